What follows belongs to an exercise in optimizing a design on an open flow for small area, a short achievable clock period and few clock cycles per item; a production flow would make more cautious choices.
RTL that was checked went through simulation tests only; none was proved equivalent to the original.
The runs stand in the order in which they began. Some may have run side by side, so a run need not build on the results above it, and the first need not be the original design.
The series may have gaps, and a smaller design here may also do less where the tests do not look.
The RTL of runs 2 and 3 was laid out without a check of its function.
Power is estimated from default activity; no workload was simulated.

==> flow/design.v <==
module abs #(
  parameter WIDTH=8
  ) (
  input clk,
  input [WIDTH-1:0] i,
  output reg [WIDTH-1:0] o,
  output reg s
);
always@(posedge clk)
begin
  s <= i[WIDTH-1];
  o <= i[WIDTH-1] ? -i : i;
end
endmodule
module sign #(
  parameter WIDTH=8
  ) (
  input clk,
  input [WIDTH-1:0] i,
  input s,
  output reg [WIDTH-1:0] o
);
always@(posedge clk)
begin
  o <= s ? -i : i;
end
endmodule
module div_multistep #(
  parameter DIVISOR_WIDTH=8,
  parameter OUTPUT_WIDTH=8,
  parameter LOGSTEPS=2
  ) (
  input clk,
  input [LOGSTEPS-1:0] state,
  input [DIVISOR_WIDTH-1:0] divisor_in,
  input [DIVISOR_WIDTH:0] acc_in,
  input [OUTPUT_WIDTH-1:0] quot_in,
  input sign_in,
  output reg [DIVISOR_WIDTH-1:0] divisor_out,
  output [DIVISOR_WIDTH:0] acc_out,
  output [OUTPUT_WIDTH-1:0] quot_out,
  output reg sign_out
);
localparam STEPS = 1<<(LOGSTEPS);
reg [DIVISOR_WIDTH:0] acc_buf;
reg [OUTPUT_WIDTH-1:0] quot_buf;
wire [DIVISOR_WIDTH:0] acc = (state==0) ? acc_in : acc_buf;
wire [DIVISOR_WIDTH+1:0] acc_sub = acc - divisor_out;
wire acc_bigger = ~acc_sub[DIVISOR_WIDTH+1];
wire [DIVISOR_WIDTH:0] acc_temp = acc_bigger ? acc_sub : acc;
wire [OUTPUT_WIDTH-1:0] quot = (state==0) ? quot_in : quot_buf;
assign acc_out = acc_buf;
assign quot_out = quot_buf;
always@(posedge clk)
begin
  {acc_buf, quot_buf} <= {acc_temp, quot, acc_bigger};
end
always@(posedge clk)
begin
  if(state==STEPS-1)
  begin
    divisor_out <= divisor_in;
    sign_out <= sign_in;
  end
end
endmodule
module div_multi #(
  parameter DIVIDEND_WIDTH=21,
  parameter DIVISOR_WIDTH=12,
  parameter OUTPUT_WIDTH=22,
  parameter OUTPUT_FRAC=6,
  parameter LOGSTEPS=2
  ) (
  input clk,
  input rst,
  input [DIVIDEND_WIDTH-1:0] dividend,  
  input [DIVISOR_WIDTH-1:0] divisor,  
  output [OUTPUT_WIDTH-1:0] quotient,
  output pull,
  output push
);
localparam ITERATIONS = (OUTPUT_WIDTH+OUTPUT_FRAC)>>LOGSTEPS;
localparam INIT_PADDING = DIVISOR_WIDTH + OUTPUT_WIDTH - DIVIDEND_WIDTH;
localparam STEPS = 1<<(LOGSTEPS);
wire [DIVISOR_WIDTH-1:0] divisor_i [0:ITERATIONS];
wire [DIVISOR_WIDTH:0] accumulator [0:ITERATIONS];
wire [OUTPUT_WIDTH-1:0] quotient_i [0:ITERATIONS];
wire sign_i [0:ITERATIONS];
reg [LOGSTEPS-1:0] state;
always@(posedge clk)
begin
  if(rst)
    state <= 0;
  else
    state <= state + 1;
end
assign pull = state == STEPS - 3;
assign push = state == 1;
wire dividend_sign;
wire divisor_sign;
wire [DIVIDEND_WIDTH-1:0] dividend_abs;
abs #(.WIDTH(DIVIDEND_WIDTH)) abs_dividend (
  .clk(clk),
  .i(dividend),
  .o(dividend_abs),
  .s(dividend_sign)
);
abs #(.WIDTH(DIVISOR_WIDTH)) abs_divisor (
  .clk(clk),
  .i(divisor),
  .o(divisor_i[0]),
  .s(divisor_sign)
);
assign sign_i[0] = dividend_sign ^ divisor_sign;
assign {accumulator[0], quotient_i[0]} = { {INIT_PADDING{1'b0}}, dividend_abs, 1'b0};
genvar i;
generate
  for (i=0; i<ITERATIONS; i=i+1) begin
    div_multistep #(.DIVISOR_WIDTH(DIVISOR_WIDTH), .OUTPUT_WIDTH(OUTPUT_WIDTH), .LOGSTEPS(LOGSTEPS))
    step (
      .clk(clk),
      .state(state),
      .divisor_in(divisor_i[i]),
      .acc_in(accumulator[i]),
      .quot_in(quotient_i[i]),
      .sign_in(sign_i[i]),
      .divisor_out(divisor_i[i+1]),
      .acc_out(accumulator[i+1]),
      .quot_out(quotient_i[i+1]),
      .sign_out(sign_i[i+1])
    );
  end
endgenerate
reg quotient_sign;
always@(posedge clk) quotient_sign <= sign_i[ITERATIONS];
sign #(.WIDTH(OUTPUT_WIDTH)) sign_quotient (
  .clk(clk),
  .i(quotient_i[ITERATIONS]),
  .s(quotient_sign),
  .o(quotient)
);
endmodule
module precalc(
  input clk,
  input rst,
  input [121:0] vertices_data,
  input vertices_empty,
  output vertices_pull,
  output reg [216:0] triangle_data,
  input triangle_full,
  output reg triangle_push
);
localparam DSEL_Q =4'h0,
           DSEL_MZ=4'h1,
           DSEL_MR=4'h2,
           DSEL_MG=4'h3,
           DSEL_MB=4'h4,
           DSEL_M1=4'h5,
           DSEL_M2=4'h6,
           DSEL_M3=4'h7,
           DSEL_NZ=4'h8,
           DSEL_NR=4'h9,
           DSEL_NG=4'hA,
           DSEL_NB=4'hB;
localparam MSEL_QX=3'h0,
           MSEL_QZ=3'h1,
           MSEL_QR=3'h2,
           MSEL_QG=3'h3,
           MSEL_QB=3'h4;
wire [7:0] vertex_command = vertices_data[121:114];
wire [37:0] vertex_a = vertices_data[113:76];  
wire [37:0] vertex_b = vertices_data[75:38];  
wire [37:0] vertex_c = vertices_data[37:0];  
reg [7:0] command [0:1];
reg signed [16:0] dividend;  
reg signed [12:0] divisor;   
wire signed [17:0] quotient; 
reg signed [10:0] mult;  
wire signed [18:0] product;      
reg  [5:0] x1[0:1], x2[0:1], x3[0:1];  
reg  [5:0] y1[0:1], y2[0:1], y3[0:1];  
reg  [9:0] z1[0:1], z2[0:1], z3[0:1];  
reg  [4:0] r1[0:1], r2[0:1], r3[0:1];  
reg  [5:0] g1[0:1], g2[0:1], g3[0:1];  
reg  [4:0] b1[0:1], b2[0:1], b3[0:1];  
reg signed  [6:0] Q;      reg load_Q;       
reg signed [16:0] mz;     reg load_mz;      
reg signed [11:0] mr;     reg load_mr;      
reg signed [12:0] mg;     reg load_mg;      
reg signed [11:0] mb;     reg load_mb;      
reg signed [12:0] m1;     reg load_m1;      
reg signed [12:0] m2;     reg load_m2;      
reg signed [12:0] m3;     reg load_m3;      
reg signed [16:0] nz;     reg load_nz;      
reg signed [11:0] nr;     reg load_nr;      
reg signed [12:0] ng;     reg load_ng;      
reg signed [11:0] nb;     reg load_nb;      
reg signed [12:0] QMultX; reg load_QMultX;  
reg signed [16:0] QMultZ; reg load_QMultZ;  
reg signed [11:0] QMultR; reg load_QMultR;  
reg signed [12:0] QMultG; reg load_QMultG;  
reg signed [11:0] QMultB; reg load_QMultB;  
reg [3:0] div_sel;
reg [2:0] mult_sel;
wire div_next;
reg [5:0] state;
reg pop;
reg push;
reg empty[0:1];
wire [5:0] ya = vertex_a[31:26];
wire [5:0] yb = vertex_b[31:26];
wire [5:0] yc = vertex_c[31:26];
wire [2:0] sort_sel = {ya<=yb,ya<=yc,yb<=yc};
assign vertices_pull = pop & ~triangle_full;
always@(posedge clk)
begin
  if(rst)
  begin
    empty[0]<=1; empty[1]<=1;
  end
  else if(pop)
  begin
    empty[0]<=vertices_empty | triangle_full;
    empty[1]<=empty[0];
    case(sort_sel)
      'b111: begin  
        {x1[0],y1[0],z1[0],r1[0],g1[0],b1[0]} <= vertex_a;
        {x2[0],y2[0],z2[0],r2[0],g2[0],b2[0]} <= vertex_b;
        {x3[0],y3[0],z3[0],r3[0],g3[0],b3[0]} <= vertex_c;
      end
      'b110: begin  
        {x1[0],y1[0],z1[0],r1[0],g1[0],b1[0]} <= vertex_a;
        {x2[0],y2[0],z2[0],r2[0],g2[0],b2[0]} <= vertex_c;
        {x3[0],y3[0],z3[0],r3[0],g3[0],b3[0]} <= vertex_b;
      end
      'b011: begin  
        {x1[0],y1[0],z1[0],r1[0],g1[0],b1[0]} <= vertex_b;
        {x2[0],y2[0],z2[0],r2[0],g2[0],b2[0]} <= vertex_a;
        {x3[0],y3[0],z3[0],r3[0],g3[0],b3[0]} <= vertex_c;
      end
      'b100: begin  
        {x1[0],y1[0],z1[0],r1[0],g1[0],b1[0]} <= vertex_c;
        {x2[0],y2[0],z2[0],r2[0],g2[0],b2[0]} <= vertex_a;
        {x3[0],y3[0],z3[0],r3[0],g3[0],b3[0]} <= vertex_b;
      end
      'b001: begin  
        {x1[0],y1[0],z1[0],r1[0],g1[0],b1[0]} <= vertex_b;
        {x2[0],y2[0],z2[0],r2[0],g2[0],b2[0]} <= vertex_c;
        {x3[0],y3[0],z3[0],r3[0],g3[0],b3[0]} <= vertex_a;
      end
      'b000: begin  
        {x1[0],y1[0],z1[0],r1[0],g1[0],b1[0]} <= vertex_c;
        {x2[0],y2[0],z2[0],r2[0],g2[0],b2[0]} <= vertex_b;
        {x3[0],y3[0],z3[0],r3[0],g3[0],b3[0]} <= vertex_a;
      end
    endcase
    x1[1]<=x1[0];
    x2[1]<=x2[0];
    x3[1]<=x3[0];
    y1[1]<=y1[0];
    y2[1]<=y2[0];
    y3[1]<=y3[0];
    z1[1]<=z1[0];
    z2[1]<=z2[0];
    z3[1]<=z3[0];
    r1[1]<=r1[0];
    r2[1]<=r2[0];
    r3[1]<=r3[0];
    g1[1]<=g1[0];
    g2[1]<=g2[0];
    g3[1]<=g3[0];
    b1[1]<=b1[0];
    b2[1]<=b2[0];
    b3[1]<=b3[0];
    command[0]<=vertex_command;
    command[1]<=command[0];
  end
end
always@(posedge clk)
begin
  triangle_data <= { 
    command[1],
    x1[1],x2[1],x3[1],  
    y1[1],y2[1],y3[1],  
    m1,m2,m3,  
    z1[1],mz,nz,  
    r1[1],mr,nr,  
    g1[1],mg,ng,  
    b1[1],mb,nb   
  };
  triangle_push <= push & !empty[1];
end
always@*
begin
  pop = 0;
  div_sel = 0;
  load_Q = 0;
  load_mz = 0;
  load_mr = 0;
  load_mg = 0;
  load_mb = 0;
  load_m1 = 0;
  load_m2 = 0;
  load_m3 = 0;
  load_nz = 0;
  load_nr = 0;
  load_ng = 0;
  load_nb = 0;
  mult_sel = 0;
  load_QMultX = 0;
  load_QMultZ = 0;
  load_QMultR = 0;
  load_QMultG = 0;
  load_QMultB = 0;
  push = 0;
  case(state)
    'h00:
    begin
      div_sel = DSEL_Q;
    end
    'h01:
    begin
      div_sel = DSEL_Q;
      load_nz = 1;
    end
    'h02:
    begin
      div_sel = DSEL_Q;
    end
    'h03:
    begin
      div_sel = DSEL_Q;
    end
    'h04:
    begin
      div_sel = DSEL_MZ;
    end
    'h05:
    begin
      div_sel = DSEL_MZ;
      load_nr = 1;
    end
    'h06:
    begin
      div_sel = DSEL_MZ;
    end
    'h07:
    begin
      div_sel = DSEL_MZ;
    end
    'h08:
    begin
      div_sel = DSEL_MR;
    end
    'h09:
    begin
      div_sel = DSEL_MR;
      load_ng = 1;
    end
    'h0A:
    begin
      div_sel = DSEL_MR;
    end
    'h0B:
    begin
      div_sel = DSEL_MR;
    end
    'h0C:
    begin
      div_sel = DSEL_MG;
    end
    'h0D:
    begin
      div_sel = DSEL_MG;
      load_nb = 1;
    end
    'h0E:
    begin
      div_sel = DSEL_MG;
    end
    'h0F:
    begin
      div_sel = DSEL_MG;
    end
    'h10:
    begin
      div_sel = DSEL_MB;
    end
    'h11:
    begin
      div_sel = DSEL_MB;
    end
    'h12:
    begin
      div_sel = DSEL_MB;
    end
    'h13:
    begin
      div_sel = DSEL_MB;
    end
    'h14:
    begin
      div_sel = DSEL_M1;
    end
    'h15:
    begin
      div_sel = DSEL_M1;
    end
    'h16:
    begin
      div_sel = DSEL_M1;
    end
    'h17:
    begin
      div_sel = DSEL_M1;
    end
    'h18:
    begin
      div_sel = DSEL_M2;
    end
    'h19:
    begin
      div_sel = DSEL_M2;
    end
    'h1A:
    begin
      div_sel = DSEL_M2;
    end
    'h1B:
    begin
      div_sel = DSEL_M2;
    end
    'h1C:
    begin
      div_sel = DSEL_M3;
    end
    'h1D:
    begin
      div_sel = DSEL_M3;
      load_Q = 1;
    end
    'h1E:
    begin
      div_sel = DSEL_M3;
      push = 1;
    end
    'h1F:
    begin
      mult_sel = MSEL_QX;
      div_sel = DSEL_M3;
    end
    'h20:
    begin
      mult_sel = MSEL_QZ;
    end
    'h21:
    begin
      load_mz = 1;
      mult_sel = MSEL_QR;
      load_QMultX = 1;
    end
    'h22:
    begin
      mult_sel = MSEL_QG;
      load_QMultZ = 1;
    end
    'h23:
    begin
      mult_sel = MSEL_QB;
      load_QMultR = 1;
    end
    'h24:
    begin
      div_sel = DSEL_NZ;
      load_QMultG = 1;
    end
    'h25:
    begin
      div_sel = DSEL_NZ;
      load_mr = 1;
      load_QMultB = 1;
    end
    'h26:
    begin
      div_sel = DSEL_NZ;
    end
    'h27:
    begin
      div_sel = DSEL_NZ;
    end
    'h28:
    begin
      div_sel = DSEL_NR;
    end
    'h29:
    begin
      div_sel = DSEL_NR;
      load_mg = 1;
    end
    'h2A:
    begin
      div_sel = DSEL_NR;
    end
    'h2B:
    begin
      div_sel = DSEL_NR;
    end
    'h2C:
    begin
      div_sel = DSEL_NG;
    end
    'h2D:
    begin
      div_sel = DSEL_NG;
      load_mb = 1;
    end
    'h2E:
    begin
      div_sel = DSEL_NG;
    end
    'h2F:
    begin
      div_sel = DSEL_NG;
    end
    'h30:
    begin
      div_sel = DSEL_NB;
    end
    'h31:
    begin
      div_sel = DSEL_NB;
      load_m1 = 1;
    end
    'h32:
    begin
      div_sel = DSEL_NB;
    end
    'h33:
    begin
      div_sel = DSEL_NB;
    end
    'h34:
    begin
      mult_sel = MSEL_QX;
    end
    'h35:
    begin
      load_m2 = 1;
    end
    'h39:
    begin
      load_m3 = 1;
    end
    'h3F:
    begin
      pop = 1;
    end
  endcase
end
always@(posedge clk)
begin
  if(rst)
    state <= 0;
  else
    state <= state + 1;
end
reg signed [6:0] y3y1;
reg signed [6:0] y2y1;
reg signed [6:0] y3y2;
reg signed [6:0] x3x1;
reg signed [6:0] x2x1;
reg signed [6:0] x3x2;
reg signed [10:0] z3z1;
reg signed [5:0] r3r1;
reg signed [6:0] g3g1;
reg signed [5:0] b3b1;
reg signed [12:0] x2Qxx1;
reg signed [16:0] z2Qzz1;
reg signed [11:0] r2Qrr1;
reg signed [12:0] g2Qgg1;
reg signed [11:0] b2Qbb1;
always@*
begin
  y3y1   = (y3[0]-y1[0]);
  y2y1   = (y2[0]-y1[0]);
  y3y2   = (y3[0]-y2[0]);
  x3x1   = (x3[0]-x1[0]);
  x2x1   = (x2[0]-x1[0]);
  x3x2   = (x3[0]-x2[0]);
  z3z1   = (z3[0]-z1[0]);
  r3r1   = (r3[0]-r1[0]);
  g3g1   = (g3[0]-g1[0]);
  b3b1   = (b3[0]-b1[0]);
  x2Qxx1 = (-QMultX-{x1[0],6'h00})+{x2[0],6'h00};
  z2Qzz1 = (-QMultZ-{z1[0],6'h00})+{z2[0],6'h00};
  r2Qrr1 = (-QMultR-{r1[0],6'h00})+{r2[0],6'h00};
  g2Qgg1 = (-QMultG-{g1[0],6'h00})+{g2[0],6'h00};
  b2Qbb1 = (-QMultB-{b1[0],6'h00})+{b2[0],6'h00};
end
always@(posedge clk)
begin
  case(div_sel)
    DSEL_Q : dividend <= y2y1;
    DSEL_MZ: dividend <= z3z1;
    DSEL_MR: dividend <= r3r1;
    DSEL_MG: dividend <= g3g1;
    DSEL_MB: dividend <= b3b1;
    DSEL_M1: dividend <= x3x1;
    DSEL_M2: dividend <= x2x1;
    DSEL_M3: dividend <= x3x2;
    DSEL_NZ: dividend <= z2Qzz1;
    DSEL_NR: dividend <= r2Qrr1;
    DSEL_NG: dividend <= g2Qgg1;
    DSEL_NB: dividend <= b2Qbb1;
    default: dividend <= 0;
  endcase
end
always@(posedge clk)
begin
  case(div_sel)
    DSEL_Q : divisor <= y3y1;
    DSEL_MZ: divisor <= y3y1;
    DSEL_MR: divisor <= y3y1;
    DSEL_MG: divisor <= y3y1;
    DSEL_MB: divisor <= y3y1;
    DSEL_M1: divisor <= y3y1;
    DSEL_M2: divisor <= y2y1;
    DSEL_M3: divisor <= y3y2;
    DSEL_NZ: divisor <= x2Qxx1;
    DSEL_NR: divisor <= x2Qxx1;
    DSEL_NG: divisor <= x2Qxx1;
    DSEL_NB: divisor <= x2Qxx1;
    default: divisor <= 0;
  endcase
end
always@(posedge clk)
begin
  if(load_Q)
  begin
    Q<=quotient[6:0];
  end
  if(load_mz)
  begin
    mz<=quotient[16:0];
  end
  if(load_mr)
  begin
    mr<=quotient[11:0];
  end
  if(load_mg)
  begin
    mg<=quotient[12:0];
  end
  if(load_mb)
  begin
    mb<=quotient[11:0];
  end
  if(load_m1)
  begin
    m1<=quotient[12:0];
  end
  if(load_m2)
  begin
    m2<=quotient[12:0];
  end
  if(load_m3)
  begin
    m3<=quotient[12:0];
  end
  if(load_nz)
  begin
    nz<=quotient[16:0];
  end
  if(load_nr)
  begin
    nr<=quotient[11:0];
  end
  if(load_ng)
  begin
    ng<=quotient[12:0];
  end
  if(load_nb)
  begin
    nb<=quotient[11:0];
  end
end
always@(posedge clk) 
begin
  case(mult_sel)
    MSEL_QX: mult <= x3x1;
    MSEL_QZ: mult <= z3z1;
    MSEL_QR: mult <= r3r1;
    MSEL_QG: mult <= g3g1;
    MSEL_QB: mult <= b3b1;
    default: mult <= 0;
  endcase
end
always@(posedge clk)
begin
  if(load_QMultX)
  begin
    QMultX<=product[12:0];
  end
  if(load_QMultZ)
  begin
    QMultZ<=product[16:0];
  end
  if(load_QMultR)
  begin
    QMultR<=product[11:0];
  end
  if(load_QMultG)
  begin
    QMultG<=product[12:0];
  end
  if(load_QMultB)
  begin
    QMultB<=product[11:0];
  end
end
div_multi #(
  .DIVIDEND_WIDTH(17),
  .DIVISOR_WIDTH(13),
  .OUTPUT_WIDTH(18),
  .OUTPUT_FRAC(6),
  .LOGSTEPS(2)
) precalcdiv (
  .clk(clk),
  .rst(rst),
  .dividend(dividend),
  .divisor(divisor),
  .quotient(quotient),
  .pull(div_next)
);
reg signed [18:0] product_r;
always@(posedge clk)
  product_r <= $signed({1'h0,Q}) * mult;
assign product = product_r;
endmodule
==> flow/run.sh <==
#!/bin/bash
# synth_recipe.tcl (not shown) runs the flow's synth.tcl, then flattens the netlist and writes it again
# the make line also repeats each setting of config.mk as NAME=value (left out here)
make -C /OpenROAD-flow-scripts/flow DESIGN_CONFIG=/design/flow/config.mk WORK_HOME=/design/flow/orfs CLKGATE_MAP_FILE= SYNTH_SCRIPT=/design/flow/synth_recipe.tcl finish
==> flow/config.mk <==
export PLATFORM = sky130hd
export DESIGN_NAME = precalc
export DESIGN_NICKNAME = precalc
export VERILOG_FILES = /design/flow/design.v
export SDC_FILE = /design/flow/constraint.sdc
export NUM_CORES = 4
export LEC_CHECK = 0
export CAP_MARGIN = 20
export CORE_MARGIN = 2
export CORE_UTILIZATION = 40
export SLEW_MARGIN = 20
==> flow/constraint.sdc <==
create_clock -name core_clock -period 5.5 [get_ports {clk}]
set_input_delay 1.1000 -clock core_clock [delete_from_list [all_inputs] [get_ports {clk}]]
set_output_delay 1.1000 -clock core_clock [all_outputs]
set_load 0.01 [all_outputs]
==> impl_metrics.toml, run 1 <==
[run_status]
status = "complete, no violations"

[power_and_ir_drop]
powerDensity_mw_per_mm2 = 368
p_leak_nw = 22.8
finalPower_mw = 20.4
ir_worst_vdd_uv = 344

[synthesis]
synth.cell_area_mm2 = 0.0460
yosys_most_used_dff = "dfxtp_1"
yosysSeqAreaShare_pct = 56.4
synthAdderAreaFrac_pct = 11.8
syn_nets = 4247
synthDistinctLibCells = 83
muxShareOfSynthArea_pct = 6.36
synth-seq-cells = 1048
async_flop_share_pct = 0
synthSimpleGateAreaFrac_pct = 8.32
avgSynthCellArea_um2 = 12.3
ys.warnings.count = 26
synth_xor_area_share_pct = 3.77
syn_inst = 3751
synth_compound_area_share_pct = 9.46
synth_edf_count = 497
synth_top_family_by_area = "adder cells"

[floorplan]
die_w_um = 343
rows = 124
die_area_mm2 = 0.118
die_h_um = 343
core_area_mm2 = 0.114
num_io_pins = 345
start_util_pct = 40.3

[clocking]
cts_buffers = 110
root_buffer = "clkbuf_16"
clkSinkCount = 1048
post-cts-setup-buffer-count = 0
cts_tree = "built"
path_clk_slew_ps = 70
ctsResizeCount = 0
cts_buffer_depth = 3
ctsHoldBuffers = 0
clock_latency_ps = 740
htreeDepth = 3

[placed_design]
routabilityCongestion = 0.913
port_buffers = 344
placed_area_mm2 = 0.0513
place_hpwl_mm = 83.6

[worst_setup_path]
slowest_stage = "edfxtp_1"
cp-end-kind = "flip-flop"
cp.arrival_ps = 5120
critPathKind = "reg2reg"
crit_required_ps = 6130
worstReg2RegStart = "Q[2]"
r2r_slack_ps = 1010
setup.worst_path.start_class = "flip-flop"
worst_r2r_endpoint = "product[15]"
worstRegToRegCells = 15
path_max_fanout = 11
crit_chain = "and2_1 > fa_1 > fa_1 > inv_1 > fa_1 > fa_1 > inv_1 > ha_1 > o21a_1 > o21ai_1 > nand2b_1 > a31o_1 > a41o_1 > o41ai_1 > xnor2_1"
critPathMaxStageDelay_ps = 530
crit_top_cell = "fa_1"

[layout]
final_util_pct = 48.4
post-route-cell-area_mm2 = 0.0553
layout-drive-gt1-share_pct = 11.4
final_cell_mix = "dfxtp_1 (549), edfxtp_1 (497), inv_1 (365)"
area_growth_pct = 20.2
fillers = 10200
final_common_cell = "dfxtp_1"
num_antenna_cells = 0
nets = 4647

[timing]
max_freq_mhz = 223
rsz0062_at_grt = "no"
worst_pin_slew_ps = 1060
slew_headroom_pct = 29.6
finClkSkew_ps = 82.7
finalSetupViolations = 0
final.setup.tns_ps = 0
fin_crit_sh_pct = 81.6
period_needed_ps = 4490
hold_violations = 0
maxSlewViolCount = 0

[global_route]
antenna_found_initial = 4
grt.met1_usage_pct = 24.6
grt_max_degree = 79
grt_pass1_wl_mm = 171
grt_use_total_pct = 18.8
use_met2_pct = 31.8
top_usage_layer = "met2"
grt_overflow = 0
met3_usage_pct = 2.87
grt_pass1_vias = 28800

[worst_hold_path]
hold_depth = 0
hold_start = "nb[2]"
hold_class = "reg2reg"
whs_endpoint = "triangle_data[2]"

[drt]
ant_nets = 0
wl_mm = 112
vias = 28700
drt_first_pass_iters = 5
first_iter_violations = 1731
via_per_inst = 4.99
drc = 0
wl_per_cell_um = 19.4

[job]
drv_cap = 0
-- final cells by class --
cell class | instances | area, um^2 | share of cell area [%]
Timing Repair Buffer | 375 | 3750 | 6.78
Sequential cell | 1048 | 26000 | 47.0
Clock buffer | 156 | 3220 | 5.83
Inverter | 367 | 1380 | 2.49
Multi-Input combinational cell | 2249 | 18400 | 33.3
Tap cell | 1512 | 1890 | 3.42
Clock inverter | 54 | 698 | 1.26
-- power breakdown --
group | switching [mW] | total [mW] | leakage, nW | internal [mW]
sequential | 0.516 | 9.48 | 9.11 | 8.96
combinational | 1.49 | 3.12 | 11.8 | 1.63
clock | 3.23 | 7.76 | 1.90 | 4.53
total | 5.23 | 20.4 | 22.8 | 15.1
-- sequential cells by signal, indices dropped and copies added (netlist names), 13 cells and up --
name                                 cells
QMultG                                  13
QMultX                                  13
QMultZ                                  17
command                                 16
dividend                                17
divisor                                 13
m1                                      13
m2                                      13
m3                                      13
mg                                      13
mz                                      17
ng                                      13
nz                                      17
precalcdiv.abs_dividend.o               17
precalcdiv.abs_divisor.o                13
precalcdiv.genblk1.step.acc_buf         84
precalcdiv.genblk1.step.divisor_out     78
precalcdiv.genblk1.step.quot_buf       108
precalcdiv.sign_quotient.o              17
product                                 17
triangle_data                          217
z1                                      20
-- Yosys cell counts (17+ instances only) --
master	n	share of area, %
a211o_1	18	0.34
inv_1	365	3.0
xnor2_1	155	3.0
nand3_1	39	0.42
mux2i_1	28	0.61
nand2_1	342	2.8
or3_1	19	0.26
xor2_1	43	0.82
o21a_1	24	0.39
o21ai_0	75	0.82
and2_1	59	0.80
mux2_4	35	1.1
dfxtp_1	551	24
clkbuf_1	40	0.33
o22ai_1	17	0.23
a211oi_1	39	0.64
nor2b_1	58	0.79
mux2_2	179	4.4
a21o_1	54	0.88
fa_1	104	4.5
o21ai_1	29	0.32
edfxtp_1	497	32
ha_1	266	7.2
nor2_1	150	1.2
a21oi_1	94	1.0
a22oi_1	117	1.9
nor3_1	82	0.89
buf_2	33	0.36
nand2b_1	20	0.27
-- metrics by stage --
step	worst slack (ps)	cells	hold slack (ps)
global route	802	5761	317
finish	1010	5761	292
global placement	953	5550	324
CTS	988	5760	301
floorplan	816	3751	323
detailed placement	891	5550	327
-- cells by family after synthesis --
family / after synthesis
adders and majority gates: 370
xor gates and xnor gates: 198
muxes: 249
buffers and inverters: 454
DFF: 1048
AOI/OAI and AO/OA: 608
and+or+nand+nor: 824
-- worst max-delay path: cells and delay by family (launching register included) --
kind                       cells  cell delay [ps]
xor gates and xnor gates       1              160
buffers and inverters          2               90
and+or+nand+nor                2              320
DFF                            1              530
adders and majority gates      5             2210
AOI/OAI and AO/OA              5             1110
-- how the worst max path moves through the flow --
stage                      start          end  slack (ps)  cells after the start
2_1_floorplan                rst     b1[0][0]         820                      3
3_3_place_gp   vertices_data[65]     b2[0][0]         950                     11
3_5_place_dp   vertices_data[65]     b2[0][1]         890                     11
4_1_cts                     Q[2]  product[15]         990                     15
5_1_grt                     Q[2]  product[15]         800                     15
6_report                    Q[2]  product[15]        1010                     15
-- per-layer routing --
layer / routed length [um] / up-vias
met5: 0 / -
met4: 3360 / 0
met3: 5650 / 178
met2: 53800 / 746
met1: 48900 / 13800
li1: - / 14000
Testbench counts, summed over its fixed seeds: cycles 33,536, items 512.
==> run 2: too many edits to list; what changed since run 1 <==
flow/design.v: 739 -> 3014 lines; modules unchanged: 0
  precalc: edited, 597 -> 3014 lines, shown in part
  removed: abs, sign, div_multistep, div_multi
==> module precalc as of run 2, first 37 of 3014 lines <==
module precalc(
  input clk,
  input rst,
  input [121:0] vertices_data,
  input vertices_empty,
  output vertices_pull,
  output reg [216:0] triangle_data,
  input triangle_full,
  output reg triangle_push
);
assign vertices_pull = ~triangle_full;
wire [7:0] cmd_s0 = vertices_data[121:114];
reg [7:0] cmd_s1; always @(posedge clk) cmd_s1 <= cmd_s0;
reg [7:0] cmd_s2; always @(posedge clk) cmd_s2 <= cmd_s1;
reg [7:0] cmd_s3; always @(posedge clk) cmd_s3 <= cmd_s2;
reg [7:0] cmd_s4; always @(posedge clk) cmd_s4 <= cmd_s3;
reg [7:0] cmd_s5; always @(posedge clk) cmd_s5 <= cmd_s4;
reg [7:0] cmd_s6; always @(posedge clk) cmd_s6 <= cmd_s5;
reg [7:0] cmd_s7; always @(posedge clk) cmd_s7 <= cmd_s6;
reg [7:0] cmd_s8; always @(posedge clk) cmd_s8 <= cmd_s7;
reg [7:0] cmd_s9; always @(posedge clk) cmd_s9 <= cmd_s8;
reg [7:0] cmd_s10; always @(posedge clk) cmd_s10 <= cmd_s9;
reg [7:0] cmd_s11; always @(posedge clk) cmd_s11 <= cmd_s10;
reg [7:0] cmd_s12; always @(posedge clk) cmd_s12 <= cmd_s11;
reg [7:0] cmd_s13; always @(posedge clk) cmd_s13 <= cmd_s12;
reg [7:0] cmd_s14; always @(posedge clk) cmd_s14 <= cmd_s13;
reg [7:0] cmd_s15; always @(posedge clk) cmd_s15 <= cmd_s14;
reg [7:0] cmd_s16; always @(posedge clk) cmd_s16 <= cmd_s15;
reg [7:0] cmd_s17; always @(posedge clk) cmd_s17 <= cmd_s16;
reg [7:0] cmd_s18; always @(posedge clk) cmd_s18 <= cmd_s17;
reg [7:0] cmd_s19; always @(posedge clk) cmd_s19 <= cmd_s18;
reg [7:0] cmd_s20; always @(posedge clk) cmd_s20 <= cmd_s19;
reg [7:0] cmd_s21; always @(posedge clk) cmd_s21 <= cmd_s20;
reg [7:0] cmd_s22; always @(posedge clk) cmd_s22 <= cmd_s21;
reg [7:0] cmd_s23; always @(posedge clk) cmd_s23 <= cmd_s22;
reg [7:0] cmd_s24; always @(posedge clk) cmd_s24 <= cmd_s23;
reg [7:0] cmd_s25; always @(posedge clk) cmd_s25 <= cmd_s24;
--- a/flow/config.mk
+++ b/flow/config.mk
@@ -5,7 +5,9 @@
 export SDC_FILE = /design/flow/constraint.sdc
 export NUM_CORES = 4
 export LEC_CHECK = 0
+export ABC_CLOCK_PERIOD_IN_PS = 3000
 export CAP_MARGIN = 20
 export CORE_MARGIN = 2
 export CORE_UTILIZATION = 40
+export SETUP_SLACK_MARGIN = 2.5
 export SLEW_MARGIN = 20
==> impl_metrics.toml, run 2 <==
[synthesis]
synthDistinctLibCells = 94
yosys_most_used_dff = "dfxtp_1"
syn_inst = 15600
async_flop_share_pct = 0
yosysTopAreaCell = "dfxtp_1"
synth-seq-cells = 5173
yosys-top-cells-area = "dfxtp_1 (57%), ha_1 (11%), mux2_2 (3.8%), xnor2_1 (3.5%), fa_1 (2.7%)"
synth.cell_area_mm2 = 0.181
yosysSeqAreaShare_pct = 57.3
ys.warnings.count = 1
synth_top_cells_by_count = "dfxtp_1 (5173), ha_1 (1540), inv_1 (1262), nand2_1 (882), nor2_1 (826)"
synth_edf_count = 0
avgSynthCellArea_um2 = 11.6
yosys.area.top_type_share_pct = 57.3
syn_nets = 17500
synth_most_common_cell = "dfxtp_1"

[worst_hold_path]
hold_depth = 0
hold_class = "reg2reg"

[global_route]
grt_pass1_vias = 106000
grt_use_total_pct = 15.2
grt_pass1_wl_mm = 561
grt_max_degree = 53
antenna_found_initial = 43
top_usage_layer = "met2"
grt_overflow = 0
grt.met1_usage_pct = 20.0
met3_usage_pct = 2.15
use_met2_pct = 26.0

[clocking]
root_buffer = "clkbuf_16"
cts_buffer_depth = 4
clkSinkCount = 5173
cts_buffers = 535
cts_tree = "built"
path_clk_slew_ps = 60
clock_latency_ps = 1050
htreeDepth = 6

[placed_design]
pre_cts_slack_ps = 35.2
port_buffers = 344
place_hpwl_mm = 266
post-place-cells = 21900
routabilityCongestion = 0.832

[floorplan]
num_io_pins = 345
die_area_mm2 = 0.457
core_area_mm2 = 0.449
start_util_pct = 40.2
die_w_um = 676
rows = 246
die_h_um = 676

[timing]
setup_ws_ps = 214
fin_crit_sh_pct = 96.1
worst_pin_slew_ps = 1130
hold_violations = 0
finClkSkew_ps = 99.0
period_needed_ps = 5290
rsz0062_at_grt = "yes"
max_freq_mhz = 189
maxSlewViolCount = 0
slew_headroom_pct = 23.6
finalSetupViolations = 0
holdWs_ps = 265

[worst_setup_path]
path_max_fanout = 5
setup.worst_path.start_class = "flip-flop"
slowest_stage = "fa_1"
crit_required_ps = 6470
cp.arrival_ps = 6260
cp-end-kind = "flip-flop"
critPathMaxStageDelay_ps = 490
worstRegToRegCells = 30
critPathKind = "reg2reg"

[layout]
finalNonFillerCells = 23100
final_cell_mix = "dfxtp_1 (5114), ha_1 (1449), inv_1 (1223)"
nets = 18600
layout-drive-gt1-share_pct = 15.3
area_growth_pct = 19.7
final_common_cell = "dfxtp_1"

[drt]
drc = 0
wl_per_cell_um = 15.4
ant_nets = 0
first_iter_violations = 4381
drt_first_pass_iters = 5
via_per_inst = 4.55
wl_mm = 355
vias = 105000

[job]
drv_cap = 0

[run_status]
status = "complete, no violations"
[run 2: cell types whose count changed after synthesis, sizes merged, moves of 573 or more]
cell   previous run  this run
dfxtp           551      5173
ha              266      1540
inv             366      1262
o21ai           111       833
nor2            152       826
a21oi            95       669
xnor2           155       728
[run 2: kinds of logic (layout without fill, tap and decap cells)]
kind of cell,count (synthesis),after routing,synth area share [%]
other cells,0,9,0
mux,851,851,5.14
simple gates,2791,2791,7.27
xor+xnor,1122,1122,5.45
compound gates,2495,2496,8.51
buf+inv,1422,2936,2.99
fa+ha+maj,1780,1780,13.3
flops,5173,5173,57.3
[run 2: critical path: cells and delay by family (launching register included)]
kind	cells	cell delay, ps
simple gates	7	810
flops	1	330
fa+ha+maj	4	1150
compound gates	13	2310
buf+inv	5	500
xor+xnor	1	110
[run 2: worst paths after layout]
| check | slack (ps) | from | end |
|---|---|---|---|
| worst min register to register | 270 | aNZ_6_s8 | aNZ_6_s9 |
| worst max-delay path | 210 | y31u_s2[1] | Nb_h3_s3[11] |
| worst max register to register | 210 | y31u_s2[1] | Nb_h3_s3[11] |
| worst min-delay path | 270 | aNZ_6_s8 | aNZ_6_s9 |
[run 2: routing by layer]
layer | part of all wire (%) | wire length (um)
met5 | 0.0056 | 20
met4 | 2.6 | 9380
met3 | 3.8 | 13600
met2 | 47 | 166000
met1 | 47 | 166000
[run 2: layout make-up]
class,instances,area (um^2)
fill,40000,233000
sequential,5173,104000
multi-input combinational,9040,75100
clock buffer,721,15200
tap,5952,7450
timing repair buffer,719,6670
inverter,1262,4820
clock inverter,234,3260
antenna,9,22.5
[run 2: timing repair]
item                                    CTS  global route
pin swaps                               140           238
buffers inserted                        122           130
gates cloned                              7             1
setup endpoints to repair              1383          1419
resized for setup                       343           478
endpoints found under the hold margin     0             0
hold buffers                              0             0
[run 2: metrics by stage]
step | TNS, ps | util (%) | area (um^2)
after detailed placement | 0 | 43.0 | 193000
after CTS | 0 | 47.5 | 213000
after global placement | 0 | 43.0 | 193000
after floorplan | 0 | - | 182000
final | 0 | 48.1 | 216000
after global routing | -67.5 | 48.1 | 216000
Power of run 2 is left out: the tool's default activity adds up to more than one toggle a clock period on the data nets, which glitch-free logic cannot reach.
==> run 3: too many edits to list; what changed since run 2 <==
flow/design.v: 3014 -> 2351 lines; modules unchanged: 0
  precalc: edited, 3014 -> 2351 lines, shown in part
==> module precalc, changes in run 3, first 28 of 4107 lines <==
@@ -35,44 +35,61 @@
 reg [7:0] cmd_s23; always @(posedge clk) cmd_s23 <= cmd_s22;
 reg [7:0] cmd_s24; always @(posedge clk) cmd_s24 <= cmd_s23;
 reg [7:0] cmd_s25; always @(posedge clk) cmd_s25 <= cmd_s24;
-wire [37:0] va_s0 = vertices_data[113:76];
-wire [37:0] vb_s0 = vertices_data[75:38];
-wire [37:0] vc_s0 = vertices_data[37:0];
-wire [0:0] sab_s0 = va_s0[31:26] <= vb_s0[31:26];
-wire [0:0] sac_s0 = va_s0[31:26] <= vc_s0[31:26];
-wire [0:0] sbc_s0 = vb_s0[31:26] <= vc_s0[31:26];
-wire [37:0] v1_s0 = (sab_s0 & sac_s0) ? va_s0 : ((!sab_s0 & sbc_s0) ? vb_s0 : vc_s0);
+reg [7:0] cmd_s26; always @(posedge clk) cmd_s26 <= cmd_s25;
+reg [7:0] cmd_s27; always @(posedge clk) cmd_s27 <= cmd_s26;
+reg [7:0] cmd_s28; always @(posedge clk) cmd_s28 <= cmd_s27;
+wire [37:0] av_s0 = vertices_data[113:76];
+wire [37:0] bv_s0 = vertices_data[75:38];
+wire [37:0] cv_s0 = vertices_data[37:0];
+wire [0:0] sab_s0 = av_s0[31:26] <= bv_s0[31:26];
+wire [0:0] sac_s0 = av_s0[31:26] <= cv_s0[31:26];
+wire [0:0] sbc_s0 = bv_s0[31:26] <= cv_s0[31:26];
+wire [37:0] v1_s0 = (sab_s0 & sac_s0) ? av_s0 : ((!sab_s0 & sbc_s0) ? bv_s0 : cv_s0);
 reg [37:0] v1_s1; always @(posedge clk) v1_s1 <= v1_s0;
-wire [37:0] v3_s0 = (sac_s0 & sbc_s0) ? vc_s0 : ((!sbc_s0 & sab_s0) ? vb_s0 : va_s0);
+wire [37:0] v3_s0 = (sac_s0 & sbc_s0) ? cv_s0 : ((!sbc_s0 & sab_s0) ? bv_s0 : av_s0);
 reg [37:0] v3_s1; always @(posedge clk) v3_s1 <= v3_s0;
-wire [37:0] v2_s0 = ((sab_s0 & sbc_s0) | (!sab_s0 & !sbc_s0)) ? vb_s0 : (((sab_s0 & !sac_s0) | (!sab_s0 & sac_s0)) ? va_s0 : vc_s0);
+wire [37:0] v2_s0 = ((sab_s0 & sbc_s0) | (!sab_s0 & !sbc_s0)) ? bv_s0 : (((sab_s0 & !sac_s0) | (!sab_s0 & sac_s0)) ? av_s0 : cv_s0);
 reg [37:0] v2_s1; always @(posedge clk) v2_s1 <= v2_s0;
==> flow/config.mk (replaced) <==
export PLATFORM = sky130hd
export DESIGN_NAME = precalc
export DESIGN_NICKNAME = precalc
export VERILOG_FILES = /design/flow/design.v
export SDC_FILE = /design/flow/constraint.sdc
export NUM_CORES = 4
export LEC_CHECK = 0
export ABC_AREA = 1
export CAP_MARGIN = 20
export CORE_MARGIN = 2
export CORE_UTILIZATION = 40
export SETUP_SLACK_MARGIN = 2.6
export SLEW_MARGIN = 20
==> impl_metrics.toml, run 3 <==
[run_status]
status = "complete, no violations"

[worst_setup_path]
cp-end-kind = "flip-flop"
worstRegToRegCells = 18
crit_required_ps = 6480
r2r_slack_ps = 2080
cp.arrival_ps = 4400
path_max_fanout = 6
critPathKind = "reg2reg"
worstReg2RegStart = "y31_s1[3]"
setup.worst_path.start_class = "flip-flop"
worst_r2r_endpoint = "qm_cs3_s2[9]"

[clocking]
path_clk_slew_ps = 60
cts_buffers = 575
clkSinkCount = 5701
cts_buffer_depth = 4
clock_latency_ps = 1080
root_buffer = "clkbuf_16"
cts_tree = "built"
htreeDepth = 6

[floorplan]
start_util_pct = 40.2
die_area_mm2 = 0.518
die_h_um = 720
core_area_mm2 = 0.510
rows = 262
num_io_pins = 345
die_w_um = 720

[worst_hold_path]
hold_depth = 0
whs_endpoint = "r1_s11[2]"
hold_class = "reg2reg"
hold_start = "r1_s10[2]"

[timing]
maxSlewViolCount = 0
worst_pin_slew_ps = 1160
max_freq_mhz = 293
final.setup.tns_ps = 0
finalSetupViolations = 0
hold_violations = 0
fin_crit_sh_pct = 62.1
period_needed_ps = 3420
slew_headroom_pct = 22.4
finClkSkew_ps = 71.2
holdWs_ps = 288
rsz0062_at_grt = "yes"

[placed_design]
routabilityCongestion = 0.875
place_hpwl_mm = 335
port_buffers = 344
placed_area_mm2 = 0.216

[synthesis]
synth.cell_area_mm2 = 0.205
synthDistinctLibCells = 73
synth-seq-cells = 5701
ys.warnings.count = 1
yosys_most_used_dff = "dfxtp_1"
synth_edf_count = 0
synth_top_cells_by_count = "dfxtp_1 (5701), inv_1 (3355), nand2_1 (3332), ha_1 (1206), nor2_1 (1065)"
yosysSeqAreaShare_pct = 55.7
synth_most_common_cell = "dfxtp_1"
syn_nets = 22500
async_flop_share_pct = 0
yosysTopAreaCell = "dfxtp_1"
syn_inst = 20200
avgSynthCellArea_um2 = 10.1
yosys-top-cells-area = "dfxtp_1 (56%), fa_1 (9.1%), ha_1 (7.4%), inv_1 (6.1%), nand2_1 (6.1%)"
yosys.area.top_type_share_pct = 55.7

[global_route]
grt_overflow = 0
grt_pass1_vias = 132000
grt_pass1_wl_mm = 719
grt_max_degree = 75
grt_use_total_pct = 17.4
antenna_found_initial = 20

[drt]
vias = 129000
ant_nets = 0
wl_mm = 465
via_per_inst = 4.50
wl_per_cell_um = 16.2
first_iter_violations = 5603
drc = 0
drt_first_pass_iters = 6

[layout]
final_common_cell = "dfxtp_1"
layout-drive-gt1-share_pct = 14.8
final_cell_mix = "dfxtp_1 (5610), inv_1 (3090), nand2_1 (3053)"
nets = 23700
area_growth_pct = 21.9
post-route-cell-area_mm2 = 0.250

[job]
drv_cap = 0
## run 3: changes by cell type in the layout (fill, tap and decap cells not counted), moves of 327 or more
cell     before   now
dfxtp_1    5114  5610
fa_1        232   847
inv_1      1223  3090
mux2_2      566     1
nand2_1     839  3053
xnor2_1     718   391
## run 3: final cells by class
cell class / instances / area [um^2]
diodes: 100 / 250
clock buffers: 776 / 16300
clock inverters: 251 / 3820
fillers: 45700 / 260000
inverters: 3368 / 12900
multi-input cells: 10800 / 84100
flip-flops and latches: 5701 / 114000
well taps: 6732 / 8420
repair buffers: 1016 / 9810
repair inverters: 3 / 23.8
## run 3: layer usage
layer,track usage (%),part of all wire [%]
met1,20.8,42
met2,30.6,49
met3,2.63,4.3
met4,8.10,5.2
met5,0,0.0024
## run 3: logic make-up (layout without fill, tap and decap cells)
logic type / after synthesis / count (layout) / synth area share, %
fa+ha+maj: 2138 / 2138 / 16.5
other cells: 0 / 100 / 0
xor+xnor: 979 / 979 / 4.19
buf+inv: 3754 / 5414 / 6.94
mux: 12 / 12 / 0.0592
simple gates: 5393 / 5410 / 10.8
compound gates: 2253 / 2279 / 5.90
flops: 5701 / 5701 / 55.7
## run 3: what timing repair did
| item | 4_1_cts | 5_1_grt |
|---|---|---|
| hold buffers | 0 | 0 |
| gates cloned | 48 | 19 |
| endpoints found under the setup margin | 1130 | 939 |
| pin swaps | 400 | 497 |
| resized for setup | 1496 | 968 |
| setup buffers | 362 | 228 |
## run 3: stage by stage
step	utilization (%)	instances	setup WS, ps
final	49.0	28800	2080
after detailed placement	42.4	27000	870
after CTS	47.9	28400	2100
after global placement	42.4	27000	865
after global routing	49.0	28800	1960
after floorplan	-	20200	2100
## run 3: how the worst max path moves through the flow
stage / startpoint / to / slack (ps) / depth (start not counted)
after global placement: vertices_data[102] / y31_s1[1] / 860 / 17
after floorplan: vertices_data[26] / y21_s1[3] / 2100 / 16
final: y31_s1[3] / qm_cs3_s2[9] / 2080 / 18
after detailed placement: vertices_data[26] / v1_s1[21] / 870 / 14
after global routing: y31_s1[3] / qm_cs3_s2[6] / 1960 / 17
after CTS: y31_s1[5] / qm_cs3_s2[6] / 2100 / 17
## run 3: worst max-delay path: stages, from the launching register on
cell     delay, ps
dfxtp_4        420
inv_6           60
nand2_8         90
nor2_4          40
inv_2           60
nor2_2          50
inv_2          100
nand2_2         80
nor4_2         270
nand4_1        200
nor3_2         200
nand4_1        130
nor3_2         150
nand4_1        120
buf_6          160
nand2_2         50
inv_2           50
fa_1           510
fa_2           570
Power of run 3 is not shown: the default activity estimate is doubtful for this run.
--- run 4: outline of the changes from run 3 ---
flow/design.v: 2351 -> 3336 lines; modules unchanged: 0
  precalc: edited, 2351 -> 3336 lines, shown in part
==> module precalc, changes in run 4, first 28 of 3620 lines <==
@@ -37,7 +37,6 @@
 reg [7:0] cmd_s25; always @(posedge clk) cmd_s25 <= cmd_s24;
 reg [7:0] cmd_s26; always @(posedge clk) cmd_s26 <= cmd_s25;
 reg [7:0] cmd_s27; always @(posedge clk) cmd_s27 <= cmd_s26;
-reg [7:0] cmd_s28; always @(posedge clk) cmd_s28 <= cmd_s27;
 wire [37:0] av_s0 = vertices_data[113:76];
 wire [37:0] bv_s0 = vertices_data[75:38];
 wire [37:0] cv_s0 = vertices_data[37:0];
@@ -78,7 +77,6 @@
 reg [0:0] valid_s25; always @(posedge clk) valid_s25 <= ~rst & valid_s24;
 reg [0:0] valid_s26; always @(posedge clk) valid_s26 <= ~rst & valid_s25;
 reg [0:0] valid_s27; always @(posedge clk) valid_s27 <= ~rst & valid_s26;
-reg [0:0] valid_s28; always @(posedge clk) valid_s28 <= ~rst & valid_s27;
 wire [6:0] dab_s0 = {1'b0,bv_s0[31:26]} - {1'b0,av_s0[31:26]};
 wire [6:0] dac_s0 = {1'b0,cv_s0[31:26]} - {1'b0,av_s0[31:26]};
 wire [6:0] dbc_s0 = {1'b0,cv_s0[31:26]} - {1'b0,bv_s0[31:26]};
@@ -87,9 +85,85 @@
 wire [6:0] ndbc_s0 = -dbc_s0;
 wire [5:0] y21_s0 = (!sab_s0 & !sac_s0 & !sbc_s0) ? ndbc_s0[5:0] : (!sab_s0 & !sac_s0 & sbc_s0) ? dbc_s0[5:0] : (sab_s0 & !sac_s0 & !sbc_s0) ? ndac_s0[5:0] : (!sab_s0 & sac_s0 & sbc_s0) ? ndab_s0[5:0] : (sab_s0 & sac_s0 & !sbc_s0) ? dac_s0[5:0] : (sab_s0 & sac_s0 & sbc_s0) ? dab_s0[5:0] : 6'd0;
 reg [5:0] y21_s1; always @(posedge clk) y21_s1 <= y21_s0;
+reg [5:0] y21_s2; always @(posedge clk) y21_s2 <= y21_s1;
+reg [5:0] y21_s3; always @(posedge clk) y21_s3 <= y21_s2;
+reg [5:0] y21_s4; always @(posedge clk) y21_s4 <= y21_s3;
+reg [5:0] y21_s5; always @(posedge clk) y21_s5 <= y21_s4;
+reg [5:0] y21_s6; always @(posedge clk) y21_s6 <= y21_s5;
+reg [5:0] y21_s7; always @(posedge clk) y21_s7 <= y21_s6;
+reg [5:0] y21_s8; always @(posedge clk) y21_s8 <= y21_s7;
+reg [5:0] y21_s9; always @(posedge clk) y21_s9 <= y21_s8;
--- a/flow/config.mk
+++ b/flow/config.mk
@@ -5,9 +5,8 @@
 export SDC_FILE = /design/flow/constraint.sdc
 export NUM_CORES = 4
 export LEC_CHECK = 0
-export ABC_AREA = 1
 export CAP_MARGIN = 20
 export CORE_MARGIN = 2
 export CORE_UTILIZATION = 40
-export SETUP_SLACK_MARGIN = 2.6
+export SETUP_SLACK_MARGIN = 2.3
 export SLEW_MARGIN = 20
==> impl_metrics.toml, run 4 <==
[timing]
worst_pin_slew_ps = 1160
max_freq_mhz = 272
fin_crit_sh_pct = 66.9
finalSetupViolations = 0
rsz0062_at_grt = "yes"
slew_headroom_pct = 22.9
final.setup.tns_ps = 0
hold_violations = 0
maxSlewViolCount = 0
period_needed_ps = 3680
finClkSkew_ps = 90.0

[clocking]
root_buffer = "clkbuf_16"
clkSinkCount = 6354
cts_buffer_depth = 4
path_clk_slew_ps = 60
htreeDepth = 6
cts_tree = "built"
cts_buffers = 632
clock_latency_ps = 1080

[synthesis]
yosysTopAreaCell = "dfxtp_1"
avgSynthCellArea_um2 = 12.3
synth_top_cells_by_count = "dfxtp_1 (6354), inv_1 (1396), ha_1 (1375), nor2_1 (838), a21oi_1 (744)"
ys.warnings.count = 1
yosys.area.top_type_share_pct = 61.9
synth_edf_count = 0
synth_most_common_cell = "dfxtp_1"
yosysSeqAreaShare_pct = 61.9
syn_inst = 16800
yosys_most_used_dff = "dfxtp_1"
async_flop_share_pct = 0
synthDistinctLibCells = 92
yosys-top-cells-area = "dfxtp_1 (62%), ha_1 (8.4%), fa_1 (4.4%), xnor2_1 (2.9%), inv_1 (2.5%)"
syn_nets = 18700
synth-seq-cells = 6354
synth.cell_area_mm2 = 0.206

[layout]
layout-drive-gt1-share_pct = 15.5
area_growth_pct = 20.5
nets = 19900
post-route-cell-area_mm2 = 0.248
final_cell_mix = "dfxtp_1 (6308), inv_1 (1316), ha_1 (1297)"
fillers = 44700
final_common_cell = "dfxtp_1"

[floorplan]
die_area_mm2 = 0.520
num_io_pins = 345
die_w_um = 721
rows = 263
core_area_mm2 = 0.512
die_h_um = 721
start_util_pct = 40.1

[placed_design]
place_hpwl_mm = 295
port_buffers = 344
placed_area_mm2 = 0.218
routabilityCongestion = 0.849

[worst_setup_path]
crit_required_ps = 6480
setup.worst_path.start_class = "flip-flop"
path_max_fanout = 6
cp-end-kind = "flip-flop"
critPathKind = "reg2reg"
cp.arrival_ps = 4660

[global_route]
antenna_found_initial = 50
grt_overflow = 0
grt_pass1_wl_mm = 635
grt_pass1_vias = 115000
grt_max_degree = 59
grt_use_total_pct = 15.3

[drt]
drc = 0
ant_nets = 0
vias = 114000
via_per_inst = 4.50
drt_first_pass_iters = 5
wl_mm = 410
wl_per_cell_um = 16.2
first_iter_violations = 5118

[job]
drv_cap = 0

[worst_hold_path]
hold_class = "reg2reg"

[run_status]
status = "complete, no violations"
==> run 4: cell count changes after synthesis, moves of 232 or more <==
cell / previous run / this run
a21o_1: 55 / 287
dfxtp_1: 5701 / 6354
fa_1: 932 / 447
inv_1: 3355 / 1396
mux2_2: 1 / 453
mux2i_1: 11 / 266
nand2_1: 3332 / 718
nand3_1: 429 / 81
nor2b_1: 0 / 233
o21ai_0: 1015 / 639
xnor2_1: 403 / 679
==> run 4: per-stage QoR <==
stage	utilization [%]	std cells	hold slack (ps)	worst slack [ps]
5_1_grt	48.3	25300	256	1680
2_1_floorplan	-	16800	310	1880
3_3_place_gp	42.5	23700	310	594
6_report	48.4	25300	261	1820
4_1_cts	47.7	25100	266	1800
3_5_place_dp	42.5	23700	312	637
==> run 4: path summary, 6_finish.rpt <==
path                      from       endpoint  slack (ps)  depth (start not counted)
hold / removal       nz_b3_s10      nz_b3_s11         260                          0
hold reg to reg      nz_b3_s10      nz_b3_s11         260                          0
setup reg to reg  qm_cc4_s2[9]  NG_cs29_s3[3]        1820                         14
setup / recovery  qm_cc4_s2[9]  NG_cs29_s3[3]        1820                         14
==> run 4: layout make-up <==
type	instances	area (um^2)	share of cell area (%)
flip-flops and latches	6354	127000	51.4
multi-input cells	8786	76400	30.9
clock buffers	850	17900	7.23
well taps	6757	8450	3.41
repair buffers	792	7910	3.19
inverters	1399	5330	2.15
clock inverters	309	4340	1.75
diodes	21	52.6	0.0212
==> run 4: critical path, cell delays in order, from the launching register on <==
cell      delay (ps)
dfxtp_2          330
ha_4             240
a2111o_1         370
a31oi_1          150
o21a_2           210
o31ai_4          100
a21o_1           220
xor2_1           150
a21o_4           280
buf_12           150
buf_16           130
and2_4           160
fa_1             510
inv_2             40
fa_2             510
==> run 4: routing by layer <==
metal	up-vias	GRT usage (%)	wire (um)	share of wire [%]
met5	-	0	27	0.0066
met4	4	5.25	13600	3.3
met3	751	2.47	17300	4.2
met2	1855	24.8	184000	45
met1	53000	20.8	195000	48
li1	58100	-	-	-
==> run 4: kinds of logic (layout without fill, tap and decap cells) <==
logic type / count (synthesis) / in the layout / share of synthesized area, %
DFF: 6354 / 6354 / 61.9
and+or+nand+nor: 2611 / 2611 / 5.97
AOI/OAI and AO/OA: 2505 / 2511 / 7.71
adders and majority gates: 1822 / 1822 / 12.7
buffers and inverters: 1648 / 3350 / 3.04
xor gates and xnor gates: 1028 / 1028 / 4.38
muxes: 814 / 814 / 4.31
other: 0 / 21 / 0
==> run 4: what timing repair did <==
item,4_1_cts,5_1_grt
gates cloned,17,10
hold buffers,0,0
resized for setup,640,486
setup buffers,212,141
endpoints found under the setup margin,849,801
pin swaps,213,247
Testbench counts for the RTL of run 4, summed over its fixed seeds: cycles 728, items 512.
Power of run 4 is left out: the tool's default activity adds up to more than one toggle a clock period on the data nets, which glitch-free logic cannot reach.
==> run 5: too many edits to list; what changed since run 4 <==
flow/design.v: 3336 -> 1696 lines; modules unchanged: 0
  precalc: edited, 3336 -> 1696 lines, shown in part
==> module precalc as of run 5, first 38 of 1696 lines <==
module precalc(
  input clk,
  input rst,
  input [121:0] vertices_data,
  input vertices_empty,
  output vertices_pull,
  output reg [216:0] triangle_data,
  input triangle_full,
  output reg triangle_push
);
assign vertices_pull = ~triangle_full;
wire [7:0] cmd_s0 = vertices_data[121:114];
reg [7:0] cmd_s1; always @(posedge clk) cmd_s1 <= cmd_s0;
reg [7:0] cmd_s2; always @(posedge clk) cmd_s2 <= cmd_s1;
reg [7:0] cmd_s3; always @(posedge clk) cmd_s3 <= cmd_s2;
reg [7:0] cmd_s4; always @(posedge clk) cmd_s4 <= cmd_s3;
reg [7:0] cmd_s5; always @(posedge clk) cmd_s5 <= cmd_s4;
reg [7:0] cmd_s6; always @(posedge clk) cmd_s6 <= cmd_s5;
reg [7:0] cmd_s7; always @(posedge clk) cmd_s7 <= cmd_s6;
reg [7:0] cmd_s8; always @(posedge clk) cmd_s8 <= cmd_s7;
reg [7:0] cmd_s9; always @(posedge clk) cmd_s9 <= cmd_s8;
reg [7:0] cmd_s10; always @(posedge clk) cmd_s10 <= cmd_s9;
reg [7:0] cmd_s11; always @(posedge clk) cmd_s11 <= cmd_s10;
reg [7:0] cmd_s12; always @(posedge clk) cmd_s12 <= cmd_s11;
reg [7:0] cmd_s13; always @(posedge clk) cmd_s13 <= cmd_s12;
reg [7:0] cmd_s14; always @(posedge clk) cmd_s14 <= cmd_s13;
reg [7:0] cmd_s15; always @(posedge clk) cmd_s15 <= cmd_s14;
reg [7:0] cmd_s16; always @(posedge clk) cmd_s16 <= cmd_s15;
reg [7:0] cmd_s17; always @(posedge clk) cmd_s17 <= cmd_s16;
reg [7:0] cmd_s18; always @(posedge clk) cmd_s18 <= cmd_s17;
wire [37:0] av_s0 = vertices_data[113:76];
wire [37:0] bv_s0 = vertices_data[75:38];
wire [37:0] cv_s0 = vertices_data[37:0];
wire [0:0] sab_s0 = av_s0[31:26] <= bv_s0[31:26];
wire [0:0] sac_s0 = av_s0[31:26] <= cv_s0[31:26];
wire [0:0] sbc_s0 = bv_s0[31:26] <= cv_s0[31:26];
wire [37:0] v1_s0 = (sab_s0 & sac_s0) ? av_s0 : ((!sab_s0 & sbc_s0) ? bv_s0 : cv_s0);
reg [37:0] v1_s1; always @(posedge clk) v1_s1 <= v1_s0;
--- a/flow/config.mk
+++ b/flow/config.mk
@@ -5,8 +5,9 @@
 export SDC_FILE = /design/flow/constraint.sdc
 export NUM_CORES = 4
 export LEC_CHECK = 0
+export ABC_AREA = 1
 export CAP_MARGIN = 20
 export CORE_MARGIN = 2
 export CORE_UTILIZATION = 40
-export SETUP_SLACK_MARGIN = 2.3
+export SETUP_SLACK_MARGIN = 2.6
 export SLEW_MARGIN = 20
==> impl_metrics.toml, run 5 <==
[drt]
drc = 0
wl_per_cell_um = 18.1
dr_wl_met2_mm = 250
met1_length_mm = 233
ant_nets = 0
first_iter_violations = 9619
vias = 144000
wl_mm = 542
via_per_inst = 4.81
met3_length_mm = 27.6
drt_first_pass_iters = 14
top_layer = "met5"

[layout]
final_common_cell = "nand2_1"
area_growth_pct = 16.6
nets = 25700
final_cell_mix = "nand2_1 (4378), dfxtp_1 (3896), inv_1 (3849)"
layout-drive-gt1-share_pct = 8.64

[clocking]
clock_latency_ps = 1080
ctsHoldBuffers = 0
cts_buffers = 415
clkSinkCount = 4012
path_clk_slew_ps = 60
cts_tree = "built"
cts_buffer_depth = 4
root_buffer = "clkbuf_16"
htreeDepth = 5

[synthesis]
synthAdderAreaFrac_pct = 20.0
syn_inst = 22200
synth-seq-cells = 4012
synth_top_cells_by_count = "nand2_1 (4482), dfxtp_1 (4012), inv_1 (4010), ha_1 (1555), a21oi_1 (1179)"
yosys_most_used_dff = "dfxtp_1"
synth_xor_area_share_pct = 4.25
synth_compound_area_share_pct = 8.82
synthSimpleGateAreaFrac_pct = 16.0
synthDistinctLibCells = 89
syn_nets = 24800
yosys.area.top_type_share_pct = 42.0
yosys-top-cells-area = "dfxtp_1 (42%), ha_1 (10%), fa_1 (9.9%), nand2_1 (8.8%), inv_1 (7.9%)"
muxShareOfSynthArea_pct = 0.0792
yosysSeqAreaShare_pct = 42.0
ys.warnings.count = 1
synth.cell_area_mm2 = 0.191
yosysTopAreaCell = "dfxtp_1"
async_flop_share_pct = 0
synth_most_common_cell = "nand2_1"
synth_top_family_by_area = "adder cells"
avgSynthCellArea_um2 = 8.61
synth_edf_count = 0

[floorplan]
num_io_pins = 345
die_h_um = 695
core_area_mm2 = 0.475
die_w_um = 695
rows = 253
start_util_pct = 40.2
die_area_mm2 = 0.484

[global_route]
grt_use_total_pct = 21.8
grt_max_degree = 45
grt_pass1_wl_mm = 821
antenna_found_initial = 45
grt_pass1_vias = 141000
grt_overflow = 0

[worst_setup_path]
path_max_fanout = 4
setup.worst_path.start_class = "flip-flop"
crit_required_ps = 6350
cp.arrival_ps = 3900
cp-end-kind = "flip-flop"
critPathKind = "reg2reg"

[timing]
slew_headroom_pct = 23.3
max_freq_mhz = 328
rsz0062_at_grt = "yes"
finClkSkew_ps = 148
maxSlewViolCount = 0
hold_violations = 0
finalSetupViolations = 0
worst_pin_slew_ps = 1150
fin_crit_sh_pct = 55.5
period_needed_ps = 3050
final.setup.tns_ps = 0

[worst_hold_path]
hold_class = "reg2reg"

[run_status]
status = "complete, no violations"

[placed_design]
place_hpwl_mm = 424
port_buffers = 344
routabilityCongestion = 0.965

[job]
drv_cap = 0
run 5: cell count changes after synthesis, sizes merged, moves of 252 or more:
cell / before / now
a21oi: 754 / 1188
dfxtp: 6354 / 4012
fa: 447 / 943
inv: 1397 / 4039
mux2: 545 / 1
mux2i: 266 / 14
nand2: 718 / 4512
nand3: 81 / 828
nand4: 9 / 287
nor2: 838 / 1189
o21ai: 707 / 1116
xnor2: 679 / 349
run 5: critical path, stage by stage (launching register included):
cell and delay, ps:
dfxtp_2 320, fa_2 590, fa_1 440, ha_4 320
nand2_4 70, nor2_4 180, buf_4 150, a21oi_4 50
o21ai_4 100, nand2_2 90, nand2_2 70, nand2_2 60
nand2_2 80, nand2_2 60, nand2_2 70, a21oi_1 70
o21ai_0 80, nand2_1 70
run 5: stage by stage:
step                      area, um^2  std cells  worst slack (ps)  hold WS (ps)  util [%]
after global placement        202000      28600               829           310      42.5
after global routing          223000      29900              2330           249      46.9
after floorplan               192000      22200              2110           310         -
after CTS                     219000      29600              2460           249      46.1
after detailed placement      202000      28600               807           312      42.5
final                         223000      30000              2450           245      46.9
run 5: kinds of logic after synthesis:
family | after synthesis
buf+inv | 4420
compound gates | 2992
xor+xnor | 924
flops | 4012
fa+ha+maj | 2498
simple gates | 7346
mux | 15
run 5: final timing paths:
kind         slack (ps)           from       end  cells after the start
max                2450  qm_cs2_s2[12]   Q_s3[4]                     17
min                 240       b3_s2[2]  b3_s3[2]                      0
max reg2reg        2450  qm_cs2_s2[12]   Q_s3[4]                     17
min reg2reg         240       b3_s2[2]  b3_s3[2]                      0
run 5: what timing repair did:
item / 4_1_cts / 5_1_grt
hold endpoints to repair: 0 / 0
gates resized for setup: 540 / 569
buffers inserted: 178 / 173
gates cloned: 11 / 15
pin swaps: 61 / 205
setup endpoints to repair: 805 / 573
run 5: final cells by class:
cell class | instances | area [um^2]
fill | 45700 | 252000
sequential | 4012 | 80500
timing repair buffer | 781 | 7450
timing repair inverter | 10 | 65.1
clock buffer | 549 | 11500
inverter | 4047 | 15500
multi-input combinational | 13800 | 96400
antenna | 192 | 480
tap | 6375 | 7980
clock inverter | 224 | 3080
run 5: layer usage:
layer	vias up	track usage [%]
li1	72100	-
met1	67300	27.5
met2	3666	36.6
met3	1069	3.01
met4	12	10.5
met5	-	0
Testbench counts for the RTL of run 5, summed over its fixed seeds: cycles 656, items 512.
Power of run 5 is not shown: the default activity estimate is doubtful for this run.
==> inputs of run 6 (changes only) <==
--- a/flow/config.mk
+++ b/flow/config.mk
@@ -8,6 +8,6 @@
 export ABC_AREA = 1
 export CAP_MARGIN = 20
 export CORE_MARGIN = 2
-export CORE_UTILIZATION = 40
+export CORE_UTILIZATION = 60
 export SETUP_SLACK_MARGIN = 2.6
 export SLEW_MARGIN = 20
==> impl_metrics.toml, run 6 <==
[drt]
wl_per_cell_um = 19.6
vias = 147000
ant_nets = 0
wl_mm = 539
via_per_inst = 5.32
first_iter_violations = 11200
drt_first_pass_iters = 9
drc = 0

[worst_setup_path]
cp.arrival_ps = 3980
crit_required_ps = 6380
setup.worst_path.start_class = "flip-flop"
cp-end-kind = "flip-flop"
crit_top_cell = "buf_4"
slowest_stage = "fa_2"
crit_chain = "buf_12 > buf_16 > nand2_4 > inv_2 > fa_2 > inv_2 > buf_4 > buf_4 > buf_4 > buf_4 > buf_4 > buf_4 > buf_6 > xor2_4 > xor2_2 > xor2_1 > inv_1"
worst-path-buf-inv = 12
path_delay_family = "buffers and inverters"
path_max_fanout = 6
critPathKind = "reg2reg"
critPathMaxStageDelay_ps = 600

[global_route]
met3_usage_pct = 4.52
use_met2_pct = 53.8
grt_max_degree = 77
grt_pass1_wl_mm = 815
top_usage_layer = "met2"
grt_overflow = 0
grt_use_total_pct = 32.4
grt.met1_usage_pct = 40.7
antenna_found_initial = 42
grt_pass1_vias = 144000

[synthesis]
synth_xor_area_share_pct = 4.25
synth.cell_area_mm2 = 0.191
synth_top_cells_by_count = "nand2_1 (4482), dfxtp_1 (4012), inv_1 (4010), ha_1 (1555), a21oi_1 (1179)"
ys.warnings.count = 1
yosysSeqAreaShare_pct = 42.0
synth_compound_area_share_pct = 8.82
synthAdderAreaFrac_pct = 20.0
synth-seq-cells = 4012
avgSynthCellArea_um2 = 8.61
synthDistinctLibCells = 89
synthSimpleGateAreaFrac_pct = 16.0
yosys_most_used_dff = "dfxtp_1"
yosysTopAreaCell = "dfxtp_1"
muxShareOfSynthArea_pct = 0.0792
syn_inst = 22200
synth_top_family_by_area = "adder cells"
synth_most_common_cell = "nand2_1"
async_flop_share_pct = 0
yosys-top-cells-area = "dfxtp_1 (42%), ha_1 (10%), fa_1 (9.9%), nand2_1 (8.8%), inv_1 (7.9%)"
yosys.area.top_type_share_pct = 42.0
synth_edf_count = 0
syn_nets = 24800

[floorplan]
die_area_mm2 = 0.323
num_io_pins = 345
core_area_mm2 = 0.318
start_util_pct = 60.2
die_w_um = 569
rows = 207
die_h_um = 569

[timing]
worst_pin_slew_ps = 1140
final.setup.tns_ps = 0
slew_headroom_pct = 23.3
fin_crit_sh_pct = 56.4
max_freq_mhz = 322
period_needed_ps = 3100
finalSetupViolations = 0
hold_violations = 0
setup_ws_ps = 2400
maxSlewViolCount = 0
finClkSkew_ps = 81.4
rsz0062_at_grt = "yes"

[layout]
nets = 25600
layout-drive-gt1-share_pct = 8.45
final_common_cell = "nand2_1"
final_cell_mix = "nand2_1 (4372), dfxtp_1 (3910), inv_1 (3836)"
post-route-cell-area_mm2 = 0.219
area_growth_pct = 14.5

[placed_design]
pre_cts_slack_ps = 788
placed_area_mm2 = 0.199
place_hpwl_mm = 412
port_buffers = 344
routabilityCongestion = 1.01

[worst_hold_path]
hold_class = "reg2reg"

[clocking]
cts_buffer_depth = 4
path_clk_slew_ps = 70
htreeDepth = 5
clock_latency_ps = 970
cts_tree = "built"
cts_buffers = 385
root_buffer = "clkbuf_16"
clkSinkCount = 4012

[job]
drv_cap = 0

[run_status]
status = "complete, no violations"
## run 6: final timing paths
check | end | from | slack (ps) | cells past startpoint
setup / recovery | NB_S_s4[11] | Q_s3[3] | 2400 | 17
hold / removal | nb_b7_s15 | nb_b7_s14 | 280 | 0
setup reg to reg | NB_S_s4[11] | Q_s3[3] | 2400 | 17
hold reg to reg | nb_b7_s15 | nb_b7_s14 | 280 | 0
## run 6: layout make-up
cell class,count,area (um^2)
antenna,92,230
timing repair inverter,6,42.5
clock inverter,206,3090
sequential,4012,80500
fill,25000,98500
tap,4180,5230
inverter,4047,15500
timing repair buffer,753,7270
clock buffer,498,10800
multi-input combinational,13800,96400
## run 6: cells by family (layout without fill, tap and decap cells)
kind of cell             Yosys count  count (layout)
buffers and inverters           4420            5510
other                              0              92
AND/OR/NAND/NOR                 7346            7350
multiplexers                      15              15
adder cells (fa/ha/maj)         2498            2498
AO/OA/AOI/OAI                   2992            2992
flip-flops                      4012            4012
XOR/XNOR                         924             924
## run 6: worst reg2reg max path, stage by stage (launching register included)
cell and delay, ps:
dfxtp_4 360, buf_12 130, buf_16 150, nand2_4 80, inv_2 40, fa_2 600
inv_2 50, buf_4 130, buf_4 120, buf_4 120, buf_4 130, buf_4 120
buf_4 120, buf_6 120, xor2_4 190, xor2_2 210, xor2_1 240, inv_1 70
## run 6: routing by layer
metal,routed length [um],share of wire (%)
met1,221000,41
met2,249000,46
met3,35100,6.5
met4,34200,6.3
met5,123,0.023
## run 6: repair_timing
item | 4_1_cts | 5_1_grt
gates resized for setup | 551 | 535
buffers inserted | 172 | 158
setup endpoints to repair | 809 | 596
hold buffers | 0 | 0
cloned | 10 | 15
pin swaps | 146 | 190
## run 6: per-stage QoR
step	std cells	util [%]	hold slack [ps]
after detailed placement	26400	62.7	312
after CTS	27300	67.9	284
final	27600	69.0	283
after global placement	26400	62.7	310
after floorplan	22200	-	310
after global routing	27600	69.0	282
Power of run 6 is left out: the tool's default activity adds up to more than one toggle a clock period on the data nets, which glitch-free logic cannot reach.
==> inputs of run 7 (changes only) <==
--- a/flow/design.v
+++ b/flow/design.v
@@ -31,9 +31,12 @@
 wire [37:0] av_s0 = vertices_data[113:76];
 wire [37:0] bv_s0 = vertices_data[75:38];
 wire [37:0] cv_s0 = vertices_data[37:0];
-wire [0:0] sab_s0 = av_s0[31:26] <= bv_s0[31:26];
-wire [0:0] sac_s0 = av_s0[31:26] <= cv_s0[31:26];
-wire [0:0] sbc_s0 = bv_s0[31:26] <= cv_s0[31:26];
+wire [6:0] dab_s0 = {1'b0,bv_s0[31:26]} - {1'b0,av_s0[31:26]};
+wire [6:0] dac_s0 = {1'b0,cv_s0[31:26]} - {1'b0,av_s0[31:26]};
+wire [6:0] dbc_s0 = {1'b0,cv_s0[31:26]} - {1'b0,bv_s0[31:26]};
+wire [0:0] sab_s0 = ~dab_s0[6];
+wire [0:0] sac_s0 = ~dac_s0[6];
+wire [0:0] sbc_s0 = ~dbc_s0[6];
 wire [37:0] v1_s0 = (sab_s0 & sac_s0) ? av_s0 : ((!sab_s0 & sbc_s0) ? bv_s0 : cv_s0);
 reg [37:0] v1_s1; always @(posedge clk) v1_s1 <= v1_s0;
 wire [37:0] v3_s0 = (sac_s0 & sbc_s0) ? cv_s0 : ((!sbc_s0 & sab_s0) ? bv_s0 : av_s0);
@@ -59,12 +62,9 @@
 reg [0:0] valid_s16; always @(posedge clk) valid_s16 <= ~rst & valid_s15;
 reg [0:0] valid_s17; always @(posedge clk) valid_s17 <= ~rst & valid_s16;
 reg [0:0] valid_s18; always @(posedge clk) valid_s18 <= ~rst & valid_s17;
-wire [6:0] dab_s0 = {1'b0,bv_s0[31:26]} - {1'b0,av_s0[31:26]};
-wire [6:0] dac_s0 = {1'b0,cv_s0[31:26]} - {1'b0,av_s0[31:26]};
-wire [6:0] dbc_s0 = {1'b0,cv_s0[31:26]} - {1'b0,bv_s0[31:26]};
-wire [6:0] ndab_s0 = -dab_s0;
-wire [6:0] ndac_s0 = -dac_s0;
-wire [6:0] ndbc_s0 = -dbc_s0;
+wire [6:0] ndab_s0 = {1'b0,av_s0[31:26]} - {1'b0,bv_s0[31:26]};
+wire [6:0] ndac_s0 = {1'b0,av_s0[31:26]} - {1'b0,cv_s0[31:26]};
+wire [6:0] ndbc_s0 = {1'b0,bv_s0[31:26]} - {1'b0,cv_s0[31:26]};
 wire [5:0] y21_s0 = (!sab_s0 & !sac_s0 & !sbc_s0) ? ndbc_s0[5:0] : (!sab_s0 & !sac_s0 & sbc_s0) ? dbc_s0[5:0] : (sab_s0 & !sac_s0 & !sbc_s0) ? ndac_s0[5:0] : (!sab_s0 & sac_s0 & sbc_s0) ? ndab_s0[5:0] : (sab_s0 & sac_s0 & !sbc_s0) ? dac_s0[5:0] : (sab_s0 & sac_s0 & sbc_s0) ? dab_s0[5:0] : 6'd0;
 reg [5:0] y21_s1; always @(posedge clk) y21_s1 <= y21_s0;
 wire [5:0] y31_s0 = (!sab_s0 & !sac_s0 & !sbc_s0) ? ndac_s0[5:0] : (!sab_s0 & !sac_s0 & sbc_s0) ? ndab_s0[5:0] : (sab_s0 & !sac_s0 & !sbc_s0) ? ndbc_s0[5:0] : (!sab_s0 & sac_s0 & sbc_s0) ? dbc_s0[5:0] : (sab_s0 & sac_s0 & !sbc_s0) ? dab_s0[5:0] : (sab_s0 & sac_s0 & sbc_s0) ? dac_s0[5:0] : 6'd0;
@@ -389,14 +389,15 @@
 wire [12:0] DX_cc8_s3 = {((DX_cs5_s3) & (DX_cc5_s3) | (DX_cs5_s3) & (DX_cs6_s3) | (DX_cc5_s3) & (DX_cs6_s3)), 1'b0};
 wire [12:0] DX_cs9_s3 = DX_cc6_s3 ^ DX_cs7_s3 ^ DX_cc7_s3;
 wire [12:0] DX_cc9_s3 = {((DX_cc6_s3) & (DX_cs7_s3) | (DX_cc6_s3) & (DX_cc7_s3) | (DX_cs7_s3) & (DX_cc7_s3)), 1'b0};
+reg [12:0] DX_cc9_s4; always @(posedge clk) DX_cc9_s4 <= DX_cc9_s3;
 wire [12:0] DX_cs10_s3 = DX_cs8_s3 ^ DX_cc8_s3 ^ DX_cs9_s3;
+reg [12:0] DX_cs10_s4; always @(posedge clk) DX_cs10_s4 <= DX_cs10_s3;
 wire [12:0] DX_cc10_s3 = {((DX_cs8_s3) & (DX_cc8_s3) | (DX_cs8_s3) & (DX_cs9_s3) | (DX_cc8_s3) & (DX_cs9_s3)), 1'b0};
-wire [12:0] DX_cs11_s3 = DX_cs10_s3 ^ DX_cc10_s3 ^ DX_cc9_s3;
-wire [12:0] DX_cc11_s3 = {((DX_cs10_s3) & (DX_cc10_s3) | (DX_cs10_s3) & (DX_cc9_s3) | (DX_cc10_s3) & (DX_cc9_s3)), 1'b0};
-wire [12:0] DX_S_s3 = DX_cs11_s3;
-reg [12:0] DX_S_s4; always @(posedge clk) DX_S_s4 <= DX_S_s3;
-wire [12:0] DX_C_s3 = DX_cc11_s3;
-reg [12:0] DX_C_s4; always @(posedge clk) DX_C_s4 <= DX_C_s3;
+reg [12:0] DX_cc10_s4; always @(posedge clk) DX_cc10_s4 <= DX_cc10_s3;
+wire [12:0] DXh_cs11_s4 = DX_cs10_s4 ^ DX_cc10_s4 ^ DX_cc9_s4;
+wire [12:0] DXh_cc11_s4 = {((DX_cs10_s4) & (DX_cc10_s4) | (DX_cs10_s4) & (DX_cc9_s4) | (DX_cc10_s4) & (DX_cc9_s4)), 1'b0};
+wire [12:0] DX_S_s4 = DXh_cs11_s4;
+wire [12:0] DX_C_s4 = DXh_cc11_s4;
 wire [16:0] NZ_c31x_s3 = {{6{z31_s3[10]}}, z31_s3};
 wire [16:0] NZ_op0_s3 = {z21_s3, 6'b0};
 wire [16:0] NZ_op1_s3 = 17'd7;
@@ -417,14 +418,15 @@
 wire [16:0] NZ_cc15_s3 = {((NZ_cs12_s3) & (NZ_cc12_s3) | (NZ_cs12_s3) & (NZ_cs13_s3) | (NZ_cc12_s3) & (NZ_cs13_s3)), 1'b0};
 wire [16:0] NZ_cs16_s3 = NZ_cc13_s3 ^ NZ_cs14_s3 ^ NZ_cc14_s3;
 wire [16:0] NZ_cc16_s3 = {((NZ_cc13_s3) & (NZ_cs14_s3) | (NZ_cc13_s3) & (NZ_cc14_s3) | (NZ_cs14_s3) & (NZ_cc14_s3)), 1'b0};
+reg [16:0] NZ_cc16_s4; always @(posedge clk) NZ_cc16_s4 <= NZ_cc16_s3;
 wire [16:0] NZ_cs17_s3 = NZ_cs15_s3 ^ NZ_cc15_s3 ^ NZ_cs16_s3;
+reg [16:0] NZ_cs17_s4; always @(posedge clk) NZ_cs17_s4 <= NZ_cs17_s3;
 wire [16:0] NZ_cc17_s3 = {((NZ_cs15_s3) & (NZ_cc15_s3) | (NZ_cs15_s3) & (NZ_cs16_s3) | (NZ_cc15_s3) & (NZ_cs16_s3)), 1'b0};
-wire [16:0] NZ_cs18_s3 = NZ_cs17_s3 ^ NZ_cc17_s3 ^ NZ_cc16_s3;
-wire [16:0] NZ_cc18_s3 = {((NZ_cs17_s3) & (NZ_cc17_s3) | (NZ_cs17_s3) & (NZ_cc16_s3) | (NZ_cc17_s3) & (NZ_cc16_s3)), 1'b0};
-wire [16:0] NZ_S_s3 = NZ_cs18_s3;
-reg [16:0] NZ_S_s4; always @(posedge clk) NZ_S_s4 <= NZ_S_s3;
-wire [16:0] NZ_C_s3 = NZ_cc18_s3;
-reg [16:0] NZ_C_s4; always @(posedge clk) NZ_C_s4 <= NZ_C_s3;
+reg [16:0] NZ_cc17_s4; always @(posedge clk) NZ_cc17_s4 <= NZ_cc17_s3;
+wire [16:0] NZh_cs18_s4 = NZ_cs17_s4 ^ NZ_cc17_s4 ^ NZ_cc16_s4;
+wire [16:0] NZh_cc18_s4 = {((NZ_cs17_s4) & (NZ_cc17_s4) | (NZ_cs17_s4) & (NZ_cc16_s4) | (NZ_cc17_s4) & (NZ_cc16_s4)), 1'b0};
+wire [16:0] NZ_S_s4 = NZh_cs18_s4;
+wire [16:0] NZ_C_s4 = NZh_cc18_s4;
 wire [11:0] NR_c31x_s3 = {{6{r31_s3[5]}}, r31_s3};
 wire [11:0] NR_op0_s3 = {r21_s3, 6'b0};
 wire [11:0] NR_op1_s3 = 12'd7;
@@ -445,14 +447,15 @@
 wire [11:0] NR_cc22_s3 = {((NR_cs19_s3) & (NR_cc19_s3) | (NR_cs19_s3) & (NR_cs20_s3) | (NR_cc19_s3) & (NR_cs20_s3)), 1'b0};
 wire [11:0] NR_cs23_s3 = NR_cc20_s3 ^ NR_cs21_s3 ^ NR_cc21_s3;
 wire [11:0] NR_cc23_s3 = {((NR_cc20_s3) & (NR_cs21_s3) | (NR_cc20_s3) & (NR_cc21_s3) | (NR_cs21_s3) & (NR_cc21_s3)), 1'b0};
+reg [11:0] NR_cc23_s4; always @(posedge clk) NR_cc23_s4 <= NR_cc23_s3;
 wire [11:0] NR_cs24_s3 = NR_cs22_s3 ^ NR_cc22_s3 ^ NR_cs23_s3;
+reg [11:0] NR_cs24_s4; always @(posedge clk) NR_cs24_s4 <= NR_cs24_s3;
 wire [11:0] NR_cc24_s3 = {((NR_cs22_s3) & (NR_cc22_s3) | (NR_cs22_s3) & (NR_cs23_s3) | (NR_cc22_s3) & (NR_cs23_s3)), 1'b0};
-wire [11:0] NR_cs25_s3 = NR_cs24_s3 ^ NR_cc24_s3 ^ NR_cc23_s3;
-wire [11:0] NR_cc25_s3 = {((NR_cs24_s3) & (NR_cc24_s3) | (NR_cs24_s3) & (NR_cc23_s3) | (NR_cc24_s3) & (NR_cc23_s3)), 1'b0};
-wire [11:0] NR_S_s3 = NR_cs25_s3;
-reg [11:0] NR_S_s4; always @(posedge clk) NR_S_s4 <= NR_S_s3;
-wire [11:0] NR_C_s3 = NR_cc25_s3;
-reg [11:0] NR_C_s4; always @(posedge clk) NR_C_s4 <= NR_C_s3;
+reg [11:0] NR_cc24_s4; always @(posedge clk) NR_cc24_s4 <= NR_cc24_s3;
+wire [11:0] NRh_cs25_s4 = NR_cs24_s4 ^ NR_cc24_s4 ^ NR_cc23_s4;
+wire [11:0] NRh_cc25_s4 = {((NR_cs24_s4) & (NR_cc24_s4) | (NR_cs24_s4) & (NR_cc23_s4) | (NR_cc24_s4) & (NR_cc23_s4)), 1'b0};
+wire [11:0] NR_S_s4 = NRh_cs25_s4;
+wire [11:0] NR_C_s4 = NRh_cc25_s4;
 wire [12:0] NG_c31x_s3 = {{6{g31_s3[6]}}, g31_s3};
 wire [12:0] NG_op0_s3 = {g21_s3, 6'b0};
 wire [12:0] NG_op1_s3 = 13'd7;
@@ -473,14 +476,15 @@
 wire [12:0] NG_cc29_s3 = {((NG_cs26_s3) & (NG_cc26_s3) | (NG_cs26_s3) & (NG_cs27_s3) | (NG_cc26_s3) & (NG_cs27_s3)), 1'b0};
 wire [12:0] NG_cs30_s3 = NG_cc27_s3 ^ NG_cs28_s3 ^ NG_cc28_s3;
 wire [12:0] NG_cc30_s3 = {((NG_cc27_s3) & (NG_cs28_s3) | (NG_cc27_s3) & (NG_cc28_s3) | (NG_cs28_s3) & (NG_cc28_s3)), 1'b0};
+reg [12:0] NG_cc30_s4; always @(posedge clk) NG_cc30_s4 <= NG_cc30_s3;
 wire [12:0] NG_cs31_s3 = NG_cs29_s3 ^ NG_cc29_s3 ^ NG_cs30_s3;
+reg [12:0] NG_cs31_s4; always @(posedge clk) NG_cs31_s4 <= NG_cs31_s3;
 wire [12:0] NG_cc31_s3 = {((NG_cs29_s3) & (NG_cc29_s3) | (NG_cs29_s3) & (NG_cs30_s3) | (NG_cc29_s3) & (NG_cs30_s3)), 1'b0};
-wire [12:0] NG_cs32_s3 = NG_cs31_s3 ^ NG_cc31_s3 ^ NG_cc30_s3;
-wire [12:0] NG_cc32_s3 = {((NG_cs31_s3) & (NG_cc31_s3) | (NG_cs31_s3) & (NG_cc30_s3) | (NG_cc31_s3) & (NG_cc30_s3)), 1'b0};
-wire [12:0] NG_S_s3 = NG_cs32_s3;
-reg [12:0] NG_S_s4; always @(posedge clk) NG_S_s4 <= NG_S_s3;
-wire [12:0] NG_C_s3 = NG_cc32_s3;
-reg [12:0] NG_C_s4; always @(posedge clk) NG_C_s4 <= NG_C_s3;
+reg [12:0] NG_cc31_s4; always @(posedge clk) NG_cc31_s4 <= NG_cc31_s3;
+wire [12:0] NGh_cs32_s4 = NG_cs31_s4 ^ NG_cc31_s4 ^ NG_cc30_s4;
+wire [12:0] NGh_cc32_s4 = {((NG_cs31_s4) & (NG_cc31_s4) | (NG_cs31_s4) & (NG_cc30_s4) | (NG_cc31_s4) & (NG_cc30_s4)), 1'b0};
+wire [12:0] NG_S_s4 = NGh_cs32_s4;
+wire [12:0] NG_C_s4 = NGh_cc32_s4;
 wire [11:0] NB_c31x_s3 = {{6{b31_s3[5]}}, b31_s3};
 wire [11:0] NB_op0_s3 = {b21_s3, 6'b0};
 wire [11:0] NB_op1_s3 = 12'd7;
@@ -501,14 +505,15 @@
 wire [11:0] NB_cc36_s3 = {((NB_cs33_s3) & (NB_cc33_s3) | (NB_cs33_s3) & (NB_cs34_s3) | (NB_cc33_s3) & (NB_cs34_s3)), 1'b0};
 wire [11:0] NB_cs37_s3 = NB_cc34_s3 ^ NB_cs35_s3 ^ NB_cc35_s3;
 wire [11:0] NB_cc37_s3 = {((NB_cc34_s3) & (NB_cs35_s3) | (NB_cc34_s3) & (NB_cc35_s3) | (NB_cs35_s3) & (NB_cc35_s3)), 1'b0};
+reg [11:0] NB_cc37_s4; always @(posedge clk) NB_cc37_s4 <= NB_cc37_s3;
 wire [11:0] NB_cs38_s3 = NB_cs36_s3 ^ NB_cc36_s3 ^ NB_cs37_s3;
+reg [11:0] NB_cs38_s4; always @(posedge clk) NB_cs38_s4 <= NB_cs38_s3;
 wire [11:0] NB_cc38_s3 = {((NB_cs36_s3) & (NB_cc36_s3) | (NB_cs36_s3) & (NB_cs37_s3) | (NB_cc36_s3) & (NB_cs37_s3)), 1'b0};
-wire [11:0] NB_cs39_s3 = NB_cs38_s3 ^ NB_cc38_s3 ^ NB_cc37_s3;
-wire [11:0] NB_cc39_s3 = {((NB_cs38_s3) & (NB_cc38_s3) | (NB_cs38_s3) & (NB_cc37_s3) | (NB_cc38_s3) & (NB_cc37_s3)), 1'b0};
-wire [11:0] NB_S_s3 = NB_cs39_s3;
-reg [11:0] NB_S_s4; always @(posedge clk) NB_S_s4 <= NB_S_s3;
-wire [11:0] NB_C_s3 = NB_cc39_s3;
-reg [11:0] NB_C_s4; always @(posedge clk) NB_C_s4 <= NB_C_s3;
+reg [11:0] NB_cc38_s4; always @(posedge clk) NB_cc38_s4 <= NB_cc38_s3;
+wire [11:0] NBh_cs39_s4 = NB_cs38_s4 ^ NB_cc38_s4 ^ NB_cc37_s4;
+wire [11:0] NBh_cc39_s4 = {((NB_cs38_s4) & (NB_cc38_s4) | (NB_cs38_s4) & (NB_cc37_s4) | (NB_cc38_s4) & (NB_cc37_s4)), 1'b0};
+wire [11:0] NB_S_s4 = NBh_cs39_s4;
+wire [11:0] NB_C_s4 = NBh_cc39_s4;
 wire [12:0] DX_s4 = DX_S_s4 + DX_C_s4;
 wire [16:0] NZ_s4 = NZ_S_s4 + NZ_C_s4;
 wire [11:0] NR_s4 = NR_S_s4 + NR_C_s4;
@@ -573,7 +578,6 @@
 reg [0:0] aNZ_1_s10; always @(posedge clk) aNZ_1_s10 <= aNZ_1_s9;
 reg [0:0] aNZ_1_s11; always @(posedge clk) aNZ_1_s11 <= aNZ_1_s10;
 reg [0:0] aNZ_1_s12; always @(posedge clk) aNZ_1_s12 <= aNZ_1_s11;
-reg [0:0] aNZ_1_s13; always @(posedge clk) aNZ_1_s13 <= aNZ_1_s12;
 wire [0:0] aNZ_2_s4 = aNZ_s4[2];
 reg [0:0] aNZ_2_s5; always @(posedge clk) aNZ_2_s5 <= aNZ_2_s4;
 reg [0:0] aNZ_2_s6; always @(posedge clk) aNZ_2_s6 <= aNZ_2_s5;
@@ -591,7 +595,6 @@
 reg [0:0] aNZ_3_s9; always @(posedge clk) aNZ_3_s9 <= aNZ_3_s8;
 reg [0:0] aNZ_3_s10; always @(posedge clk) aNZ_3_s10 <= aNZ_3_s9;
 reg [0:0] aNZ_3_s11; always @(posedge clk) aNZ_3_s11 <= aNZ_3_s10;
-reg [0:0] aNZ_3_s12; always @(posedge clk) aNZ_3_s12 <= aNZ_3_s11;
 wire [0:0] aNZ_4_s4 = aNZ_s4[4];
 reg [0:0] aNZ_4_s5; always @(posedge clk) aNZ_4_s5 <= aNZ_4_s4;
 reg [0:0] aNZ_4_s6; always @(posedge clk) aNZ_4_s6 <= aNZ_4_s5;
@@ -607,7 +610,6 @@
 reg [0:0] aNZ_5_s8; always @(posedge clk) aNZ_5_s8 <= aNZ_5_s7;
 reg [0:0] aNZ_5_s9; always @(posedge clk) aNZ_5_s9 <= aNZ_5_s8;
 reg [0:0] aNZ_5_s10; always @(posedge clk) aNZ_5_s10 <= aNZ_5_s9;
-reg [0:0] aNZ_5_s11; always @(posedge clk) aNZ_5_s11 <= aNZ_5_s10;
 wire [0:0] aNZ_6_s4 = aNZ_s4[6];
 reg [0:0] aNZ_6_s5; always @(posedge clk) aNZ_6_s5 <= aNZ_6_s4;
 reg [0:0] aNZ_6_s6; always @(posedge clk) aNZ_6_s6 <= aNZ_6_s5;
@@ -621,7 +623,6 @@
 reg [0:0] aNZ_7_s7; always @(posedge clk) aNZ_7_s7 <= aNZ_7_s6;
 reg [0:0] aNZ_7_s8; always @(posedge clk) aNZ_7_s8 <= aNZ_7_s7;
 reg [0:0] aNZ_7_s9; always @(posedge clk) aNZ_7_s9 <= aNZ_7_s8;
-reg [0:0] aNZ_7_s10; always @(posedge clk) aNZ_7_s10 <= aNZ_7_s9;
 wire [0:0] aNZ_8_s4 = aNZ_s4[8];
 reg [0:0] aNZ_8_s5; always @(posedge clk) aNZ_8_s5 <= aNZ_8_s4;
 reg [0:0] aNZ_8_s6; always @(posedge clk) aNZ_8_s6 <= aNZ_8_s5;
@@ -633,7 +634,6 @@
 reg [0:0] aNZ_9_s6; always @(posedge clk) aNZ_9_s6 <= aNZ_9_s5;
 reg [0:0] aNZ_9_s7; always @(posedge clk) aNZ_9_s7 <= aNZ_9_s6;
 reg [0:0] aNZ_9_s8; always @(posedge clk) aNZ_9_s8 <= aNZ_9_s7;
-reg [0:0] aNZ_9_s9; always @(posedge clk) aNZ_9_s9 <= aNZ_9_s8;
 wire [0:0] aNZ_10_s4 = aNZ_s4[10];
 reg [0:0] aNZ_10_s5; always @(posedge clk) aNZ_10_s5 <= aNZ_10_s4;
 reg [0:0] aNZ_10_s6; always @(posedge clk) aNZ_10_s6 <= aNZ_10_s5;
@@ -643,7 +643,6 @@
 reg [0:0] aNZ_11_s5; always @(posedge clk) aNZ_11_s5 <= aNZ_11_s4;
 reg [0:0] aNZ_11_s6; always @(posedge clk) aNZ_11_s6 <= aNZ_11_s5;
 reg [0:0] aNZ_11_s7; always @(posedge clk) aNZ_11_s7 <= aNZ_11_s6;
-reg [0:0] aNZ_11_s8; always @(posedge clk) aNZ_11_s8 <= aNZ_11_s7;
 wire [0:0] aNZ_12_s4 = aNZ_s4[12];
 reg [0:0] aNZ_12_s5; always @(posedge clk) aNZ_12_s5 <= aNZ_12_s4;
 reg [0:0] aNZ_12_s6; always @(posedge clk) aNZ_12_s6 <= aNZ_12_s5;
@@ -651,7 +650,6 @@
 wire [0:0] aNZ_13_s4 = aNZ_s4[13];
 reg [0:0] aNZ_13_s5; always @(posedge clk) aNZ_13_s5 <= aNZ_13_s4;
 reg [0:0] aNZ_13_s6; always @(posedge clk) aNZ_13_s6 <= aNZ_13_s5;
-reg [0:0] aNZ_13_s7; always @(posedge clk) aNZ_13_s7 <= aNZ_13_s6;
 wire [0:0] aNZ_14_s4 = aNZ_s4[14];
 reg [0:0] aNZ_14_s5; always @(posedge clk) aNZ_14_s5 <= aNZ_14_s4;
 reg [0:0] aNZ_14_s6; always @(posedge clk) aNZ_14_s6 <= aNZ_14_s5;
@@ -712,7 +710,6 @@
 reg [0:0] nz_b0_s12; always @(posedge clk) nz_b0_s12 <= nz_b0_s11;
 reg [0:0] nz_b0_s13; always @(posedge clk) nz_b0_s13 <= nz_b0_s12;
 reg [0:0] nz_b0_s14; always @(posedge clk) nz_b0_s14 <= nz_b0_s13;
-reg [0:0] nz_b0_s15; always @(posedge clk) nz_b0_s15 <= nz_b0_s14;
 wire [0:0] nz_x0_s5 = aNZ_16_s5;
 wire [0:0] nz_r0_s5 = nz_b0_s5 ? nz_t0_s5[0:0] : nz_x0_s5[0:0];
 wire [2:0] nz_t1_s5 = {1'b0, {nz_r0_s5, aNZ_15_s5}} - {1'b0, aDX_s5[1:0]};
@@ -730,8 +727,11 @@
 wire [1:0] nz_x1_s5 = {nz_r0_s5, aNZ_15_s5};
 wire [1:0] nz_r1_s5 = nz_b1_s5 ? nz_t1_s5[1:0] : nz_x1_s5[1:0];
 reg [1:0] nz_r1_s6; always @(posedge clk) nz_r1_s6 <= nz_r1_s5;
-wire [3:0] nz_t2_s6 = {1'b0, {nz_r1_s6, aNZ_14_s6}} - {1'b0, aDX_s6[2:0]};
-wire [0:0] nz_b2_s6 = (aDX_s6[12:3] == 10'd0) & ~nz_t2_s6[3];
+wire [3:0] nz_x2_s6 = {nz_r1_s6, aNZ_14_s6, aNZ_13_s6};
+wire [15:0] nz_t2a_s6 = {12'b0, nz_x2_s6} - {3'b0, aDX_s6};
+wire [15:0] nz_t2b_s6 = {12'b0, nz_x2_s6} - {2'b0, aDX_s6, 1'b0};
+wire [15:0] nz_t2c_s6 = {12'b0, nz_x2_s6} - {1'b0, aDX3_s6};
+wire [0:0] nz_b2_s6 = ~nz_t2b_s6[15];
 reg [0:0] nz_b2_s7; always @(posedge clk) nz_b2_s7 <= nz_b2_s6;
 reg [0:0] nz_b2_s8; always @(posedge clk) nz_b2_s8 <= nz_b2_s7;
 reg [0:0] nz_b2_s9; always @(posedge clk) nz_b2_s9 <= nz_b2_s8;
@@ -741,15 +741,8 @@
 reg [0:0] nz_b2_s13; always @(posedge clk) nz_b2_s13 <= nz_b2_s12;
 reg [0:0] nz_b2_s14; always @(posedge clk) nz_b2_s14 <= nz_b2_s13;
 reg [0:0] nz_b2_s15; always @(posedge clk) nz_b2_s15 <= nz_b2_s14;
-reg [0:0] nz_b2_s16; always @(posedge clk) nz_b2_s16 <= nz_b2_s15;
-wire [2:0] nz_x2_s6 = {nz_r1_s6, aNZ_14_s6};
-wire [2:0] nz_r2_s6 = nz_b2_s6 ? nz_t2_s6[2:0] : nz_x2_s6[2:0];
-reg [2:0] nz_r2_s7; always @(posedge clk) nz_r2_s7 <= nz_r2_s6;
-wire [4:0] nz_x3_s7 = {nz_r2_s7, aNZ_13_s7, aNZ_12_s7};
-wire [15:0] nz_t3a_s7 = {11'b0, nz_x3_s7} - {3'b0, aDX_s7};
-wire [15:0] nz_t3b_s7 = {11'b0, nz_x3_s7} - {2'b0, aDX_s7, 1'b0};
-wire [15:0] nz_t3c_s7 = {11'b0, nz_x3_s7} - {1'b0, aDX3_s7};
-wire [0:0] nz_b3_s7 = ~nz_t3b_s7[15];
+wire [0:0] nz_b3_s6 = ~nz_t2c_s6[15] | (~nz_t2a_s6[15] & ~(~nz_t2b_s6[15]));
+reg [0:0] nz_b3_s7; always @(posedge clk) nz_b3_s7 <= nz_b3_s6;
 reg [0:0] nz_b3_s8; always @(posedge clk) nz_b3_s8 <= nz_b3_s7;
 reg [0:0] nz_b3_s9; always @(posedge clk) nz_b3_s9 <= nz_b3_s8;
 reg [0:0] nz_b3_s10; always @(posedge clk) nz_b3_s10 <= nz_b3_s9;
@@ -759,15 +752,21 @@
 reg [0:0] nz_b3_s14; always @(posedge clk) nz_b3_s14 <= nz_b3_s13;
 reg [0:0] nz_b3_s15; always @(posedge clk) nz_b3_s15 <= nz_b3_s14;
 reg [0:0] nz_b3_s16; always @(posedge clk) nz_b3_s16 <= nz_b3_s15;
-wire [0:0] nz_b4_s7 = ~nz_t3c_s7[15] | (~nz_t3a_s7[15] & ~(~nz_t3b_s7[15]));
-wire [4:0] nz_r3_s7 = ~nz_t3c_s7[15] ? nz_t3c_s7[4:0] : ~nz_t3b_s7[15] ? nz_t3b_s7[4:0] : ~nz_t3a_s7[15] ? nz_t3a_s7[4:0] : nz_x3_s7[4:0];
-reg [4:0] nz_r3_s8; always @(posedge clk) nz_r3_s8 <= nz_r3_s7;
-wire [6:0] nz_x5_s8 = {nz_r3_s8, aNZ_11_s8, aNZ_10_s8};
-wire [15:0] nz_t5a_s8 = {9'b0, nz_x5_s8} - {3'b0, aDX_s8};
-wire [15:0] nz_t5b_s8 = {9'b0, nz_x5_s8} - {2'b0, aDX_s8, 1'b0};
-wire [15:0] nz_t5c_s8 = {9'b0, nz_x5_s8} - {1'b0, aDX3_s8};
-wire [0:0] nz_b5_s8 = ~nz_t5b_s8[15];
-wire [0:0] nz_b6_s8 = ~nz_t5c_s8[15] | (~nz_t5a_s8[15] & ~(~nz_t5b_s8[15]));
+wire [3:0] nz_r2_s6 = ~nz_t2c_s6[15] ? nz_t2c_s6[3:0] : ~nz_t2b_s6[15] ? nz_t2b_s6[3:0] : ~nz_t2a_s6[15] ? nz_t2a_s6[3:0] : nz_x2_s6[3:0];
+reg [3:0] nz_r2_s7; always @(posedge clk) nz_r2_s7 <= nz_r2_s6;
+wire [5:0] nz_x4_s7 = {nz_r2_s7, aNZ_12_s7, aNZ_11_s7};
+wire [15:0] nz_t4a_s7 = {10'b0, nz_x4_s7} - {3'b0, aDX_s7};
+wire [15:0] nz_t4b_s7 = {10'b0, nz_x4_s7} - {2'b0, aDX_s7, 1'b0};
+wire [15:0] nz_t4c_s7 = {10'b0, nz_x4_s7} - {1'b0, aDX3_s7};
+wire [0:0] nz_b4_s7 = ~nz_t4b_s7[15];
+wire [0:0] nz_b5_s7 = ~nz_t4c_s7[15] | (~nz_t4a_s7[15] & ~(~nz_t4b_s7[15]));
+wire [5:0] nz_r4_s7 = ~nz_t4c_s7[15] ? nz_t4c_s7[5:0] : ~nz_t4b_s7[15] ? nz_t4b_s7[5:0] : ~nz_t4a_s7[15] ? nz_t4a_s7[5:0] : nz_x4_s7[5:0];
+reg [5:0] nz_r4_s8; always @(posedge clk) nz_r4_s8 <= nz_r4_s7;
+wire [7:0] nz_x6_s8 = {nz_r4_s8, aNZ_10_s8, aNZ_9_s8};
+wire [15:0] nz_t6a_s8 = {8'b0, nz_x6_s8} - {3'b0, aDX_s8};
+wire [15:0] nz_t6b_s8 = {8'b0, nz_x6_s8} - {2'b0, aDX_s8, 1'b0};
+wire [15:0] nz_t6c_s8 = {8'b0, nz_x6_s8} - {1'b0, aDX3_s8};
+wire [0:0] nz_b6_s8 = ~nz_t6b_s8[15];
 reg [0:0] nz_b6_s9; always @(posedge clk) nz_b6_s9 <= nz_b6_s8;
 reg [0:0] nz_b6_s10; always @(posedge clk) nz_b6_s10 <= nz_b6_s9;
 reg [0:0] nz_b6_s11; always @(posedge clk) nz_b6_s11 <= nz_b6_s10;
@@ -777,13 +776,8 @@
 reg [0:0] nz_b6_s15; always @(posedge clk) nz_b6_s15 <= nz_b6_s14;
 reg [0:0] nz_b6_s16; always @(posedge clk) nz_b6_s16 <= nz_b6_s15;
 reg [0:0] nz_b6_s17; always @(posedge clk) nz_b6_s17 <= nz_b6_s16;
-wire [6:0] nz_r5_s8 = ~nz_t5c_s8[15] ? nz_t5c_s8[6:0] : ~nz_t5b_s8[15] ? nz_t5b_s8[6:0] : ~nz_t5a_s8[15] ? nz_t5a_s8[6:0] : nz_x5_s8[6:0];
-reg [6:0] nz_r5_s9; always @(posedge clk) nz_r5_s9 <= nz_r5_s8;
-wire [8:0] nz_x7_s9 = {nz_r5_s9, aNZ_9_s9, aNZ_8_s9};
-wire [15:0] nz_t7a_s9 = {7'b0, nz_x7_s9} - {3'b0, aDX_s9};
-wire [15:0] nz_t7b_s9 = {7'b0, nz_x7_s9} - {2'b0, aDX_s9, 1'b0};
-wire [15:0] nz_t7c_s9 = {7'b0, nz_x7_s9} - {1'b0, aDX3_s9};
-wire [0:0] nz_b7_s9 = ~nz_t7b_s9[15];
+wire [0:0] nz_b7_s8 = ~nz_t6c_s8[15] | (~nz_t6a_s8[15] & ~(~nz_t6b_s8[15]));
+reg [0:0] nz_b7_s9; always @(posedge clk) nz_b7_s9 <= nz_b7_s8;
 reg [0:0] nz_b7_s10; always @(posedge clk) nz_b7_s10 <= nz_b7_s9;
 reg [0:0] nz_b7_s11; always @(posedge clk) nz_b7_s11 <= nz_b7_s10;
 reg [0:0] nz_b7_s12; always @(posedge clk) nz_b7_s12 <= nz_b7_s11;
@@ -792,7 +786,13 @@
 reg [0:0] nz_b7_s15; always @(posedge clk) nz_b7_s15 <= nz_b7_s14;
 reg [0:0] nz_b7_s16; always @(posedge clk) nz_b7_s16 <= nz_b7_s15;
 reg [0:0] nz_b7_s17; always @(posedge clk) nz_b7_s17 <= nz_b7_s16;
-wire [0:0] nz_b8_s9 = ~nz_t7c_s9[15] | (~nz_t7a_s9[15] & ~(~nz_t7b_s9[15]));
+wire [7:0] nz_r6_s8 = ~nz_t6c_s8[15] ? nz_t6c_s8[7:0] : ~nz_t6b_s8[15] ? nz_t6b_s8[7:0] : ~nz_t6a_s8[15] ? nz_t6a_s8[7:0] : nz_x6_s8[7:0];
+reg [7:0] nz_r6_s9; always @(posedge clk) nz_r6_s9 <= nz_r6_s8;
+wire [9:0] nz_x8_s9 = {nz_r6_s9, aNZ_8_s9, aNZ_7_s9};
+wire [15:0] nz_t8a_s9 = {6'b0, nz_x8_s9} - {3'b0, aDX_s9};
+wire [15:0] nz_t8b_s9 = {6'b0, nz_x8_s9} - {2'b0, aDX_s9, 1'b0};
+wire [15:0] nz_t8c_s9 = {6'b0, nz_x8_s9} - {1'b0, aDX3_s9};
+wire [0:0] nz_b8_s9 = ~nz_t8b_s9[15];
 reg [0:0] nz_b8_s10; always @(posedge clk) nz_b8_s10 <= nz_b8_s9;
 reg [0:0] nz_b8_s11; always @(posedge clk) nz_b8_s11 <= nz_b8_s10;
 reg [0:0] nz_b8_s12; always @(posedge clk) nz_b8_s12 <= nz_b8_s11;
@@ -801,13 +801,8 @@
 reg [0:0] nz_b8_s15; always @(posedge clk) nz_b8_s15 <= nz_b8_s14;
 reg [0:0] nz_b8_s16; always @(posedge clk) nz_b8_s16 <= nz_b8_s15;
 reg [0:0] nz_b8_s17; always @(posedge clk) nz_b8_s17 <= nz_b8_s16;
-wire [8:0] nz_r7_s9 = ~nz_t7c_s9[15] ? nz_t7c_s9[8:0] : ~nz_t7b_s9[15] ? nz_t7b_s9[8:0] : ~nz_t7a_s9[15] ? nz_t7a_s9[8:0] : nz_x7_s9[8:0];
-reg [8:0] nz_r7_s10; always @(posedge clk) nz_r7_s10 <= nz_r7_s9;
-wire [10:0] nz_x9_s10 = {nz_r7_s10, aNZ_7_s10, aNZ_6_s10};
-wire [15:0] nz_t9a_s10 = {5'b0, nz_x9_s10} - {3'b0, aDX_s10};
-wire [15:0] nz_t9b_s10 = {5'b0, nz_x9_s10} - {2'b0, aDX_s10, 1'b0};
-wire [15:0] nz_t9c_s10 = {5'b0, nz_x9_s10} - {1'b0, aDX3_s10};
-wire [0:0] nz_b9_s10 = ~nz_t9b_s10[15];
+wire [0:0] nz_b9_s9 = ~nz_t8c_s9[15] | (~nz_t8a_s9[15] & ~(~nz_t8b_s9[15]));
+reg [0:0] nz_b9_s10; always @(posedge clk) nz_b9_s10 <= nz_b9_s9;
 reg [0:0] nz_b9_s11; always @(posedge clk) nz_b9_s11 <= nz_b9_s10;
 reg [0:0] nz_b9_s12; always @(posedge clk) nz_b9_s12 <= nz_b9_s11;
 reg [0:0] nz_b9_s13; always @(posedge clk) nz_b9_s13 <= nz_b9_s12;
@@ -815,7 +810,13 @@
 reg [0:0] nz_b9_s15; always @(posedge clk) nz_b9_s15 <= nz_b9_s14;
 reg [0:0] nz_b9_s16; always @(posedge clk) nz_b9_s16 <= nz_b9_s15;
 reg [0:0] nz_b9_s17; always @(posedge clk) nz_b9_s17 <= nz_b9_s16;
-wire [0:0] nz_b10_s10 = ~nz_t9c_s10[15] | (~nz_t9a_s10[15] & ~(~nz_t9b_s10[15]));
+wire [9:0] nz_r8_s9 = ~nz_t8c_s9[15] ? nz_t8c_s9[9:0] : ~nz_t8b_s9[15] ? nz_t8b_s9[9:0] : ~nz_t8a_s9[15] ? nz_t8a_s9[9:0] : nz_x8_s9[9:0];
+reg [9:0] nz_r8_s10; always @(posedge clk) nz_r8_s10 <= nz_r8_s9;
+wire [11:0] nz_x10_s10 = {nz_r8_s10, aNZ_6_s10, aNZ_5_s10};
+wire [15:0] nz_t10a_s10 = {4'b0, nz_x10_s10} - {3'b0, aDX_s10};
+wire [15:0] nz_t10b_s10 = {4'b0, nz_x10_s10} - {2'b0, aDX_s10, 1'b0};
+wire [15:0] nz_t10c_s10 = {4'b0, nz_x10_s10} - {1'b0, aDX3_s10};
+wire [0:0] nz_b10_s10 = ~nz_t10b_s10[15];
 reg [0:0] nz_b10_s11; always @(posedge clk) nz_b10_s11 <= nz_b10_s10;
 reg [0:0] nz_b10_s12; always @(posedge clk) nz_b10_s12 <= nz_b10_s11;
 reg [0:0] nz_b10_s13; always @(posedge clk) nz_b10_s13 <= nz_b10_s12;
@@ -823,97 +824,101 @@
 reg [0:0] nz_b10_s15; always @(posedge clk) nz_b10_s15 <= nz_b10_s14;
 reg [0:0] nz_b10_s16; always @(posedge clk) nz_b10_s16 <= nz_b10_s15;
 reg [0:0] nz_b10_s17; always @(posedge clk) nz_b10_s17 <= nz_b10_s16;
-wire [10:0] nz_r9_s10 = ~nz_t9c_s10[15] ? nz_t9c_s10[10:0] : ~nz_t9b_s10[15] ? nz_t9b_s10[10:0] : ~nz_t9a_s10[15] ? nz_t9a_s10[10:0] : nz_x9_s10[10:0];
-reg [10:0] nz_r9_s11; always @(posedge clk) nz_r9_s11 <= nz_r9_s10;
-wire [12:0] nz_x11_s11 = {nz_r9_s11, aNZ_5_s11, aNZ_4_s11};
-wire [15:0] nz_t11a_s11 = {3'b0, nz_x11_s11} - {3'b0, aDX_s11};
-wire [15:0] nz_t11b_s11 = {3'b0, nz_x11_s11} - {2'b0, aDX_s11, 1'b0};
-wire [15:0] nz_t11c_s11 = {3'b0, nz_x11_s11} - {1'b0, aDX3_s11};
-wire [0:0] nz_b11_s11 = ~nz_t11b_s11[15];
+wire [0:0] nz_b11_s10 = ~nz_t10c_s10[15] | (~nz_t10a_s10[15] & ~(~nz_t10b_s10[15]));
+reg [0:0] nz_b11_s11; always @(posedge clk) nz_b11_s11 <= nz_b11_s10;
 reg [0:0] nz_b11_s12; always @(posedge clk) nz_b11_s12 <= nz_b11_s11;
 reg [0:0] nz_b11_s13; always @(posedge clk) nz_b11_s13 <= nz_b11_s12;
 reg [0:0] nz_b11_s14; always @(posedge clk) nz_b11_s14 <= nz_b11_s13;
 reg [0:0] nz_b11_s15; always @(posedge clk) nz_b11_s15 <= nz_b11_s14;
 reg [0:0] nz_b11_s16; always @(posedge clk) nz_b11_s16 <= nz_b11_s15;
 reg [0:0] nz_b11_s17; always @(posedge clk) nz_b11_s17 <= nz_b11_s16;
-wire [0:0] nz_b12_s11 = ~nz_t11c_s11[15] | (~nz_t11a_s11[15] & ~(~nz_t11b_s11[15]));
+wire [11:0] nz_r10_s10 = ~nz_t10c_s10[15] ? nz_t10c_s10[11:0] : ~nz_t10b_s10[15] ? nz_t10b_s10[11:0] : ~nz_t10a_s10[15] ? nz_t10a_s10[11:0] : nz_x10_s10[11:0];
+reg [11:0] nz_r10_s11; always @(posedge clk) nz_r10_s11 <= nz_r10_s10;
+wire [13:0] nz_x12_s11 = {nz_r10_s11, aNZ_4_s11, aNZ_3_s11};
+wire [15:0] nz_t12a_s11 = {2'b0, nz_x12_s11} - {3'b0, aDX_s11};
+wire [15:0] nz_t12b_s11 = {2'b0, nz_x12_s11} - {2'b0, aDX_s11, 1'b0};
+wire [15:0] nz_t12c_s11 = {2'b0, nz_x12_s11} - {1'b0, aDX3_s11};
+wire [0:0] nz_b12_s11 = ~nz_t12b_s11[15];
 reg [0:0] nz_b12_s12; always @(posedge clk) nz_b12_s12 <= nz_b12_s11;
 reg [0:0] nz_b12_s13; always @(posedge clk) nz_b12_s13 <= nz_b12_s12;
 reg [0:0] nz_b12_s14; always @(posedge clk) nz_b12_s14 <= nz_b12_s13;
 reg [0:0] nz_b12_s15; always @(posedge clk) nz_b12_s15 <= nz_b12_s14;
 reg [0:0] nz_b12_s16; always @(posedge clk) nz_b12_s16 <= nz_b12_s15;
 reg [0:0] nz_b12_s17; always @(posedge clk) nz_b12_s17 <= nz_b12_s16;
-wire [11:0] nz_r11_s11 = ~nz_t11c_s11[15] ? nz_t11c_s11[11:0] : ~nz_t11b_s11[15] ? nz_t11b_s11[11:0] : ~nz_t11a_s11[15] ? nz_t11a_s11[11:0] : nz_x11_s11[11:0];
-reg [11:0] nz_r11_s12; always @(posedge clk) nz_r11_s12 <= nz_r11_s11;
-wire [13:0] nz_x13_s12 = {nz_r11_s12, aNZ_3_s12, aNZ_2_s12};
-wire [15:0] nz_t13a_s12 = {2'b0, nz_x13_s12} - {3'b0, aDX_s12};
-wire [15:0] nz_t13b_s12 = {2'b0, nz_x13_s12} - {2'b0, aDX_s12, 1'b0};
-wire [15:0] nz_t13c_s12 = {2'b0, nz_x13_s12} - {1'b0, aDX3_s12};
-wire [0:0] nz_b13_s12 = ~nz_t13b_s12[15];
+wire [0:0] nz_b13_s11 = ~nz_t12c_s11[15] | (~nz_t12a_s11[15] & ~(~nz_t12b_s11[15]));
+reg [0:0] nz_b13_s12; always @(posedge clk) nz_b13_s12 <= nz_b13_s11;
 reg [0:0] nz_b13_s13; always @(posedge clk) nz_b13_s13 <= nz_b13_s12;
 reg [0:0] nz_b13_s14; always @(posedge clk) nz_b13_s14 <= nz_b13_s13;
 reg [0:0] nz_b13_s15; always @(posedge clk) nz_b13_s15 <= nz_b13_s14;
 reg [0:0] nz_b13_s16; always @(posedge clk) nz_b13_s16 <= nz_b13_s15;
 reg [0:0] nz_b13_s17; always @(posedge clk) nz_b13_s17 <= nz_b13_s16;
-wire [0:0] nz_b14_s12 = ~nz_t13c_s12[15] | (~nz_t13a_s12[15] & ~(~nz_t13b_s12[15]));
+wire [11:0] nz_r12_s11 = ~nz_t12c_s11[15] ? nz_t12c_s11[11:0] : ~nz_t12b_s11[15] ? nz_t12b_s11[11:0] : ~nz_t12a_s11[15] ? nz_t12a_s11[11:0] : nz_x12_s11[11:0];
+reg [11:0] nz_r12_s12; always @(posedge clk) nz_r12_s12 <= nz_r12_s11;
+wire [13:0] nz_x14_s12 = {nz_r12_s12, aNZ_2_s12, aNZ_1_s12};
+wire [15:0] nz_t14a_s12 = {2'b0, nz_x14_s12} - {3'b0, aDX_s12};
+wire [15:0] nz_t14b_s12 = {2'b0, nz_x14_s12} - {2'b0, aDX_s12, 1'b0};
+wire [15:0] nz_t14c_s12 = {2'b0, nz_x14_s12} - {1'b0, aDX3_s12};
+wire [0:0] nz_b14_s12 = ~nz_t14b_s12[15];
 reg [0:0] nz_b14_s13; always @(posedge clk) nz_b14_s13 <= nz_b14_s12;
 reg [0:0] nz_b14_s14; always @(posedge clk) nz_b14_s14 <= nz_b14_s13;
 reg [0:0] nz_b14_s15; always @(posedge clk) nz_b14_s15 <= nz_b14_s14;
 reg [0:0] nz_b14_s16; always @(posedge clk) nz_b14_s16 <= nz_b14_s15;
 reg [0:0] nz_b14_s17; always @(posedge clk) nz_b14_s17 <= nz_b14_s16;
-wire [11:0] nz_r13_s12 = ~nz_t13c_s12[15] ? nz_t13c_s12[11:0] : ~nz_t13b_s12[15] ? nz_t13b_s12[11:0] : ~nz_t13a_s12[15] ? nz_t13a_s12[11:0] : nz_x13_s12[11:0];
-reg [11:0] nz_r13_s13; always @(posedge clk) nz_r13_s13 <= nz_r13_s12;
-wire [13:0] nz_x15_s13 = {nz_r13_s13, aNZ_1_s13, aNZ_0_s13};
-wire [15:0] nz_t15a_s13 = {2'b0, nz_x15_s13} - {3'b0, aDX_s13};
-wire [15:0] nz_t15b_s13 = {2'b0, nz_x15_s13} - {2'b0, aDX_s13, 1'b0};
-wire [15:0] nz_t15c_s13 = {2'b0, nz_x15_s13} - {1'b0, aDX3_s13};
-wire [0:0] nz_b15_s13 = ~nz_t15b_s13[15];
+wire [0:0] nz_b15_s12 = ~nz_t14c_s12[15] | (~nz_t14a_s12[15] & ~(~nz_t14b_s12[15]));
+reg [0:0] nz_b15_s13; always @(posedge clk) nz_b15_s13 <= nz_b15_s12;
 reg [0:0] nz_b15_s14; always @(posedge clk) nz_b15_s14 <= nz_b15_s13;
 reg [0:0] nz_b15_s15; always @(posedge clk) nz_b15_s15 <= nz_b15_s14;
 reg [0:0] nz_b15_s16; always @(posedge clk) nz_b15_s16 <= nz_b15_s15;
 reg [0:0] nz_b15_s17; always @(posedge clk) nz_b15_s17 <= nz_b15_s16;
-wire [0:0] nz_b16_s13 = ~nz_t15c_s13[15] | (~nz_t15a_s13[15] & ~(~nz_t15b_s13[15]));
+wire [11:0] nz_r14_s12 = ~nz_t14c_s12[15] ? nz_t14c_s12[11:0] : ~nz_t14b_s12[15] ? nz_t14b_s12[11:0] : ~nz_t14a_s12[15] ? nz_t14a_s12[11:0] : nz_x14_s12[11:0];
+reg [11:0] nz_r14_s13; always @(posedge clk) nz_r14_s13 <= nz_r14_s12;
+wire [13:0] nz_x16_s13 = {nz_r14_s13, aNZ_0_s13, 1'b0};
+wire [15:0] nz_t16a_s13 = {2'b0, nz_x16_s13} - {3'b0, aDX_s13};
+wire [15:0] nz_t16b_s13 = {2'b0, nz_x16_s13} - {2'b0, aDX_s13, 1'b0};
+wire [15:0] nz_t16c_s13 = {2'b0, nz_x16_s13} - {1'b0, aDX3_s13};
+wire [0:0] nz_b16_s13 = ~nz_t16b_s13[15];
 reg [0:0] nz_b16_s14; always @(posedge clk) nz_b16_s14 <= nz_b16_s13;
 reg [0:0] nz_b16_s15; always @(posedge clk) nz_b16_s15 <= nz_b16_s14;
 reg [0:0] nz_b16_s16; always @(posedge clk) nz_b16_s16 <= nz_b16_s15;
 reg [0:0] nz_b16_s17; always @(posedge clk) nz_b16_s17 <= nz_b16_s16;
-wire [11:0] nz_r15_s13 = ~nz_t15c_s13[15] ? nz_t15c_s13[11:0] : ~nz_t15b_s13[15] ? nz_t15b_s13[11:0] : ~nz_t15a_s13[15] ? nz_t15a_s13[11:0] : nz_x15_s13[11:0];
-reg [11:0] nz_r15_s14; always @(posedge clk) nz_r15_s14 <= nz_r15_s13;
-wire [13:0] nz_x17_s14 = {nz_r15_s14, 1'b0, dxz_s14};
-wire [15:0] nz_t17a_s14 = {2'b0, nz_x17_s14} - {3'b0, aDX_s14};
-wire [15:0] nz_t17b_s14 = {2'b0, nz_x17_s14} - {2'b0, aDX_s14, 1'b0};
-wire [15:0] nz_t17c_s14 = {2'b0, nz_x17_s14} - {1'b0, aDX3_s14};
-wire [0:0] nz_b17_s14 = ~nz_t17b_s14[15];
+wire [0:0] nz_b17_s13 = ~nz_t16c_s13[15] | (~nz_t16a_s13[15] & ~(~nz_t16b_s13[15]));
+reg [0:0] nz_b17_s14; always @(posedge clk) nz_b17_s14 <= nz_b17_s13;
 reg [0:0] nz_b17_s15; always @(posedge clk) nz_b17_s15 <= nz_b17_s14;
 reg [0:0] nz_b17_s16; always @(posedge clk) nz_b17_s16 <= nz_b17_s15;
 reg [0:0] nz_b17_s17; always @(posedge clk) nz_b17_s17 <= nz_b17_s16;
-wire [0:0] nz_b18_s14 = ~nz_t17c_s14[15] | (~nz_t17a_s14[15] & ~(~nz_t17b_s14[15]));
+wire [11:0] nz_r16_s13 = ~nz_t16c_s13[15] ? nz_t16c_s13[11:0] : ~nz_t16b_s13[15] ? nz_t16b_s13[11:0] : ~nz_t16a_s13[15] ? nz_t16a_s13[11:0] : nz_x16_s13[11:0];
+reg [11:0] nz_r16_s14; always @(posedge clk) nz_r16_s14 <= nz_r16_s13;
+wire [13:0] nz_x18_s14 = {nz_r16_s14, dxz_s14, nz_b0_s14};
+wire [15:0] nz_t18a_s14 = {2'b0, nz_x18_s14} - {3'b0, aDX_s14};
+wire [15:0] nz_t18b_s14 = {2'b0, nz_x18_s14} - {2'b0, aDX_s14, 1'b0};
+wire [15:0] nz_t18c_s14 = {2'b0, nz_x18_s14} - {1'b0, aDX3_s14};
+wire [0:0] nz_b18_s14 = ~nz_t18b_s14[15];
 reg [0:0] nz_b18_s15; always @(posedge clk) nz_b18_s15 <= nz_b18_s14;
 reg [0:0] nz_b18_s16; always @(posedge clk) nz_b18_s16 <= nz_b18_s15;
 reg [0:0] nz_b18_s17; always @(posedge clk) nz_b18_s17 <= nz_b18_s16;
-wire [11:0] nz_r17_s14 = ~nz_t17c_s14[15] ? nz_t17c_s14[11:0] : ~nz_t17b_s14[15] ? nz_t17b_s14[11:0] : ~nz_t17a_s14[15] ? nz_t17a_s14[11:0] : nz_x17_s14[11:0];
-reg [11:0] nz_r17_s15; always @(posedge clk) nz_r17_s15 <= nz_r17_s14;
-wire [13:0] nz_x19_s15 = {nz_r17_s15, nz_b0_s15, nz_b1_s15};
-wire [15:0] nz_t19a_s15 = {2'b0, nz_x19_s15} - {3'b0, aDX_s15};
-wire [15:0] nz_t19b_s15 = {2'b0, nz_x19_s15} - {2'b0, aDX_s15, 1'b0};
-wire [15:0] nz_t19c_s15 = {2'b0, nz_x19_s15} - {1'b0, aDX3_s15};
-wire [0:0] nz_b19_s15 = ~nz_t19b_s15[15];
+wire [0:0] nz_b19_s14 = ~nz_t18c_s14[15] | (~nz_t18a_s14[15] & ~(~nz_t18b_s14[15]));
+reg [0:0] nz_b19_s15; always @(posedge clk) nz_b19_s15 <= nz_b19_s14;
 reg [0:0] nz_b19_s16; always @(posedge clk) nz_b19_s16 <= nz_b19_s15;
 reg [0:0] nz_b19_s17; always @(posedge clk) nz_b19_s17 <= nz_b19_s16;
-wire [0:0] nz_b20_s15 = ~nz_t19c_s15[15] | (~nz_t19a_s15[15] & ~(~nz_t19b_s15[15]));
+wire [11:0] nz_r18_s14 = ~nz_t18c_s14[15] ? nz_t18c_s14[11:0] : ~nz_t18b_s14[15] ? nz_t18b_s14[11:0] : ~nz_t18a_s14[15] ? nz_t18a_s14[11:0] : nz_x18_s14[11:0];
+reg [11:0] nz_r18_s15; always @(posedge clk) nz_r18_s15 <= nz_r18_s14;
+wire [13:0] nz_x20_s15 = {nz_r18_s15, nz_b1_s15, nz_b2_s15};
+wire [15:0] nz_t20a_s15 = {2'b0, nz_x20_s15} - {3'b0, aDX_s15};
+wire [15:0] nz_t20b_s15 = {2'b0, nz_x20_s15} - {2'b0, aDX_s15, 1'b0};
+wire [15:0] nz_t20c_s15 = {2'b0, nz_x20_s15} - {1'b0, aDX3_s15};
+wire [0:0] nz_b20_s15 = ~nz_t20b_s15[15];
 reg [0:0] nz_b20_s16; always @(posedge clk) nz_b20_s16 <= nz_b20_s15;
 reg [0:0] nz_b20_s17; always @(posedge clk) nz_b20_s17 <= nz_b20_s16;
-wire [11:0] nz_r19_s15 = ~nz_t19c_s15[15] ? nz_t19c_s15[11:0] : ~nz_t19b_s15[15] ? nz_t19b_s15[11:0] : ~nz_t19a_s15[15] ? nz_t19a_s15[11:0] : nz_x19_s15[11:0];
-reg [11:0] nz_r19_s16; always @(posedge clk) nz_r19_s16 <= nz_r19_s15;
-wire [13:0] nz_x21_s16 = {nz_r19_s16, nz_b2_s16, nz_b3_s16};
-wire [15:0] nz_t21a_s16 = {2'b0, nz_x21_s16} - {3'b0, aDX_s16};
-wire [15:0] nz_t21b_s16 = {2'b0, nz_x21_s16} - {2'b0, aDX_s16, 1'b0};
-wire [15:0] nz_t21c_s16 = {2'b0, nz_x21_s16} - {1'b0, aDX3_s16};
-wire [0:0] nz_b21_s16 = ~nz_t21b_s16[15];
+wire [0:0] nz_b21_s15 = ~nz_t20c_s15[15] | (~nz_t20a_s15[15] & ~(~nz_t20b_s15[15]));
+reg [0:0] nz_b21_s16; always @(posedge clk) nz_b21_s16 <= nz_b21_s15;
 reg [0:0] nz_b21_s17; always @(posedge clk) nz_b21_s17 <= nz_b21_s16;
-wire [0:0] nz_b22_s16 = ~nz_t21c_s16[15] | (~nz_t21a_s16[15] & ~(~nz_t21b_s16[15]));
+wire [11:0] nz_r20_s15 = ~nz_t20c_s15[15] ? nz_t20c_s15[11:0] : ~nz_t20b_s15[15] ? nz_t20b_s15[11:0] : ~nz_t20a_s15[15] ? nz_t20a_s15[11:0] : nz_x20_s15[11:0];
+reg [11:0] nz_r20_s16; always @(posedge clk) nz_r20_s16 <= nz_r20_s15;
+wire [13:0] nz_t22_s16 = {1'b0, {nz_r20_s16, nz_b3_s16}} - {1'b0, aDX_s16};
+wire [0:0] nz_b22_s16 = ~nz_t22_s16[13];
 reg [0:0] nz_b22_s17; always @(posedge clk) nz_b22_s17 <= nz_b22_s16;
-wire [11:0] nz_r21_s16 = ~nz_t21c_s16[15] ? nz_t21c_s16[11:0] : ~nz_t21b_s16[15] ? nz_t21b_s16[11:0] : ~nz_t21a_s16[15] ? nz_t21a_s16[11:0] : nz_x21_s16[11:0];
+wire [12:0] nz_x22_s16 = {nz_r20_s16, nz_b3_s16};
+wire [11:0] nz_r22_s16 = nz_b22_s16 ? nz_t22_s16[11:0] : nz_x22_s16[11:0];
 wire [5:0] ey21_s14 = y2_s14 - y1_s14;
 reg [5:0] ey21_s15; always @(posedge clk) ey21_s15 <= ey21_s14;
 wire [5:0] ey31_s14 = y3_s14 - y1_s14;
--- a/flow/config.mk
+++ b/flow/config.mk
@@ -8,6 +8,6 @@
 export ABC_AREA = 1
 export CAP_MARGIN = 20
 export CORE_MARGIN = 2
-export CORE_UTILIZATION = 60
-export SETUP_SLACK_MARGIN = 2.6
+export CORE_UTILIZATION = 40
+export SETUP_SLACK_MARGIN = 2.7
 export SLEW_MARGIN = 20
==> impl_metrics.toml, run 7 <==
[drt]
wl_mm = 532
ant_nets = 0
drc = 0
via_per_inst = 4.80
vias = 144000
wl_per_cell_um = 17.7
first_iter_violations = 9237
drt_first_pass_iters = 6

[worst_setup_path]
path_max_fanout = 2
r2r_slack_ps = 2580
critPathKind = "reg2reg"
cp-end-kind = "flip-flop"
worst_r2r_endpoint = "Q_s3[4]"
setup.worst_path.start_class = "flip-flop"
cp.arrival_ps = 3850
crit_required_ps = 6430
worstRegToRegCells = 17
worstReg2RegStart = "qm_cs2_s2[7]"

[synthesis]
synth.cell_area_mm2 = 0.193
synth_edf_count = 0
yosys_most_used_dff = "dfxtp_1"
synth_most_common_cell = "nand2_1"
yosysSeqAreaShare_pct = 42.2
yosys.area.top_type_share_pct = 42.2
async_flop_share_pct = 0
synthDistinctLibCells = 81
avgSynthCellArea_um2 = 8.64
syn_nets = 24900
synth_top_cells_by_count = "nand2_1 (4510), dfxtp_1 (4064), inv_1 (3998), ha_1 (1568), a21oi_1 (1253)"
ys.warnings.count = 1
yosys-top-cells-area = "dfxtp_1 (42%), ha_1 (10%), fa_1 (9.9%), nand2_1 (8.8%), inv_1 (7.8%)"
syn_inst = 22300
synth-seq-cells = 4064
yosysTopAreaCell = "dfxtp_1"

[floorplan]
die_w_um = 698
start_util_pct = 40.2
num_io_pins = 345
die_h_um = 698
die_area_mm2 = 0.487
rows = 254
core_area_mm2 = 0.479

[layout]
final_common_cell = "nand2_1"
final_cell_mix = "nand2_1 (4338), dfxtp_1 (3945), inv_1 (3848)"
layout-drive-gt1-share_pct = 10.1
area_growth_pct = 17.5
nets = 25800
finalNonFillerCells = 30100

[global_route]
grt_use_total_pct = 21.1
grt_pass1_wl_mm = 812
grt_overflow = 0
antenna_found_initial = 36
grt_pass1_vias = 142000
grt_max_degree = 63

[run_status]
status = "complete, no violations"

[timing]
period_needed_ps = 2920
finalSetupViolations = 0
max_freq_mhz = 342
rsz0062_at_grt = "yes"
final.setup.tns_ps = 0
finClkSkew_ps = 133
hold_violations = 0
fin_crit_sh_pct = 53.1
slew_headroom_pct = 19.9
maxSlewViolCount = 0
worst_pin_slew_ps = 1200

[placed_design]
post-place-cells = 28700
port_buffers = 344
routabilityCongestion = 0.947
place_hpwl_mm = 413

[clocking]
htreeDepth = 5
ctsHoldBuffers = 0
cts_tree = "built"
path_clk_slew_ps = 60
cts_buffers = 421
clock_latency_ps = 1070
clkSinkCount = 4064
root_buffer = "clkbuf_16"
cts_buffer_depth = 4

[worst_hold_path]
whs_endpoint = "r1_s15[0]"
hold_start = "r1_s14[0]"
hold_class = "reg2reg"
hold_depth = 0

[job]
drv_cap = 0
-- run 7: cell types whose count changed in the layout (fill, tap and decap cells not counted), sizes merged, moves of 49 or more --
cell,before,now
dfxtp,4012,4064
a21oi,1188,1260
dlygate4sd2,218,110
nand3,828,779
clkbuf,506,568
clkdlybuf4s15,2,88
buf,399,537
-- run 7: routing by layer --
layer | vias up | part of all wire (%) | GRT usage, %
met5 | - | 0.024 | 0
met2 | 3418 | 46 | 35.7
met3 | 1029 | 4.8 | 2.77
met1 | 67400 | 43 | 26.9
li1 | 72400 | - | -
met4 | 12 | 5.3 | 9.80
-- run 7: area by class of cell --
class / count / area, um^2
inverters: 4034 / 15600
repair buffers: 857 / 7720
diodes: 97 / 243
repair inverters: 15 / 96.3
clock buffers: 562 / 11900
multi-input cells: 13800 / 98300
flip-flops and latches: 4064 / 81600
fillers: 46000 / 253000
well taps: 6400 / 8010
clock inverters: 222 / 3110
-- run 7: cell families after synthesis --
group / synth area share (%)
AOI/OAI and AO/OA: 8.84
xor gates and xnor gates: 4.42
adders and majority gates: 20.1
buffers and inverters: 8.71
DFF: 42.2
muxes: 0.0792
and+or+nand+nor: 15.7
-- run 7: worst max path at each step --
stage                                  from         to  slack [ps]  cells past startpoint
after floorplan           vertices_data[64]  y21_s1[2]        2200                     21
after global placement    vertices_data[64]  y21_s1[2]         780                     22
after detailed placement  vertices_data[64]   v1_s1[5]         770                     15
after CTS                      qm_cs2_s2[6]    Q_s3[4]        2570                     16
after global routing           qm_cs2_s2[7]    Q_s3[4]        2350                     16
final                          qm_cs2_s2[7]    Q_s3[4]        2580                     17
-- run 7: critical path: stages, from the launching register on --
cell     delay, ps
dfxtp_2        320
fa_1           590
fa_1           440
ha_1           300
nand2_2         70
buf_4          140
o21ai_1        170
a21oi_1        100
o21ai_2         80
nand2_2         80
nand2_2         70
nand2_2         60
nand2_2         90
nand2_2         60
nand2_2         60
a21oi_1         50
o21ai_1         80
nand2_1         50
-- run 7: per-stage QoR --
| stage | utilization (%) | worst slack, ps | instance area (um^2) | hold slack (ps) |
|---|---|---|---|---|
| 6_report | 47.3 | 2580 | 227000 | 213 |
| 5_1_grt | 47.2 | 2350 | 226000 | 232 |
| 4_1_cts | 46.2 | 2570 | 221000 | 198 |
| 3_5_place_dp | 42.4 | 772 | 203000 | 312 |
| 3_3_place_gp | 42.4 | 780 | 203000 | 310 |
| 2_1_floorplan | - | 2200 | 193000 | 310 |
-- run 7: repair_timing --
item,4_1_cts,5_1_grt
cloned,8,17
setup buffers,189,238
setup endpoints to repair,941,598
resized for setup,870,796
pin swaps,83,252
Testbench counts for the RTL of run 7, summed over its fixed seeds: cycles 656, items 512.
Power of run 7 is not shown: the default activity estimate is doubtful for this run.
==> run 8: too many edits to list; what changed since run 7 <==
flow/design.v: 1701 -> 1798 lines; modules unchanged: 0
  precalc: edited, 1701 -> 1798 lines, shown in part
==> module precalc, changes in run 8, first 34 of 995 lines <==
@@ -518,18 +518,10 @@
 wire [16:0] NZ_s4 = NZ_S_s4 + NZ_C_s4;
 wire [11:0] NR_s4 = NR_S_s4 + NR_C_s4;
 reg [11:0] NR_s5; always @(posedge clk) NR_s5 <= NR_s4;
-reg [11:0] NR_s6; always @(posedge clk) NR_s6 <= NR_s5;
-reg [11:0] NR_s7; always @(posedge clk) NR_s7 <= NR_s6;
-reg [11:0] NR_s8; always @(posedge clk) NR_s8 <= NR_s7;
 wire [12:0] NG_s4 = NG_S_s4 + NG_C_s4;
 reg [12:0] NG_s5; always @(posedge clk) NG_s5 <= NG_s4;
-reg [12:0] NG_s6; always @(posedge clk) NG_s6 <= NG_s5;
-reg [12:0] NG_s7; always @(posedge clk) NG_s7 <= NG_s6;
 wire [11:0] NB_s4 = NB_S_s4 + NB_C_s4;
 reg [11:0] NB_s5; always @(posedge clk) NB_s5 <= NB_s4;
-reg [11:0] NB_s6; always @(posedge clk) NB_s6 <= NB_s5;
-reg [11:0] NB_s7; always @(posedge clk) NB_s7 <= NB_s6;
-reg [11:0] NB_s8; always @(posedge clk) NB_s8 <= NB_s7;
 wire [12:0] DXm1_s4 = DX_S_s4 + DX_C_s4 + {13{1'b1}};
 wire [16:0] NZm1_s4 = NZ_S_s4 + NZ_C_s4 + {17{1'b1}};
 wire [12:0] aDX_s4 = DX_s4[12] ? ~DXm1_s4 : DX_s4;
@@ -684,9 +676,6 @@
 reg [0:0] sNZ_s17; always @(posedge clk) sNZ_s17 <= sNZ_s16;
 wire [0:0] sDX_s4 = DX_s4[12];
 reg [0:0] sDX_s5; always @(posedge clk) sDX_s5 <= sDX_s4;
-reg [0:0] sDX_s6; always @(posedge clk) sDX_s6 <= sDX_s5;
-reg [0:0] sDX_s7; always @(posedge clk) sDX_s7 <= sDX_s6;
-reg [0:0] sDX_s8; always @(posedge clk) sDX_s8 <= sDX_s7;
 wire [14:0] aDX3_s5 = {2'b0, aDX_s5} + {1'b0, aDX_s5, 1'b0};
 reg [14:0] aDX3_s6; always @(posedge clk) aDX3_s6 <= aDX3_s5;
 reg [14:0] aDX3_s7; always @(posedge clk) aDX3_s7 <= aDX3_s6;
@@ -698,7 +687,6 @@
 reg [14:0] aDX3_s13; always @(posedge clk) aDX3_s13 <= aDX3_s12;
 reg [14:0] aDX3_s14; always @(posedge clk) aDX3_s14 <= aDX3_s13;
 reg [14:0] aDX3_s15; always @(posedge clk) aDX3_s15 <= aDX3_s14;
-reg [14:0] aDX3_s16; always @(posedge clk) aDX3_s16 <= aDX3_s15;
==> impl_metrics.toml, run 8 <==
[clocking]
cts_buffer_depth = 4
path_clk_slew_ps = 60
ctsHoldBuffers = 0
cts_buffers = 424
clkSinkCount = 4123
cts_tree = "built"
clock_latency_ps = 1050
root_buffer = "clkbuf_16"
htreeDepth = 5

[global_route]
grt_max_degree = 77
antenna_found_initial = 37
grt_use_total_pct = 20.5
grt_pass1_wl_mm = 774
grt_pass1_vias = 136000
grt_overflow = 0

[worst_setup_path]
worst-path-buf-inv = 3
crit_required_ps = 6430
path_delay_family = "adder cells"
critPathMaxStageDelay_ps = 550
critPathKind = "reg2reg"
cp-end-kind = "flip-flop"
slowest_stage = "fa_1"
cp.arrival_ps = 3780
crit_chain = "fa_1 > fa_1 > ha_4 > a21oi_4 > o21ai_1 > nand3_1 > o2111ai_2 > nand2_2 > nand2_2 > buf_6 > buf_6 > buf_6 > nor2_4 > o21ai_2"
path_max_fanout = 3
crit_top_cell = "buf_6"
r2r_slack_ps = 2650
setup.worst_path.start_class = "flip-flop"

[drt]
wl_per_cell_um = 17.5
wl_mm = 508
ant_nets = 0
via_per_inst = 4.77
vias = 138000
drt_first_pass_iters = 6
drc = 0
first_iter_violations = 8531

[placed_design]
routabilityCongestion = 0.948
port_buffers = 344
pre_cts_slack_ps = 832
place_hpwl_mm = 397

[synthesis]
yosysSeqAreaShare_pct = 43.4
synth.cell_area_mm2 = 0.190
yosys_most_used_dff = "dfxtp_1"
synthDistinctLibCells = 89
syn_nets = 24100
yosys.area.top_type_share_pct = 43.4
synth-seq-cells = 4123
async_flop_share_pct = 0
avgSynthCellArea_um2 = 8.83
synth_most_common_cell = "nand2_1"
synth_top_cells_by_count = "nand2_1 (4233), dfxtp_1 (4123), inv_1 (3880), ha_1 (1481), a21oi_1 (1158)"
syn_inst = 21500
yosysTopAreaCell = "dfxtp_1"
yosys-top-cells-area = "dfxtp_1 (43%), fa_1 (10%), ha_1 (9.8%), nand2_1 (8.4%), inv_1 (7.7%)"
synth_edf_count = 0
ys.warnings.count = 1

[layout]
nets = 24900
fillers = 44900
layout-drive-gt1-share_pct = 9.52
final_cell_mix = "nand2_1 (4099), dfxtp_1 (3987), inv_1 (3776)"
area_growth_pct = 16.8
final_common_cell = "nand2_1"

[timing]
finalSetupViolations = 0
fin_crit_sh_pct = 51.8
rsz0062_at_grt = "yes"
max_freq_mhz = 351
worst_pin_slew_ps = 1220
setup_ws_ps = 2650
hold_violations = 0
maxSlewViolCount = 0
finClkSkew_ps = 88.1
slew_headroom_pct = 18.6
holdWs_ps = 262
final.setup.tns_ps = 0
period_needed_ps = 2850

[job]
drv_cap = 0

[floorplan]
start_util_pct = 40.1
die_w_um = 693
core_area_mm2 = 0.474
rows = 253
die_area_mm2 = 0.481
die_h_um = 693
num_io_pins = 345

[worst_hold_path]
hold_class = "reg2reg"

[run_status]
status = "complete, no violations"
## run 8: final cells by class
type	count	area [um^2]	area share [%]
clock inverters	201	2670	1.20
flip-flops and latches	4123	82800	37.3
diodes	75	188	0.0846
multi-input cells	13100	94200	42.5
clock buffers	579	11900	5.38
repair inverters	14	100	0.0451
well taps	6247	7820	3.52
inverters	3921	15100	6.79
repair buffers	778	7040	3.17
## run 8: metrics by stage
step | utilization, % | area (um^2) | instances
2_1_floorplan | - | 190000 | 21500
3_3_place_gp | 42.3 | 200000 | 27800
3_5_place_dp | 42.3 | 200000 | 27800
4_1_cts | 45.9 | 217000 | 28700
5_1_grt | 46.8 | 222000 | 29000
6_report | 46.8 | 222000 | 29000
## run 8: cells by family (layout without fill, tap and decap cells)
group / count (synthesis) / count (layout) / synth area share [%]
AO/OA/AOI/OAI: 2914 / 2914 / 8.56
adder cells (fa/ha/maj): 2441 / 2441 / 19.9
flip-flops: 4123 / 4123 / 43.4
AND/OR/NAND/NOR: 6681 / 6684 / 14.6
XOR/XNOR: 1047 / 1047 / 4.84
multiplexers: 14 / 14 / 0.0777
other: 0 / 75 / 0
buffers and inverters: 4302 / 5493 / 8.58
## run 8: layer usage
metal / vias up / part of all wire [%] / GRT usage (%)
met4: 6 / 5.4 / 10.0
met2: 3414 / 47 / 35.0
met1: 64500 / 43 / 25.7
li1: 69500 / - / -
met5: - / 0.0075 / 0
met3: 1040 / 5.0 / 2.55
## run 8: final timing paths
kind	end	cells after the start	startpoint
worst min register to register	y3_s18[0]	0	y3_s17[0]
worst max register to register	Q_s3[3]	14	qm_cs2_s2[9]
worst min-delay path	y3_s18[0]	0	y3_s17[0]
worst max-delay path	Q_s3[3]	14	qm_cs2_s2[9]
## run 8: what timing repair did
action,CTS,global route
gates resized for setup,827,697
pin swaps,53,177
endpoints found under the setup margin,1011,698
buffers inserted,138,222
cloned,8,12
Testbench counts for the RTL of run 8, summed over its fixed seeds: cycles 656, items 512.
Power of run 8 is not shown: the default activity estimate is doubtful for this run.
## Run 9: large edit since run 8, in outline
flow/design.v: 1798 -> 2822 lines; modules unchanged: 0
  precalc: edited, 1798 -> 2822 lines, shown in part
==> module precalc, changes in run 9, first 34 of 1589 lines <==
@@ -257,17 +257,6 @@
 wire [9:0] z3_s1 = v3_s1[25:16];
 reg [9:0] z3_s2; always @(posedge clk) z3_s2 <= z3_s1;
 reg [9:0] z3_s3; always @(posedge clk) z3_s3 <= z3_s2;
-reg [9:0] z3_s4; always @(posedge clk) z3_s4 <= z3_s3;
-reg [9:0] z3_s5; always @(posedge clk) z3_s5 <= z3_s4;
-reg [9:0] z3_s6; always @(posedge clk) z3_s6 <= z3_s5;
-reg [9:0] z3_s7; always @(posedge clk) z3_s7 <= z3_s6;
-reg [9:0] z3_s8; always @(posedge clk) z3_s8 <= z3_s7;
-reg [9:0] z3_s9; always @(posedge clk) z3_s9 <= z3_s8;
-reg [9:0] z3_s10; always @(posedge clk) z3_s10 <= z3_s9;
-reg [9:0] z3_s11; always @(posedge clk) z3_s11 <= z3_s10;
-reg [9:0] z3_s12; always @(posedge clk) z3_s12 <= z3_s11;
-reg [9:0] z3_s13; always @(posedge clk) z3_s13 <= z3_s12;
-reg [9:0] z3_s14; always @(posedge clk) z3_s14 <= z3_s13;
 wire [4:0] r3_s1 = v3_s1[15:11];
 reg [4:0] r3_s2; always @(posedge clk) r3_s2 <= r3_s1;
 reg [4:0] r3_s3; always @(posedge clk) r3_s3 <= r3_s2;
@@ -276,13 +265,6 @@
 reg [4:0] r3_s6; always @(posedge clk) r3_s6 <= r3_s5;
 reg [4:0] r3_s7; always @(posedge clk) r3_s7 <= r3_s6;
 reg [4:0] r3_s8; always @(posedge clk) r3_s8 <= r3_s7;
-reg [4:0] r3_s9; always @(posedge clk) r3_s9 <= r3_s8;
-reg [4:0] r3_s10; always @(posedge clk) r3_s10 <= r3_s9;
-reg [4:0] r3_s11; always @(posedge clk) r3_s11 <= r3_s10;
-reg [4:0] r3_s12; always @(posedge clk) r3_s12 <= r3_s11;
-reg [4:0] r3_s13; always @(posedge clk) r3_s13 <= r3_s12;
-reg [4:0] r3_s14; always @(posedge clk) r3_s14 <= r3_s13;
-reg [4:0] r3_s15; always @(posedge clk) r3_s15 <= r3_s14;
 wire [5:0] g3_s1 = v3_s1[10:5];
 reg [5:0] g3_s2; always @(posedge clk) g3_s2 <= g3_s1;
 reg [5:0] g3_s3; always @(posedge clk) g3_s3 <= g3_s2;
@@ -290,14 +272,6 @@
 reg [5:0] g3_s5; always @(posedge clk) g3_s5 <= g3_s4;
==> impl_metrics.toml, run 9 <==
[floorplan]
core_area_mm2 = 0.460
die_h_um = 684
rows = 249
die_area_mm2 = 0.468
num_io_pins = 345
die_w_um = 684
start_util_pct = 40.2

[worst_hold_path]
hold_start = "y2_s14[5]"
whs_endpoint = "y2_s15[5]"
hold_class = "reg2reg"
hold_depth = 0

[clocking]
htreeDepth = 5
cts_tree = "built"
ctsHoldBuffers = 0
path_clk_slew_ps = 60
cts_buffers = 468
clkSinkCount = 4670
root_buffer = "clkbuf_16"
cts_buffer_depth = 4
clock_latency_ps = 1080

[timing]
slew_headroom_pct = 25.3
period_needed_ps = 2950
maxSlewViolCount = 0
worst_pin_slew_ps = 1120
fin_crit_sh_pct = 53.7
finClkSkew_ps = 100
finalSetupViolations = 0
max_freq_mhz = 339
final.setup.tns_ps = 0
rsz0062_at_grt = "yes"
hold_violations = 0

[worst_setup_path]
crit_chain = "fa_1 > fa_1 > ha_4 > a21oi_1 > o21ai_2 > a21oi_1 > o21ai_2 > nand2_1 > nand2_1 > nand2_1 > nand2_1 > nand2_1 > nand2_1 > a21oi_1 > o21ai_1 > nand2_1"
crit_required_ps = 6490
r2r_slack_ps = 2550
worstRegToRegCells = 16
worstReg2RegStart = "qm_cs1_s2[12]"
setup.worst_path.start_class = "flip-flop"
path_delay_family = "adder cells"
cp-end-kind = "flip-flop"
worst_r2r_endpoint = "Q_s3[4]"
crit_top_cell = "nand2_1"
critPathKind = "reg2reg"
critPathMaxStageDelay_ps = 570
slowest_stage = "fa_1"
path_max_fanout = 3
worst-path-buf-inv = 0
cp.arrival_ps = 3940

[placed_design]
routabilityCongestion = 0.919
port_buffers = 344
place_hpwl_mm = 347

[drt]
drc = 0
wl_mm = 448
ant_nets = 0
vias = 125000
drt_first_pass_iters = 5
first_iter_violations = 6481
via_per_inst = 4.66
wl_per_cell_um = 16.7

[synthesis]
synthDistinctLibCells = 81
synth_edf_count = 0
yosys-top-cells-area = "dfxtp_1 (51%), ha_1 (11%), nand2_1 (5.8%), inv_1 (5.6%), fa_1 (5.2%)"
yosysTopAreaCell = "dfxtp_1"
synth-seq-cells = 4670
syn_inst = 19200
ys.warnings.count = 1
yosysSeqAreaShare_pct = 50.6
yosys.area.top_type_share_pct = 50.6
async_flop_share_pct = 0
synth.cell_area_mm2 = 0.185
synth_most_common_cell = "dfxtp_1"
yosys_most_used_dff = "dfxtp_1"
syn_nets = 21500
avgSynthCellArea_um2 = 9.64
synth_top_cells_by_count = "dfxtp_1 (4670), nand2_1 (2858), inv_1 (2764), ha_1 (1672), o21ai_0 (1381)"

[global_route]
grt_pass1_vias = 122000
grt_max_degree = 77
grt_overflow = 0
grt_pass1_wl_mm = 681
antenna_found_initial = 46
grt_use_total_pct = 18.5

[job]
drv_cap = 0

[layout]
layout-drive-gt1-share_pct = 10.0
final_common_cell = "dfxtp_1"
fillers = 42900
area_growth_pct = 17.8
nets = 22400
final_cell_mix = "dfxtp_1 (4580), nand2_1 (2765), inv_1 (2663)"

[run_status]
status = "complete, no violations"
run 9: cell count changes after synthesis, sizes merged, moves of 157 or more:
cell	previous run	this run
nand2	4255	2876
inv	3911	2787
dfxtp	4123	4670
fa	960	480
o21ai	1138	1406
nor2	1053	797
ha	1481	1672
a21oi	1164	1321
run 9: how the worst max path moves through the flow:
stage	from	endpoint	slack (ps)	cells after the start
finish	qm_cs1_s2[12]	Q_s3[4]	2550	16
global route	qm_cs1_s2[12]	Q_s3[4]	2400	16
CTS	md_y3y1_s8x_s17[2]	res_mb_s18[11]	2540	18
detailed placement	vertices_data[64]	y21_s1[3]	770	18
global placement	vertices_data[64]	y31_s1[1]	830	18
floorplan	vertices_data[64]	y31_s1[1]	2160	17
run 9: through the flow:
step           instance area, um^2  utilization [%]  setup slack (ps)  std cells  hold slack, ps
3_3_place_gp                196000             42.5               830      25500             310
5_1_grt                     218000             47.3              2400      26800             279
3_5_place_dp                196000             42.5               772      25500             312
6_report                    218000             47.4              2550      26800             283
2_1_floorplan               185000                -              2160      19200             310
4_1_cts                     214000             46.6              2540      26500             272
run 9: what timing repair did:
action	CTS	global route
gates resized for setup	900	528
gates cloned	7	8
buffers inserted	136	220
endpoints found under the setup margin	939	568
pin swaps	77	170
run 9: layout make-up:
type                            count  area (um^2)  area share (%)
Clock buffer                      620        13100            6.03
Sequential cell                  4670        93700            43.0
Inverter                         2794        10800            4.95
Timing Repair Buffer              739         6700            3.08
Timing Repair inverter              6         40.0          0.0184
Antenna cell                       55          138          0.0632
Clock inverter                    248         3370            1.55
Tap cell                         6149         7690            3.53
Multi-Input combinational cell  11500        82300            37.8
run 9: cells by family (layout without fill, tap and decap cells):
group	after synthesis	count (layout)	share of synthesized area (%)
mux	35	35	0.196
fa+ha+maj	2152	2152	16.5
other cells	0	55	0
xor+xnor	1273	1275	6.04
buf+inv	3038	4407	6.25
compound gates	3358	3358	9.94
simple gates	4661	4665	10.5
flops	4670	4670	50.6
run 9: layer usage:
layer / routed length (um) / vias up / global-route usage, %
li1: - / 64100 / -
met1: 196000 / 57500 / 22.9
met2: 216000 / 2313 / 32.3
met3: 17600 / 818 / 2.28
met4: 19200 / 0 / 8.05
met5: 0 / - / 0
Testbench counts for the RTL of run 9, summed over its fixed seeds: cycles 656, items 512.
Power of run 9 is left out: the tool's default activity adds up to more than one toggle a clock period on the data nets, which glitch-free logic cannot reach.
==> inputs of run 10 (changes only) <==
--- a/flow/design.v
+++ b/flow/design.v
@@ -280,31 +280,29 @@
 reg [4:0] b3_s6; always @(posedge clk) b3_s6 <= b3_s5;
 reg [4:0] b3_s7; always @(posedge clk) b3_s7 <= b3_s6;
 reg [4:0] b3_s8; always @(posedge clk) b3_s8 <= b3_s7;
-wire [17:0] rtab_s1 = (y31_s1 == 6'd63) ? 18'd4162 : (y31_s1 == 6'd62) ? 18'd4229 : (y31_s1 == 6'd61) ? 18'd4298 : (y31_s1 == 6'd60) ? 18'd4370 : (y31_s1 == 6'd59) ? 18'd4444 : (y31_s1 == 6'd58) ? 18'd4520 : (y31_s1 == 6'd57) ? 18'd4600 : (y31_s1 == 6'd56) ? 18'd4682 : (y31_s1 == 6'd55) ? 18'd4767 : (y31_s1 == 6'd54) ? 18'd4855 : (y31_s1 == 6'd53) ? 18'd4947 : (y31_s1 == 6'd52) ? 18'd5042 : (y31_s1 == 6'd51) ? 18'd5141 : (y31_s1 == 6'd50) ? 18'd5243 : (y31_s1 == 6'd49) ? 18'd5350 : (y31_s1 == 6'd48) ? 18'd5462 : (y31_s1 == 6'd47) ? 18'd5578 : (y31_s1 == 6'd46) ? 18'd5699 : (y31_s1 == 6'd45) ? 18'd5826 : (y31_s1 == 6'd44) ? 18'd5958 : (y31_s1 == 6'd43) ? 18'd6097 : (y31_s1 == 6'd42) ? 18'd6242 : (y31_s1 == 6'd41) ? 18'd6394 : (y31_s1 == 6'd40) ? 18'd6554 : (y31_s1 == 6'd39) ? 18'd6722 : (y31_s1 == 6'd38) ? 18'd6899 : (y31_s1 == 6'd37) ? 18'd7085 : (y31_s1 == 6'd36) ? 18'd7282 : (y31_s1 == 6'd35) ? 18'd7490 : (y31_s1 == 6'd34) ? 18'd7711 : (y31_s1 == 6'd33) ? 18'd7944 : (y31_s1 == 6'd32) ? 18'd8192 : (y31_s1 == 6'd31) ? 18'd8457 : (y31_s1 == 6'd30) ? 18'd8739 : (y31_s1 == 6'd29) ? 18'd9040 : (y31_s1 == 6'd28) ? 18'd9363 : (y31_s1 == 6'd27) ? 18'd9710 : (y31_s1 == 6'd26) ? 18'd10083 : (y31_s1 == 6'd25) ? 18'd10486 : (y31_s1 == 6'd24) ? 18'd10923 : (y31_s1 == 6'd23) ? 18'd11398 : (y31_s1 == 6'd22) ? 18'd11916 : (y31_s1 == 6'd21) ? 18'd12484 : (y31_s1 == 6'd20) ? 18'd13108 : (y31_s1 == 6'd19) ? 18'd13798 : (y31_s1 == 6'd18) ? 18'd14564 : (y31_s1 == 6'd17) ? 18'd15421 : (y31_s1 == 6'd16) ? 18'd16384 : (y31_s1 == 6'd15) ? 18'd17477 : (y31_s1 == 6'd14) ? 18'd18725 : (y31_s1 == 6'd13) ? 18'd20165 : (y31_s1 == 6'd12) ? 18'd21846 : (y31_s1 == 6'd11) ? 18'd23832 : (y31_s1 == 6'd10) ? 18'd26215 : (y31_s1 == 6'd9) ? 18'd29128 : (y31_s1 == 6'd8) ? 18'd32768 : (y31_s1 == 6'd7) ? 18'd37450 : (y31_s1 == 6'd6) ? 18'd43691 : (y31_s1 == 6'd5) ? 18'd52429 : (y31_s1 == 6'd4) ? 18'd65536 : (y31_s1 == 6'd3) ? 18'd87382 : (y31_s1 == 6'd2) ? 18'd131072 : 18'd0;
+wire [18:0] rtab_s1 = (y31_s1 == 6'd63) ? 19'd4162 : (y31_s1 == 6'd62) ? 19'd4229 : (y31_s1 == 6'd61) ? 19'd4298 : (y31_s1 == 6'd60) ? 19'd4370 : (y31_s1 == 6'd59) ? 19'd4444 : (y31_s1 == 6'd58) ? 19'd4520 : (y31_s1 == 6'd57) ? 19'd4600 : (y31_s1 == 6'd56) ? 19'd4682 : (y31_s1 == 6'd55) ? 19'd4767 : (y31_s1 == 6'd54) ? 19'd4855 : (y31_s1 == 6'd53) ? 19'd4947 : (y31_s1 == 6'd52) ? 19'd5042 : (y31_s1 == 6'd51) ? 19'd5141 : (y31_s1 == 6'd50) ? 19'd5243 : (y31_s1 == 6'd49) ? 19'd5350 : (y31_s1 == 6'd48) ? 19'd5462 : (y31_s1 == 6'd47) ? 19'd5578 : (y31_s1 == 6'd46) ? 19'd5699 : (y31_s1 == 6'd45) ? 19'd5826 : (y31_s1 == 6'd44) ? 19'd5958 : (y31_s1 == 6'd43) ? 19'd6097 : (y31_s1 == 6'd42) ? 19'd6242 : (y31_s1 == 6'd41) ? 19'd6394 : (y31_s1 == 6'd40) ? 19'd6554 : (y31_s1 == 6'd39) ? 19'd6722 : (y31_s1 == 6'd38) ? 19'd6899 : (y31_s1 == 6'd37) ? 19'd7085 : (y31_s1 == 6'd36) ? 19'd7282 : (y31_s1 == 6'd35) ? 19'd7490 : (y31_s1 == 6'd34) ? 19'd7711 : (y31_s1 == 6'd33) ? 19'd7944 : (y31_s1 == 6'd32) ? 19'd8192 : (y31_s1 == 6'd31) ? 19'd8457 : (y31_s1 == 6'd30) ? 19'd8739 : (y31_s1 == 6'd29) ? 19'd9040 : (y31_s1 == 6'd28) ? 19'd9363 : (y31_s1 == 6'd27) ? 19'd9710 : (y31_s1 == 6'd26) ? 19'd10083 : (y31_s1 == 6'd25) ? 19'd10486 : (y31_s1 == 6'd24) ? 19'd10923 : (y31_s1 == 6'd23) ? 19'd11398 : (y31_s1 == 6'd22) ? 19'd11916 : (y31_s1 == 6'd21) ? 19'd12484 : (y31_s1 == 6'd20) ? 19'd13108 : (y31_s1 == 6'd19) ? 19'd13798 : (y31_s1 == 6'd18) ? 19'd14564 : (y31_s1 == 6'd17) ? 19'd15421 : (y31_s1 == 6'd16) ? 19'd16384 : (y31_s1 == 6'd15) ? 19'd17477 : (y31_s1 == 6'd14) ? 19'd18725 : (y31_s1 == 6'd13) ? 19'd20165 : (y31_s1 == 6'd12) ? 19'd21846 : (y31_s1 == 6'd11) ? 19'd23832 : (y31_s1 == 6'd10) ? 19'd26215 : (y31_s1 == 6'd9) ? 19'd29128 : (y31_s1 == 6'd8) ? 19'd32768 : (y31_s1 == 6'd7) ? 19'd37450 : (y31_s1 == 6'd6) ? 19'd43691 : (y31_s1 == 6'd5) ? 19'd52429 : (y31_s1 == 6'd4) ? 19'd65536 : (y31_s1 == 6'd3) ? 19'd87382 : (y31_s1 == 6'd2) ? 19'd131072 : 19'd262144;
 wire [0:0] qz_s1 = y31_s1 == 6'd0;
 reg [0:0] qz_s2; always @(posedge clk) qz_s2 <= qz_s1;
-wire [0:0] qe_s1 = y21_s1 == y31_s1;
-reg [0:0] qe_s2; always @(posedge clk) qe_s2 <= qe_s1;
-wire [23:0] qpp0_s1 = {24{y21_s1[0]}} & ({6'b0, rtab_s1} << 0);
-wire [23:0] qpp1_s1 = {24{y21_s1[1]}} & ({6'b0, rtab_s1} << 1);
-wire [23:0] qpp2_s1 = {24{y21_s1[2]}} & ({6'b0, rtab_s1} << 2);
-wire [23:0] qpp3_s1 = {24{y21_s1[3]}} & ({6'b0, rtab_s1} << 3);
-wire [23:0] qpp4_s1 = {24{y21_s1[4]}} & ({6'b0, rtab_s1} << 4);
-wire [23:0] qpp5_s1 = {24{y21_s1[5]}} & ({6'b0, rtab_s1} << 5);
-wire [23:0] qm_cs1_s1 = qpp0_s1 ^ qpp1_s1 ^ qpp2_s1;
-reg [23:0] qm_cs1_s2; always @(posedge clk) qm_cs1_s2 <= qm_cs1_s1;
-wire [23:0] qm_cc1_s1 = {((qpp0_s1) & (qpp1_s1) | (qpp0_s1) & (qpp2_s1) | (qpp1_s1) & (qpp2_s1)), 1'b0};
-reg [23:0] qm_cc1_s2; always @(posedge clk) qm_cc1_s2 <= qm_cc1_s1;
-wire [23:0] qm_cs2_s1 = qpp3_s1 ^ qpp4_s1 ^ qpp5_s1;
-reg [23:0] qm_cs2_s2; always @(posedge clk) qm_cs2_s2 <= qm_cs2_s1;
-wire [23:0] qm_cc2_s1 = {((qpp3_s1) & (qpp4_s1) | (qpp3_s1) & (qpp5_s1) | (qpp4_s1) & (qpp5_s1)), 1'b0};
-reg [23:0] qm_cc2_s2; always @(posedge clk) qm_cc2_s2 <= qm_cc2_s1;
-wire [23:0] qm2_cs3_s2 = qm_cs1_s2 ^ qm_cc1_s2 ^ qm_cs2_s2;
-wire [23:0] qm2_cc3_s2 = {((qm_cs1_s2) & (qm_cc1_s2) | (qm_cs1_s2) & (qm_cs2_s2) | (qm_cc1_s2) & (qm_cs2_s2)), 1'b0};
-wire [23:0] qm2_cs4_s2 = qm2_cs3_s2 ^ qm2_cc3_s2 ^ qm_cc2_s2;
-wire [23:0] qm2_cc4_s2 = {((qm2_cs3_s2) & (qm2_cc3_s2) | (qm2_cs3_s2) & (qm_cc2_s2) | (qm2_cc3_s2) & (qm_cc2_s2)), 1'b0};
-wire [23:0] rq_s2 = qm2_cs4_s2 + qm2_cc4_s2;
-wire [6:0] Q_s2 = qz_s2 ? 7'd127 : qe_s2 ? 7'd64 : {1'b0, rq_s2[17:12]};
+wire [24:0] qpp0_s1 = {25{y21_s1[0]}} & ({6'b0, rtab_s1} << 0);
+wire [24:0] qpp1_s1 = {25{y21_s1[1]}} & ({6'b0, rtab_s1} << 1);
+wire [24:0] qpp2_s1 = {25{y21_s1[2]}} & ({6'b0, rtab_s1} << 2);
+wire [24:0] qpp3_s1 = {25{y21_s1[3]}} & ({6'b0, rtab_s1} << 3);
+wire [24:0] qpp4_s1 = {25{y21_s1[4]}} & ({6'b0, rtab_s1} << 4);
+wire [24:0] qpp5_s1 = {25{y21_s1[5]}} & ({6'b0, rtab_s1} << 5);
+wire [24:0] qm_cs1_s1 = qpp0_s1 ^ qpp1_s1 ^ qpp2_s1;
+reg [24:0] qm_cs1_s2; always @(posedge clk) qm_cs1_s2 <= qm_cs1_s1;
+wire [24:0] qm_cc1_s1 = {((qpp0_s1) & (qpp1_s1) | (qpp0_s1) & (qpp2_s1) | (qpp1_s1) & (qpp2_s1)), 1'b0};
+reg [24:0] qm_cc1_s2; always @(posedge clk) qm_cc1_s2 <= qm_cc1_s1;
+wire [24:0] qm_cs2_s1 = qpp3_s1 ^ qpp4_s1 ^ qpp5_s1;
+reg [24:0] qm_cs2_s2; always @(posedge clk) qm_cs2_s2 <= qm_cs2_s1;
+wire [24:0] qm_cc2_s1 = {((qpp3_s1) & (qpp4_s1) | (qpp3_s1) & (qpp5_s1) | (qpp4_s1) & (qpp5_s1)), 1'b0};
+reg [24:0] qm_cc2_s2; always @(posedge clk) qm_cc2_s2 <= qm_cc2_s1;
+wire [24:0] qm2_cs3_s2 = qm_cs1_s2 ^ qm_cc1_s2 ^ qm_cs2_s2;
+wire [24:0] qm2_cc3_s2 = {((qm_cs1_s2) & (qm_cc1_s2) | (qm_cs1_s2) & (qm_cs2_s2) | (qm_cc1_s2) & (qm_cs2_s2)), 1'b0};
+wire [24:0] qm2_cs4_s2 = qm2_cs3_s2 ^ qm2_cc3_s2 ^ qm_cc2_s2;
+wire [24:0] qm2_cc4_s2 = {((qm2_cs3_s2) & (qm2_cc3_s2) | (qm2_cs3_s2) & (qm_cc2_s2) | (qm2_cc3_s2) & (qm_cc2_s2)), 1'b0};
+wire [24:0] rq_s2 = qm2_cs4_s2 + qm2_cc4_s2;
+wire [6:0] Q_s2 = rq_s2[18:12] | {7{qz_s2}};
 reg [6:0] Q_s3; always @(posedge clk) Q_s3 <= Q_s2;
 wire [6:0] x21_s1 = {1'b0,x2_s1} - {1'b0,x1_s1};
 reg [6:0] x21_s2; always @(posedge clk) x21_s2 <= x21_s1;
==> impl_metrics.toml, run 10 <==
[run_status]
status = "complete, no violations"

[synthesis]
ys.warnings.count = 1
syn_inst = 19400
synth.cell_area_mm2 = 0.186
syn_nets = 21700
synth_edf_count = 0
yosysTopAreaCell = "dfxtp_1"
avgSynthCellArea_um2 = 9.58
synth_most_common_cell = "dfxtp_1"
synth_top_cells_by_count = "dfxtp_1 (4673), nand2_1 (2958), inv_1 (2767), ha_1 (1673), o21ai_0 (1323)"
yosys.area.top_type_share_pct = 50.4
synthDistinctLibCells = 68
yosys_most_used_dff = "dfxtp_1"
synth-seq-cells = 4673
yosysSeqAreaShare_pct = 50.4
async_flop_share_pct = 0
yosys-top-cells-area = "dfxtp_1 (50%), ha_1 (11%), nand2_1 (6.0%), inv_1 (5.6%), fa_1 (5.2%)"

[worst_setup_path]
cp.arrival_ps = 3820
crit_top_cell = "nor2_2"
crit_required_ps = 6470
critPathKind = "reg2reg"
worst-path-buf-inv = 4
path_max_fanout = 7
cp-end-kind = "flip-flop"
critPathMaxStageDelay_ps = 420
worstReg2RegStart = "y31_s1[1]"
crit_chain = "buf_8 > clkinvlp_4 > buf_6 > nor2_4 > nand2_4 > nor2_4 > nor2_2 > nand2_2 > nand4_1 > nor2_2 > nand4_1 > nor2_2 > nand4_4 > nand2_2 > fa_1 > inv_1"
setup.worst_path.start_class = "flip-flop"
path_delay_family = "simple AND/OR/NAND/NOR gates"
slowest_stage = "fa_1"
crit_start = "y31_s1[1]"

[clocking]
ctsHoldBuffers = 0
cts_tree = "built"
cts_buffer_depth = 4
path_clk_slew_ps = 60
clkSinkCount = 4673
clock_latency_ps = 1060
htreeDepth = 5
root_buffer = "clkbuf_16"
cts_buffers = 470

[drt]
drt_first_pass_iters = 6
met1_length_mm = 197
dr_wl_met2_mm = 220
drc = 0
top_layer = "met5"
first_iter_violations = 6586
met3_length_mm = 17.5
via_per_inst = 4.69
wl_per_cell_um = 16.9
ant_nets = 0
vias = 127000
wl_mm = 458

[timing]
max_freq_mhz = 350
hold_violations = 0
rsz0062_at_grt = "yes"
period_needed_ps = 2860
fin_crit_sh_pct = 51.9
slew_headroom_pct = 26.9
finalSetupViolations = 0
worst_pin_slew_ps = 1100
finClkSkew_ps = 104
final.setup.tns_ps = 0
maxSlewViolCount = 0

[layout]
nets = 22700
layout-drive-gt1-share_pct = 10.9
fillers = 43100
area_growth_pct = 18.5
final_common_cell = "dfxtp_1"
final_cell_mix = "dfxtp_1 (4575), nand2_1 (2818), inv_1 (2644)"

[floorplan]
die_h_um = 685
die_w_um = 685
start_util_pct = 40.1
die_area_mm2 = 0.469
core_area_mm2 = 0.463
rows = 250
num_io_pins = 345

[global_route]
antenna_found_initial = 37
grt_overflow = 0
grt_max_degree = 77
grt_use_total_pct = 19.0
grt_pass1_wl_mm = 703
grt_pass1_vias = 126000

[worst_hold_path]
hold_class = "reg2reg"
hold_start = "m3_s_s10"

[placed_design]
port_buffers = 344
routabilityCongestion = 0.928
place_hpwl_mm = 354

[job]
drv_cap = 0
run 10: cell count changes in the layout (fill, tap and decap cells not counted), sizes merged, moves of 15 or more:
| cell | delta |
|---|---|
| nor2 | +95 |
| a21o | +15 |
| nand3 | +38 |
| a21boi | -25 |
| o21ai | -64 |
| buf | +66 |
| clkdlybuf4s15 | -30 |
| nor3 | +21 |
| nand2 | +96 |
| inv | -15 |
run 10: cell families after synthesis:
group | synth area share [%]
compound gates | 9.84
xor+xnor | 5.96
fa+ha+maj | 16.5
buf+inv | 6.24
flops | 50.4
mux | 0.188
simple gates | 10.9
run 10: worst reg2reg max path: cells and delay by family (launching register included):
family | cells | cell delay, ps
adders and majority gates | 1 | 420
and+or+nand+nor | 11 | 1590
DFF | 1 | 330
buffers and inverters | 4 | 460
run 10: area by class of cell:
class | instances | area (um^2) | share of cell area, %
diodes | 50 | 125 | 0.0569
clock buffers | 627 | 13300 | 6.06
clock inverters | 259 | 3600 | 1.64
inverters | 2781 | 10700 | 4.88
multi-input cells | 11700 | 83800 | 38.1
flip-flops and latches | 4673 | 93700 | 42.6
well taps | 6174 | 7720 | 3.51
repair buffers | 784 | 6890 | 3.13
repair inverters | 8 | 56.3 | 0.0256
run 10: layer usage:
metal | track usage (%) | vias to the layer above
met5 | 0 | -
met4 | 8.90 | 4
met3 | 2.38 | 915
met2 | 33.1 | 2232
met1 | 23.2 | 58800
li1 | - | 64800
run 10: through the flow:
| stage | hold WS [ps] | utilization (%) | setup WS, ps | instance area [um^2] | std cells |
|---|---|---|---|---|---|
| 3_3_place_gp | 310 | 42.4 | 696 | 196000 | 25700 |
| 3_5_place_dp | 312 | 42.4 | 704 | 196000 | 25700 |
| 4_1_cts | 260 | 46.6 | 2620 | 216000 | 26800 |
| 6_report | 276 | 47.5 | 2640 | 220000 | 27000 |
| 2_1_floorplan | 310 | - | 2250 | 186000 | 19400 |
| 5_1_grt | 265 | 47.5 | 2530 | 220000 | 27000 |
run 10: what timing repair did:
| item | 4_1_cts | 5_1_grt |
|---|---|---|
| gates resized for setup | 971 | 639 |
| setup endpoints to repair | 976 | 604 |
| pin swaps | 117 | 244 |
| buffers inserted | 179 | 214 |
| gates cloned | 6 | 10 |
run 10: final timing paths:
kind	to	slack, ps	depth (start not counted)
worst max-delay path	qm_cs2_s2[11]	2640	16
worst max register to register	qm_cs2_s2[11]	2640	16
worst min-delay path	m3_s_s11	280	0
worst min register to register	m3_s_s11	280	0
Testbench counts for the RTL of run 10, summed over its fixed seeds: cycles 656, items 512.
Power of run 10 is left out for the same reason.
==> run 11: too many edits to list; what changed since run 10 <==
flow/design.v: 2820 -> 2895 lines; modules unchanged: 0
  precalc: edited, 2820 -> 2895 lines, shown in part
==> module precalc, changes in run 11, first 28 of 1935 lines <==
@@ -256,7 +256,6 @@
 reg [5:0] y3_s18; always @(posedge clk) y3_s18 <= y3_s17;
 wire [9:0] z3_s1 = v3_s1[25:16];
 reg [9:0] z3_s2; always @(posedge clk) z3_s2 <= z3_s1;
-reg [9:0] z3_s3; always @(posedge clk) z3_s3 <= z3_s2;
 wire [4:0] r3_s1 = v3_s1[15:11];
 reg [4:0] r3_s2; always @(posedge clk) r3_s2 <= r3_s1;
 reg [4:0] r3_s3; always @(posedge clk) r3_s3 <= r3_s2;
@@ -264,14 +263,12 @@
 reg [4:0] r3_s5; always @(posedge clk) r3_s5 <= r3_s4;
 reg [4:0] r3_s6; always @(posedge clk) r3_s6 <= r3_s5;
 reg [4:0] r3_s7; always @(posedge clk) r3_s7 <= r3_s6;
-reg [4:0] r3_s8; always @(posedge clk) r3_s8 <= r3_s7;
 wire [5:0] g3_s1 = v3_s1[10:5];
 reg [5:0] g3_s2; always @(posedge clk) g3_s2 <= g3_s1;
 reg [5:0] g3_s3; always @(posedge clk) g3_s3 <= g3_s2;
 reg [5:0] g3_s4; always @(posedge clk) g3_s4 <= g3_s3;
 reg [5:0] g3_s5; always @(posedge clk) g3_s5 <= g3_s4;
 reg [5:0] g3_s6; always @(posedge clk) g3_s6 <= g3_s5;
-reg [5:0] g3_s7; always @(posedge clk) g3_s7 <= g3_s6;
 wire [4:0] b3_s1 = v3_s1[4:0];
 reg [4:0] b3_s2; always @(posedge clk) b3_s2 <= b3_s1;
 reg [4:0] b3_s3; always @(posedge clk) b3_s3 <= b3_s2;
@@ -279,7 +276,6 @@
 reg [4:0] b3_s5; always @(posedge clk) b3_s5 <= b3_s4;
 reg [4:0] b3_s6; always @(posedge clk) b3_s6 <= b3_s5;
 reg [4:0] b3_s7; always @(posedge clk) b3_s7 <= b3_s6;
-reg [4:0] b3_s8; always @(posedge clk) b3_s8 <= b3_s7;
==> impl_metrics.toml, run 11 <==
[synthesis]
synth-seq-cells = 4745
synth_top_cells_by_count = "dfxtp_1 (4745), nand2_1 (2854), inv_1 (2675), ha_1 (1673), a21oi_1 (1404)"
yosys.area.top_type_share_pct = 50.9
async_flop_share_pct = 0
synth_edf_count = 0
synth.cell_area_mm2 = 0.187
synth_most_common_cell = "dfxtp_1"
syn_nets = 21600
avgSynthCellArea_um2 = 9.67
yosysSeqAreaShare_pct = 50.9
yosys_most_used_dff = "dfxtp_1"
synthDistinctLibCells = 70
syn_inst = 19300
ys.warnings.count = 1
yosysTopAreaCell = "dfxtp_1"
yosys-top-cells-area = "dfxtp_1 (51%), ha_1 (11%), nand2_1 (5.7%), inv_1 (5.4%), fa_1 (5.2%)"

[worst_setup_path]
worst-path-buf-inv = 1
critPathMaxStageDelay_ps = 840
setup.worst_path.start_class = "flip-flop"
path_delay_family = "XOR/XNOR gates"
crit_required_ps = 6320
cp.arrival_ps = 3630
cp-end-kind = "flip-flop"
path_max_fanout = 4
r2r_slack_ps = 2690
critPathKind = "reg2reg"
crit_chain = "inv_1 > ha_1 > nand2_1 > o21ai_0 > xor2_1 > nor2_1 > nand3_1 > nor3_4"
slowest_stage = "xor2_1"

[layout]
multi_input_area_mm2 = 0.0831
fillers = 43200
layout-drive-gt1-share_pct = 9.71
final_util_pct = 47.4
nets = 22600
final_cell_mix = "dfxtp_1 (4668), nand2_1 (2758), inv_1 (2572)"
regArea_mm2 = 0.0951
area_growth_pct = 17.9
final_common_cell = "dfxtp_1"

[drt]
via_per_inst = 4.70
drt_first_pass_iters = 10
ant_nets = 0
drc = 0
wl_mm = 459
wl_per_cell_um = 17.1
first_iter_violations = 6756
vias = 126000

[timing]
finalSetupViolations = 0
hold_violations = 0
fin_crit_sh_pct = 51.1
slew_headroom_pct = 22.6
finClkSkew_ps = 101
final.setup.tns_ps = 0
worst_pin_slew_ps = 1150
rsz0062_at_grt = "yes"
maxSlewViolCount = 0
max_freq_mhz = 356
period_needed_ps = 2810

[floorplan]
start_util_pct = 40.2
die_h_um = 687
core_area_mm2 = 0.464
num_io_pins = 345
die_area_mm2 = 0.472
rows = 250
die_w_um = 687

[global_route]
grt_max_degree = 77
grt_use_total_pct = 18.8
grt_overflow = 0
grt_pass1_vias = 124000
grt_pass1_wl_mm = 699
antenna_found_initial = 35

[clocking]
ctsHoldBuffers = 0
cts_buffer_depth = 4
path_clk_slew_ps = 60
htreeDepth = 5
cts_buffers = 473
root_buffer = "clkbuf_16"
clock_latency_ps = 1070
clkSinkCount = 4745
cts_tree = "built"

[placed_design]
routabilityCongestion = 0.914
port_buffers = 344
place_hpwl_mm = 355

[run_status]
status = "complete, no violations"

[worst_hold_path]
hold_class = "reg2reg"

[job]
drv_cap = 0
[run 11: cell types whose count changed in the layout (fill, tap and decap cells not counted), sizes merged, moves of 55 or more]
cell   before   now
xor2      714   801
xnor2     548   493
nor2      892   961
inv      2748  2676
o21ai    1342  1257
buf       494   389
dfxtp    4673  4745
a21oi    1317  1413
nand2    2975  2872
[run 11: path summary, 6_finish.rpt]
kind	cells after the start	end	from
max	8	m3_dz_s7	y2_s6[1]
min	0	mz_b8_s17	mz_b8_s16
min reg2reg	0	mz_b8_s17	mz_b8_s16
max reg2reg	8	m3_dz_s7	y2_s6[1]
[run 11: cells by family after synthesis]
group	Yosys count	synth area share (%)
adders and majority gates	2157	16.4
muxes	33	0.184
buffers and inverters	2930	5.99
DFF	4745	50.9
xor gates and xnor gates	1294	6.08
AOI/OAI and AO/OA	3303	9.69
and+or+nand+nor	4848	10.8
[run 11: layout make-up]
| type | instances | share of cell area (%) |
|---|---|---|
| Sequential cell | 4745 | 43.2 |
| Inverter | 2699 | 4.73 |
| Timing Repair Buffer | 701 | 2.96 |
| Clock buffer | 639 | 6.07 |
| Clock inverter | 236 | 1.65 |
| Tap cell | 6174 | 3.51 |
| Antenna cell | 60 | 0.0682 |
| Timing Repair inverter | 9 | 0.0284 |
| Multi-Input combinational cell | 11600 | 37.8 |
[run 11: what timing repair did]
item | in CTS | in global routing
gates resized for setup | 833 | 535
gates cloned | 3 | 17
setup endpoints to repair | 904 | 601
buffers inserted | 134 | 179
pin swaps | 34 | 118
[run 11: metal layers]
metal  wire, um  up-vias  track usage (%)
met5         55        -                0
met4      20700        8             7.76
met3      18500      854             2.40
met2     221000     2440             32.9
met1     199000    58500             23.4
li1           -    64600                -
[run 11: worst reg2reg max path: stages, from the launching register on]
cell and delay [ps]:
dfxtp_1 510, inv_1 200, ha_1 330, nand2_1 60, o21ai_0 310, xor2_1 840
nor2_1 90, nand3_1 160, nor3_4 90
[run 11: stage by stage]
stage / cell area (um^2) / setup slack [ps] / hold WS (ps) / std cells
after detailed placement: 197000 / 927 / 312 / 25600
after global placement: 197000 / 945 / 310 / 25600
after CTS: 216000 / 2580 / 280 / 26700
after floorplan: 187000 / 2250 / 310 / 19300
final: 220000 / 2690 / 285 / 26900
after global routing: 220000 / 2580 / 297 / 26900
Testbench counts for the RTL of run 11, summed over its fixed seeds: cycles 656, items 512.
Power of run 11 is left out for the same reason.
==> inputs of run 12 (changes only) <==
==> flow/design.v: back to that of run 10 <==
--- a/flow/config.mk
+++ b/flow/config.mk
@@ -8,6 +8,6 @@
 export ABC_AREA = 1
 export CAP_MARGIN = 20
 export CORE_MARGIN = 2
-export CORE_UTILIZATION = 40
+export CORE_UTILIZATION = 50
 export SETUP_SLACK_MARGIN = 2.7
 export SLEW_MARGIN = 20
==> impl_metrics.toml, run 12 <==
[drt]
first_iter_violations = 6347
wl_mm = 448
drc = 0
wl_per_cell_um = 17.4
via_per_inst = 4.90
ant_nets = 0
vias = 126000
drt_first_pass_iters = 8

[synthesis]
yosysTopAreaCell = "dfxtp_1"
yosys.area.top_type_share_pct = 50.4
synth_top_family_by_area = "adder cells"
yosys-top-cells-area = "dfxtp_1 (50%), ha_1 (11%), nand2_1 (6.0%), inv_1 (5.6%), fa_1 (5.2%)"
synth_edf_count = 0
yosysSeqAreaShare_pct = 50.4
synth_most_common_cell = "dfxtp_1"
synthAdderAreaFrac_pct = 16.5
synth_compound_area_share_pct = 9.84
synth_top_cells_by_count = "dfxtp_1 (4673), nand2_1 (2958), inv_1 (2767), ha_1 (1673), o21ai_0 (1323)"
ys.warnings.count = 1
synthDistinctLibCells = 68
synth.cell_area_mm2 = 0.186
yosys_most_used_dff = "dfxtp_1"
muxShareOfSynthArea_pct = 0.188
synth-seq-cells = 4673
synth_xor_area_share_pct = 5.96
async_flop_share_pct = 0
syn_inst = 19400
syn_nets = 21700
avgSynthCellArea_um2 = 9.58
synthSimpleGateAreaFrac_pct = 10.9

[timing]
max_freq_mhz = 359
slew_headroom_pct = 25.1
rsz0062_at_grt = "yes"
final.setup.tns_ps = 0
maxSlewViolCount = 0
fin_crit_sh_pct = 50.7
finalSetupViolations = 0
holdWs_ps = 280
worst_pin_slew_ps = 1110
hold_violations = 0
finClkSkew_ps = 122
period_needed_ps = 2790

[worst_setup_path]
critPathKind = "reg2reg"
worst-path-buf-inv = 1
slowest_stage = "xor2_1"
path_delay_family = "compound AO/OA/AOI/OAI gates"
setup.worst_path.start_class = "flip-flop"
crit_required_ps = 6300
crit_top_cell = "nand2_1"
critPathMaxStageDelay_ps = 600
crit_chain = "inv_1 > ha_1 > a21oi_1 > o21bai_1 > nand2_1 > nand2_1 > a21oi_1 > nand2_1 > xor2_1"
path_max_fanout = 7
cp.arrival_ps = 3590
cp-end-kind = "flip-flop"

[clocking]
path_clk_slew_ps = 70
root_buffer = "clkbuf_16"
clock_latency_ps = 1050
clkSinkCount = 4673
cts_buffers = 456
htreeDepth = 5
ctsHoldBuffers = 0
cts_tree = "built"
cts_buffer_depth = 4

[placed_design]
port_buffers = 344
routabilityCongestion = 0.948
place_hpwl_mm = 346

[worst_hold_path]
hold_class = "reg2reg"

[floorplan]
die_h_um = 613
rows = 223
die_w_um = 613
num_io_pins = 345
die_area_mm2 = 0.376
core_area_mm2 = 0.369
start_util_pct = 50.3

[layout]
final_cell_mix = "dfxtp_1 (4606), nand2_1 (2843), inv_1 (2649)"
nets = 22700
fillers = 32000
regArea_mm2 = 0.0937
layout-drive-gt1-share_pct = 9.88
final_util_pct = 59.0
area_growth_pct = 17.3
final_common_cell = "dfxtp_1"
multi_input_area_mm2 = 0.0835

[global_route]
grt_max_degree = 77
grt_pass1_vias = 123000
grt_pass1_wl_mm = 683
grt_use_total_pct = 23.2
antenna_found_initial = 29
grt_overflow = 0

[run_status]
status = "complete, no violations"

[job]
drv_cap = 0
run 12: cell types whose count changed in the layout (fill, tap and decap cells not counted), moves of 54 or more:
cell | before | now
dlygate4sd2_1 | 75 | 190
a21oi_1 | 1343 | 1255
nor2_1 | 902 | 822
dfxtp_1 | 4668 | 4606
nand2_1 | 2758 | 2843
inv_1 | 2572 | 2649
xnor2_1 | 486 | 540
buf_4 | 297 | 383
xor2_1 | 788 | 687
o21ai_1 | 75 | 199
run 12: timing repair:
| action | CTS | global route |
|---|---|---|
| gates resized for setup | 662 | 562 |
| cloned | 4 | 8 |
| endpoints found under the hold margin | 0 | 0 |
| setup buffers | 154 | 242 |
| endpoints found under the setup margin | 984 | 579 |
| pin swaps | 82 | 172 |
run 12: kinds of logic after synthesis:
| group | after synthesis |
|---|---|
| multiplexers | 34 |
| buffers and inverters | 3032 |
| XOR/XNOR | 1262 |
| adder cells (fa/ha/maj) | 2157 |
| AND/OR/NAND/NOR | 4885 |
| flip-flops | 4673 |
| AO/OA/AOI/OAI | 3326 |
run 12: area by class of cell:
type	count	area share (%)
Antenna cell	39	0.0448
Sequential cell	4673	43.0
Clock inverter	230	1.50
Clock buffer	617	5.98
Timing Repair inverter	5	0.0149
Tap cell	4950	2.85
Inverter	2781	4.93
Timing Repair Buffer	798	3.30
Multi-Input combinational cell	11700	38.4
run 12: through the flow:
step,setup WS [ps],std cells,area [um^2]
3_3_place_gp,841,24500,195000
2_1_floorplan,2250,19400,186000
4_1_cts,2600,25500,214000
5_1_grt,2500,25800,218000
6_report,2710,25800,218000
3_5_place_dp,849,24500,195000
run 12: worst paths after layout:
path,slack (ps),start,endpoint,depth (start not counted)
max,2710,g1_s7[2],mg_a_3_s8,9
min,280,nz_b2_s7,nz_b2_s8,0
max reg2reg,2710,g1_s7[2],mg_a_3_s8,9
min reg2reg,280,nz_b2_s7,nz_b2_s8,0
run 12: worst reg2reg max path, stage by stage, from the launching register on:
cell,delay [ps]
dfxtp_1,500
inv_1,100
ha_1,360
a21oi_1,150
o21bai_1,100
nand2_1,70
nand2_1,40
a21oi_1,460
nand2_1,140
xor2_1,600
run 12: per-layer routing:
layer | wire length (um) | share of wire, % | vias to the layer above | track usage [%]
li1 | - | - | 64800 | -
met1 | 196000 | 44 | 58100 | 29.2
met2 | 213000 | 48 | 2413 | 40.1
met3 | 16900 | 3.8 | 836 | 2.69
met4 | 22300 | 5.0 | 4 | 10.4
met5 | 26 | 0.0058 | - | 0
Testbench counts for the RTL of run 12, summed over its fixed seeds: cycles 656, items 512.
Power of run 12 is left out for the same reason.
==> inputs of run 13 (changes only) <==
==> flow/design.v: back to that of run 11 <==
--- a/flow/config.mk
+++ b/flow/config.mk
@@ -8,6 +8,6 @@
 export ABC_AREA = 1
 export CAP_MARGIN = 20
 export CORE_MARGIN = 2
-export CORE_UTILIZATION = 50
-export SETUP_SLACK_MARGIN = 2.7
+export CORE_UTILIZATION = 40
+export SETUP_SLACK_MARGIN = 2.85
 export SLEW_MARGIN = 20
==> impl_metrics.toml, run 13 <==
[drt]
wl_mm = 467
drc = 0
vias = 128000
drt_first_pass_iters = 8
ant_nets = 0
via_per_inst = 4.72
first_iter_violations = 7041
wl_per_cell_um = 17.2

[clocking]
clkSinkCount = 4745
cts_buffers = 475
cts_tree = "built"
clock_latency_ps = 1060
path_clk_slew_ps = 60
cts_buffer_depth = 4
htreeDepth = 5
root_buffer = "clkbuf_16"

[worst_setup_path]
critPathMaxStageDelay_ps = 570
path_delay_family = "adder cells"
critPathKind = "reg2reg"
crit_required_ps = 6450
cp.arrival_ps = 3730
cp-end-kind = "flip-flop"
crit_chain = "fa_1 > fa_1 > ha_4 > nand2_1 > a21oi_4 > a211oi_4 > nand3_4 > nand2_4 > nand2_4 > nand2_2 > nand2_2 > a21oi_2 > xor2_1 > nand2_1"
setup.worst_path.start_class = "flip-flop"
worst-path-buf-inv = 0
path_max_fanout = 3
slowest_stage = "fa_1"

[synthesis]
yosys.area.top_type_share_pct = 50.9
syn_inst = 19300
synth_edf_count = 0
syn_nets = 21600
synth_most_common_cell = "dfxtp_1"
ys.warnings.count = 1
synth_top_cells_by_count = "dfxtp_1 (4745), nand2_1 (2854), inv_1 (2675), ha_1 (1673), a21oi_1 (1404)"
synthDistinctLibCells = 70
synth.cell_area_mm2 = 0.187
synth-seq-cells = 4745
yosysTopAreaCell = "dfxtp_1"
avgSynthCellArea_um2 = 9.67
yosys_most_used_dff = "dfxtp_1"
yosysSeqAreaShare_pct = 50.9
yosys-top-cells-area = "dfxtp_1 (51%), ha_1 (11%), nand2_1 (5.7%), inv_1 (5.4%), fa_1 (5.2%)"
async_flop_share_pct = 0

[global_route]
antenna_found_initial = 35
grt_pass1_vias = 126000
grt_max_degree = 77
grt_pass1_wl_mm = 705
grt_use_total_pct = 19.0
grt_overflow = 0

[floorplan]
die_area_mm2 = 0.472
rows = 250
die_w_um = 687
start_util_pct = 40.2
core_area_mm2 = 0.464
num_io_pins = 345
die_h_um = 687

[timing]
finalSetupViolations = 0
max_freq_mhz = 360
worst_pin_slew_ps = 1200
finClkSkew_ps = 88.3
hold_violations = 0
period_needed_ps = 2780
maxSlewViolCount = 0
slew_headroom_pct = 19.5
rsz0062_at_grt = "yes"
fin_crit_sh_pct = 50.5
final.setup.tns_ps = 0

[layout]
final_cell_mix = "dfxtp_1 (4556), nand2_1 (2699), inv_1 (2515)"
nets = 22800
area_growth_pct = 19.9
post-route-cell-area_mm2 = 0.224
final_common_cell = "dfxtp_1"
finalNonFillerCells = 27100
layout-drive-gt1-share_pct = 13.5

[placed_design]
place_hpwl_mm = 355
post-place-cells = 25600
routabilityCongestion = 0.930
placed_area_mm2 = 0.197
port_buffers = 344

[job]
drv_cap = 0

[run_status]
status = "complete, no violations"

[worst_hold_path]
hold_class = "reg2reg"
==> run 13: changes by cell type after synthesis, sizes merged, moves of 70 or more <==
cell	previous run	this run
a21oi	1317	1413
dfxtp	4673	4745
inv	2773	2690
nand2	2971	2866
nor2	890	960
o21ai	1342	1256
xor2	714	801
==> run 13: metrics by stage <==
stage	setup WS [ps]	hold WS [ps]	utilization (%)
floorplan	2250	310	-
detailed placement	944	312	42.5
global placement	892	310	42.5
finish	2720	268	48.2
CTS	2640	261	47.0
global route	2590	268	48.2
==> run 13: worst paths after layout <==
| check | end | cells past startpoint | slack, ps | from |
|---|---|---|---|---|
| worst max-delay path | Q_s3[5] | 14 | 2720 | qm_cs1_s2[11] |
| worst min-delay path | mb_b7_s15 | 0 | 270 | mb_b7_s14 |
| worst max register to register | Q_s3[5] | 14 | 2720 | qm_cs1_s2[11] |
| worst min register to register | mb_b7_s15 | 0 | 270 | mb_b7_s14 |
==> run 13: cells by family (layout without fill, tap and decap cells) <==
logic type | after synthesis | in the layout | share of synthesized area, %
AND/OR/NAND/NOR | 4848 | 4862 | 10.8
AO/OA/AOI/OAI | 3303 | 3303 | 9.69
adder cells (fa/ha/maj) | 2157 | 2157 | 16.4
XOR/XNOR | 1294 | 1294 | 6.08
multiplexers | 33 | 33 | 0.184
other | 0 | 54 | 0
flip-flops | 4745 | 4745 | 50.9
buffers and inverters | 2930 | 4514 | 5.99
==> run 13: cell type report <==
cell class / instances / area (um^2)
fillers: 42800 / 240000
clock buffers: 623 / 13400
diodes: 54 / 135
inverters: 2699 / 10500
multi-input cells: 11600 / 84900
well taps: 6174 / 7720
clock inverters: 268 / 3660
repair buffers: 914 / 8080
repair inverters: 10 / 67.6
flip-flops and latches: 4745 / 95300
==> run 13: per-layer routing <==
layer  routed length, um  part of all wire (%)  GRT usage (%)  vias up
li1                    -                     -              -    65100
met1              201000                    43           23.4    59400
met2              226000                    48           33.3     2588
met3               18200                   3.9           2.26      930
met4               22300                   4.8           8.32        4
met5                  24                0.0051              0        -
==> run 13: repair_timing <==
action                     in CTS  in global routing
hold buffers                    0                  0
gates cloned                    6                 26
pin swaps                     106                273
resized for setup            1634                901
buffers inserted              249                277
setup endpoints to repair     960                710
==> run 13: worst reg2reg max path, delay by kind of cell, from the launching register on <==
family | cells | cell delay [ps]
adders and majority gates | 3 | 1280
and+or+nand+nor | 7 | 540
DFF | 1 | 320
AOI/OAI and AO/OA | 3 | 390
xor gates and xnor gates | 1 | 150
Testbench counts for the RTL of run 13, summed over its fixed seeds: cycles 656, items 512.
Power of run 13 is left out for the same reason.
==> inputs of run 14 (changes only) <==
--- a/flow/config.mk
+++ b/flow/config.mk
@@ -8,6 +8,6 @@
 export ABC_AREA = 1
 export CAP_MARGIN = 20
 export CORE_MARGIN = 2
-export CORE_UTILIZATION = 40
-export SETUP_SLACK_MARGIN = 2.85
+export CORE_UTILIZATION = 50
+export SETUP_SLACK_MARGIN = 2.7
 export SLEW_MARGIN = 20
==> impl_metrics.toml, run 14 <==
[synthesis]
yosys_most_used_dff = "dfxtp_1"
synth_edf_count = 0
syn_nets = 21600
yosysSeqAreaShare_pct = 50.9
avgSynthCellArea_um2 = 9.67
ys.warnings.count = 1
synth-seq-cells = 4745
synth.cell_area_mm2 = 0.187
synth_top_cells_by_count = "dfxtp_1 (4745), nand2_1 (2854), inv_1 (2675), ha_1 (1673), a21oi_1 (1404)"
yosys-top-cells-area = "dfxtp_1 (51%), ha_1 (11%), nand2_1 (5.7%), inv_1 (5.4%), fa_1 (5.2%)"
synth_most_common_cell = "dfxtp_1"
syn_inst = 19300
yosys.area.top_type_share_pct = 50.9
synthDistinctLibCells = 70
yosysTopAreaCell = "dfxtp_1"
async_flop_share_pct = 0

[global_route]
grt_overflow = 0
grt_use_total_pct = 23.1
antenna_found_initial = 33
met3_usage_pct = 2.68
grt.met1_usage_pct = 30.0
grt_pass1_vias = 124000
top_usage_layer = "met2"
grt_max_degree = 77
grt_pass1_wl_mm = 690
use_met2_pct = 39.4

[worst_setup_path]
setup.worst_path.start_class = "flip-flop"
crit_chain = "fa_1 > fa_1 > ha_4 > nand2_4 > a21oi_4 > a211oi_4 > nand3_4 > nand2_2 > nand2_2 > nand2_2 > nand2_2 > a21oi_2 > xor2_1 > nand2_1"
path_max_fanout = 3
cp.arrival_ps = 3800
worstReg2RegStart = "qm_cs2_s2[13]"
critPathMaxStageDelay_ps = 570
crit_required_ps = 6400
r2r_slack_ps = 2600
worstRegToRegCells = 14
cp-end-kind = "flip-flop"
slowest_stage = "fa_1"
crit_top_cell = "nand2_2"
crit_start = "qm_cs2_s2[13]"
cp-endpoint = "Q_s3[5]"
worst_r2r_endpoint = "Q_s3[5]"
critPathKind = "reg2reg"

[timing]
max_freq_mhz = 345
slew_headroom_pct = 12.9
hold_violations = 0
final.setup.tns_ps = 0
finalSetupViolations = 0
worst_pin_slew_ps = 1290
period_needed_ps = 2900
maxSlewViolCount = 0
finClkSkew_ps = 102
rsz0062_at_grt = "yes"
holdWs_ps = 268
fin_crit_sh_pct = 52.7

[placed_design]
place_hpwl_mm = 347
post-place-cells = 24400
routabilityCongestion = 0.923
port_buffers = 344
placed_area_mm2 = 0.196

[drt]
drc = 0
wl_mm = 449
ant_nets = 0
via_per_inst = 4.92
drt_first_pass_iters = 6
first_iter_violations = 6740
vias = 126000
wl_per_cell_um = 17.5

[clocking]
clkSinkCount = 4745
root_buffer = "clkbuf_16"
cts_buffers = 459
cts_buffer_depth = 4
path_clk_slew_ps = 70
clock_latency_ps = 1000
htreeDepth = 5
cts_tree = "built"

[floorplan]
die_area_mm2 = 0.378
num_io_pins = 345
rows = 224
die_w_um = 615
core_area_mm2 = 0.372
die_h_um = 615
start_util_pct = 50.2

[layout]
post-route-cell-area_mm2 = 0.218
nets = 22500
finalNonFillerCells = 25600
layout-drive-gt1-share_pct = 9.11
final_common_cell = "dfxtp_1"
final_cell_mix = "dfxtp_1 (4667), nand2_1 (2769), inv_1 (2572)"
area_growth_pct = 16.5

[worst_hold_path]
hold_depth = 0
hold_class = "reg2reg"

[job]
drv_cap = 0

[run_status]
status = "complete, no violations"
-- run 14: cell counts after synthesis --
No cell type changed its count.
-- run 14: what timing repair did --
item,CTS,global route
setup endpoints to repair,866,600
gates cloned,4,10
buffers inserted,123,178
gates resized for setup,657,496
pin swaps,43,117
hold buffers,0,0
-- run 14: per-layer routing --
metal / vias up / share of wire (%)
li1: 64400 / -
met1: 58300 / 45
met2: 2417 / 47
met3: 798 / 4.1
met4: 8 / 4.2
met5: - / 0.013
-- run 14: layout make-up --
cell class	count	area, um^2
Fill cell	32400	154000
Sequential cell	4745	95100
Multi-Input combinational cell	11600	83000
Clock buffer	605	12800
Inverter	2699	10400
Tap cell	4972	6220
Timing Repair Buffer	682	6200
Clock inverter	250	3620
Timing Repair inverter	8	55.1
Antenna cell	15	37.5
-- run 14: critical path, delay by kind of cell (launching register included) --
family | cells | cell delay [ps]
adder cells (fa/ha/maj) | 3 | 1340
XOR/XNOR | 1 | 150
flip-flops | 1 | 320
AO/OA/AOI/OAI | 3 | 390
AND/OR/NAND/NOR | 7 | 580
-- run 14: metrics by stage --
| step | utilization, % | worst slack, ps |
|---|---|---|
| final | 58.5 | 2600 |
| after global routing | 58.5 | 2410 |
| after CTS | 57.6 | 2600 |
| after detailed placement | 52.6 | 924 |
| after global placement | 52.6 | 969 |
| after floorplan | - | 2250 |
-- run 14: worst min-delay path by stage --
stage | startpoint | to | slack [ps]
5_1_grt | anr_4_s6 | anr_4_s7 | 230
2_1_floorplan | NB_cs38_s4[0] | NB_s5[0] | 310
6_report | anr_4_s6 | anr_4_s7 | 270
4_1_cts | anr_4_s6 | anr_4_s7 | 230
3_3_place_gp | g1_s4[2] | g1_s5[2] | 310
3_5_place_dp | z1_s12[6] | z1_s13[6] | 310
-- run 14: cells by family (layout without fill, tap and decap cells) --
group / Yosys count / count (layout) / share of synthesized area [%]
and+or+nand+nor: 4848 / 4853 / 10.8
DFF: 4745 / 4745 / 50.9
AOI/OAI and AO/OA: 3303 / 3304 / 9.69
buffers and inverters: 2930 / 4244 / 5.99
adders and majority gates: 2157 / 2157 / 16.4
xor gates and xnor gates: 1294 / 1294 / 6.08
muxes: 33 / 33 / 0.184
other: 0 / 15 / 0
Power of run 14 is left out for the same reason.
==> inputs of run 15 (changes only) <==
--- a/flow/config.mk
+++ b/flow/config.mk
@@ -9,5 +9,5 @@
 export CAP_MARGIN = 20
 export CORE_MARGIN = 2
 export CORE_UTILIZATION = 50
-export SETUP_SLACK_MARGIN = 2.7
+export SETUP_SLACK_MARGIN = 2.85
 export SLEW_MARGIN = 20
==> impl_metrics.toml, run 15 <==
[run_status]
status = "complete, no violations"

[worst_setup_path]
crit_chain = "fa_1 > fa_1 > ha_4 > nand2_2 > a21oi_2 > a211oi_2 > nand3_2 > buf_4 > buf_6 > nand2_4 > o311ai_4 > a21oi_1 > o21ai_1"
cp-end-kind = "flip-flop"
cp_num_cells = 13
critPathKind = "reg2reg"
cp.arrival_ps = 3700
setup.worst_path.start_class = "flip-flop"
path_max_fanout = 2
path_delay_family = "adder cells"
worst-path-buf-inv = 2
crit_top_cell = "fa_1"
worstRegToRegCells = 13
crit_required_ps = 6390
slowest_stage = "fa_1"
critPathMaxStageDelay_ps = 560

[drt]
met1_length_mm = 200
first_iter_violations = 7117
ant_nets = 0
via_per_inst = 4.94
drc = 0
vias = 128000
wl_per_cell_um = 17.5
met3_length_mm = 19.0
drt_first_pass_iters = 6
wl_mm = 453
top_layer = "met5"
dr_wl_met2_mm = 213

[worst_hold_path]
hold_depth = 0
hold_class = "reg2reg"

[clocking]
htreeDepth = 5
cts_buffers = 465
cts_buffer_depth = 4
clkSinkCount = 4745
ctsHoldBuffers = 0
path_clk_slew_ps = 60
cts_tree = "built"
root_buffer = "clkbuf_16"
clock_latency_ps = 980

[synthesis]
synth_edf_count = 0
synth_top_cells_by_count = "dfxtp_1 (4745), nand2_1 (2854), inv_1 (2675), ha_1 (1673), a21oi_1 (1404)"
yosys_most_used_dff = "dfxtp_1"
yosysTopAreaCell = "dfxtp_1"
synth.cell_area_mm2 = 0.187
yosys-top-cells-area = "dfxtp_1 (51%), ha_1 (11%), nand2_1 (5.7%), inv_1 (5.4%), fa_1 (5.2%)"
yosys.area.top_type_share_pct = 50.9
synth-seq-cells = 4745
avgSynthCellArea_um2 = 9.67
syn_inst = 19300
synthDistinctLibCells = 70
synth_most_common_cell = "dfxtp_1"
syn_nets = 21600
ys.warnings.count = 1
yosysSeqAreaShare_pct = 50.9
async_flop_share_pct = 0

[floorplan]
core_area_mm2 = 0.372
num_io_pins = 345
die_w_um = 615
start_util_pct = 50.2
die_h_um = 615
rows = 224
die_area_mm2 = 0.378

[placed_design]
port_buffers = 344
routabilityCongestion = 0.931
place_hpwl_mm = 344

[timing]
maxSlewViolCount = 0
slew_headroom_pct = 21.2
max_freq_mhz = 356
final.setup.tns_ps = 0
period_needed_ps = 2810
finClkSkew_ps = 90.2
rsz0062_at_grt = "yes"
fin_crit_sh_pct = 51.1
hold_violations = 0
finalSetupViolations = 0
worst_pin_slew_ps = 1170

[global_route]
grt_max_degree = 59
grt_pass1_vias = 124000
grt_overflow = 0
grt_use_total_pct = 23.0
grt_pass1_wl_mm = 688
antenna_found_initial = 33

[layout]
final_common_cell = "dfxtp_1"
area_growth_pct = 19.0
layout-drive-gt1-share_pct = 13.5
final_cell_mix = "dfxtp_1 (4584), nand2_1 (2696), inv_1 (2514)"
nets = 22800

[job]
drv_cap = 0
==> run 15: cell counts after synthesis <==
Identical to the previous run, type by type.
==> run 15: area by class of cell <==
class	instances	area, um^2
multi-input cells	11700	85100
flip-flops and latches	4745	95300
well taps	4972	6220
repair buffers	948	8080
clock inverters	242	3620
fillers	32000	150000
clock buffers	612	13100
inverters	2699	10500
diodes	36	90.1
repair inverters	10	76.3
==> run 15: worst paths after layout <==
check                      from        end  slack, ps
setup / recovery  qm_cc1_s2[12]    Q_s3[6]       2690
hold / removal        m1_b3_s11  m1_b3_s12        250
setup reg to reg  qm_cc1_s2[12]    Q_s3[6]       2690
hold reg to reg       m1_b3_s11  m1_b3_s12        250
==> run 15: kinds of logic after synthesis <==
group / count (synthesis) / share of synthesized area (%)
buf+inv: 2930 / 5.99
fa+ha+maj: 2157 / 16.4
compound gates: 3303 / 9.69
flops: 4745 / 50.9
xor+xnor: 1294 / 6.08
simple gates: 4848 / 10.8
mux: 33 / 0.184
==> run 15: metal layers <==
metal	global-route usage [%]	vias up
met2	39.3	2571
met5	0	-
met3	2.62	849
met4	9.03	2
li1	-	65100
met1	29.7	59400
==> run 15: timing repair <==
item                        CTS  global route
setup endpoints to repair   952           604
pin swaps                   118           297
cloned                       10            26
setup buffers               227           329
resized for setup          1622           899
==> run 15: worst reg2reg max path, stage by stage, from the launching register on <==
cell and delay (ps):
dfxtp_1 310, fa_1 560, fa_1 460, ha_4 240, nand2_2 90, a21oi_2 40, a211oi_2 180, nand3_2 170
buf_4 170, buf_6 110, nand2_4 50, o311ai_4 90, a21oi_1 140, o21ai_1 70
==> run 15: through the flow <==
stage | cells | area [um^2] | setup slack [ps] | util [%] | hold slack (ps)
2_1_floorplan | 19300 | 187000 | 2250 | - | 310
3_3_place_gp | 24400 | 196000 | 1020 | 52.6 | 310
3_5_place_dp | 24400 | 196000 | 939 | 52.6 | 312
4_1_cts | 25500 | 216000 | 2660 | 58.1 | 245
5_1_grt | 25900 | 222000 | 2540 | 59.7 | 246
6_report | 25900 | 222000 | 2690 | 59.7 | 254
Power of run 15 is left out for the same reason.

## static timing again, ports no longer ideal
Ports are ideal in the flow. The routed layouts listed here were re-timed in OpenROAD. Step 1, drivers: a clkbuf_16 drives clk and a buf_2 each remaining input, both assumed. Step 2, shift: input delay + t, output delay - t, t = (earliest + latest rising clock arrival at the registers) / 2. This alone moves slack from input paths to output paths. a / b / c = no drivers / after step 1 / after step 2; a / b = the first two.
run	t (ns)	setup WS [ns]	hold WS [ns]	worst data-port slew with drivers (ns)	pins driven straight from the clock port
run 1	0.776	1.010 / 1.010 / 0.827	0.292 / 0.292 / 0.292	0.07	1
run 2	1.104	0.214 / 0.214 / 0.214	0.265 / 0.265 / 0.265	0.07	1
run 3	1.166	2.084 / 2.084 / 1.617	0.288 / 0.288 / 0.288	0.04	1
run 4	1.155	1.818 / 1.818 / 1.304	0.261 / 0.261 / 0.261	0.16	1
run 5	1.121	2.450 / 2.450 / 1.584	0.245 / 0.245 / 0.245	0.14	1
run 6	1.049	2.399 / 2.399 / 1.663	0.283 / 0.283 / 0.283	0.08	1
run 7	1.120	2.579 / 2.579 / 1.686	0.213 / 0.213 / 0.213	0.16	1
run 8	1.121	2.650 / 2.627 / 1.764	0.262 / 0.262 / 0.262	0.12	1
run 9	1.142	2.549 / 2.549 / 1.740	0.283 / 0.283 / 0.283	0.16	1
run 10	1.137	2.643 / 2.643 / 1.721	0.276 / 0.269 / 0.276	0.16	1
run 11	1.131	2.690 / 2.690 / 1.679	0.285 / 0.285 / 0.285	0.10	1
run 12	1.083	2.711 / 2.673 / 1.720	0.280 / 0.280 / 0.280	0.11	1
run 13	1.131	2.720 / 2.720 / 1.820	0.268 / 0.268 / 0.268	0.16	1
run 14	1.067	2.600 / 2.600 / 1.832	0.268 / 0.268 / 0.268	0.16	1
run 15	1.062	2.690 / 2.690 / 1.885	0.254 / 0.254 / 0.254	0.10	1
After both steps setup and hold are still met in every run listed. For run 11, which loses most, drivers alone change the setup slack by 0.000 ns; drivers and shift together by -1.011 ns.
